Context: an optimization exercise on an open-source flow, tuned for small area. The choices shown serve that exercise and are no tape-out recipe.
RTL that was checked went through simulation tests only; none was proved equivalent to the original.
Order is by start time. A run may have started before the one above it ended, and the first run may already hold edits.
The series may have gaps, and a smaller design here may also do less where the tests do not look.
No functional check of the RTL was part of run 4.

**flow/constraint.sdc**
```tcl
create_clock -name core_clock -period 20.0 [get_ports {clk}]
set_input_delay 4.0000 -clock core_clock [delete_from_list [all_inputs] [get_ports {clk}]]
set_output_delay 4.0000 -clock core_clock [all_outputs]
set_load 0.01 [all_outputs]
```
**flow/run.sh**
```bash
#!/bin/bash
# synth_recipe.tcl (not shown) runs the flow's synth.tcl, then flattens the netlist and writes it again
# the make line also repeats each setting of config.mk as NAME=value (left out here)
make -C /OpenROAD-flow-scripts/flow DESIGN_CONFIG=/design/flow/config.mk WORK_HOME=/design/flow/orfs CLKGATE_MAP_FILE= SYNTH_SCRIPT=/design/flow/synth_recipe.tcl finish
```
**flow/design.v**
```verilog
`timescale 1ns / 1ps
module bin_to_dec(
        input [11:0] bin,      
        output reg [15:0] bcd  
    );
    reg [3:0] i;
    always @(bin) begin
        bcd = 0;
        for (i = 0; i < 12; i = i+1)begin
            bcd = {bcd[14:0], bin[11-i]};
            if(i < 11 && bcd[3:0] > 4) bcd[3:0] = bcd[3:0] + 3;
            if(i < 11 && bcd[7:4] > 4) bcd[7:4] = bcd[7:4] + 3;
            if(i < 11 && bcd[11:8] > 4) bcd[11:8] = bcd[11:8] + 3;
            if(i < 11 && bcd[15:12] > 4) bcd[15:12] = bcd[15:12] + 3;
        end
    end
endmodule
`timescale 1ns / 1ps
module edge_detector_n (
    input clk, reset_p,
    input cp, 
    output p_edge, n_edge
    );
    reg ff_cur, ff_old;
    always @(negedge clk or posedge reset_p) begin
        if(reset_p) begin 
            ff_cur <= 0;
            ff_old <= 0;
        end
        else begin
            ff_old <= ff_cur;
            ff_cur <= cp;
        end
    end
    assign p_edge = ({ff_cur, ff_old} == 2'b10) ? 1 : 0;
    assign n_edge = ({ff_cur, ff_old} == 2'b01) ? 1 : 0;
endmodule
module edge_detector_p (
    input clk, reset_p,
    input cp, 
    output p_edge, n_edge
    );
    reg ff_cur, ff_old;
    always @(posedge clk or posedge reset_p) begin
        if(reset_p) begin 
            ff_cur <= 0;
            ff_old <= 0;
        end
        else begin
            ff_old <= ff_cur;
            ff_cur <= cp;
        end
    end
    assign p_edge = ({ff_cur, ff_old} == 2'b10) ? 1 : 0;
    assign n_edge = ({ff_cur, ff_old} == 2'b01) ? 1 : 0;
endmodule
module button_cntr(
    input clk, reset_p,
    input btn,
    output btn_p_edge, btn_n_edge
    );
    reg [16:0] clk_div;
    always @(posedge clk, posedge reset_p)begin
        if (reset_p) begin
            clk_div <= 0;
        end
        else begin
            clk_div <= clk_div + 1;
        end
    end 
    wire clk_div_16;
    edge_detector_n ed1(clk, reset_p, clk_div[16], clk_div_16);
    reg debounced_btn;
    always @(posedge clk, posedge reset_p) begin
        if (reset_p) debounced_btn <= 0;
        else if (clk_div_16) debounced_btn <= btn;
    end
    edge_detector_n ed2(clk, reset_p, debounced_btn, btn_p_edge, btn_n_edge);
endmodule
`timescale 1ns / 1ps
module clock_usec # (
	parameter freq = 2  
	)(
	input clk, reset_p,
	output clock_usec );
	localparam half_freq = freq/2;
	reg [6:0] cnt_sysclk;  
	wire cp_usec;
	always @(posedge clk, posedge reset_p) begin
		if (reset_p) cnt_sysclk =0;
		else if (cnt_sysclk >= freq-1) cnt_sysclk = 0;
		else cnt_sysclk = cnt_sysclk + 1;
	end
	assign cp_usec = (cnt_sysclk < half_freq) ? 0 : 1;
	edge_detector_n ed1 (
		.clk(clk),
		.reset_p(reset_p),
		.cp(cp_usec),
		.n_edge(clock_usec)
	);
endmodule
module clock_div_1000 (
	input clk, reset_p,
	input clk_source,
	output clock_div_1000 );
	reg [8:0] cnt;
	reg cp_div_1000;
	always @(posedge clk, posedge reset_p) begin
		if (reset_p) begin
			cnt = 0;
			cp_div_1000 = 0;
		end
		else if (clk_source) begin
			if (cnt >= 499) begin 
				cnt = 0;
				cp_div_1000 = ~cp_div_1000;
			end
			else cnt = cnt + 1;
		end
	end
	edge_detector_n ed1 (
		.clk(clk),
		.reset_p(reset_p),
		.cp(cp_div_1000),
		.n_edge(clock_div_1000) );
endmodule
module clock_div_N #(
	parameter N = 1000
)(
	input clk, reset_p,
	input clk_source,
	output clock_div_N );
	reg [8:0] cnt;
	reg cp_div_N;
	always @(posedge clk, posedge reset_p) begin
		if (reset_p) begin
			cnt = 0;
			cp_div_N = 0;
		end
		else if (clk_source) begin
			if (cnt >= (N/2) -1) begin 
				cnt = 0;
				cp_div_N = ~cp_div_N;
			end
			else cnt = cnt + 1;
		end
	end
	edge_detector_n ed1 (
		.clk(clk),
		.reset_p(reset_p),
		.cp(cp_div_N),
		.n_edge(clock_div_N) );
endmodule
module clock_usec_duty50 # (
	parameter freq = 2,  
	parameter half_freq = freq/2
	)(
	input clk, reset_p,
	output cp_usec,
	output clock_usec );
	reg [6:0] cnt_sysclk;  
	always @(posedge clk, posedge reset_p) begin
		if (reset_p) cnt_sysclk =0;
		else if (cnt_sysclk >= freq-1) cnt_sysclk = 0;
		else cnt_sysclk = cnt_sysclk + 1;
	end
	assign cp_usec = (cnt_sysclk < half_freq) ? 0 : 1;
	edge_detector_n ed1 (
		.clk(clk),
		.reset_p(reset_p),
		.cp(cp_usec),
		.n_edge(clock_usec)
	);
endmodule
module clock_div_10 (
	input clk, reset_p,
	input clk_source,
	output clock_div_10 );
	integer cnt;  
	reg cp_div_10;
	always @(posedge clk, posedge reset_p) begin
		if (reset_p) begin
			cnt = 0;
			cp_div_10 = 0;
		end
		else if (clk_source) begin
			if (cnt >= 4) begin 
				cnt = 0;
				cp_div_10 = ~cp_div_10;
			end
			else cnt = cnt + 1;
		end
	end
	edge_detector_n ed1 (
		.clk(clk),
		.reset_p(reset_p),
		.cp(cp_div_10),
		.n_edge(clock_div_10) );
endmodule
module clock_min (
	input clk, reset_p,
	input clk_sec,
	output clock_min);
	reg [5:0] cnt;
	wire cp_min;
	always @(posedge clk, posedge reset_p) begin
		if (reset_p) cnt = 0;
		else if (cnt > 59)  cnt = 0;		
		else if (clk_sec) cnt = cnt + 1;
	end
	assign cp_min = (cnt < 30) ? 0 : 1;
	edge_detector_n ed1 (
		.clk(clk),
		.reset_p(reset_p),
		.cp(cp_min),
		.n_edge(clock_min) );
endmodule
module load_count_ud_N #(
	parameter N = 10 )(
	input clk, reset_p,
	input clk_up,
	input clk_dn,
	input data_load,
	input [3:0] set_value,
	output reg [3:0] digit,
	output reg clk_over_flow,
	output reg clk_under_flow );
	always @(posedge clk, posedge reset_p) begin
		if (reset_p) begin
			digit = 0;
			clk_over_flow = 0;
			clk_under_flow = 0;
		end
		else begin
			if (data_load) begin
				digit = set_value;
			end
			else if (clk_up) begin
				if (digit >= (N-1)) begin 
					digit = 0; 
					clk_over_flow = 1;
				end
				else begin digit = digit + 1;
				end
			end
			else if (clk_dn) begin
				digit = digit - 1;
				if (digit > (N-1)) begin
					digit = (N-1);
					clk_under_flow = 1;
				end
			end
			else begin 
				clk_over_flow = 0;
				clk_under_flow = 0;
			end
		end
	end
endmodule
module clk_set(
    input clk, reset_p,
    output clk_msec, clk_csec, clk_sec, clk_min);
    clock_usec usec_clk(clk, reset_p, clk_usec);
    clock_div_1000 msec_clk(clk, reset_p, clk_usec, clk_msec);
    clock_div_10 csec_clk(clk, reset_p, clk_msec, clk_csec);
    clock_div_1000 sec_clk(clk, reset_p, clk_msec, clk_sec);
    clock_min min_clk(clk, reset_p, clk_sec, clk_min);
endmodule
`timescale 1ns / 1ps
module pwm_controller #(
    parameter SYS_FREQ = 2,  
    parameter N = 12
    )(
    input clk, reset_p,
    input [N-1:0] duty,
    input [13:0] pwm_freq,
    output reg pwm    );
    localparam REAL_SYS_FREQ = SYS_FREQ * 1000 * 1000;
    reg [26:0] cnt;
    reg pwm_clk_nbit; 
    wire [26:0] temp;
    assign temp = (REAL_SYS_FREQ /pwm_freq);
    always @(posedge reset_p, posedge clk) begin
        if (reset_p) begin
            pwm_clk_nbit <= 0;
            cnt <= 0;
        end
        else begin
            if (cnt >= temp[26:N] - 1) begin
                cnt <= 0;
                pwm_clk_nbit <= 1'b1;
            end
            else begin
                pwm_clk_nbit <= 1'b0;
                cnt <= cnt + 1;
            end
        end
    end
    reg [N-1:0] cnt_duty;
    always @(posedge reset_p, posedge clk) begin
        if (reset_p) begin
            pwm <= 1'b0;
            cnt_duty <= 0;
        end
        else begin
            if (pwm_clk_nbit) begin
                cnt_duty <= cnt_duty + 1;
                if(cnt_duty < duty) pwm <= 1'b1;
                else pwm <= 1'b0;
            end           
        end
    end
endmodule
`timescale 1ns / 1ps
module btn_double_long #(
    parameter HOLD_TIME   = 700_000,  
              DOUBLE_TIME = 100_000   
)(
    input clk, reset_p,
    input btn,
    output reg single,
    output reg double,
    output reg long );
    localparam WAIT_FOR_PEDGE         = 8'b0000_0001 ,
               TIMER_RUNNING          = 8'b0000_0010 ,
               WAIT_FOR_SECOND_PEDGE  = 8'b0000_0100 ,
               SHORT_PRESS_OUT        = 8'b0000_1000 ,
               LONG_PRESS_OUT         = 8'b0001_0000 ,
               DOUBLE_TAP_OUT         = 8'b0010_0000 ;
    wire btn_p, btn_n;
    button_cntr btn0(.clk(clk),
                     .reset_p(reset_p), 
                     .btn(btn),
                     .btn_p_edge(btn_p),
                     .btn_n_edge(btn_n));
    wire clk_usec;
	clock_usec #(2) clk_us(clk, reset_p, clk_usec);
	reg [20:0] cnt_us;
	reg cnt_us_e;
	always @(negedge clk, posedge reset_p) begin
		if (reset_p) begin
			cnt_us <= 20'b0;
		end
		else begin
			if (cnt_us_e) begin
				if (clk_usec) begin
					cnt_us <= cnt_us + 1;
				end
			end
			else begin
				cnt_us <= 20'b0;
			end
		end
	end
    reg [7:0] state, next_state;
    assign led_bar = state;
    always @(negedge clk, posedge reset_p) begin
        if (reset_p) begin
            state <= WAIT_FOR_PEDGE;
        end
        else begin
            state <= next_state;
        end
    end
    always @(posedge clk, posedge reset_p) begin
        if (reset_p) begin
            cnt_us_e <= 0;
            single <= 0;
            long <= 0;
            double <= 0;
            next_state <= WAIT_FOR_PEDGE;
        end
        else begin
            case (state)
                WAIT_FOR_PEDGE : begin 
                    single <= 0;
                    long <= 0;
                    double <= 0;
                    if(btn_p)begin
                        cnt_us_e <= 1;
                        next_state <= TIMER_RUNNING;
                    end
                end
                TIMER_RUNNING : begin
                    if (cnt_us < HOLD_TIME) begin                 
                        if (btn_n) begin
                            cnt_us_e <= 0;
                            next_state <= WAIT_FOR_SECOND_PEDGE;
                        end
                    end
                    else begin
                        cnt_us_e <= 0;
                        next_state <= LONG_PRESS_OUT;
                    end
                end
                WAIT_FOR_SECOND_PEDGE : begin 
                    if (cnt_us < DOUBLE_TIME) begin
                        cnt_us_e <= 1;
                        if(btn_p) begin
                            cnt_us_e <= 0;
                            next_state <= DOUBLE_TAP_OUT;
                        end
                    end
                    else begin
                        cnt_us_e <= 0;
                        next_state <= SHORT_PRESS_OUT;
                    end
                end
                SHORT_PRESS_OUT : begin
                    single <= 1;
                    next_state <= WAIT_FOR_PEDGE;
                end
                LONG_PRESS_OUT : begin
                    long <= 1;
                    next_state <= WAIT_FOR_PEDGE;
                end
                DOUBLE_TAP_OUT : begin
                    double <= 1;
                    next_state <= WAIT_FOR_PEDGE;
                end
            endcase
        end
    end
endmodule
`timescale 1ns / 1ps
module clap_controller #(
    parameter CLAP_TO_CLAP_TIME  = 500_000,  
              DEBOUNCE_TIME      = 80_000    
)(
    input clk, reset_p,
    input clap,
    output reg single,
    output reg double  );
    localparam WAIT_FOR_FIRST_CLAP         = 8'b0000_0001 ,
               DEBOUNCE_FIRST              = 8'b0000_0010 ,
               DEBOUNCE_SECOND             = 8'b0000_0100 ,
               WAIT_FOR_SECOND_CLAP        = 8'b0000_1000 ,
               SINGLE_CLAP_OUT             = 8'b0001_0000 ,
               DOUBLE_CLAP_OUT             = 8'b0010_0000 ;
    edge_detector_n ed_clap ( .clk(clk), .reset_p(reset_p), .cp(clap), .p_edge(clap_p) );
    wire clk_usec;
	clock_usec #(2) clk_us(clk, reset_p, clk_usec);
	reg [20:0] cnt_us;
	reg cnt_us_e;
	always @(negedge clk, posedge reset_p) begin
		if (reset_p) begin
			cnt_us <= 20'b0;
		end
		else begin
			if (cnt_us_e) begin
				if (clk_usec) begin
					cnt_us <= cnt_us + 1;
				end
			end
			else begin
				cnt_us <= 20'b0;
			end
		end
	end
    reg [7:0] state, next_state;
    assign led_bar = state;
    always @(negedge clk, posedge reset_p) begin
        if (reset_p) begin
            state <= WAIT_FOR_FIRST_CLAP;
        end
        else begin
            state <= next_state;
        end
    end
    always @(posedge clk, posedge reset_p) begin
        if (reset_p) begin
            cnt_us_e <= 0;
            single <= 0;
            double <= 0;
            next_state <= WAIT_FOR_FIRST_CLAP;
        end
        else begin
            case (state) 
                WAIT_FOR_FIRST_CLAP : begin
                    if (clap_p) begin
                        next_state <= DEBOUNCE_FIRST;
                    end
                    else begin
                        single <= 0;
                        double <= 0;
                    end
                end
                DEBOUNCE_FIRST : begin
                    if (cnt_us < DEBOUNCE_TIME) begin
                        cnt_us_e <= 1;
                    end
                    else begin
                        cnt_us_e <= 0;
                        next_state <= WAIT_FOR_SECOND_CLAP;
                    end
                end
                WAIT_FOR_SECOND_CLAP : begin
                    if (cnt_us < CLAP_TO_CLAP_TIME) begin
                        cnt_us_e <= 1;
                        if (clap_p) begin
                            cnt_us_e <= 0;
                            next_state <= DEBOUNCE_SECOND;
                        end
                    end
                    else begin
                        cnt_us_e <= 0;
                        next_state <= SINGLE_CLAP_OUT;
                    end
                end
                DEBOUNCE_SECOND : begin
                    if (cnt_us < DEBOUNCE_TIME) begin
                        cnt_us_e <= 1;
                    end
                    else begin
                        cnt_us_e <= 0;
                        next_state <= DOUBLE_CLAP_OUT;
                    end
                end
                SINGLE_CLAP_OUT : begin
                    single <= 1;
                    next_state <= WAIT_FOR_FIRST_CLAP;
                end
                DOUBLE_CLAP_OUT : begin
                    double <= 1;
                    next_state <= WAIT_FOR_FIRST_CLAP;
                end
            endcase
        end
    end
endmodule
`timescale 1ns / 1ps
module dht11(
    input clk, reset_p,
    input dht11_in,
    output dht11_drive_low,
    output reg [7:0] humidity, temperature,
    output [7:0] led_bar);
    parameter S_IDLE        = 6'b000001;
    parameter S_LOW_18MS    = 6'b000010;
    parameter S_HIGH_20US   = 6'b000100;
    parameter S_LOW_80US    = 6'b001000;
    parameter S_HIGH_80US   = 6'b010000;
    parameter S_READ_DATA   = 6'b100000;
    parameter S_WAIT_PEDGE = 2'b01;
    parameter S_WAIT_NEDGE = 2'b10;
    reg [21:0] count_usec;
    wire clk_usec;
    reg count_usec_e;
    clock_usec usec_clk(clk, reset_p, clk_usec);
    always @(negedge clk, posedge reset_p) begin
        if(reset_p) count_usec = 0;
        else begin
            if(clk_usec && count_usec_e) count_usec = count_usec + 1;
            else if(!count_usec_e) count_usec = 0;
        end
    end
    wire dht_pedge, dht_nedge;
    edge_detector_n ed(.clk(clk), .reset_p(reset_p), .cp(dht11_in),
        .p_edge(dht_pedge), .n_edge(dht_nedge));
    reg [5:0] state, next_state;
    reg [1:0] read_state;
    assign led_bar[5:0] = state;
    always @(negedge clk, posedge reset_p) begin
        if(reset_p) state = S_IDLE;
        else state = next_state;
    end
    reg [39:0] temp_data;  
    reg [5:0] data_count;
    reg dht11_buffer;
    assign dht11_drive_low = ~dht11_buffer;
    always @(posedge clk, posedge reset_p) begin
        if(reset_p) begin
            count_usec_e = 0;
            next_state = S_IDLE;
            dht11_buffer = 1'b1;
            read_state = S_WAIT_PEDGE;
            data_count = 0;
            temp_data = 40'b0;
            humidity <= 8'b0;
            temperature <= 8'b0;
        end
        else begin
            case(state)
                S_IDLE : begin
                    if(count_usec <= 22'd3_000_000) begin
                        count_usec_e = 1;
                        dht11_buffer = 1'b1;
                    end
                    else begin
                        next_state = S_LOW_18MS;
                        count_usec_e = 0;
                    end
                end
                S_LOW_18MS : begin
                    if(count_usec <= 22'd20_000) begin
                        count_usec_e = 1;
                        dht11_buffer = 0;    
                    end
                    else begin
                        count_usec_e = 0;
                        next_state = S_HIGH_20US;
                        dht11_buffer = 1'b1;
                    end
                end
                S_HIGH_20US : begin
                    if(dht_nedge) begin
                        next_state = S_LOW_80US;
                        count_usec_e = 0;
                    end
                    else begin
                        count_usec_e = 1;
                        if (count_usec > 20) begin
                            count_usec_e = 0;
                            next_state = S_IDLE; 
                        end
                    end
                end
                S_LOW_80US : begin
                    if(dht_pedge) begin
                        next_state = S_HIGH_80US;
                        count_usec_e = 0;
                    end
                    else begin 
                        count_usec_e = 1;
                        if (count_usec > 100) begin
                            count_usec_e = 0;
                            next_state = S_IDLE; 
                        end
                    end
                end
                S_HIGH_80US : begin
                    if(dht_nedge) begin
                        next_state = S_READ_DATA;
                        count_usec_e = 0;
                    end
                    else begin 
                        count_usec_e = 1;
                        if (count_usec > 100) begin
                            count_usec_e = 0;
                            next_state = S_IDLE; 
                        end
                    end
                end
                S_READ_DATA : begin
                    case (read_state)
                        S_WAIT_PEDGE : begin
                            if(dht_pedge) begin
                                count_usec_e = 0;
                                read_state = S_WAIT_NEDGE;
                            end
                            else begin
                                count_usec_e = 1;
                                if (count_usec > 60) begin
                                    count_usec_e = 0;
                                    next_state = S_IDLE;
                                end
                            end
                        end
                        S_WAIT_NEDGE : begin
                            if (dht_nedge) begin
                                if (count_usec < 50) begin
                                    temp_data = {temp_data[38:0], 1'b0};
                                end
                                else if (count_usec < 100)begin
                                    temp_data = {temp_data[38:0], 1'b1};
                                end
                                else begin
                                    temp_data = 40'b0;
                                    next_state = S_IDLE;
                                end
                                count_usec_e = 0;
                                data_count = data_count + 1;
                                read_state = S_WAIT_PEDGE;
                            end
                            else begin
                                count_usec_e = 1;
                            end
                        end
                    endcase
                    if (data_count >= 40) begin
                        data_count = 0;
                        next_state = S_IDLE;
                        humidity <= temp_data[39:32];
                        temperature <= temp_data[23:16];
                    end
                end
                default : next_state = S_IDLE;
            endcase
        end
    end
endmodule
module dht11_top_1 (
    input clk, reset_p,
    input dht11_in,
    output dht11_drive_low,
    output [3:0] bcd_humi_10,
    output [3:0] bcd_humi_1,
    output [3:0] bcd_temp_10,
    output [3:0] bcd_temp_1
    );
    wire [7:0] humidity, temperature;
    dht11 dht(  .clk        (clk),
                .reset_p    (reset_p),
                .dht11_in   (dht11_in),
                .dht11_drive_low(dht11_drive_low),
                .humidity   (humidity),
                .temperature(temperature),
                .led_bar    (led_bar) );
    wire [15:0] bcd_humi, bcd_tmpr;
    bin_to_dec humi(.bin({4'b0000,humidity}),
                    .bcd(bcd_humi)          );
    bin_to_dec tmpr(.bin({4'b0000,temperature}),
                    .bcd(bcd_tmpr)          );
    assign bcd_humi_10 = bcd_humi[7:4];
    assign bcd_humi_1  = bcd_humi[3:0];
    assign bcd_temp_10 = bcd_tmpr[7:4];
    assign bcd_temp_1  = bcd_tmpr[3:0];
endmodule
`timescale 1ns / 1ps
module i2c_master (
	input clk, reset_p,
	input rw,
	input [6:0] addr,
	input [7:0] data_in,
	input valid,
	output reg sda,
	output reg scl );
	localparam S_IDLE      		 = 7'b000_0001;
	localparam S_COMM_START		 = 7'b000_0010;
	localparam S_SEND_ADDR 		 = 7'b000_0100;
	localparam S_RD_ACK    		 = 7'b000_1000;
	localparam S_SEND_DATA 		 = 7'b001_0000;
	localparam S_SCL_STOP  		 = 7'b010_0000;
	localparam S_COMM_STOP 		 = 7'b100_0000;
	wire [7:0] addr_rw;
	assign addr_rw = {addr, rw};
	wire clock_usec;
	clock_usec #(2) clk_us(clk, reset_p, clock_usec);
	reg [2:0] cnt_usec_5;
	reg scl_toggle_e;
	always @(posedge clk, posedge reset_p) begin
		if (reset_p) begin
			cnt_usec_5 = 3'b000;
			scl = 1'b1;
		end
		else begin
			if (scl_toggle_e) begin
				if (clock_usec) begin
					if(cnt_usec_5 >= 4) begin
						cnt_usec_5 = 0;
						scl = ~scl;
					end
					else begin
						cnt_usec_5 = cnt_usec_5 + 1;
					end
				end
			end
			else begin
				cnt_usec_5 = 3'b000;
				scl = 1'b1;
			end
		end
	end
	wire valid_p;
	edge_detector_n edge_valid(clk, reset_p, valid, valid_p);
	wire scl_p, scl_n;
	edge_detector_n edge_scl(clk, reset_p, scl, scl_p, scl_n);
	reg [6:0] state, next_state;
	always @(negedge clk, posedge reset_p)begin
		if(reset_p) begin
			state <= S_IDLE;
		end else 
		begin
			state <= next_state;
		end
	end
	reg [7:0] data_out;
	reg [2:0] d_out_cnt;
	reg send_data_done_flag;
	reg [2:0] cnt_stop;
	always @(posedge clk or posedge reset_p)begin
		if(reset_p) begin
			sda <= 1'b1;
			next_state <= S_IDLE;
			scl_toggle_e <= 1'b0;
			d_out_cnt <= 7;
			send_data_done_flag <= 1'b0;
			cnt_stop <= 0;
		end else 
		begin
			if (1) begin
				case (state)
					S_IDLE : begin 
						if(valid_p) begin
							next_state <= S_COMM_START;
						end
						else begin
							next_state <= S_IDLE;
							d_out_cnt <= 7;
						end
					end
					S_COMM_START : begin
						sda <= 1'b0;
						scl_toggle_e <= 1'b1;
						next_state <= S_SEND_ADDR;
					end
					S_SEND_ADDR : begin
						if(scl_n) sda <= addr_rw[d_out_cnt];
						else if (scl_p) begin
							if (d_out_cnt == 0) begin
								d_out_cnt <= 7;
								next_state <= S_RD_ACK;
							end
							else d_out_cnt <= d_out_cnt - 1;
						end
					end
					S_RD_ACK : begin
						if(scl_n) begin 
							sda <= 1'b1;
						end
						else if(scl_p) begin
							if(send_data_done_flag) begin
								next_state <= S_SCL_STOP; 
							end
							else begin
								next_state <= S_SEND_DATA;
							end
							send_data_done_flag <= 0;
						end
					end
					S_SEND_DATA : begin
						if(scl_n) sda <= data_in[d_out_cnt];
						else if (scl_p) begin
							if (d_out_cnt == 0) begin
								d_out_cnt <= 7;
								next_state <= S_RD_ACK;
								send_data_done_flag <= 1;
							end
							else d_out_cnt <= d_out_cnt - 1;
						end
					end
					S_SCL_STOP : begin
						if (scl_n) begin
							sda <= 1'b0;
						end
						else if (scl_p) begin
							scl_toggle_e <= 1'b0;
							next_state <= S_COMM_STOP;
						end
					end
					S_COMM_STOP : begin
						if(clock_usec) begin
							cnt_stop <= cnt_stop + 1;
							if(cnt_stop >= 3) begin
								sda <= 1'b1;
								cnt_stop <= 0;
								next_state <= S_IDLE;
							end
						end
					end
				endcase
			end
		end
	end
endmodule
module i2c_txt_lcd_top (
    input clk, reset_p,
    input rs,  
    input line,
    input [6:0] pos,
    input [(16*8)-1:0] str_data,  
    input [4:0] char_num,
    input send,
	output reg init_flag,
    output scl, sda);
    localparam ADDR = 7'h27;
    localparam IDLE         = 6'b00_0001;
    localparam WAIT         = 6'b00_0010;
    localparam INIT         = 6'b00_0100;
    localparam SEND_DATA    = 6'b00_1000;
    localparam SEND_CMD_XY  = 6'b01_0000;
    localparam RS_DATA = 1'b1;
    localparam RS_CMD  = 1'b0;
    localparam EN_0    = 1'b0;
    localparam EN_1    = 1'b1;
    localparam SET_DDRAM_ADDR_LINE1     = 8'b10_00_0000;  
    localparam SET_DDRAM_ADDR_LINE2     = 8'b11_00_0000;  
    localparam SHIFT_DIPLAY_RIGHT = 8'b0001_1100;
    localparam SHIFT_DIPLAY_LEFT  = 8'b0001_1000;
    localparam SHIFT_CURSOR_RIGHT = 8'b0001_0100;
    localparam SHIFT_CURSOR_LEFT  = 8'b0001_0000;
    reg [7:0] send_buffer;
    edge_detector_n ed_send(.clk(clk), .reset_p(reset_p), .cp(send), .p_edge(send_p) );
    wire clk_usec;
	clock_usec #(2) clk_us(clk, reset_p, clk_usec);
	reg [20:0] cnt_us;
	reg cnt_us_e;
	always @(negedge clk, posedge reset_p) begin
		if (reset_p) begin
			cnt_us <= 20'b0;
		end
		else begin
			if (cnt_us_e) begin
				if (clk_usec) begin
					cnt_us <= cnt_us + 1;
				end
			end
			else begin
				cnt_us <= 20'b0;
			end
		end
	end
	reg [5:0]state, next_state;
	always @(negedge clk, posedge reset_p) begin
		if (reset_p) begin
			state <= IDLE;
		end
		else begin
			state <= next_state;
		end
	end
    reg send_e;
    reg [7:0] data_out;
    reg [7:0] cmd_out;
    reg [7:0] char_parse[15:0];
    reg [5:0] i;
    always @(posedge clk, posedge reset_p) begin
		if (reset_p) begin
            i <= 0;
            data_out <= 8'b0;
            cmd_out <= 8'b0;
			next_state <= IDLE;
            send_buffer <= 8'b0;
            send_e <= 1'b0;
            cnt_us_e <= 1'b0;
            init_flag <= 1'b0;
			char_parse[0]  <= 8'b0;           
			char_parse[1]  <= 8'b0;           
			char_parse[2]  <= 8'b0;           
			char_parse[3]  <= 8'b0;           
			char_parse[4]  <= 8'b0;           
			char_parse[5]  <= 8'b0;           
			char_parse[6]  <= 8'b0;           
			char_parse[7]  <= 8'b0;           
			char_parse[8]  <= 8'b0;           
			char_parse[9]  <= 8'b0;           
			char_parse[10] <= 8'b0;           
			char_parse[11] <= 8'b0;           
			char_parse[12] <= 8'b0;           
			char_parse[13] <= 8'b0;           
			char_parse[14] <= 8'b0;           
			char_parse[15] <= 8'b0;   
		end
		else begin
			case (state)
                IDLE : begin
                    if (init_flag == 1) begin
                        if(send_p) begin
                            if (rs) begin
                                next_state <= SEND_DATA;
                                char_parse[ 0]  <= str_data[  7:  0];
                                char_parse[ 1]  <= str_data[ 15:  8];
                                char_parse[ 2]  <= str_data[ 23: 16];
                                char_parse[ 3]  <= str_data[ 31: 24];
                                char_parse[ 4]  <= str_data[ 39: 32];
                                char_parse[ 5]  <= str_data[ 47: 40];
                                char_parse[ 6]  <= str_data[ 55: 48];
                                char_parse[ 7]  <= str_data[ 63: 56];
                                char_parse[ 8]  <= str_data[ 71: 64];
                                char_parse[ 9]  <= str_data[ 79: 72];
                                char_parse[10]  <= str_data[ 87: 80];
                                char_parse[11]  <= str_data[ 95: 88];
                                char_parse[12]  <= str_data[103: 96];
                                char_parse[13]  <= str_data[111:104];
                                char_parse[14]  <= str_data[119:112];
                                char_parse[15]  <= str_data[127:120];
                            end
                            else begin
                                next_state <= SEND_CMD_XY;
                            end
                        end
                        else next_state <= IDLE;
                    end
                    else next_state <= WAIT;
                end
                WAIT : begin
                    if (cnt_us <= 20'd40_000) begin
                            cnt_us_e <= 1'b1;
                        end
                    else begin
                        next_state = INIT;
                        cnt_us_e <= 1'b0;
                    end
                end
                INIT : begin 
                    cnt_us_e = 1'b1;
                    if      (cnt_us <= 20'd100) send_buffer <= {4'b0011, 4'b0000};
                    else if (cnt_us <= 20'd200) send_e      <= 1'b1;
                    else if (cnt_us <= 20'd300) send_e      <= 1'b0;
                    else if (cnt_us <= 20'd4500) send_buffer <= {4'b0011, 4'b0100};
                    else if (cnt_us <= 20'd4600) send_e      <= 1'b1;
                    else if (cnt_us <= 20'd4700) send_e      <= 1'b0;
                    else if (cnt_us <= 20'd4800) send_buffer <= {4'b0011, 4'b0000};
                    else if (cnt_us <= 20'd4900) send_e      <= 1'b1;
                    else if (cnt_us <= 20'd5000) send_e      <= 1'b0;
                    else if (cnt_us <= 20'd9000) send_buffer <= {4'b0011, 4'b0100};
                    else if (cnt_us <= 20'd9100) send_e      <= 1'b1;
                    else if (cnt_us <= 20'd9200) send_e      <= 1'b0;
                    else if (cnt_us <= 20'd9300) send_buffer <= {4'b0011, 4'b0000};
                    else if (cnt_us <= 20'd9400) send_e      <= 1'b1;
                    else if (cnt_us <= 20'd9500) send_e      <= 1'b0;
                    else if (cnt_us <= 20'd14000) send_buffer <= {4'b0011, 4'b0100};
                    else if (cnt_us <= 20'd14100) send_e      <= 1'b1;
                    else if (cnt_us <= 20'd14200) send_e      <= 1'b0;
                    else if (cnt_us <= 20'd14300) send_buffer <= {4'b0011, 4'b0000};
                    else if (cnt_us <= 20'd14400) send_e      <= 1'b1;
                    else if (cnt_us <= 20'd14500) send_e      <= 1'b0;
                    else if (cnt_us <= 20'd18000) send_buffer <= {4'b0010, 4'b0100};
                    else if (cnt_us <= 20'd18100) send_e      <= 1'b1;
                    else if (cnt_us <= 20'd18200) send_e      <= 1'b0;
                    else if (cnt_us <= 20'd18300) send_buffer <= {4'b0010, 4'b0000};
                    else if (cnt_us <= 20'd18400) send_e      <= 1'b1;
                    else if (cnt_us <= 20'd18500) send_e      <= 1'b0;
                    else if (cnt_us <= 20'd19000) send_buffer <= {4'b0010, 4'b0100};
                    else if (cnt_us <= 20'd19100) send_e      <= 1'b1;
                    else if (cnt_us <= 20'd19200) send_e      <= 1'b0;
                    else if (cnt_us <= 20'd19300) send_buffer <= {4'b0010, 4'b0000};
                    else if (cnt_us <= 20'd19400) send_e      <= 1'b1;
                    else if (cnt_us <= 20'd19500) send_e      <= 1'b0;
                    else if (cnt_us <= 20'd19600) send_buffer <= {4'b1000, 4'b0100};
                    else if (cnt_us <= 20'd19700) send_e      <= 1'b1;
                    else if (cnt_us <= 20'd19800) send_e      <= 1'b0;
                    else if (cnt_us <= 20'd19900) send_buffer <= {4'b1000, 4'b0000};
                    else if (cnt_us <= 20'd20000) send_e      <= 1'b1;
                    else if (cnt_us <= 20'd20100) send_e      <= 1'b0;
                    else if (cnt_us <= 20'd20200) send_buffer <= {4'b0000, 4'b0100};
                    else if (cnt_us <= 20'd20300) send_e      <= 1'b1;
                    else if (cnt_us <= 20'd20400) send_e      <= 1'b0;
                    else if (cnt_us <= 20'd20500) send_buffer <= {4'b0000, 4'b0000};
                    else if (cnt_us <= 20'd20600) send_e      <= 1'b1;
                    else if (cnt_us <= 20'd20700) send_e      <= 1'b0;
                    else if (cnt_us <= 20'd20800) send_buffer <= {4'b1100, 4'b0100};
                    else if (cnt_us <= 20'd20900) send_e      <= 1'b1;
                    else if (cnt_us <= 20'd21000) send_e      <= 1'b0;
                    else if (cnt_us <= 20'd21100) send_buffer <= {4'b1100, 4'b0000};
                    else if (cnt_us <= 20'd21200) send_e      <= 1'b1;
                    else if (cnt_us <= 20'd21300) send_e      <= 1'b0;
                    else if (cnt_us <= 20'd21400) send_buffer <= {4'b0000, 4'b0100};
                    else if (cnt_us <= 20'd21500) send_e      <= 1'b1;
                    else if (cnt_us <= 20'd21600) send_e      <= 1'b0;
                    else if (cnt_us <= 20'd21700) send_buffer <= {4'b0000, 4'b0000};
                    else if (cnt_us <= 20'd21800) send_e      <= 1'b1;
                    else if (cnt_us <= 20'd21900) send_e      <= 1'b0;
                    else if (cnt_us <= 20'd22000) send_buffer <= {4'b0001, 4'b0100};
                    else if (cnt_us <= 20'd22100) send_e      <= 1'b1;
                    else if (cnt_us <= 20'd22200) send_e      <= 1'b0;
                    else if (cnt_us <= 20'd22300) send_buffer <= {4'b0001, 4'b0000};
                    else if (cnt_us <= 20'd22400) send_e      <= 1'b1;
                    else if (cnt_us <= 20'd22500) send_e      <= 1'b0;
                    else if (cnt_us <= 20'd22600) send_buffer <= {4'b0000, 4'b0100};
                    else if (cnt_us <= 20'd22700) send_e      <= 1'b1;
                    else if (cnt_us <= 20'd22800) send_e      <= 1'b0;
                    else if (cnt_us <= 20'd22900) send_buffer <= {4'b0000, 4'b0000};
                    else if (cnt_us <= 20'd23000) send_e      <= 1'b1;
                    else if (cnt_us <= 20'd23100) send_e      <= 1'b0;
                    else if (cnt_us <= 20'd23200) send_buffer <= {4'b0110, 4'b0100};
                    else if (cnt_us <= 20'd23300) send_e      <= 1'b1;
                    else if (cnt_us <= 20'd23400) send_e      <= 1'b0;
                    else if (cnt_us <= 20'd23500) send_buffer <= {4'b0110, 4'b1000};
                    else if (cnt_us <= 20'd23600) send_e      <= 1'b1;
                    else if (cnt_us <= 20'd23700) send_e      <= 1'b0;
                    else if (cnt_us <= 20'd23800) begin
                        init_flag <= 1'b1;
                        next_state <= IDLE;
                        cnt_us_e = 1'b0;
                    end
                end
                SEND_CMD_XY : begin
                    cnt_us_e = 1'b1;
                    cmd_out = line ? (SET_DDRAM_ADDR_LINE2+pos) : (SET_DDRAM_ADDR_LINE1+pos) ;
                    if      (cnt_us <= 20'd100) send_buffer  <= {cmd_out[7:4], 1'b1, EN_1, 1'b0, RS_CMD};
                    else if (cnt_us <= 20'd200) send_e       <= 1'b1;
                    else if (cnt_us <= 20'd300) send_e       <= 1'b0;
                    else if (cnt_us <= 20'd400) send_buffer  <= {cmd_out[7:4], 1'b1, EN_0, 1'b0, RS_CMD};
                    else if (cnt_us <= 20'd500) send_e       <= 1'b1;
                    else if (cnt_us <= 20'd600) send_e       <= 1'b0;
                    else if (cnt_us <= 20'd700) send_buffer <= {cmd_out[3:0], 1'b1, EN_1, 1'b0, RS_CMD};
                    else if (cnt_us <= 20'd800) send_e      <= 1'b1;
                    else if (cnt_us <= 20'd900) send_e      <= 1'b0;
                    else if (cnt_us <= 20'd1000) send_buffer <= {cmd_out[3:0], 1'b1, EN_0, 1'b0, RS_CMD};
                    else if (cnt_us <= 20'd1100) send_e      <= 1'b1;
                    else if (cnt_us <= 20'd1200) send_e      <= 1'b0;
                    else if (cnt_us <= 20'd1300) begin
                        next_state <= IDLE;
                        cnt_us_e = 1'b0;
                    end
                end
                SEND_DATA : begin
                    cnt_us_e = 1'b1;                    
                    data_out = char_parse[char_num-1-i];
                    if      (cnt_us <= 20'd100) send_buffer  <= {data_out[7:4], 1'b1, EN_1, 1'b0, RS_DATA};
                    else if (cnt_us <= 20'd200) send_e       <= 1'b1;
                    else if (cnt_us <= 20'd300) send_e       <= 1'b0;
                    else if (cnt_us <= 20'd400) send_buffer  <= {data_out[7:4], 1'b1, EN_0, 1'b0, RS_DATA};
                    else if (cnt_us <= 20'd500) send_e       <= 1'b1;
                    else if (cnt_us <= 20'd600) send_e       <= 1'b0;
                    else if (cnt_us <= 20'd700) send_buffer <= {data_out[3:0], 1'b1, EN_1, 1'b0, RS_DATA};
                    else if (cnt_us <= 20'd800) send_e      <= 1'b1;
                    else if (cnt_us <= 20'd900) send_e      <= 1'b0;
                    else if (cnt_us <= 20'd1000) send_buffer <= {data_out[3:0], 1'b1, EN_0, 1'b0, RS_DATA};
                    else if (cnt_us <= 20'd1100) send_e      <= 1'b1;
                    else if (cnt_us <= 20'd1200) send_e      <= 1'b0;
                    else if (cnt_us <= 20'd1300) begin
                        i = i + 1;
                        cnt_us_e = 1'b0;
                        if (i == char_num) begin
                            next_state <= IDLE;
                            i = 0;
                        end
                        else begin
                            next_state <= SEND_DATA;
                        end
                    end
                end
            endcase
 		end
	end
    i2c_master i2c( .clk(clk),
                    .reset_p(reset_p),
                    .rw(1'b0),
                    .addr(ADDR),
                    .data_in(send_buffer),
                    .valid(send_e),
                    .sda(sda),
                    .scl(scl) );
endmodule 
module fan_info( 
    input clk, reset_p,
	input dht11_in,
	output dht11_drive_low,
	input [7:0] fan_speed,
	input [3:0] fan_timer_state,
    input [7:0] time_h_1, time_m_10, time_m_1, time_s_10, time_s_1,
    output scl, sda );
    localparam GOTO_LINE1    = 10'b00_0000_0001;
    localparam SEND_LINE1    = 10'b00_0000_0010;
    localparam GOTO_LINE2    = 10'b00_0000_0100;
    localparam SEND_LINE2    = 10'b00_0000_1000;
    wire init_flag;
    wire clk_usec, clk_msec, clk_sec;
	clock_usec #(2) usec (clk, reset_p, clk_usec);
    clock_div_1000     msec (clk, reset_p, clk_usec, clk_msec);
    clock_div_1000      sec (clk, reset_p, clk_msec, clk_sec);
	reg [20:0] cnt_ms;
	reg toggle_var;
	always @(negedge clk, posedge reset_p) begin
		if (reset_p) begin
			cnt_ms <= 20'b0;
			toggle_var <= 1'b0;
		end
		else begin
			if (clk_msec) begin
				cnt_ms <= cnt_ms + 1;
				if (cnt_ms > 500)begin
					toggle_var <= ~toggle_var;
					cnt_ms <= 20'b0;
				end
			end
		end
	end
    assign led_bar = {7'b0, toggle_var};
	reg [20:0] cnt_us;
	reg cnt_us_e;
	always @(negedge clk, posedge reset_p) begin
		if (reset_p) begin
			cnt_us <= 20'b0;
		end
		else begin
			if (cnt_us_e) begin
				if (clk_usec) begin
					cnt_us <= cnt_us + 1;
				end
			end
			else begin
				cnt_us <= 20'b0;
			end
		end
	end
	reg [9:0]state, next_state;
	always @(negedge clk, posedge reset_p) begin
		if (reset_p) begin
			state <= GOTO_LINE1;
		end
		else begin
			state <= next_state;
		end
	end
	wire [7:0] temp_10, temp_1;
	wire [7:0] humi_10, humi_1;
	reg [(7*8)-1:0] fan_speed_display;
    always @(posedge clk, posedge reset_p) begin
        if (reset_p) begin
			fan_speed_display <= 56'b0;
        end
        else begin		
			if (toggle_var) begin
				case (fan_speed)
					8'b0000_0001 : fan_speed_display       <= "       ";
					8'b0000_0010 : fan_speed_display       <= "+      ";
					8'b0000_0100 : fan_speed_display       <= "+*     ";
					8'b0000_1000 : fan_speed_display       <= "+*+    ";
					8'b0001_0000 : fan_speed_display       <= "+*+*   ";
					8'b0010_0000 : fan_speed_display       <= "+*+*+  ";
					8'b0100_0000 : fan_speed_display       <= "+*+*+* ";
					8'b1000_0000 : fan_speed_display       <= "+*+*+*+";
					default      : fan_speed_display       <= "       ";
				endcase 
			end
			else begin
				case (fan_speed)
					8'b0000_0001 : fan_speed_display       <= "       ";
					8'b0000_0010 : fan_speed_display       <= "*      ";
					8'b0000_0100 : fan_speed_display       <= "*+     ";
					8'b0000_1000 : fan_speed_display       <= "*+*    ";
					8'b0001_0000 : fan_speed_display       <= "*+*+   ";
					8'b0010_0000 : fan_speed_display       <= "*+*+*  ";
					8'b0100_0000 : fan_speed_display       <= "*+*+*+ ";
					8'b1000_0000 : fan_speed_display       <= "*+*+*+*";
					default      : fan_speed_display       <= "       ";
				endcase 
			end
        end
    end
    reg rs;
    reg line;
    reg [6:0] pos;
    reg [(16*8)-1:0] str_data;
    reg [4:0] char_num;
    reg send;
    always @(posedge clk, posedge reset_p) begin
        if (reset_p) begin
            rs <= 0;
            line <= 0;
            pos <= 0;
            str_data <= 128'b0;
            char_num <= 0;
            send <= 0;
            cnt_us_e <= 0;
            next_state <= GOTO_LINE1;
        end
        else if (init_flag) begin
            case (state)
                GOTO_LINE1 : begin
                    if (cnt_us < 50_000) begin
                        cnt_us_e <= 1;
                        line <= 0;
                        pos <= 0;
                        rs <= 0;
                        send <= 1;
                    end
                    else begin
                        send <= 0;
                        cnt_us_e <= 0;
                        next_state <= SEND_LINE1;
                    end
                end
                SEND_LINE1 : begin
                    if (cnt_us < 50_000) begin  
                        cnt_us_e <= 1;
                        str_data <= {fan_speed_display, " ", humi_10+8'h30, humi_1+8'h30, "% ", temp_10+8'h30, temp_1+8'h30, 8'b1101_1111,"C"};  
                        char_num <= 16;
                        rs <= 1;
                        send <= 1;
                    end
                    else begin
                        send <= 0;
                        cnt_us_e <= 0;
                        next_state <= GOTO_LINE2;                        
                    end
                end
                GOTO_LINE2: begin
                    if (cnt_us < 50_000) begin
                        cnt_us_e <= 1;
                        line <= 1;
                        pos <= 0;
                        rs <= 0;
                        send <= 1;
                    end
                    else begin
                        send <= 0;
                        cnt_us_e <= 0;
                        next_state <= SEND_LINE2;
                    end
                end
                SEND_LINE2 : begin
                    if (cnt_us < 50_000) begin  
                        cnt_us_e <= 1;
						if (fan_timer_state == 4'b0001) begin
							if (fan_speed == 8'b0000_0001) begin
								str_data <= "  WA!! SANS!!!  ";
							end
							else begin
								str_data <= "  FAN  RUNNING  ";
							end
						end
						else begin
							str_data <= {"RUNNING ", time_h_1+8'h30, "h", time_m_10+8'h30, time_m_1+8'h30, "m", time_s_10+8'h30, time_s_1+8'h30, "s"};
						end
                        char_num <= 16;
                        rs <= 1;
                        send <= 1;
                    end
                    else begin
                        send <= 0;
                        cnt_us_e <= 0;
                        next_state <= GOTO_LINE1;                        
                    end
                end
            endcase
        end
    end
	dht11_top_1 dht(.clk            (clk),
					.reset_p        (reset_p),
					.dht11_in       (dht11_in),
					.dht11_drive_low(dht11_drive_low),
                    .bcd_humi_10    (humi_10),
                    .bcd_humi_1     (humi_1),
                    .bcd_temp_10    (temp_10),
                    .bcd_temp_1     (temp_1)  );
    i2c_txt_lcd_top str(.clk        (clk),
                        .reset_p    (reset_p),
                        .rs         (rs),
                        .line       (line),
                        .pos        (pos),
                        .str_data     (str_data),
                        .char_num   (char_num),
                        .send       (send),
                        .init_flag  (init_flag),
                        .scl        (scl),
                        .sda        (sda) );
endmodule
module fan_controller #(parameter SYS_FREQ = 2, N = 12) (
    input clk, reset_p,
    input btn,
    input btn_back,
    input fan_en,
    input set_idle,
    output reg [7:0] state,
    output pwm, 
    output reg run_e);
    localparam S_IDLE = 8'b0000_0001;
    localparam S_1    = 8'b0000_0010;
    localparam S_2    = 8'b0000_0100;
    localparam S_3    = 8'b0000_1000;
    localparam S_4    = 8'b0001_0000;
    localparam S_5    = 8'b0010_0000;
    localparam S_6    = 8'b0100_0000;
    localparam S_7    = 8'b1000_0000;
    reg [7:0] next_state;
    always @(negedge clk, posedge reset_p) begin
        if(reset_p) begin
            state <= S_IDLE;
        end
        else begin
            state <= next_state;
        end
    end
    always @(posedge clk, posedge reset_p) begin
        if(reset_p) begin
            next_state <= S_IDLE;
        end
        else begin
            if ( (fan_en == 1) && (set_idle == 0) ) begin
                if (btn) begin
                    next_state <= {state[6:0], state[7]};
                end 
                if (btn_back) begin
                    next_state <= {state[0], state[7:1]};
                end
            end
            else begin
                next_state <= S_IDLE; 
            end
        end
    end
    reg [N-1:0] fan_duty;
    always @(posedge clk, posedge reset_p) begin
        if (reset_p) begin
            fan_duty <= 0;
        end
        else begin
            case (state)
                S_IDLE : begin
                    fan_duty <= 0;
                    run_e <= 0;
                end
                S_1 : begin
                    fan_duty <= 1023;
                    run_e <= 1;
                end
                S_2 : begin
                    fan_duty <= 1535;
                end
                S_3 : begin
                    fan_duty <= 2047;
                end
                S_4 : begin
                    fan_duty <= 2559;
                end
                S_5 : begin
                    fan_duty <= 3071;
                end
                S_6 : begin
                    fan_duty <= 3583;
                end
                S_7 : begin
                    fan_duty <= 4095;
                    run_e <= 1;
                end
            endcase
        end
    end
    pwm_controller #(SYS_FREQ, N) pwm_fan (.clk(clk),
                                   .reset_p(reset_p),
                                   .duty(fan_duty),  
                                   .pwm_freq(200),
                                   .pwm(pwm)
                                   );
endmodule
`timescale 1ns / 1ps
module led_controller(
    input clk, reset_p,
    input btn,
    input led_clr,
    output led);
    parameter IDLE      = 4'b0001;       
    parameter LED_1STEP = 4'b0010;
    parameter LED_2STEP = 4'b0100;
    parameter LED_3STEP = 4'b1000;
    reg [6:0] duty;    
    reg [3:0] state;       
    always @(posedge clk, posedge reset_p) begin
        if(reset_p)begin
            state <= IDLE;
            duty <= 0;
        end
        else begin 
            if(btn)begin
                if(state == IDLE)begin
                    state <= LED_1STEP;
                    duty <= 13;
                end
                else if(state == LED_1STEP)begin
                    state <= LED_2STEP;
                    duty <= 38;
                end
                else if(state == LED_2STEP)begin
                    state <= LED_3STEP;
                    duty <= 64;
                end
                else begin
                    state <= IDLE;
                    duty <= 0;
                end
            end
            else if (led_clr)begin
                state <= IDLE;
                duty <= 0;
            end
        end
    end
    pwm_controller #(2, 9) pwm_led (.clk(clk),
                              .reset_p(reset_p),
                              .duty(duty),
                              .pwm_freq(100),
                              .pwm(led)
                              );    
endmodule
`timescale 1ns / 1ps
module servo_rotation #(
    parameter SYS_FREQ = 2,
    parameter N = 12
) (
    input clk, reset_p,
    input start_stop,
    input rot_toggle,
    input btn_long,
    input rot_en,
    output [7:0]duty_out,
    output motor_pwm );
    localparam offset = 9;
    localparam deg_0_t   =  512;  
    localparam deg_90_t  =  308;  
    localparam deg_180_t =  104;  
    localparam deg_0_a   = deg_0_t   + offset;  
    localparam deg_90_a  = deg_90_t  + offset;  
    localparam deg_180_a = deg_180_t + offset;  
    wire clk_usec, clk_msec, clk_Nmsec;
    clock_usec #(SYS_FREQ) usec(clk, reset_p, clk_usec);
    clock_div_1000 msec(clk, reset_p, clk_usec, clk_msec);
    clock_div_N #(4) Nmsec(clk, reset_p, clk_msec, clk_Nmsec);
    reg [N-1:0] pwm_duty;
    reg dir_toggle;
    reg on_off;
    reg [N-1:0] pwm_duty_v;
    reg dir_toggle_v;
    always @(posedge clk, posedge reset_p) begin
        if(reset_p) begin 
            pwm_duty <= deg_90_a;
            dir_toggle <= 1'b1;
            on_off <= 1'b0;
        end
        else begin
            if (start_stop) begin
                on_off <= ~on_off;
            end
            else if (rot_toggle) begin
                dir_toggle <= ~dir_toggle;
            end
            else begin
                if (on_off && rot_en) begin
                    if (clk_Nmsec) begin
                        pwm_duty_v = ( dir_toggle ? pwm_duty + 1 : pwm_duty - 1 );
                        dir_toggle_v = dir_toggle;
                        if (pwm_duty_v <= deg_180_a) dir_toggle_v = ~dir_toggle;
                        else if (pwm_duty_v >= deg_0_a) dir_toggle_v = ~dir_toggle;
                        pwm_duty <= pwm_duty_v;
                        dir_toggle <= dir_toggle_v;
                    end
                end
            end
        end
    end
    assign duty_out = pwm_duty[7:0];
    pwm_controller #(SYS_FREQ, N) pwm_motor(.clk      (clk), 
                                            .reset_p  (reset_p), 
                                            .duty     (pwm_duty),
                                            .pwm_freq (50), 
                                            .pwm      (motor_pwm)          );
endmodule
module fan_timer(
    input clk, reset_p,
    input btn,
    input run_e,
    output reg alarm, 
    output reg [3:0] state,
    output timeout_pedge,
    output [19:0] cur_time,
    output [3:0] led_bar);
    parameter OFF          = 4'b0001;
    parameter ONE          = 4'b0010;
    parameter THREE        = 4'b0100;
    parameter FIVE         = 4'b1000;
    wire btn_pedge, btn_nedge;
    button_cntr ed0(.clk(clk), .reset_p(reset_p), .btn(btn), .btn_p_edge(btn_pedge), .btn_n_edge(btn_nedge));
    reg [3:0]next_state;
    always @(negedge clk or posedge reset_p)begin
        if(reset_p)state = OFF;
        else state = next_state;
    end
    assign led_bar = state;
    reg clk_en;
    reg [3:0] set_value;
    down_timer down(.clk(clk), .en(clk_en), .reset_p(reset_p), .load_enable(btn_nedge), .set_value(set_value), .cur_time(cur_time));
    always @(posedge clk, posedge reset_p) begin
        if(reset_p) begin
            next_state <= OFF;
        end
        else begin
            if (run_e) begin
                if (btn_pedge) begin
                    next_state <= {state[2:0], state[3]};
                end 
            end
            else begin
                next_state <= OFF;
            end
        end
    end
    always @(posedge clk or posedge reset_p)begin
        if(reset_p)begin
            clk_en <= 0;
            set_value <= 0;
        end
        else begin
            case(state)
            OFF:begin
                clk_en <= 0;
            end
            ONE:begin
                clk_en <= 1;
                set_value <= 1;
            end
            THREE:begin
                set_value <= 3;
            end
            FIVE:begin
                set_value <= 5;
            end
            endcase
        end
    end
    always @(posedge clk or posedge reset_p)begin
        if(reset_p) alarm = 0;
        else begin
            if(cur_time==0) alarm = 1;
            else alarm = 0;
        end
    end
    edge_detector_n ed_timeout(.clk(clk), .reset_p(reset_p), .cp(alarm), .p_edge(timeout_pedge));
endmodule
module down_timer(
    input clk, reset_p,
    input en,
    input load_enable,
    input [3:0] set_value,
    output [19:0] cur_time);
    wire clk_sec, clk_sec10, clk_min1, clk_min10, clk_hour;
    wire [3:0] cur_sec1, cur_sec10, cur_min1, cur_min10, cur_hour;
    clk_set_en tb_clk(clk, en, reset_p, clk_msec, clk_sec);
    load_count_dn_en #(10) sec1(.clk(clk), .en(en), .reset_p(reset_p), .clk_dn(clk_sec),
        .data_load(load_enable), .set_value(4'd0), .digit(cur_sec1), .clk_under_flow(clk_sec10));
    load_count_dn_en #(6) sec10(.clk(clk), .en(en), .reset_p(reset_p), .clk_dn(clk_sec10),
        .data_load(load_enable), .set_value(set_value), .digit(cur_sec10), .clk_under_flow(clk_min1));
    load_count_dn_en #(10) min1(.clk(clk), .en(en), .reset_p(reset_p), .clk_dn(clk_min1),
        .data_load(load_enable), .set_value(4'd0), .digit(cur_min1), .clk_under_flow(clk_min10));
    load_count_dn_en #(6) min10(.clk(clk), .en(en), .reset_p(reset_p), .clk_dn(clk_min10),
        .data_load(load_enable), .set_value(4'd0), .digit(cur_min10), .clk_under_flow(clk_hour));
    load_count_dn_en #(10) hour(.clk(clk), .en(en), .reset_p(reset_p), .clk_dn(clk_hour),
        .data_load(load_enable), .set_value(4'd0), .digit(cur_hour), .clk_under_flow());
    assign cur_time = {cur_hour, cur_min10, cur_min1, cur_sec10, cur_sec1};
endmodule
module clk_set_en(
    input clk, en, reset_p,
    output clk_msec, clk_sec);
    reg [6:0] cnt_sysclk;
    always @(posedge clk, posedge reset_p) begin
        if (reset_p) cnt_sysclk <= 0;
        else if (en) begin
            if (cnt_sysclk >= 2-1) cnt_sysclk <= 0;
            else cnt_sysclk <= cnt_sysclk + 1;
        end
    end
    wire cp_usec = (cnt_sysclk < 1) ? 0 : 1;
    wire clk_usec;
    edge_detector_n_en ed_us(clk, en, reset_p, cp_usec, clk_usec);
    reg [8:0] cnt_ms, cnt_s;
    reg cp_ms, cp_s;
    always @(posedge clk, posedge reset_p) begin
        if (reset_p) begin
            cnt_ms <= 0; cp_ms <= 0;
            cnt_s <= 0; cp_s <= 0;
        end
        else if (en) begin
            if (clk_usec) begin
                if (cnt_ms >= 499) begin cnt_ms <= 0; cp_ms <= ~cp_ms; end
                else cnt_ms <= cnt_ms + 1;
            end
            if (clk_msec) begin
                if (cnt_s >= 499) begin cnt_s <= 0; cp_s <= ~cp_s; end
                else cnt_s <= cnt_s + 1;
            end
        end
    end
    edge_detector_n_en ed_ms(clk, en, reset_p, cp_ms, clk_msec);
    edge_detector_n_en ed_s (clk, en, reset_p, cp_s,  clk_sec);
endmodule
module edge_detector_n_en (
    input clk, en, reset_p,
    input cp,
    output n_edge);
    reg ff_cur, ff_old;
    always @(negedge clk or posedge reset_p) begin
        if(reset_p) begin
            ff_cur <= 0;
            ff_old <= 0;
        end
        else if (en) begin
            ff_old <= ff_cur;
            ff_cur <= cp;
        end
    end
    assign n_edge = ({ff_cur, ff_old} == 2'b01) ? 1 : 0;
endmodule
module load_count_dn_en #(
    parameter N = 10 )(
    input clk, en, reset_p,
    input clk_dn,
    input data_load,
    input [3:0] set_value,
    output reg [3:0] digit,
    output reg clk_under_flow );
    always @(posedge clk, posedge reset_p) begin
        if (reset_p) begin
            digit <= 0;
            clk_under_flow <= 0;
        end
        else if (en) begin
            if (data_load) begin
                digit <= set_value;
            end
            else if (clk_dn) begin
                if (digit - 4'd1 > (N-1)) begin
                    digit <= (N-1);
                    clk_under_flow <= 1;
                end
                else digit <= digit - 4'd1;
            end
            else begin
                clk_under_flow <= 0;
            end
        end
    end
endmodule
`timescale 1ns / 1ps
module ultra_sonic_controller(
    input clk, 
    input reset_p, 
    input echo,
    output reg trig,
    output reg sencer);
    parameter S_IDLE = 3'b001;
    parameter S_Trig_10US = 3'b010;
    parameter S_Read_Data = 3'b100;
    reg [11:0] distance;
    reg [21:0] count_usec;
    wire clk_usec;
    reg count_usec_e;
    clock_usec #(2) usec_clk(clk, reset_p, clk_usec);
    always @(negedge clk or posedge reset_p)begin
        if(reset_p) count_usec = 0;
        else begin
            if(clk_usec && count_usec_e) count_usec = count_usec +1;
            else if(!count_usec_e) count_usec = 0;
        end
    end
    wire echo_pedge, echo_nedge;
    edge_detector_n ed(.clk(clk), .reset_p(reset_p), .cp(echo), .p_edge(echo_pedge), .n_edge(echo_nedge));
    reg [2:0] state, next_state;
    always @(posedge clk, posedge reset_p)begin
        if(reset_p)sencer <= 0;
        else if(distance < 12'h5)sencer <= 1;
        else sencer <= 0;
    end
    always @(negedge clk or posedge reset_p) begin
        if(reset_p) state = S_IDLE;
        else state = next_state;
    end
    reg cnt_e;
    wire [11:0] cm;
    sr04_div58 div58(clk, reset_p, clk_usec, cnt_e, cm);
    always @(posedge clk or posedge reset_p)begin
        if(reset_p)begin
            count_usec_e = 0;
            next_state = S_IDLE;
            trig = 0;
            cnt_e <= 0;
            distance <= 0;
        end
        else begin
            case(state)
                S_IDLE:begin
                    if(count_usec < 22'd1000_000)begin
                        count_usec_e = 1;
                    end
                    else begin
                        next_state = S_Trig_10US;
                        count_usec_e = 0;
                    end
                end
                S_Trig_10US:begin
                    if(count_usec <= 22'd10)begin
                        count_usec_e = 1;
                        trig = 1;
                    end
                    else begin
                        count_usec_e = 0;
                        next_state = S_Read_Data;
                        trig = 0;
                    end
                end
                S_Read_Data:begin
                    if(echo_pedge)begin
                        cnt_e <= 1;
                    end
                    else if(echo_nedge)begin
                        next_state = S_IDLE;
                        distance <= cm;
                        cnt_e <= 0;
                    end
                end
                default : next_state = S_IDLE;
            endcase
        end
    end
endmodule
module sr04_div58(
    input clk, reset_p,
    input clk_usec, cnt_e,
    output reg [11:0] cm);
    integer cnt;
    always @(posedge clk or posedge reset_p)begin
        if (reset_p)begin
            cm <= 0;
            cnt <= 0;
        end
        else begin
            if(cnt_e)begin
                if(clk_usec)begin
                    if(cnt + 1 >= 58)begin
                        cnt <= 0;
                        cm <= cm +1;
                    end
                    else cnt <= cnt + 1;
                end
            end
            else begin
                cnt <= 0;
                cm <= 0;
            end
        end
    end
endmodule
`timescale 1ns / 1ps
module buz (
	input clk, reset_p,
	input [6:0] melody_data,
	input buz_stop,
	output reg buz_clk
	);
	parameter sys_freq = 2;  
	parameter do_1_freq	   = 33;
	parameter do_s_1_freq  = 35;
	parameter re_1_freq	   = 37;
	parameter re_s_1_freq  = 39;
	parameter mi_1_freq	   = 41;
	parameter pa_1_freq	   = 44;
	parameter pa_s_1_freq  = 46;
	parameter so_1_freq	   = 49;
	parameter so_s_1_freq  = 52;
	parameter la_1_freq	   = 55;
	parameter la_s_1_freq  = 58;
	parameter ti_1_freq	   = 62;
	parameter do_2_freq	   = 65;
	parameter do_s_2_freq  = 69;
	parameter re_2_freq	   = 73;
	parameter re_s_2_freq  = 78;
	parameter mi_2_freq	   = 82;
	parameter pa_2_freq	   = 87;
	parameter pa_s_2_freq  = 92;
	parameter so_2_freq	   = 98;
	parameter so_s_2_freq  = 104;
	parameter la_2_freq	   = 110;
	parameter la_s_2_freq  = 117;
	parameter ti_2_freq	   = 123;
	parameter do_3_freq	   = 131;
	parameter do_s_3_freq  = 139;
	parameter re_3_freq	   = 147;
	parameter re_s_3_freq  = 156;
	parameter mi_3_freq	   = 165;
	parameter pa_3_freq	   = 175;
	parameter pa_s_3_freq  = 185;
	parameter so_3_freq	   = 196;
	parameter so_s_3_freq  = 208;
	parameter la_3_freq	   = 220;
	parameter la_s_3_freq  = 233;
	parameter ti_3_freq	   = 247;
	parameter do_4_freq	   = 262;
	parameter do_s_4_freq  = 277;
	parameter re_4_freq	   = 294;
	parameter re_s_4_freq  = 311;
	parameter mi_4_freq	   = 330;
	parameter pa_4_freq	   = 349;
	parameter pa_s_4_freq  = 370;
	parameter so_4_freq	   = 392;
	parameter so_s_4_freq  = 415;
	parameter la_4_freq	   = 440;
	parameter la_s_4_freq  = 466;
	parameter ti_4_freq	   = 494;
	parameter do_5_freq	   = 523;
	parameter do_s_5_freq  = 554;
	parameter re_5_freq	   = 587;
	parameter re_s_5_freq  = 622;
	parameter mi_5_freq	   = 659;
	parameter pa_5_freq	   = 698;
	parameter pa_s_5_freq  = 740;
	parameter so_5_freq	   = 784;
	parameter so_s_5_freq  = 831;
	parameter la_5_freq	   = 880;
	parameter la_s_5_freq  = 932;
	parameter ti_5_freq	   = 988;
	parameter do_6_freq	   = 1047;
	parameter do_s_6_freq  = 1109;
	parameter re_6_freq	   = 1175;
	parameter re_s_6_freq  = 1245;
	parameter mi_6_freq	   = 1319;
	parameter pa_6_freq	   = 1397;
	parameter pa_s_6_freq  = 1480;
	parameter so_6_freq	   = 1568;
	parameter so_s_6_freq  = 1661;
	parameter la_6_freq	   = 1760;
	parameter la_s_6_freq  = 1865;
	parameter ti_6_freq	   = 1976;
	parameter do_7_freq	   = 2093;
	parameter do_s_7_freq  = 2217;
	parameter re_7_freq	   = 2349;
	parameter re_s_7_freq  = 2489;
	parameter mi_7_freq	   = 2637;
	parameter pa_7_freq	   = 2794;
	parameter pa_s_7_freq  = 2960;
	parameter so_7_freq	   = 3136;
	parameter so_s_7_freq  = 3322;
	parameter la_7_freq	   = 3520;
	parameter la_s_7_freq  = 3729;
	parameter ti_7_freq	   = 3951;
	parameter do_8_freq	   = 4186;
	parameter do_s_8_freq  = 4435;
	parameter re_8_freq	   = 4699;
	parameter re_s_8_freq  = 4978;
	parameter mi_8_freq	   = 5274;
	parameter pa_8_freq	   = 5588;
	parameter pa_s_8_freq  = 5920;
	parameter so_8_freq	   = 6272;
	parameter so_s_8_freq  = 6645;
	parameter la_8_freq	   = 7040;
	parameter la_s_8_freq  = 7459;
	parameter ti_8_freq	   = 7902;
	parameter do_9_freq	   = 8372;
	parameter do_s_9_freq  = 8870;
	parameter re_9_freq	   = 9397;
	parameter re_s_9_freq  = 9956;
	parameter mi_9_freq	   = 10548;
	parameter pa_9_freq	   = 11175;
	parameter pa_s_9_freq  = 11840;
	parameter so_9_freq	   = 12544;
	parameter so_s_9_freq  = 13290;
	parameter la_9_freq	   = 14080;
	parameter la_s_9_freq  = 14917;
	parameter ti_9_freq	   = 15804;
	wire clk_usec_duty50;
	wire clk_msec_duty50;
	wire clk_usec_tick;
	clock_usec_duty50 #(sys_freq) clk_usec (
		.clk(clk),
		.reset_p(reset_p),
		.cp_usec(clk_usec_duty50),
		.clock_usec(clk_usec_tick) 
	);
	reg [13:0] freq;
	always @(posedge clk, posedge reset_p) begin
		if (reset_p) begin
			freq <= 0;
		end
		else begin
			case (melody_data)
				 0 : freq <= 1;
				 1 : freq <= do_1_freq;
				 2 : freq <= do_s_1_freq;
				 3 : freq <= re_1_freq;
				 4 : freq <= re_s_1_freq;
				 5 : freq <= mi_1_freq;
				 6 : freq <= pa_1_freq;
				 7 : freq <= pa_s_1_freq;
				 8 : freq <= so_1_freq;
				 9 : freq <= so_s_1_freq;
				10 : freq <= la_1_freq;
				11 : freq <= la_s_1_freq;
				12 : freq <= ti_1_freq;
				13 : freq <= do_2_freq;
				14 : freq <= do_s_2_freq;
				15 : freq <= re_2_freq;
				16 : freq <= re_s_2_freq;
				17 : freq <= mi_2_freq;
				18 : freq <= pa_2_freq;
				19 : freq <= pa_s_2_freq;
				20 : freq <= so_2_freq;
				21 : freq <= so_s_2_freq;
				22 : freq <= la_2_freq;
				23 : freq <= la_s_2_freq;
				24 : freq <= ti_2_freq;
				25 : freq <= do_3_freq;
				26 : freq <= do_s_3_freq;
				27 : freq <= re_3_freq;
				28 : freq <= re_s_3_freq;
				29 : freq <= mi_3_freq;
				30 : freq <= pa_3_freq;
				31 : freq <= pa_s_3_freq;
				32 : freq <= so_3_freq;
				33 : freq <= so_s_3_freq;
				34 : freq <= la_3_freq;
				35 : freq <= la_s_3_freq;
				36 : freq <= ti_3_freq;
				37 : freq <= do_4_freq;
				38 : freq <= do_s_4_freq;
				39 : freq <= re_4_freq;
				40 : freq <= re_s_4_freq;
				41 : freq <= mi_4_freq;
				42 : freq <= pa_4_freq;
				43 : freq <= pa_s_4_freq;
				44 : freq <= so_4_freq;
				45 : freq <= so_s_4_freq;
				46 : freq <= la_4_freq;
				47 : freq <= la_s_4_freq;
				48 : freq <= ti_4_freq;
				49 : freq <= do_5_freq;
				50 : freq <= do_s_5_freq;
				51 : freq <= re_5_freq;
				52 : freq <= re_s_5_freq;
				53 : freq <= mi_5_freq;
				54 : freq <= pa_5_freq;
				55 : freq <= pa_s_5_freq;
				56 : freq <= so_5_freq;
				57 : freq <= so_s_5_freq;
				58 : freq <= la_5_freq;
				59 : freq <= la_s_5_freq;
				60 : freq <= ti_5_freq;
				61 : freq <= do_6_freq;
				62 : freq <= do_s_6_freq;
				63 : freq <= re_6_freq;
				64 : freq <= re_s_6_freq;
				65 : freq <= mi_6_freq;
				66 : freq <= pa_6_freq;
				67 : freq <= pa_s_6_freq;
				68 : freq <= so_6_freq;
				69 : freq <= so_s_6_freq;
				70 : freq <= la_6_freq;
				71 : freq <= la_s_6_freq;
				72 : freq <= ti_6_freq;
				73 : freq <= do_7_freq;
				74 : freq <= do_s_7_freq;
				75 : freq <= re_7_freq;
				76 : freq <= re_s_7_freq;
				77 : freq <= mi_7_freq;
				78 : freq <= pa_7_freq;
				79 : freq <= pa_s_7_freq;
				80 : freq <= so_7_freq;
				81 : freq <= so_s_7_freq;
				82 : freq <= la_7_freq;
				83 : freq <= la_s_7_freq;
				84 : freq <= ti_7_freq;
				85 : freq <= do_8_freq;
				86 : freq <= do_s_8_freq;
				87 : freq <= re_8_freq;
				88 : freq <= re_s_8_freq;
				89 : freq <= mi_8_freq;
				90 : freq <= pa_8_freq;
				91 : freq <= pa_s_8_freq;
				92 : freq <= so_8_freq;
				93 : freq <= so_s_8_freq;
				94 : freq <= la_8_freq;
				95 : freq <= la_s_8_freq;
				96 : freq <= ti_8_freq;
				97 : freq <= do_9_freq;
				98 : freq <= do_s_9_freq;
				99 : freq <= re_9_freq;
				100: freq <= re_s_9_freq;
				101: freq <= mi_9_freq;
				102: freq <= pa_9_freq;
				103: freq <= pa_s_9_freq;
				104: freq <= so_9_freq;
				105: freq <= so_s_9_freq;
				106: freq <= la_9_freq;
				107: freq <= la_s_9_freq;
				108: freq <= ti_9_freq;				
				default: freq <= 1;
			endcase
		end
	end
	reg [18:0] freq_cnt;
	always @(posedge clk, posedge reset_p) begin
		if (reset_p) begin 
			buz_clk <= 0;
			freq_cnt <= 0;
		end
		else begin
			if (buz_stop==0) begin
				if (clk_usec_tick) begin
					freq_cnt <= freq_cnt + freq;
					if (freq_cnt > 500000) begin 
						freq_cnt <= 0;
						buz_clk <= ~buz_clk;
					end
				end	
			end
		end
	end
endmodule
module time_millis #(
	parameter sys_freq = 2  
	)(
	input clk, reset_p,
	input timer_en,
	output reg [31:0] millis
	);
	wire clk_usec_tick, clk_msec_tick;
	clock_usec #(sys_freq) clk_usec (.clk(clk),
									 .reset_p(reset_p),
									 .clock_usec(clk_usec_tick) );
	clock_div_1000 clk_msec (.clk(clk),
							 .reset_p(reset_p),
							 .clk_source(clk_usec_tick),
							 .clock_div_1000(clk_msec_tick) );
	always @(posedge clk, posedge reset_p) begin
		if (reset_p) begin
			millis <= 0;
		end
		else begin
			if (timer_en) begin
				if (clk_msec_tick) begin
					millis <= millis + 1;
				end
			end
			else begin
				millis <= 0;
			end
		end
	end
endmodule
module buz_top (
	input clk, reset_p,
	input buz_on,
	output buz_clk
	);
	parameter C1  =   1;
	parameter Db1 =   2;
	parameter D1  =   3;
	parameter Eb1 =   4;
	parameter E1  =   5;
	parameter F1  =   6;
	parameter Gb1 =   7;
	parameter G1  =   8;
	parameter Ab1 =   9;
	parameter A1  =  10;
	parameter Bb1 =  11;
	parameter B1  =  12;
	parameter C2  =  13;
	parameter Db2 =  14;
	parameter D2  =  15;
	parameter Eb2 =  16;
	parameter E2  =  17;
	parameter F2  =  18;
	parameter Gb2 =  19;
	parameter G2  =  20;
	parameter Ab2 =  21;
	parameter A2  =  22;
	parameter Bb2 =  23;
	parameter B2  =  24;
	parameter C3  =  25;
	parameter Db3 =  26;
	parameter D3  =  27;
	parameter Eb3 =  28;
	parameter E3  =  29;
	parameter F3  =  30;
	parameter Gb3 =  31;
	parameter G3  =  32;
	parameter Ab3 =  33;
	parameter A3  =  34;
	parameter Bb3 =  35;
	parameter B3  =  36;
	parameter C4  =  37;
	parameter Db4 =  38;
	parameter D4  =  39;
	parameter Eb4 =  40;
	parameter E4  =  41;
	parameter F4  =  42;
	parameter Gb4 =  43;
	parameter G4  =  44;
	parameter Ab4 =  45;
	parameter A4  =  46;
	parameter Bb4 =  47;
	parameter B4  =  48;
	parameter C5  =  49;
	parameter Db5 =  50;
	parameter D5  =  51;
	parameter Eb5 =  52;
	parameter E5  =  53;
	parameter F5  =  54;
	parameter Gb5 =  55;
	parameter G5  =  56;
	parameter Ab5 =  57;
	parameter A5  =  58;
	parameter Bb5 =  59;
	parameter B5  =  60;
	parameter C6  =  61;
	parameter Db6 =  62;
	parameter D6  =  63;
	parameter Eb6 =  64;
	parameter E6  =  65;
	parameter F6  =  66;
	parameter Gb6 =  67;
	parameter G6  =  68;
	parameter Ab6 =  69;
	parameter A6  =  70;
	parameter Bb6 =  71;
	parameter B6  =  72;
	parameter C7  =  73;
	parameter Db7 =  74;
	parameter D7  =  75;
	parameter Eb7 =  76;
	parameter E7  =  77;
	parameter F7  =  78;
	parameter Gb7 =  79;
	parameter G7  =  80;
	parameter Ab7 =  81;
	parameter A7  =  82;
	parameter Bb7 =  83;
	parameter B7  =  84;
	parameter C8  =  85;
	parameter Db8 =  86;
	parameter D8  =  87;
	parameter Eb8 =  88;
	parameter E8  =  89;
	parameter F8  =  90;
	parameter Gb8 =  91;
	parameter G8  =  92;
	parameter Ab8 =  93;
	parameter A8  =  94;
	parameter Bb8 =  95;
	parameter B8  =  96;
	parameter C9  =  97;
	parameter Db9 =  98;
	parameter D9  =  99;
	parameter Eb9 = 100;
	parameter E9  = 101;
	parameter F9  = 102;
	parameter Gb9 = 103;
	parameter G9  = 104;
	parameter Ab9 = 105;
	parameter A9  = 106;
	parameter Bb9 = 107; 
	parameter B9  = 108;		
	localparam integer DIV = 2;
	function [6:0] tone_rom(input [9:0] k);
		case (k)
			10'd0: tone_rom = 0;
			10'd1: tone_rom = 0;
			10'd2: tone_rom = D4;
			10'd3: tone_rom = 0;
			10'd4: tone_rom = D4;
			10'd5: tone_rom = 0;
			10'd6: tone_rom = D5;
			10'd7: tone_rom = 0;
			10'd8: tone_rom = A4;
			10'd9: tone_rom = 0;
			10'd10: tone_rom = Ab4;
			10'd11: tone_rom = 0;
			10'd12: tone_rom = G4;
			10'd13: tone_rom = 0;
			10'd14: tone_rom = F4;
			10'd15: tone_rom = 0;
			10'd16: tone_rom = D4;
			10'd17: tone_rom = 0;
			10'd18: tone_rom = F4;
			10'd19: tone_rom = 0;
			10'd20: tone_rom = G4;
			10'd21: tone_rom = 0;
			10'd22: tone_rom = C4;
			10'd23: tone_rom = 0;
			10'd24: tone_rom = C4;
			10'd25: tone_rom = 0;
			10'd26: tone_rom = 0;
			10'd27: tone_rom = 0;
			10'd28: tone_rom = 0;
			10'd29: tone_rom = 0;
			10'd30: tone_rom = D5;
			10'd31: tone_rom = 0;
			10'd32: tone_rom = A4;
			10'd33: tone_rom = 0;
			10'd34: tone_rom = Ab4;
			10'd35: tone_rom = 0;
			10'd36: tone_rom = G4;
			10'd37: tone_rom = 0;
			10'd38: tone_rom = F4;
			10'd39: tone_rom = 0;
			10'd40: tone_rom = D4;
			10'd41: tone_rom = 0;
			10'd42: tone_rom = F4;
			10'd43: tone_rom = 0;
			10'd44: tone_rom = G4;
			10'd45: tone_rom = 0;
			10'd46: tone_rom = B3;
			10'd47: tone_rom = 0;
			10'd48: tone_rom = B3;
			10'd49: tone_rom = 0;
			10'd50: tone_rom = D5;
			10'd51: tone_rom = 0;
			10'd52: tone_rom = A4;
			10'd53: tone_rom = 0;
			10'd54: tone_rom = Ab4;
			10'd55: tone_rom = 0;
			10'd56: tone_rom = G4;
			10'd57: tone_rom = 0;
			10'd58: tone_rom = F4;
			10'd59: tone_rom = 0;
			10'd60: tone_rom = D4;
			10'd61: tone_rom = 0;
			10'd62: tone_rom = F4;
			10'd63: tone_rom = 0;
			10'd64: tone_rom = G4;
			10'd65: tone_rom = 0;
			10'd66: tone_rom = 0;
			10'd67: tone_rom = 0;
			10'd68: tone_rom = 0;
			10'd69: tone_rom = 0;
			10'd70: tone_rom = Bb3;
			10'd71: tone_rom = 0;
			10'd72: tone_rom = Bb3;
			10'd73: tone_rom = 0;
			10'd74: tone_rom = D5;
			10'd75: tone_rom = 0;
			10'd76: tone_rom = A4;
			10'd77: tone_rom = 0;
			10'd78: tone_rom = Ab4;
			10'd79: tone_rom = 0;
			10'd80: tone_rom = G4;
			10'd81: tone_rom = 0;
			10'd82: tone_rom = F4;
			10'd83: tone_rom = 0;
			10'd84: tone_rom = D4;
			10'd85: tone_rom = 0;
			10'd86: tone_rom = F4;
			10'd87: tone_rom = 0;
			10'd88: tone_rom = G4;
			10'd89: tone_rom = 0;
			10'd90: tone_rom = D5;
			10'd91: tone_rom = 0;
			10'd92: tone_rom = D5;
			10'd93: tone_rom = 0;
			10'd94: tone_rom = D6;
			10'd95: tone_rom = 0;
			10'd96: tone_rom = A5;
			10'd97: tone_rom = 0;
			10'd98: tone_rom = Ab5;
			10'd99: tone_rom = 0;
			10'd100: tone_rom = G5;
			10'd101: tone_rom = 0;
			10'd102: tone_rom = F5;
			10'd103: tone_rom = 0;
			10'd104: tone_rom = D5;
			10'd105: tone_rom = 0;
			10'd106: tone_rom = F5;
			10'd107: tone_rom = 0;
			10'd108: tone_rom = G5;
			10'd109: tone_rom = 0;
			10'd110: tone_rom = C5;
			10'd111: tone_rom = 0;
			10'd112: tone_rom = C5;
			10'd113: tone_rom = 0;
			10'd114: tone_rom = D6;
			10'd115: tone_rom = 0;
			10'd116: tone_rom = A5;
			10'd117: tone_rom = 0;
			10'd118: tone_rom = Ab5;
			10'd119: tone_rom = 0;
			10'd120: tone_rom = G5;
			10'd121: tone_rom = 0;
			10'd122: tone_rom = F5;
			10'd123: tone_rom = 0;
			10'd124: tone_rom = D5;
			10'd125: tone_rom = 0;
			10'd126: tone_rom = F5;
			10'd127: tone_rom = 0;
			10'd128: tone_rom = G5;
			10'd129: tone_rom = 0;
			10'd130: tone_rom = B4;
			10'd131: tone_rom = 0;
			10'd132: tone_rom = B4;
			10'd133: tone_rom = 0;
			10'd134: tone_rom = D6;
			10'd135: tone_rom = 0;
			10'd136: tone_rom = A5;
			10'd137: tone_rom = 0;
			10'd138: tone_rom = Ab5;
			10'd139: tone_rom = 0;
			10'd140: tone_rom = G5;
			10'd141: tone_rom = 0;
			10'd142: tone_rom = F5;
			10'd143: tone_rom = 0;
			10'd144: tone_rom = D5;
			10'd145: tone_rom = 0;
			10'd146: tone_rom = F5;
			10'd147: tone_rom = 0;
			10'd148: tone_rom = G5;
			10'd149: tone_rom = 0;
			10'd150: tone_rom = Bb4;
			10'd151: tone_rom = 0;
			10'd152: tone_rom = Bb4;
			10'd153: tone_rom = 0;
			10'd154: tone_rom = D6;
			10'd155: tone_rom = 0;
			10'd156: tone_rom = A5;
			10'd157: tone_rom = 0;
			10'd158: tone_rom = Ab5;
			10'd159: tone_rom = 0;
			10'd160: tone_rom = G5;
			10'd161: tone_rom = 0;
			10'd162: tone_rom = F5;
			10'd163: tone_rom = 0;
			10'd164: tone_rom = D5;
			10'd165: tone_rom = 0;
			10'd166: tone_rom = F5;
			10'd167: tone_rom = 0;
			10'd168: tone_rom = G5;
			10'd169: tone_rom = 0;
			10'd170: tone_rom = D5;
			10'd171: tone_rom = 0;
			10'd172: tone_rom = D5;
			10'd173: tone_rom = 0;
			10'd174: tone_rom = D6;
			10'd175: tone_rom = 0;
			10'd176: tone_rom = A5;
			10'd177: tone_rom = 0;
			10'd178: tone_rom = Ab5;
			10'd179: tone_rom = 0;
			10'd180: tone_rom = G5;
			10'd181: tone_rom = 0;
			10'd182: tone_rom = F5;
			10'd183: tone_rom = 0;
			10'd184: tone_rom = D5;
			10'd185: tone_rom = 0;
			10'd186: tone_rom = F5;
			10'd187: tone_rom = 0;
			10'd188: tone_rom = G5;
			10'd189: tone_rom = 0;
			10'd190: tone_rom = C5;
			10'd191: tone_rom = 0;
			10'd192: tone_rom = C5;
			10'd193: tone_rom = 0;
			10'd194: tone_rom = D6;
			10'd195: tone_rom = 0;
			10'd196: tone_rom = A5;
			10'd197: tone_rom = 0;
			10'd198: tone_rom = Ab5;
			10'd199: tone_rom = 0;
			10'd200: tone_rom = G5;
			10'd201: tone_rom = 0;
			10'd202: tone_rom = F5;
			10'd203: tone_rom = 0;
			10'd204: tone_rom = D5;
			10'd205: tone_rom = 0;
			10'd206: tone_rom = F5;
			10'd207: tone_rom = 0;
			10'd208: tone_rom = G5;
			10'd209: tone_rom = 0;
			10'd210: tone_rom = B4;
			10'd211: tone_rom = 0;
			10'd212: tone_rom = B4;
			10'd213: tone_rom = 0;
			10'd214: tone_rom = D6;
			10'd215: tone_rom = 0;
			10'd216: tone_rom = A5;
			10'd217: tone_rom = 0;
			10'd218: tone_rom = Ab5;
			10'd219: tone_rom = 0;
			10'd220: tone_rom = G5;
			10'd221: tone_rom = 0;
			10'd222: tone_rom = F5;
			10'd223: tone_rom = 0;
			10'd224: tone_rom = D5;
			10'd225: tone_rom = 0;
			10'd226: tone_rom = F5;
			10'd227: tone_rom = 0;
			10'd228: tone_rom = G5;
			10'd229: tone_rom = 0;
			10'd230: tone_rom = Bb4;
			10'd231: tone_rom = 0;
			10'd232: tone_rom = Bb4;
			10'd233: tone_rom = 0;
			10'd234: tone_rom = D6;
			10'd235: tone_rom = 0;
			10'd236: tone_rom = A5;
			10'd237: tone_rom = 0;
			10'd238: tone_rom = Ab5;
			10'd239: tone_rom = 0;
			10'd240: tone_rom = G5;
			10'd241: tone_rom = 0;
			10'd242: tone_rom = F5;
			10'd243: tone_rom = 0;
			10'd244: tone_rom = D5;
			10'd245: tone_rom = 0;
			10'd246: tone_rom = F5;
			10'd247: tone_rom = 0;
			10'd248: tone_rom = G5;
			10'd249: tone_rom = 0;
			10'd250: tone_rom = F5;
			10'd251: tone_rom = 0;
			10'd252: tone_rom = F5;
			10'd253: tone_rom = 0;
			10'd254: tone_rom = F5;
			10'd255: tone_rom = 0;
			10'd256: tone_rom = F5;
			10'd257: tone_rom = 0;
			10'd258: tone_rom = F5;
			10'd259: tone_rom = 0;
			10'd260: tone_rom = D5;
			10'd261: tone_rom = 0;
			10'd262: tone_rom = D5;
			10'd263: tone_rom = 0;
			10'd264: tone_rom = F5;
			10'd265: tone_rom = 0;
			10'd266: tone_rom = F5;
			10'd267: tone_rom = 0;
			10'd268: tone_rom = F5;
			10'd269: tone_rom = 0;
			10'd270: tone_rom = G5;
			10'd271: tone_rom = 0;
			10'd272: tone_rom = Ab5;
			10'd273: tone_rom = 0;
			10'd274: tone_rom = G5;
			10'd275: tone_rom = 0;
			10'd276: tone_rom = Ab5;
			10'd277: tone_rom = 0;
			10'd278: tone_rom = G5;
			10'd279: tone_rom = 0;
			10'd280: tone_rom = F5;
			10'd281: tone_rom = 0;
			10'd282: tone_rom = D5;
			10'd283: tone_rom = 0;
			10'd284: tone_rom = F5;
			10'd285: tone_rom = 0;
			10'd286: tone_rom = G5;
			10'd287: tone_rom = 0;
			10'd288: tone_rom = F5;
			10'd289: tone_rom = 0;
			10'd290: tone_rom = F5;
			10'd291: tone_rom = 0;
			10'd292: tone_rom = F5;
			10'd293: tone_rom = 0;
			10'd294: tone_rom = G5;
			10'd295: tone_rom = 0;
			10'd296: tone_rom = Ab5;
			10'd297: tone_rom = 0;
			10'd298: tone_rom = A5;
			10'd299: tone_rom = 0;
			10'd300: tone_rom = C6;
			10'd301: tone_rom = 0;
			10'd302: tone_rom = A5;
			10'd303: tone_rom = 0;
			10'd304: tone_rom = D6;
			10'd305: tone_rom = 0;
			10'd306: tone_rom = D6;
			10'd307: tone_rom = 0;
			10'd308: tone_rom = D6;
			10'd309: tone_rom = 0;
			10'd310: tone_rom = A5;
			10'd311: tone_rom = 0;
			10'd312: tone_rom = D6;
			10'd313: tone_rom = 0;
			10'd314: tone_rom = C6;
			10'd315: tone_rom = 0;
			10'd316: tone_rom = G6;
			10'd317: tone_rom = 0;
			10'd318: tone_rom = A5;
			10'd319: tone_rom = 0;
			10'd320: tone_rom = A5;
			10'd321: tone_rom = 0;
			10'd322: tone_rom = A5;
			10'd323: tone_rom = 0;
			10'd324: tone_rom = A5;
			10'd325: tone_rom = 0;
			10'd326: tone_rom = A5;
			10'd327: tone_rom = 0;
			10'd328: tone_rom = G5;
			10'd329: tone_rom = 0;
			10'd330: tone_rom = G5;
			10'd331: tone_rom = 0;
			10'd332: tone_rom = A5;
			10'd333: tone_rom = 0;
			10'd334: tone_rom = A5;
			10'd335: tone_rom = 0;
			10'd336: tone_rom = A5;
			10'd337: tone_rom = 0;
			10'd338: tone_rom = A5;
			10'd339: tone_rom = 0;
			10'd340: tone_rom = G5;
			10'd341: tone_rom = 0;
			10'd342: tone_rom = A5;
			10'd343: tone_rom = 0;
			10'd344: tone_rom = D6;
			10'd345: tone_rom = 0;
			10'd346: tone_rom = A5;
			10'd347: tone_rom = 0;
			10'd348: tone_rom = G5;
			10'd349: tone_rom = 0;
			10'd350: tone_rom = D6;
			10'd351: tone_rom = 0;
			10'd352: tone_rom = A5;
			10'd353: tone_rom = 0;
			10'd354: tone_rom = G5;
			10'd355: tone_rom = 0;
			10'd356: tone_rom = F5;
			10'd357: tone_rom = 0;
			10'd358: tone_rom = C6;
			10'd359: tone_rom = 0;
			10'd360: tone_rom = G5;
			10'd361: tone_rom = 0;
			10'd362: tone_rom = F5;
			10'd363: tone_rom = 0;
			10'd364: tone_rom = E5;
			10'd365: tone_rom = 0;
			10'd366: tone_rom = Bb4;
			10'd367: tone_rom = 0;
			10'd368: tone_rom = C5;
			10'd369: tone_rom = 0;
			10'd370: tone_rom = D5;
			10'd371: tone_rom = 0;
			10'd372: tone_rom = F5;
			10'd373: tone_rom = 0;
			10'd374: tone_rom = C6;
			10'd375: tone_rom = 0;
			default: tone_rom = 0;
		endcase
	endfunction
	function [12:0] dur_rom(input [8:0] k);
		case (k)
			9'd0: dur_rom = 0;
			9'd1: dur_rom = 0;
			9'd2: dur_rom = 125/DIV;
			9'd3: dur_rom = 125/DIV;
			9'd4: dur_rom = 125/DIV;
			9'd5: dur_rom = 125/DIV;
			9'd6: dur_rom = 250/DIV;
			9'd7: dur_rom = 250/DIV;
			9'd8: dur_rom = 375/DIV;
			9'd9: dur_rom = 375/DIV;
			9'd10: dur_rom = 250/DIV;
			9'd11: dur_rom = 250/DIV;
			9'd12: dur_rom = 250/DIV;
			9'd13: dur_rom = 250/DIV;
			9'd14: dur_rom = 250/DIV;
			9'd15: dur_rom = 250/DIV;
			9'd16: dur_rom = 125/DIV;
			9'd17: dur_rom = 125/DIV;
			9'd18: dur_rom = 125/DIV;
			9'd19: dur_rom = 125/DIV;
			9'd20: dur_rom = 125/DIV;
			9'd21: dur_rom = 125/DIV;
			9'd22: dur_rom = 125/DIV;
			9'd23: dur_rom = 125/DIV;
			9'd24: dur_rom = 125/DIV;
			9'd25: dur_rom = 125/DIV;
			9'd26: dur_rom = 0/DIV;
			9'd27: dur_rom = 0/DIV;
			9'd28: dur_rom = 0/DIV;
			9'd29: dur_rom = 0/DIV;
			9'd30: dur_rom = 250/DIV;
			9'd31: dur_rom = 250/DIV;
			9'd32: dur_rom = 375/DIV;
			9'd33: dur_rom = 375/DIV;
			9'd34: dur_rom = 250/DIV;
			9'd35: dur_rom = 250/DIV;
			9'd36: dur_rom = 250/DIV;
			9'd37: dur_rom = 250/DIV;
			9'd38: dur_rom = 250/DIV;
			9'd39: dur_rom = 250/DIV;
			9'd40: dur_rom = 125/DIV;
			9'd41: dur_rom = 125/DIV;
			9'd42: dur_rom = 125/DIV;
			9'd43: dur_rom = 125/DIV;
			9'd44: dur_rom = 125/DIV;
			9'd45: dur_rom = 125/DIV;
			9'd46: dur_rom = 125/DIV;
			9'd47: dur_rom = 125/DIV;
			9'd48: dur_rom = 125/DIV;
			9'd49: dur_rom = 125/DIV;
			9'd50: dur_rom = 250/DIV;
			9'd51: dur_rom = 250/DIV;
			9'd52: dur_rom = 375/DIV;
			9'd53: dur_rom = 375/DIV;
			9'd54: dur_rom = 250/DIV;
			9'd55: dur_rom = 250/DIV;
			9'd56: dur_rom = 250/DIV;
			9'd57: dur_rom = 250/DIV;
			9'd58: dur_rom = 250/DIV;
			9'd59: dur_rom = 250/DIV;
			9'd60: dur_rom = 125/DIV;
			9'd61: dur_rom = 125/DIV;
			9'd62: dur_rom = 125/DIV;
			9'd63: dur_rom = 125/DIV;
			9'd64: dur_rom = 125/DIV;
			9'd65: dur_rom = 125/DIV;
			9'd66: dur_rom = 0/DIV;
			9'd67: dur_rom = 0/DIV;
			9'd68: dur_rom = 0/DIV;
			9'd69: dur_rom = 0/DIV;
			9'd70: dur_rom = 125/DIV;
			9'd71: dur_rom = 125/DIV;
			9'd72: dur_rom = 125/DIV;
			9'd73: dur_rom = 125/DIV;
			9'd74: dur_rom = 250/DIV;
			9'd75: dur_rom = 250/DIV;
			9'd76: dur_rom = 375/DIV;
			9'd77: dur_rom = 375/DIV;
			9'd78: dur_rom = 250/DIV;
			9'd79: dur_rom = 250/DIV;
			9'd80: dur_rom = 250/DIV;
			9'd81: dur_rom = 250/DIV;
			9'd82: dur_rom = 250/DIV;
			9'd83: dur_rom = 250/DIV;
			9'd84: dur_rom = 125/DIV;
			9'd85: dur_rom = 125/DIV;
			9'd86: dur_rom = 125/DIV;
			9'd87: dur_rom = 125/DIV;
			9'd88: dur_rom = 125/DIV;
			9'd89: dur_rom = 125/DIV;
			9'd90: dur_rom = 125/DIV;
			9'd91: dur_rom = 125/DIV;
			9'd92: dur_rom = 125/DIV;
			9'd93: dur_rom = 125/DIV;
			9'd94: dur_rom = 250/DIV;
			9'd95: dur_rom = 250/DIV;
			9'd96: dur_rom = 375/DIV;
			9'd97: dur_rom = 375/DIV;
			9'd98: dur_rom = 250/DIV;
			9'd99: dur_rom = 250/DIV;
			9'd100: dur_rom = 250/DIV;
			9'd101: dur_rom = 250/DIV;
			9'd102: dur_rom = 250/DIV;
			9'd103: dur_rom = 250/DIV;
			9'd104: dur_rom = 125/DIV;
			9'd105: dur_rom = 125/DIV;
			9'd106: dur_rom = 125/DIV;
			9'd107: dur_rom = 125/DIV;
			9'd108: dur_rom = 125/DIV;
			9'd109: dur_rom = 125/DIV;
			9'd110: dur_rom = 125/DIV;
			9'd111: dur_rom = 125/DIV;
			9'd112: dur_rom = 125/DIV;
			9'd113: dur_rom = 125/DIV;
			9'd114: dur_rom = 250/DIV;
			9'd115: dur_rom = 250/DIV;
			9'd116: dur_rom = 375/DIV;
			9'd117: dur_rom = 375/DIV;
			9'd118: dur_rom = 250/DIV;
			9'd119: dur_rom = 250/DIV;
			9'd120: dur_rom = 250/DIV;
			9'd121: dur_rom = 250/DIV;
			9'd122: dur_rom = 250/DIV;
			9'd123: dur_rom = 250/DIV;
			9'd124: dur_rom = 125/DIV;
			9'd125: dur_rom = 125/DIV;
			9'd126: dur_rom = 125/DIV;
			9'd127: dur_rom = 125/DIV;
			9'd128: dur_rom = 125/DIV;
			9'd129: dur_rom = 125/DIV;
			9'd130: dur_rom = 125/DIV;
			9'd131: dur_rom = 125/DIV;
			9'd132: dur_rom = 125/DIV;
			9'd133: dur_rom = 125/DIV;
			9'd134: dur_rom = 250/DIV;
			9'd135: dur_rom = 250/DIV;
			9'd136: dur_rom = 375/DIV;
			9'd137: dur_rom = 375/DIV;
			9'd138: dur_rom = 250/DIV;
			9'd139: dur_rom = 250/DIV;
			9'd140: dur_rom = 250/DIV;
			9'd141: dur_rom = 250/DIV;
			9'd142: dur_rom = 250/DIV;
			9'd143: dur_rom = 250/DIV;
			9'd144: dur_rom = 125/DIV;
			9'd145: dur_rom = 125/DIV;
			9'd146: dur_rom = 125/DIV;
			9'd147: dur_rom = 125/DIV;
			9'd148: dur_rom = 125/DIV;
			9'd149: dur_rom = 125/DIV;
			9'd150: dur_rom = 125/DIV;
			9'd151: dur_rom = 125/DIV;
			9'd152: dur_rom = 125/DIV;
			9'd153: dur_rom = 125/DIV;
			9'd154: dur_rom = 250/DIV;
			9'd155: dur_rom = 250/DIV;
			9'd156: dur_rom = 375/DIV;
			9'd157: dur_rom = 375/DIV;
			9'd158: dur_rom = 250/DIV;
			9'd159: dur_rom = 250/DIV;
			9'd160: dur_rom = 250/DIV;
			9'd161: dur_rom = 250/DIV;
			9'd162: dur_rom = 250/DIV;
			9'd163: dur_rom = 250/DIV;
			9'd164: dur_rom = 125/DIV;
			9'd165: dur_rom = 125/DIV;
			9'd166: dur_rom = 125/DIV;
			9'd167: dur_rom = 125/DIV;
			9'd168: dur_rom = 125/DIV;
			9'd169: dur_rom = 125/DIV;
			9'd170: dur_rom = 125/DIV;
			9'd171: dur_rom = 125/DIV;
			9'd172: dur_rom = 125/DIV;
			9'd173: dur_rom = 125/DIV;
			9'd174: dur_rom = 250/DIV;
			9'd175: dur_rom = 250/DIV;
			9'd176: dur_rom = 375/DIV;
			9'd177: dur_rom = 375/DIV;
			9'd178: dur_rom = 250/DIV;
			9'd179: dur_rom = 250/DIV;
			9'd180: dur_rom = 250/DIV;
			9'd181: dur_rom = 250/DIV;
			9'd182: dur_rom = 250/DIV;
			9'd183: dur_rom = 250/DIV;
			9'd184: dur_rom = 125/DIV;
			9'd185: dur_rom = 125/DIV;
			9'd186: dur_rom = 125/DIV;
			9'd187: dur_rom = 125/DIV;
			9'd188: dur_rom = 125/DIV;
			9'd189: dur_rom = 125/DIV;
			9'd190: dur_rom = 125/DIV;
			9'd191: dur_rom = 125/DIV;
			9'd192: dur_rom = 125/DIV;
			9'd193: dur_rom = 125/DIV;
			9'd194: dur_rom = 250/DIV;
			9'd195: dur_rom = 250/DIV;
			9'd196: dur_rom = 375/DIV;
			9'd197: dur_rom = 375/DIV;
			9'd198: dur_rom = 250/DIV;
			9'd199: dur_rom = 250/DIV;
			9'd200: dur_rom = 250/DIV;
			9'd201: dur_rom = 250/DIV;
			9'd202: dur_rom = 250/DIV;
			9'd203: dur_rom = 250/DIV;
			9'd204: dur_rom = 125/DIV;
			9'd205: dur_rom = 125/DIV;
			9'd206: dur_rom = 125/DIV;
			9'd207: dur_rom = 125/DIV;
			9'd208: dur_rom = 125/DIV;
			9'd209: dur_rom = 125/DIV;
			9'd210: dur_rom = 125/DIV;
			9'd211: dur_rom = 125/DIV;
			9'd212: dur_rom = 125/DIV;
			9'd213: dur_rom = 125/DIV;
			9'd214: dur_rom = 250/DIV;
			9'd215: dur_rom = 250/DIV;
			9'd216: dur_rom = 375/DIV;
			9'd217: dur_rom = 325/DIV;
			9'd218: dur_rom = 250/DIV;
			9'd219: dur_rom = 250/DIV;
			9'd220: dur_rom = 250/DIV;
			9'd221: dur_rom = 250/DIV;
			9'd222: dur_rom = 250/DIV;
			9'd223: dur_rom = 250/DIV;
			9'd224: dur_rom = 125/DIV;
			9'd225: dur_rom = 125/DIV;
			9'd226: dur_rom = 125/DIV;
			9'd227: dur_rom = 125/DIV;
			9'd228: dur_rom = 125/DIV;
			9'd229: dur_rom = 125/DIV;
			9'd230: dur_rom = 125/DIV;
			9'd231: dur_rom = 125/DIV;
			9'd232: dur_rom = 125/DIV;
			9'd233: dur_rom = 125/DIV;
			9'd234: dur_rom = 250/DIV;
			9'd235: dur_rom = 250/DIV;
			9'd236: dur_rom = 375/DIV;
			9'd237: dur_rom = 375/DIV;
			9'd238: dur_rom = 250/DIV;
			9'd239: dur_rom = 250/DIV;
			9'd240: dur_rom = 250/DIV;
			9'd241: dur_rom = 250/DIV;
			9'd242: dur_rom = 250/DIV;
			9'd243: dur_rom = 250/DIV;
			9'd244: dur_rom = 125/DIV;
			9'd245: dur_rom = 125/DIV;
			9'd246: dur_rom = 125/DIV;
			9'd247: dur_rom = 125/DIV;
			9'd248: dur_rom = 125/DIV;
			9'd249: dur_rom = 125/DIV;
			9'd250: dur_rom = 250/DIV;
			9'd251: dur_rom = 250/DIV;
			9'd252: dur_rom = 125/DIV;
			9'd253: dur_rom = 125/DIV;
			9'd254: dur_rom = 125/DIV;
			9'd255: dur_rom = 250/DIV;
			9'd256: dur_rom = 250/DIV;
			9'd257: dur_rom = 250/DIV;
			9'd258: dur_rom = 250/DIV;
			9'd259: dur_rom = 250/DIV;
			9'd260: dur_rom = 250/DIV;
			9'd261: dur_rom = 250/DIV;
			9'd262: dur_rom = 625/DIV;
			9'd263: dur_rom = 625/DIV;
			9'd264: dur_rom = 250/DIV;
			9'd265: dur_rom = 250/DIV;
			9'd266: dur_rom = 125/DIV;
			9'd267: dur_rom = 125/DIV;
			9'd268: dur_rom = 125/DIV;
			9'd269: dur_rom = 250/DIV;
			9'd270: dur_rom = 250/DIV;
			9'd271: dur_rom = 250/DIV;
			9'd272: dur_rom = 250/DIV;
			9'd273: dur_rom = 250/DIV;
			9'd274: dur_rom = 42/DIV;
			9'd275: dur_rom = 42/DIV;
			9'd276: dur_rom = 42/DIV;
			9'd277: dur_rom = 42/DIV;
			9'd278: dur_rom = 42/DIV;
			9'd279: dur_rom = 42/DIV;
			9'd280: dur_rom = 125/DIV;
			9'd281: dur_rom = 125/DIV;
			9'd282: dur_rom = 125/DIV;
			9'd283: dur_rom = 125/DIV;
			9'd284: dur_rom = 125/DIV;
			9'd285: dur_rom = 125/DIV;
			9'd286: dur_rom = 125/DIV;
			9'd287: dur_rom = 375/DIV;
			9'd288: dur_rom = 250/DIV;
			9'd289: dur_rom = 250/DIV;
			9'd290: dur_rom = 125/DIV;
			9'd291: dur_rom = 125/DIV;
			9'd292: dur_rom = 125/DIV;
			9'd293: dur_rom = 250/DIV;
			9'd294: dur_rom = 250/DIV;
			9'd295: dur_rom = 250/DIV;
			9'd296: dur_rom = 125/DIV;
			9'd297: dur_rom = 250/DIV;
			9'd298: dur_rom = 250/DIV;
			9'd299: dur_rom = 250/DIV;
			9'd300: dur_rom = 250/DIV;
			9'd301: dur_rom = 250/DIV;
			9'd302: dur_rom = 375/DIV;
			9'd303: dur_rom = 375/DIV;
			9'd304: dur_rom = 250/DIV;
			9'd305: dur_rom = 250/DIV;
			9'd306: dur_rom = 250/DIV;
			9'd307: dur_rom = 250/DIV;
			9'd308: dur_rom = 125/DIV;
			9'd309: dur_rom = 125/DIV;
			9'd310: dur_rom = 125/DIV;
			9'd311: dur_rom = 125/DIV;
			9'd312: dur_rom = 125/DIV;
			9'd313: dur_rom = 125/DIV;
			9'd314: dur_rom = 625/DIV;
			9'd315: dur_rom = 625/DIV;
			9'd316: dur_rom = 500/DIV;
			9'd317: dur_rom = 500/DIV;
			9'd318: dur_rom = 250/DIV;
			9'd319: dur_rom = 250/DIV;
			9'd320: dur_rom = 125/DIV;
			9'd321: dur_rom = 125/DIV;
			9'd322: dur_rom = 125/DIV;
			9'd323: dur_rom = 250/DIV;
			9'd324: dur_rom = 250/DIV;
			9'd325: dur_rom = 250/DIV;
			9'd326: dur_rom = 250/DIV;
			9'd327: dur_rom = 250/DIV;
			9'd328: dur_rom = 250/DIV;
			9'd329: dur_rom = 250/DIV;
			9'd330: dur_rom = 625/DIV;
			9'd331: dur_rom = 625/DIV;
			9'd332: dur_rom = 250/DIV;
			9'd333: dur_rom = 250/DIV;
			9'd334: dur_rom = 125/DIV;
			9'd335: dur_rom = 125/DIV;
			9'd336: dur_rom = 125/DIV;
			9'd337: dur_rom = 250/DIV;
			9'd338: dur_rom = 250/DIV;
			9'd339: dur_rom = 250/DIV;
			9'd340: dur_rom = 125/DIV;
			9'd341: dur_rom = 250/DIV;
			9'd342: dur_rom = 250/DIV;
			9'd343: dur_rom = 250/DIV;
			9'd344: dur_rom = 125/DIV;
			9'd345: dur_rom = 250/DIV;
			9'd346: dur_rom = 125/DIV;
			9'd347: dur_rom = 125/DIV;
			9'd348: dur_rom = 250/DIV;
			9'd349: dur_rom = 250/DIV;
			9'd350: dur_rom = 250/DIV;
			9'd351: dur_rom = 250/DIV;
			9'd352: dur_rom = 250/DIV;
			9'd353: dur_rom = 250/DIV;
			9'd354: dur_rom = 250/DIV;
			9'd355: dur_rom = 250/DIV;
			9'd356: dur_rom = 250/DIV;
			9'd357: dur_rom = 250/DIV;
			9'd358: dur_rom = 250/DIV;
			9'd359: dur_rom = 250/DIV;
			9'd360: dur_rom = 250/DIV;
			9'd361: dur_rom = 250/DIV;
			9'd362: dur_rom = 250/DIV;
			9'd363: dur_rom = 250/DIV;
			9'd364: dur_rom = 250/DIV;
			9'd365: dur_rom = 250/DIV;
			9'd366: dur_rom = 250/DIV;
			9'd367: dur_rom = 250/DIV;
			9'd368: dur_rom = 125/DIV;
			9'd369: dur_rom = 125/DIV;
			9'd370: dur_rom = 125/DIV;
			9'd371: dur_rom = 250/DIV;
			9'd372: dur_rom = 250/DIV;
			9'd373: dur_rom = 250/DIV;
			9'd374: dur_rom = 1125/DIV;
			9'd375: dur_rom = 2125/DIV;
			default: dur_rom = 0;
		endcase
	endfunction
	wire buz_on_p;
	button_cntr btn0 (clk, reset_p, buz_on, buz_on_p, buz_on_n);
	wire [31:0] current_time;
	reg [31:0] last_time;
	reg timer_en;
	time_millis time_millis_inst (.clk(clk),
								  .reset_p(reset_p),
								  .timer_en(timer_en),
								  .millis(current_time) );	
	reg [6:0] melody_data;
	reg [8:0] i;
	reg buz_stop;
	always @(posedge clk, posedge reset_p) begin
		if (reset_p) begin 
			last_time <= 32'b0;
			i <= 0;
			melody_data <= 0;
			timer_en <= 0;
			buz_stop <= 0;
		end
		else begin
			if (current_time - last_time >= dur_rom(i)) begin
				last_time <= current_time;
				melody_data <= tone_rom({1'b0, i} + 10'd1);
				i <= i + 1;
				if (i == 374) begin
					i <= 0;
					timer_en <= 0;
					buz_stop <= 1;
				end
			end
			if (buz_on_p) begin
				timer_en <= 1;
				buz_stop <= 0;
			end
			else if (buz_on_n) begin
				timer_en <= 0;
				i <= 0;
				melody_data <= 0;
				buz_stop <= 1;
			end
		end
	end
	buz buz_module_0(clk, reset_p, melody_data, buz_stop, buz_clk);	
endmodule
`timescale 1us / 1ns
module project_1(
    input        clk, 
    input        reset_p,
    input  [3:0] btn,
    input        clap,
    input        echo,
    input        dht11_in,   
    output       dht11_drive_low,  
    output [7:0] led_bar,    
    output       trig,
    output       servo_pwm,
    output       pwm, 
    output       led,
    output       buz_clk,
    output       sda,
    output       scl    );
    localparam SYS_FREQ              = 2;         
    localparam BTN_HOLD_TIME         = 700_000;   
    localparam BTN_DOUBLE_TAP_TIME   = 100_000;   
    wire        fan_en;
    wire        run_e;
    wire [7:0]  fan_led;
    wire [7:0]  timer_led;
    wire [19:0] cur_time;
    wire [7:0]  fan_speed;
    wire [3:0]  fan_timer_state;
    wire [3:0]  btn_single;
    wire [3:0]  btn_double; 
    wire [3:0]  btn_long;
    wire        timeout_pedge;
    wire        alarm;
    assign      fan_en = timeout_pedge ? 0 : 1;
    reg         buz_on;
    always @(posedge clk, posedge reset_p)begin
        if(reset_p)begin
            buz_on <= 0;
        end
        else begin
            if(timeout_pedge)begin
                buz_on <= 1;
            end
            if(btn || clap) begin
                buz_on <= 0;
            end
        end
    end
    fan_info lcd( .clk            (clk),
                  .reset_p        (reset_p),
                  .dht11_in       (dht11_in),
                  .dht11_drive_low(dht11_drive_low),
                  .fan_speed      (fan_speed),
                  .fan_timer_state(fan_timer_state),
                  .sda            (sda), 
                  .scl            (scl),
                  .time_h_1       (cur_time[19:16]),
                  .time_m_10      (cur_time[15:12]),
                  .time_m_1       (cur_time[11: 8]),
                  .time_s_10      (cur_time[ 7: 4]),
                  .time_s_1       (cur_time[ 3: 0])    );
    wire sencer;
    ultra_sonic_controller us_inst(.clk     (clk),
                                   .reset_p (reset_p),
                                   .echo    (echo),
                                   .trig    (trig),
                                   .sencer  (sencer)  );
    assign led_bar = {7'b0, sencer};
    wire clap_single, clap_double;
    clap_controller clap_inst (.clk     (clk),
                               .reset_p (reset_p),
                               .clap    (clap),
                               .single  (clap_single),
                               .double  (clap_double)  );
    btn_double_long #(BTN_HOLD_TIME, BTN_DOUBLE_TAP_TIME) btn_fan_cntr  (.clk     (clk), 
                                                                         .reset_p (reset_p), 
                                                                         .btn     (btn[0]),
                                                                         .single  (btn_single[0]), 
                                                                         .double  (btn_double[0]), 
                                                                         .long    (btn_long[0])    );
    btn_double_long #(BTN_HOLD_TIME, BTN_DOUBLE_TAP_TIME) btn_led_cntr  (.clk     (clk), 
                                                                         .reset_p (reset_p), 
                                                                         .btn     (btn[1]),
                                                                         .single  (btn_single[1]), 
                                                                         .double  (btn_double[1]), 
                                                                         .long    (btn_long[1])    );
    btn_double_long #(BTN_HOLD_TIME, BTN_DOUBLE_TAP_TIME) btn_servo_cntr(.clk     (clk), 
                                                                         .reset_p (reset_p), 
                                                                         .btn     (btn[3]),
                                                                         .single  (btn_single[3]), 
                                                                         .double  (btn_double[3]), 
                                                                         .long    (btn_long[3])    );
    wire set_fan_idle;
    wire wind_inc;
    assign set_fan_idle = btn_long[0] || clap_double || sencer;
    assign wind_inc = btn_single[0] || clap_single;
    fan_controller #(SYS_FREQ, 12) fan_cntr (.clk      (clk), 
                                    .reset_p  (reset_p), 
                                    .btn      (wind_inc), 
                                    .btn_back (btn_double[0]),
                                    .set_idle (set_fan_idle),
                                    .fan_en   (fan_en), 
                                    .state    (fan_speed), 
                                    .pwm      (pwm), 
                                    .run_e    (run_e));
    wire rot_en;
    assign rot_en = ~fan_speed[0];
    servo_rotation servo_inst(.clk        (clk), 
                              .reset_p    (reset_p), 
                              .start_stop (btn_single[3]), 
                              .rot_toggle (btn_double[3]), 
                              .btn_long   (btn_long[3]), 
                              .rot_en     (rot_en),
                              .motor_pwm  (servo_pwm) );
    buz_top buzz(.clk     (clk), 
                 .reset_p (reset_p), 
                 .buz_on  (buz_on), 
                 .buz_clk (buz_clk) );
    led_controller led_cntr(clk, reset_p, btn_single[1], btn_long[1], led);
    fan_timer fan_tmr(clk, reset_p, btn[2], run_e, alarm, fan_timer_state, timeout_pedge, cur_time, timer_led);
endmodule
```
**flow/config.mk**
```make
export PLATFORM = sky130hd
export DESIGN_NAME = project_1
export DESIGN_NICKNAME = project_1
export VERILOG_FILES = /design/flow/design.v
export SDC_FILE = /design/flow/constraint.sdc
export NUM_CORES = 4
export LEC_CHECK = 0
export CAP_MARGIN = 20
export CORE_MARGIN = 2
export CORE_UTILIZATION = 40
export SLEW_MARGIN = 20
export SYNTH_MEMORY_MAX_BITS = 16384
```
==> impl_metrics.sql, run 1 <==
INSERT INTO impl_metrics (metric_group, metric, value, unit) VALUES
('synth', 'synth_commonest_cells', 'dfrtp_1 (872), nand2_1 (797), nor2_1 (557), o21ai_0 (518), a21oi_1 (368)', ''),
('clock_tree', 'cts.root.buffer_cell', 'clkbuf_16', ''),
('worst_hold_path', 'worst_hold_path_endpoint', 'clap_inst.clk_us.ed1.ff_old$_DFF_NP0_', ''),
('global_routing', 'first_global_vias', '51611', ''),
('final_layout', 'fraction_of_layout_instances_using_a_drive_strength_above_1', '7.549', '%'),
('worst_hold_path', 'worst_hold_path_type', 'register to register', ''),
('floorplanning', 'fp.coreArea', '165400', 'um^2'),
('setup_path', 'worstPathRequired', '10.78', 'ns'),
('synth', 'post_synth_edffs', '1', ''),
('clock_tree', 'tritoncts_clock_tree', 'done', ''),
('detailed_routing', 'final_antenna_net_count', '0', ''),
('synth', 'synthDominantCellAreaShare', '32.66', '%'),
('clock_tree', 'cts.sink_count', '1224', ''),
('timing', 'rsz_0062_raised_after_global_routing', 'false', ''),
('floorplanning', 'start_util', '40.40', '%'),
('final_layout', 'layout_overhead_on_the_synthesized_area', '11.24', '%'),
('setup_path', 'path_delay_family', 'buffers and inverters', ''),
('setup_path', 'cp_slowest_cell', 'clkinvlp_4', ''),
('timing', 'timing.final.setup_violations', '0', ''),
('detailed_routing', 'viasPerCell', '5.551', ''),
('clock_tree', 'clock_latency', '0.77', 'ns'),
('synth', 'async_set_or_reset_flop_fraction_in_the_synthesized_netlist', '99.92', '%'),
('clock_tree', 'htree_levels', '4', ''),
('synth', 'post_synthesis_register_bit_count', '1224', ''),
('setup_path', 'crit-reg2reg-capture', 'lcd.str.send_buffer[6]$_DFFE_PP0P_', ''),
('final_layout', 'number_of_nets_in_the_finished_design', '7517', ''),
('synth', 'synth.area.top_cells', 'dfrtp_1 (33%), dfrtn_1 (12%), ha_1 (4.7%), nand2_1 (4.5%), xnor2_1 (3.9%)', ''),
('placement', 'placed_wire_length_estimate', '117900', 'um'),
('setup_path', 'critPathMaxFanout', '172', ''),
('clock_tree', 'hold_buffers', '0', ''),
('timing', 'finalHoldViolations', '0', ''),
('setup_path', 'worstSetupPathDepth', '4', ''),
('worst_hold_path', 'timing.hold.worst.start', 'clap_inst.clk_us.ed1.ff_cur$_DFF_NP0_', ''),
('detailed_routing', 'drtPass1Iterations', '6', ''),
('floorplanning', 'placementRows', '149', ''),
('synth', 'synthMostInstantiatedCell', 'dfrtp_1', ''),
('clock_tree', 'cts_buffers', '136', ''),
('detailed_routing', 'routed_wire_length_per_instance', '17.86', 'um'),
('placement', 'finalWeightedCongestion', '0.9733', ''),
('placement', 'port_buffers', '17', ''),
('timing', 'post-route-worst-setup-slack', '4.474', 'ns'),
('setup_path', 'worst-endpoint-arrival', '6.30', 'ns'),
('floorplanning', 'die_area', '170300', 'um^2'),
('detailed_routing', 'routed-via-count', '53042', ''),
('run_status', 'outcome', 'timing/DRC/antenna clean', ''),
('setup_path', 'r2r.worst_path.cells', '11', ''),
('global_routing', 'largest_net_degree_at_the_start_of_global_routing', '173', ''),
('clock_tree', 'ctsResizeCount', '0', ''),
('floorplanning', 'die_y', '412.7', 'um'),
('timing', 'timing.final.max_slew_violations', '0', ''),
('global_routing', 'gr-total-overflow', '0', ''),
('setup_path', 'reg2reg_from', 'lcd.str.cnt_us[2]$_DFFE_NP0P_', ''),
('detailed_routing', 'dr.first_iter.drc_count', '4342', ''),
('run', 'timing.max_cap.violations', '0', ''),
('setup_path', 'reg2reg_setup_slack', '5.53', 'ns'),
('floorplanning', 'io-pin-count', '25', ''),
('clock_tree', 'post-cts-setup-buffer-count', '0', ''),
('setup_path', 'startpoint_type', 'input port', ''),
('synth', 'synthDistinctLibCells', '99', ''),
('detailed_routing', 'detail_route.wirelength', '170700', 'um'),
('placement', 'detailedPlace.worstSlack', '3.658', 'ns'),
('synth', 'syn_inst', '7218', ''),
('detailed_routing', 'drc', '0', ''),
('clock_tree', 'cts_buffer_depth', '3', ''),
('worst_hold_path', 'min_path_cells', '0', ''),
('setup_path', 'cp_num_buf_inv', '4', ''),
('global_routing', 'grt_antenna_before_repair', '3', ''),
('synth', 'post_synthesis_sequential_area_ratio', '45.93', '%'),
('setup_path', 'cp_slowest_stage_delay', '0.66', 'ns'),
('synth', 'ys.flop_type', 'dfrtp_1', ''),
('timing', 'slew_headroom', '24.38', '%');
==> worst max-delay path by stage <==
stage	start	to	slack, ns
after floorplan	reset_p	btn_fan_cntr.btn0.ed1.ff_cur$_DFF_NP0_	-10.44
after global placement	reset_p	us_inst.count_usec[1]$_DFFE_NP0P_	3.66
after detailed placement	reset_p	us_inst.ed.ff_cur$_DFF_NP0_	3.66
after CTS	reset_p	us_inst.ed.ff_cur$_DFF_NP0_	4.42
after global routing	reset_p	us_inst.count_usec[1]$_DFFE_NP0P_	4.21
final	reset_p	btn_fan_cntr.cnt_us[14]$_DFFE_NP0P_	4.47
==> through the flow <==
| stage | hold WS [ns] | util [%] | cells | area [um^2] | setup TNS (ns) |
|---|---|---|---|---|---|
| global route | 0.3257 | 44.94 | 9555 | 74310 | 0 |
| detailed placement | 0.3249 | 42.13 | 9294 | 69660 | 0 |
| CTS | 0.3181 | 44.93 | 9554 | 74290 | 0 |
| floorplan | 0.3057 | - | 7340 | 67270 | -4093.56 |
| global placement | 0.3124 | 42.12 | 9294 | 69660 | 0 |
| finish | 0.3146 | 44.94 | 9556 | 74310 | 0 |
==> cells by family (layout without fill, tap and decap cells) <==
kind of cell / count (synthesis) / count (layout) / synth area share, %
AOI/OAI and AO/OA: 1695 / 1695 / 16.11
xor gates and xnor gates: 424 / 424 / 5.559
adders and majority gates: 255 / 255 / 4.832
buffers and inverters: 613 / 638 / 3.540
DFF: 1224 / 1224 / 45.93
muxes: 180 / 180 / 2.976
other: 2 / 126 / 0.01124
and+or+nand+nor: 2825 / 2825 / 21.04
==> layout make-up <==
| cell class | count | area, um^2 |
|---|---|---|
| Fill cell | 15807 | 91050 |
| Tap cell | 2189 | 2739 |
| Multi-Input combinational cell | 5503 | 34300 |
| Timing Repair Buffer | 108 | 940.9 |
| Sequential cell | 1224 | 30680 |
| Inverter | 269 | 1013 |
| Antenna cell | 2 | 5.005 |
| Clock inverter | 67 | 653.1 |
| Clock buffer | 194 | 3978 |
==> worst register-to-register path: stages, from the launching register on <==
cell and delay, ns:
dfrtn_1 1.16, o21ai_0 0.22, buf_4 0.21, nor4_1 0.61, a211oi_1 0.32, a211oi_1 0.29, o21ai_0 0.19, o2111ai_1 0.25
a211oi_1 0.13, a31o_2 0.30, o21ai_2 0.34, mux2_2 0.38
==> cell usage in the layout (no fill, tap or decap), drive strengths merged, types with 194 or more instances in the layout <==
cell	n
a21oi	368
o21ai	546
nor2	557
xnor2	298
ha	250
nand2	797
clkbuf	194
inv	283
dfrtp	872
and2	214
nand3	265
dfrtn	314
==> routing by layer <==
metal | vias to the layer above | track usage [%] | share of wire [%]
met4 | 2 | 6.790 | 3.2
met2 | 1305 | 31.73 | 45
met5 | - | 0 | 0.0064
li1 | 25585 | - | -
met1 | 25823 | 28.34 | 47
met3 | 327 | 2.763 | 4.8
Power of run 1 is not shown: the default activity estimate is doubtful for this run.
==> run 2, diff against run 1 <==
==> flow/design.v (replaced) <==
`timescale 1ns / 1ps
module dht11_rd(
    input  clk, reset_p,
    input  usec_n,
    input  dht11_in,
    output dht11_drive_low,
    output reg [7:0] humidity,
    output reg [7:0] temperature );
    localparam S_IDLE = 3'd0, S_LOW_18MS = 3'd1, S_HIGH_20US = 3'd2, S_LOW_80US = 3'd3,
               S_HIGH_80US = 3'd4, S_READ_DATA = 3'd5;
    reg [21:0] cnt;
    reg        cnt_e;
    always @(negedge clk, posedge reset_p) begin
        if (reset_p) cnt <= 0;
        else begin
            if (usec_n && cnt_e) cnt <= cnt + 1'b1;
            else if (!cnt_e) cnt <= 0;
        end
    end
    reg ff_cur, ff_old;
    always @(negedge clk, posedge reset_p) begin
        if (reset_p) begin
            ff_cur <= 0;
            ff_old <= 0;
        end
        else begin
            ff_old <= ff_cur;
            ff_cur <= dht11_in;
        end
    end
    wire d_pedge = ff_cur & ~ff_old;
    wire d_nedge = ~ff_cur & ff_old;
    reg [2:0] state;
    reg       rd_nedge;      
    reg [5:0] data_count;
    reg       buffer;
    reg [7:0] h_sh, t_sh;    
    assign dht11_drive_low = ~buffer;
    wire [5:0] o = data_count + 1'b1;
    wire bit_end = (state == S_READ_DATA) && rd_nedge && d_nedge;
    wire bit_bad = (cnt >= 22'd100);
    wire bit_val = (cnt >= 22'd50);
    wire load    = bit_end && (o == 6'd40);
    always @(posedge clk) begin
        if (bit_end) begin
            if (bit_bad) begin
                h_sh <= 0;
                t_sh <= 0;
            end
            else begin
                if (o >= 6'd1 && o <= 6'd8) h_sh <= {h_sh[6:0], bit_val};
                if (o >= 6'd17 && o <= 6'd24) t_sh <= {t_sh[6:0], bit_val};
            end
        end
    end
    always @(posedge clk, posedge reset_p) begin
        if (reset_p) begin
            cnt_e <= 0;
            state <= S_IDLE;
            buffer <= 1'b1;
            rd_nedge <= 0;
            data_count <= 0;
            humidity <= 0;
            temperature <= 0;
        end
        else begin
            case (state)
                S_IDLE: begin
                    if (cnt <= 22'd3000000) begin
                        cnt_e <= 1;
                        buffer <= 1;
                    end
                    else begin
                        state <= S_LOW_18MS;
                        cnt_e <= 0;
                    end
                end
                S_LOW_18MS: begin
                    if (cnt <= 22'd20000) begin
                        cnt_e <= 1;
                        buffer <= 0;
                    end
                    else begin
                        cnt_e <= 0;
                        state <= S_HIGH_20US;
                        buffer <= 1;
                    end
                end
                S_HIGH_20US: begin
                    if (d_nedge) begin
                        state <= S_LOW_80US;
                        cnt_e <= 0;
                    end
                    else if (cnt > 22'd20) begin
                        cnt_e <= 0;
                        state <= S_IDLE;
                    end
                    else cnt_e <= 1;
                end
                S_LOW_80US: begin
                    if (d_pedge) begin
                        state <= S_HIGH_80US;
                        cnt_e <= 0;
                    end
                    else if (cnt > 22'd100) begin
                        cnt_e <= 0;
                        state <= S_IDLE;
                    end
                    else cnt_e <= 1;
                end
                S_HIGH_80US: begin
                    if (d_nedge) begin
                        state <= S_READ_DATA;
                        cnt_e <= 0;
                    end
                    else if (cnt > 22'd100) begin
                        cnt_e <= 0;
                        state <= S_IDLE;
                    end
                    else cnt_e <= 1;
                end
                S_READ_DATA: begin
                    if (!rd_nedge) begin
                        if (d_pedge) begin
                            cnt_e <= 0;
                            rd_nedge <= 1;
                        end
                        else if (cnt > 22'd60) begin
                            cnt_e <= 0;
                            state <= S_IDLE;
                        end
                        else cnt_e <= 1;
                    end
                    else begin
                        if (d_nedge) begin
                            if (bit_bad) state <= S_IDLE;
                            cnt_e <= 0;
                            data_count <= o;
                            rd_nedge <= 0;
                        end
                        else cnt_e <= 1;
                    end
                    if (load) begin
                        data_count <= 0;
                        state <= S_IDLE;
                        humidity <= bit_bad ? 8'd0 : h_sh;
                        temperature <= bit_bad ? 8'd0 : t_sh;
                    end
                end
                default: state <= S_IDLE;
            endcase
        end
    end
endmodule
`timescale 1ns / 1ps
module lcd_ctrl (
    input  clk, reset_p,
    input  usec_p,
    input  usec_n,
    input  msec_n,
    input  [2:0]  fan_speed,         
    input         timer_off,
    input  [7:0]  humidity,
    input  [7:0]  temperature,
    input  [19:0] cur_time,
    output sda,
    output scl );
    reg [8:0] cnt_ms;
    reg       toggle_var;
    always @(negedge clk, posedge reset_p) begin
        if (reset_p) begin
            cnt_ms <= 0;
            toggle_var <= 0;
        end
        else if (msec_n) begin
            if (cnt_ms > 9'd500) begin
                toggle_var <= ~toggle_var;
                cnt_ms <= 0;
            end
            else cnt_ms <= cnt_ms + 1'b1;
        end
    end
    reg [15:0] f_cnt;
    reg        f_e;
    always @(negedge clk, posedge reset_p) begin
        if (reset_p) f_cnt <= 0;
        else if (f_e) begin
            if (usec_n) f_cnt <= f_cnt + 1'b1;
        end
        else f_cnt <= 0;
    end
    reg [1:0]  f_st;
    reg        send, send_d;
    reg [21:0] snap;         
    wire       init_flag;
    always @(posedge clk, posedge reset_p) begin
        if (reset_p) begin
            f_st <= 0;
            send <= 0;
            f_e <= 0;
        end
        else if (init_flag) begin
            if (f_cnt < 16'd50000) begin
                f_e <= 1;
                send <= 1;
            end
            else begin
                send <= 0;
                f_e <= 0;
                f_st <= f_st + 1'b1;
            end
        end
    end
    always @(posedge clk) begin
        if (init_flag) begin
            if (f_cnt < 16'd50000) begin
                if (!send && f_st == 2'd1) snap[19:4] <= {temperature, humidity};
                if (!send && f_st == 2'd3) snap <= {cur_time, timer_off ? ((fan_speed == 3'd0) ? 2'd0 : 2'd1) : 2'd2};
            end
            else if (f_st == 2'd0) snap[3:0] <= {fan_speed, toggle_var};
        end
    end
    always @(posedge clk, posedge reset_p) begin
        if (reset_p) send_d <= 0;
        else send_d <= send;
    end
    wire send_p = send & ~send_d;
    wire rs     = f_st[0];
    wire line   = f_st[1];
    reg [3:0] ci;                    
    reg [7:0] ch;
    reg [7:0] bcd_in;
    reg [7:0] bcd;
    reg [3:0] sp;
    integer k;
    always @* begin
        bcd_in = ci[2] ? snap[19:12] : snap[11:4];
        bcd = 0;
        for (k = 7; k >= 0; k = k - 1) begin
            if (bcd[3:0] > 4) bcd[3:0] = bcd[3:0] + 4'd3;
            if (bcd[7:4] > 4) bcd[7:4] = bcd[7:4] + 4'd3;
            bcd = {bcd[6:0], bcd_in[k]};
        end
        sp = {1'b0, snap[3:1]};
        ch = " ";
        if (!line) begin
            case (ci)
                4'd0, 4'd1, 4'd2, 4'd3, 4'd4, 4'd5, 4'd6:
                    ch = (ci < sp) ? ((ci[0] == snap[0]) ? "*" : "+") : " ";
                4'd7:  ch = " ";
                4'd8:  ch = {4'h3, bcd[7:4]};
                4'd9:  ch = {4'h3, bcd[3:0]};
                4'd10: ch = "%";
                4'd11: ch = " ";
                4'd12: ch = {4'h3, bcd[7:4]};
                4'd13: ch = {4'h3, bcd[3:0]};
                4'd14: ch = 8'b1101_1111;
                4'd15: ch = "C";
            endcase
        end
        else if (snap[1:0] == 2'd0) begin
            case (ci)
                4'd2:  ch = "W";
                4'd3:  ch = "A";
                4'd4:  ch = "!";
                4'd5:  ch = "!";
                4'd7:  ch = "S";
                4'd8:  ch = "A";
                4'd9:  ch = "N";
                4'd10: ch = "S";
                4'd11: ch = "!";
                4'd12: ch = "!";
                4'd13: ch = "!";
                default: ch = " ";
            endcase
        end
        else if (snap[1:0] == 2'd1) begin
            case (ci)
                4'd2:  ch = "F";
                4'd3:  ch = "A";
                4'd4:  ch = "N";
                4'd7:  ch = "R";
                4'd8:  ch = "U";
                4'd9:  ch = "N";
                4'd10: ch = "N";
                4'd11: ch = "I";
                4'd12: ch = "N";
                4'd13: ch = "G";
                default: ch = " ";
            endcase
        end
        else begin
            case (ci)
                4'd0:  ch = "R";
                4'd1:  ch = "U";
                4'd2:  ch = "N";
                4'd3:  ch = "N";
                4'd4:  ch = "I";
                4'd5:  ch = "N";
                4'd6:  ch = "G";
                4'd7:  ch = " ";
                4'd8:  ch = {4'h3, snap[21:18]};
                4'd9:  ch = "h";
                4'd10: ch = {4'h3, snap[17:14]};
                4'd11: ch = {4'h3, snap[13:10]};
                4'd12: ch = "m";
                4'd13: ch = {4'h3, snap[9:6]};
                4'd14: ch = {4'h3, snap[5:2]};
                4'd15: ch = "s";
            endcase
        end
    end
    reg [6:0] t_b;
    reg [8:0] t_a;
    reg       t_e;
    always @(negedge clk, posedge reset_p) begin
        if (reset_p) begin
            t_b <= 0;
            t_a <= 0;
        end
        else if (t_e) begin
            if (usec_n) begin
                if (t_b == 7'd100) begin
                    t_b <= 7'd1;
                    t_a <= t_a + 1'b1;
                end
                else t_b <= t_b + 1'b1;
            end
        end
        else begin
            t_b <= 0;
            t_a <= 0;
        end
    end
    localparam L_IDLE = 3'd0, L_WAIT = 3'd1, L_INIT = 3'd2, L_DATA = 3'd3, L_CMD = 3'd4;
    reg [2:0] l_st;
    reg [7:0] send_buffer;
    reg       send_e;
    reg       init_r;
    assign init_flag = init_r;
    reg       in_ld, in_se, in_sv, in_done;
    reg [7:0] in_buf;
    always @* begin
        in_ld = 0; in_se = 0; in_sv = 0; in_done = 0; in_buf = 8'h00;
        if (t_a < 9'd3) begin
            if (t_a == 9'd0) begin in_ld = 1; in_buf = 8'h30; end
            else begin in_se = 1; in_sv = (t_a == 9'd1); end
        end
        else if (t_a < 9'd45) begin in_ld = 1; in_buf = 8'h34; end
        else if (t_a < 9'd47) begin in_se = 1; in_sv = (t_a == 9'd45); end
        else if (t_a < 9'd48) begin in_ld = 1; in_buf = 8'h30; end
        else if (t_a < 9'd50) begin in_se = 1; in_sv = (t_a == 9'd48); end
        else if (t_a < 9'd90) begin in_ld = 1; in_buf = 8'h34; end
        else if (t_a < 9'd92) begin in_se = 1; in_sv = (t_a == 9'd90); end
        else if (t_a < 9'd93) begin in_ld = 1; in_buf = 8'h30; end
        else if (t_a < 9'd95) begin in_se = 1; in_sv = (t_a == 9'd93); end
        else if (t_a < 9'd140) begin in_ld = 1; in_buf = 8'h34; end
        else if (t_a < 9'd142) begin in_se = 1; in_sv = (t_a == 9'd140); end
        else if (t_a < 9'd143) begin in_ld = 1; in_buf = 8'h30; end
        else if (t_a < 9'd145) begin in_se = 1; in_sv = (t_a == 9'd143); end
        else if (t_a < 9'd180) begin in_ld = 1; in_buf = 8'h24; end
        else if (t_a < 9'd182) begin in_se = 1; in_sv = (t_a == 9'd180); end
        else if (t_a < 9'd185) begin
            if (t_a == 9'd182) begin in_ld = 1; in_buf = 8'h20; end
            else begin in_se = 1; in_sv = (t_a == 9'd183); end
        end
        else if (t_a < 9'd190) begin in_ld = 1; in_buf = 8'h24; end
        else if (t_a < 9'd192) begin in_se = 1; in_sv = (t_a == 9'd190); end
        else if (t_a < 9'd237) begin
            case (t_a)
                9'd192, 9'd195, 9'd198, 9'd201, 9'd204, 9'd207, 9'd210, 9'd213,
                9'd216, 9'd219, 9'd222, 9'd225, 9'd228, 9'd231, 9'd234: in_ld = 1;
                9'd193, 9'd196, 9'd199, 9'd202, 9'd205, 9'd208, 9'd211, 9'd214,
                9'd217, 9'd220, 9'd223, 9'd226, 9'd229, 9'd232, 9'd235: begin in_se = 1; in_sv = 1; end
                default: in_se = 1;
            endcase
            if      (t_a < 9'd195) in_buf = 8'h20;
            else if (t_a < 9'd198) in_buf = 8'h84;
            else if (t_a < 9'd201) in_buf = 8'h80;
            else if (t_a < 9'd204) in_buf = 8'h04;
            else if (t_a < 9'd207) in_buf = 8'h00;
            else if (t_a < 9'd210) in_buf = 8'hC4;
            else if (t_a < 9'd213) in_buf = 8'hC0;
            else if (t_a < 9'd216) in_buf = 8'h04;
            else if (t_a < 9'd219) in_buf = 8'h00;
            else if (t_a < 9'd222) in_buf = 8'h14;
            else if (t_a < 9'd225) in_buf = 8'h10;
            else if (t_a < 9'd228) in_buf = 8'h04;
            else if (t_a < 9'd231) in_buf = 8'h00;
            else if (t_a < 9'd234) in_buf = 8'h64;
            else                   in_buf = 8'h68;
        end
        else if (t_a < 9'd238) in_done = 1;
    end
    wire [3:0] nib = (l_st == L_DATA) ? (t_a < 9'd6 ? ch[7:4] : ch[3:0])
                                      : (t_a < 9'd6 ? (line ? 4'hC : 4'h8) : 4'h0);
    wire       en_bit = (t_a == 9'd0) || (t_a == 9'd6);
    always @(posedge clk, posedge reset_p) begin
        if (reset_p) begin
            ci <= 0;
            l_st <= L_IDLE;
            send_buffer <= 8'b0;
            send_e <= 1'b0;
            t_e <= 1'b0;
            init_r <= 1'b0;
        end
        else begin
            case (l_st)
                L_IDLE: begin
                    if (init_r) begin
                        if (send_p) l_st <= rs ? L_DATA : L_CMD;
                    end
                    else l_st <= L_WAIT;
                end
                L_WAIT: begin
                    if (t_a < 9'd400) t_e <= 1'b1;
                    else begin
                        l_st <= L_INIT;
                        t_e <= 1'b0;
                    end
                end
                L_INIT: begin
                    t_e <= 1'b1;
                    if (in_ld) send_buffer <= in_buf;
                    if (in_se) send_e <= in_sv;
                    if (in_done) begin
                        init_r <= 1'b1;
                        l_st <= L_IDLE;
                        t_e <= 1'b0;
                    end
                end
                default: begin       
                    t_e <= 1'b1;
                    if (t_a < 9'd12) begin
                        case (t_a)
                            9'd0, 9'd3, 9'd6, 9'd9:
                                send_buffer <= {nib, 1'b1, en_bit, 1'b0, (l_st == L_DATA)};
                            9'd1, 9'd4, 9'd7, 9'd10: send_e <= 1'b1;
                            default: send_e <= 1'b0;
                        endcase
                    end
                    else if (t_a < 9'd13) begin
                        t_e <= 1'b0;
                        if (l_st == L_DATA) begin
                            ci <= ci + 1'b1;
                            if (ci == 4'd15) l_st <= L_IDLE;
                        end
                        else l_st <= L_IDLE;
                    end
                end
            endcase
        end
    end
    i2c_tx i2c(.clk(clk), .reset_p(reset_p), .usec_p(usec_p), .data_in(send_buffer),
               .valid(send_e), .sda(sda), .scl(scl));
endmodule
module i2c_tx (
    input clk, reset_p,
    input usec_p,
    input [7:0] data_in,
    input valid,
    output reg sda,
    output reg scl );
    localparam [7:0] ADDR_RW = {7'h27, 1'b0};
    localparam S_IDLE = 3'd0, S_COMM_START = 3'd1, S_SEND_ADDR = 3'd2, S_RD_ACK = 3'd3,
               S_SEND_DATA = 3'd4, S_SCL_STOP = 3'd5, S_COMM_STOP = 3'd6;
    reg [2:0] cnt_usec_5;
    reg       scl_toggle_e;
    always @(posedge clk, posedge reset_p) begin
        if (reset_p) begin
            cnt_usec_5 <= 3'b000;
            scl <= 1'b1;
        end
        else if (scl_toggle_e) begin
            if (usec_p) begin
                if (cnt_usec_5 >= 3'd4) begin
                    cnt_usec_5 <= 0;
                    scl <= ~scl;
                end
                else cnt_usec_5 <= cnt_usec_5 + 1'b1;
            end
        end
        else begin
            cnt_usec_5 <= 3'b000;
            scl <= 1'b1;
        end
    end
    reg valid_d, scl_d;
    always @(posedge clk, posedge reset_p) begin
        if (reset_p) begin
            valid_d <= 0;
            scl_d <= 1'b0;
        end
        else begin
            valid_d <= valid;
            scl_d <= scl;
        end
    end
    wire valid_p = valid & ~valid_d;
    wire scl_p = scl & ~scl_d;
    wire scl_n = ~scl & scl_d;
    reg [2:0] state;
    reg [2:0] d_out_cnt;
    reg       done_flag;
    reg [1:0] cnt_stop;
    always @(posedge clk, posedge reset_p) begin
        if (reset_p) begin
            sda <= 1'b1;
            state <= S_IDLE;
            scl_toggle_e <= 1'b0;
            d_out_cnt <= 7;
            done_flag <= 1'b0;
            cnt_stop <= 0;
        end
        else begin
            case (state)
                S_IDLE: begin
                    if (valid_p) state <= S_COMM_START;
                    else d_out_cnt <= 7;
                end
                S_COMM_START: begin
                    sda <= 1'b0;
                    scl_toggle_e <= 1'b1;
                    state <= S_SEND_ADDR;
                end
                S_SEND_ADDR: begin
                    if (scl_n) sda <= ADDR_RW[d_out_cnt];
                    else if (scl_p) begin
                        if (d_out_cnt == 0) begin
                            d_out_cnt <= 7;
                            state <= S_RD_ACK;
                        end
                        else d_out_cnt <= d_out_cnt - 1'b1;
                    end
                end
                S_RD_ACK: begin
                    if (scl_n) sda <= 1'b1;
                    else if (scl_p) begin
                        state <= done_flag ? S_SCL_STOP : S_SEND_DATA;
                        done_flag <= 0;
                    end
                end
                S_SEND_DATA: begin
                    if (scl_n) sda <= data_in[d_out_cnt];
                    else if (scl_p) begin
                        if (d_out_cnt == 0) begin
                            d_out_cnt <= 7;
                            state <= S_RD_ACK;
                            done_flag <= 1;
                        end
                        else d_out_cnt <= d_out_cnt - 1'b1;
                    end
                end
                S_SCL_STOP: begin
                    if (scl_n) sda <= 1'b0;
                    else if (scl_p) begin
                        scl_toggle_e <= 1'b0;
                        state <= S_COMM_STOP;
                    end
                end
                S_COMM_STOP: begin
                    if (usec_p) begin
                        cnt_stop <= cnt_stop + 1'b1;
                        if (cnt_stop == 2'd3) begin
                            sda <= 1'b1;
                            cnt_stop <= 0;
                            state <= S_IDLE;
                        end
                    end
                end
                default: ;
            endcase
        end
    end
endmodule
module buz_rom(input [8:0] i, input [4:0] nc, output reg [4:0] tcode, output reg [10:0] dur, output reg [13:0] freq);
    always @* begin
        case (i)
            9'd2: tcode = 5'd4;
            9'd4: tcode = 5'd4;
            9'd6: tcode = 5'd12;
            9'd8: tcode = 5'd8;
            9'd10: tcode = 5'd7;
            9'd12: tcode = 5'd6;
            9'd14: tcode = 5'd5;
            9'd16: tcode = 5'd4;
            9'd18: tcode = 5'd5;
            9'd20: tcode = 5'd6;
            9'd22: tcode = 5'd3;
            9'd24: tcode = 5'd3;
            9'd30: tcode = 5'd12;
            9'd32: tcode = 5'd8;
            9'd34: tcode = 5'd7;
            9'd36: tcode = 5'd6;
            9'd38: tcode = 5'd5;
            9'd40: tcode = 5'd4;
            9'd42: tcode = 5'd5;
            9'd44: tcode = 5'd6;
            9'd46: tcode = 5'd2;
            9'd48: tcode = 5'd2;
            9'd50: tcode = 5'd12;
            9'd52: tcode = 5'd8;
            9'd54: tcode = 5'd7;
            9'd56: tcode = 5'd6;
            9'd58: tcode = 5'd5;
            9'd60: tcode = 5'd4;
            9'd62: tcode = 5'd5;
            9'd64: tcode = 5'd6;
            9'd70: tcode = 5'd1;
            9'd72: tcode = 5'd1;
            9'd74: tcode = 5'd12;
            9'd76: tcode = 5'd8;
            9'd78: tcode = 5'd7;
            9'd80: tcode = 5'd6;
            9'd82: tcode = 5'd5;
            9'd84: tcode = 5'd4;
            9'd86: tcode = 5'd5;
            9'd88: tcode = 5'd6;
            9'd90: tcode = 5'd12;
            9'd92: tcode = 5'd12;
            9'd94: tcode = 5'd19;
            9'd96: tcode = 5'd17;
            9'd98: tcode = 5'd16;
            9'd100: tcode = 5'd15;
            9'd102: tcode = 5'd14;
            9'd104: tcode = 5'd12;
            9'd106: tcode = 5'd14;
            9'd108: tcode = 5'd15;
            9'd110: tcode = 5'd11;
            9'd112: tcode = 5'd11;
            9'd114: tcode = 5'd19;
            9'd116: tcode = 5'd17;
            9'd118: tcode = 5'd16;
            9'd120: tcode = 5'd15;
            9'd122: tcode = 5'd14;
            9'd124: tcode = 5'd12;
            9'd126: tcode = 5'd14;
            9'd128: tcode = 5'd15;
            9'd130: tcode = 5'd10;
            9'd132: tcode = 5'd10;
            9'd134: tcode = 5'd19;
            9'd136: tcode = 5'd17;
            9'd138: tcode = 5'd16;
            9'd140: tcode = 5'd15;
            9'd142: tcode = 5'd14;
            9'd144: tcode = 5'd12;
            9'd146: tcode = 5'd14;
            9'd148: tcode = 5'd15;
            9'd150: tcode = 5'd9;
            9'd152: tcode = 5'd9;
            9'd154: tcode = 5'd19;
            9'd156: tcode = 5'd17;
            9'd158: tcode = 5'd16;
            9'd160: tcode = 5'd15;
            9'd162: tcode = 5'd14;
            9'd164: tcode = 5'd12;
            9'd166: tcode = 5'd14;
            9'd168: tcode = 5'd15;
            9'd170: tcode = 5'd12;
            9'd172: tcode = 5'd12;
            9'd174: tcode = 5'd19;
            9'd176: tcode = 5'd17;
            9'd178: tcode = 5'd16;
            9'd180: tcode = 5'd15;
            9'd182: tcode = 5'd14;
            9'd184: tcode = 5'd12;
            9'd186: tcode = 5'd14;
            9'd188: tcode = 5'd15;
            9'd190: tcode = 5'd11;
            9'd192: tcode = 5'd11;
            9'd194: tcode = 5'd19;
            9'd196: tcode = 5'd17;
            9'd198: tcode = 5'd16;
            9'd200: tcode = 5'd15;
            9'd202: tcode = 5'd14;
            9'd204: tcode = 5'd12;
            9'd206: tcode = 5'd14;
            9'd208: tcode = 5'd15;
            9'd210: tcode = 5'd10;
            9'd212: tcode = 5'd10;
            9'd214: tcode = 5'd19;
            9'd216: tcode = 5'd17;
            9'd218: tcode = 5'd16;
            9'd220: tcode = 5'd15;
            9'd222: tcode = 5'd14;
            9'd224: tcode = 5'd12;
            9'd226: tcode = 5'd14;
            9'd228: tcode = 5'd15;
            9'd230: tcode = 5'd9;
            9'd232: tcode = 5'd9;
            9'd234: tcode = 5'd19;
            9'd236: tcode = 5'd17;
            9'd238: tcode = 5'd16;
            9'd240: tcode = 5'd15;
            9'd242: tcode = 5'd14;
            9'd244: tcode = 5'd12;
            9'd246: tcode = 5'd14;
            9'd248: tcode = 5'd15;
            9'd250: tcode = 5'd14;
            9'd252: tcode = 5'd14;
            9'd254: tcode = 5'd14;
            9'd256: tcode = 5'd14;
            9'd258: tcode = 5'd14;
            9'd260: tcode = 5'd12;
            9'd262: tcode = 5'd12;
            9'd264: tcode = 5'd14;
            9'd266: tcode = 5'd14;
            9'd268: tcode = 5'd14;
            9'd270: tcode = 5'd15;
            9'd272: tcode = 5'd16;
            9'd274: tcode = 5'd15;
            9'd276: tcode = 5'd16;
            9'd278: tcode = 5'd15;
            9'd280: tcode = 5'd14;
            9'd282: tcode = 5'd12;
            9'd284: tcode = 5'd14;
            9'd286: tcode = 5'd15;
            9'd288: tcode = 5'd14;
            9'd290: tcode = 5'd14;
            9'd292: tcode = 5'd14;
            9'd294: tcode = 5'd15;
            9'd296: tcode = 5'd16;
            9'd298: tcode = 5'd17;
            9'd300: tcode = 5'd18;
            9'd302: tcode = 5'd17;
            9'd304: tcode = 5'd19;
            9'd306: tcode = 5'd19;
            9'd308: tcode = 5'd19;
            9'd310: tcode = 5'd17;
            9'd312: tcode = 5'd19;
            9'd314: tcode = 5'd18;
            9'd316: tcode = 5'd20;
            9'd318: tcode = 5'd17;
            9'd320: tcode = 5'd17;
            9'd322: tcode = 5'd17;
            9'd324: tcode = 5'd17;
            9'd326: tcode = 5'd17;
            9'd328: tcode = 5'd15;
            9'd330: tcode = 5'd15;
            9'd332: tcode = 5'd17;
            9'd334: tcode = 5'd17;
            9'd336: tcode = 5'd17;
            9'd338: tcode = 5'd17;
            9'd340: tcode = 5'd15;
            9'd342: tcode = 5'd17;
            9'd344: tcode = 5'd19;
            9'd346: tcode = 5'd17;
            9'd348: tcode = 5'd15;
            9'd350: tcode = 5'd19;
            9'd352: tcode = 5'd17;
            9'd354: tcode = 5'd15;
            9'd356: tcode = 5'd14;
            9'd358: tcode = 5'd18;
            9'd360: tcode = 5'd15;
            9'd362: tcode = 5'd14;
            9'd364: tcode = 5'd13;
            9'd366: tcode = 5'd9;
            9'd368: tcode = 5'd11;
            9'd370: tcode = 5'd12;
            9'd372: tcode = 5'd14;
            9'd374: tcode = 5'd18;
            default: tcode = 5'd0;
        endcase
        case (i)
            9'd0: dur = 11'd0;
            9'd1: dur = 11'd0;
            9'd2: dur = 11'd62;
            9'd3: dur = 11'd62;
            9'd4: dur = 11'd62;
            9'd5: dur = 11'd62;
            9'd6: dur = 11'd125;
            9'd7: dur = 11'd125;
            9'd8: dur = 11'd187;
            9'd9: dur = 11'd187;
            9'd10: dur = 11'd125;
            9'd11: dur = 11'd125;
            9'd12: dur = 11'd125;
            9'd13: dur = 11'd125;
            9'd14: dur = 11'd125;
            9'd15: dur = 11'd125;
            9'd16: dur = 11'd62;
            9'd17: dur = 11'd62;
            9'd18: dur = 11'd62;
            9'd19: dur = 11'd62;
            9'd20: dur = 11'd62;
            9'd21: dur = 11'd62;
            9'd22: dur = 11'd62;
            9'd23: dur = 11'd62;
            9'd24: dur = 11'd62;
            9'd25: dur = 11'd62;
            9'd26: dur = 11'd0;
            9'd27: dur = 11'd0;
            9'd28: dur = 11'd0;
            9'd29: dur = 11'd0;
            9'd30: dur = 11'd125;
            9'd31: dur = 11'd125;
            9'd32: dur = 11'd187;
            9'd33: dur = 11'd187;
            9'd34: dur = 11'd125;
            9'd35: dur = 11'd125;
            9'd36: dur = 11'd125;
            9'd37: dur = 11'd125;
            9'd38: dur = 11'd125;
            9'd39: dur = 11'd125;
            9'd40: dur = 11'd62;
            9'd41: dur = 11'd62;
            9'd42: dur = 11'd62;
            9'd43: dur = 11'd62;
            9'd44: dur = 11'd62;
            9'd45: dur = 11'd62;
            9'd46: dur = 11'd62;
            9'd47: dur = 11'd62;
            9'd48: dur = 11'd62;
            9'd49: dur = 11'd62;
            9'd50: dur = 11'd125;
            9'd51: dur = 11'd125;
            9'd52: dur = 11'd187;
            9'd53: dur = 11'd187;
            9'd54: dur = 11'd125;
            9'd55: dur = 11'd125;
            9'd56: dur = 11'd125;
            9'd57: dur = 11'd125;
            9'd58: dur = 11'd125;
            9'd59: dur = 11'd125;
            9'd60: dur = 11'd62;
            9'd61: dur = 11'd62;
            9'd62: dur = 11'd62;
            9'd63: dur = 11'd62;
            9'd64: dur = 11'd62;
            9'd65: dur = 11'd62;
            9'd66: dur = 11'd0;
            9'd67: dur = 11'd0;
            9'd68: dur = 11'd0;
            9'd69: dur = 11'd0;
            9'd70: dur = 11'd62;
            9'd71: dur = 11'd62;
            9'd72: dur = 11'd62;
            9'd73: dur = 11'd62;
            9'd74: dur = 11'd125;
            9'd75: dur = 11'd125;
            9'd76: dur = 11'd187;
            9'd77: dur = 11'd187;
            9'd78: dur = 11'd125;
            9'd79: dur = 11'd125;
            9'd80: dur = 11'd125;
            9'd81: dur = 11'd125;
            9'd82: dur = 11'd125;
            9'd83: dur = 11'd125;
            9'd84: dur = 11'd62;
            9'd85: dur = 11'd62;
            9'd86: dur = 11'd62;
            9'd87: dur = 11'd62;
            9'd88: dur = 11'd62;
            9'd89: dur = 11'd62;
            9'd90: dur = 11'd62;
            9'd91: dur = 11'd62;
            9'd92: dur = 11'd62;
            9'd93: dur = 11'd62;
            9'd94: dur = 11'd125;
            9'd95: dur = 11'd125;
            9'd96: dur = 11'd187;
            9'd97: dur = 11'd187;
            9'd98: dur = 11'd125;
            9'd99: dur = 11'd125;
            9'd100: dur = 11'd125;
            9'd101: dur = 11'd125;
            9'd102: dur = 11'd125;
            9'd103: dur = 11'd125;
            9'd104: dur = 11'd62;
            9'd105: dur = 11'd62;
            9'd106: dur = 11'd62;
            9'd107: dur = 11'd62;
            9'd108: dur = 11'd62;
            9'd109: dur = 11'd62;
            9'd110: dur = 11'd62;
            9'd111: dur = 11'd62;
            9'd112: dur = 11'd62;
            9'd113: dur = 11'd62;
            9'd114: dur = 11'd125;
            9'd115: dur = 11'd125;
            9'd116: dur = 11'd187;
            9'd117: dur = 11'd187;
            9'd118: dur = 11'd125;
            9'd119: dur = 11'd125;
            9'd120: dur = 11'd125;
            9'd121: dur = 11'd125;
            9'd122: dur = 11'd125;
            9'd123: dur = 11'd125;
            9'd124: dur = 11'd62;
            9'd125: dur = 11'd62;
            9'd126: dur = 11'd62;
            9'd127: dur = 11'd62;
            9'd128: dur = 11'd62;
            9'd129: dur = 11'd62;
            9'd130: dur = 11'd62;
            9'd131: dur = 11'd62;
            9'd132: dur = 11'd62;
            9'd133: dur = 11'd62;
            9'd134: dur = 11'd125;
            9'd135: dur = 11'd125;
            9'd136: dur = 11'd187;
            9'd137: dur = 11'd187;
            9'd138: dur = 11'd125;
            9'd139: dur = 11'd125;
            9'd140: dur = 11'd125;
            9'd141: dur = 11'd125;
            9'd142: dur = 11'd125;
            9'd143: dur = 11'd125;
            9'd144: dur = 11'd62;
            9'd145: dur = 11'd62;
            9'd146: dur = 11'd62;
            9'd147: dur = 11'd62;
            9'd148: dur = 11'd62;
            9'd149: dur = 11'd62;
            9'd150: dur = 11'd62;
            9'd151: dur = 11'd62;
            9'd152: dur = 11'd62;
            9'd153: dur = 11'd62;
            9'd154: dur = 11'd125;
            9'd155: dur = 11'd125;
            9'd156: dur = 11'd187;
            9'd157: dur = 11'd187;
            9'd158: dur = 11'd125;
            9'd159: dur = 11'd125;
            9'd160: dur = 11'd125;
            9'd161: dur = 11'd125;
            9'd162: dur = 11'd125;
            9'd163: dur = 11'd125;
            9'd164: dur = 11'd62;
            9'd165: dur = 11'd62;
            9'd166: dur = 11'd62;
            9'd167: dur = 11'd62;
            9'd168: dur = 11'd62;
            9'd169: dur = 11'd62;
            9'd170: dur = 11'd62;
            9'd171: dur = 11'd62;
            9'd172: dur = 11'd62;
            9'd173: dur = 11'd62;
            9'd174: dur = 11'd125;
            9'd175: dur = 11'd125;
            9'd176: dur = 11'd187;
            9'd177: dur = 11'd187;
            9'd178: dur = 11'd125;
            9'd179: dur = 11'd125;
            9'd180: dur = 11'd125;
            9'd181: dur = 11'd125;
            9'd182: dur = 11'd125;
            9'd183: dur = 11'd125;
            9'd184: dur = 11'd62;
            9'd185: dur = 11'd62;
            9'd186: dur = 11'd62;
            9'd187: dur = 11'd62;
            9'd188: dur = 11'd62;
            9'd189: dur = 11'd62;
            9'd190: dur = 11'd62;
            9'd191: dur = 11'd62;
            9'd192: dur = 11'd62;
            9'd193: dur = 11'd62;
            9'd194: dur = 11'd125;
            9'd195: dur = 11'd125;
            9'd196: dur = 11'd187;
            9'd197: dur = 11'd187;
            9'd198: dur = 11'd125;
            9'd199: dur = 11'd125;
            9'd200: dur = 11'd125;
            9'd201: dur = 11'd125;
            9'd202: dur = 11'd125;
            9'd203: dur = 11'd125;
            9'd204: dur = 11'd62;
            9'd205: dur = 11'd62;
            9'd206: dur = 11'd62;
            9'd207: dur = 11'd62;
            9'd208: dur = 11'd62;
            9'd209: dur = 11'd62;
            9'd210: dur = 11'd62;
            9'd211: dur = 11'd62;
            9'd212: dur = 11'd62;
            9'd213: dur = 11'd62;
            9'd214: dur = 11'd125;
            9'd215: dur = 11'd125;
            9'd216: dur = 11'd187;
            9'd217: dur = 11'd162;
            9'd218: dur = 11'd125;
            9'd219: dur = 11'd125;
            9'd220: dur = 11'd125;
            9'd221: dur = 11'd125;
            9'd222: dur = 11'd125;
            9'd223: dur = 11'd125;
            9'd224: dur = 11'd62;
            9'd225: dur = 11'd62;
            9'd226: dur = 11'd62;
            9'd227: dur = 11'd62;
            9'd228: dur = 11'd62;
            9'd229: dur = 11'd62;
            9'd230: dur = 11'd62;
            9'd231: dur = 11'd62;
            9'd232: dur = 11'd62;
            9'd233: dur = 11'd62;
            9'd234: dur = 11'd125;
            9'd235: dur = 11'd125;
            9'd236: dur = 11'd187;
            9'd237: dur = 11'd187;
            9'd238: dur = 11'd125;
            9'd239: dur = 11'd125;
            9'd240: dur = 11'd125;
            9'd241: dur = 11'd125;
            9'd242: dur = 11'd125;
            9'd243: dur = 11'd125;
            9'd244: dur = 11'd62;
            9'd245: dur = 11'd62;
            9'd246: dur = 11'd62;
            9'd247: dur = 11'd62;
            9'd248: dur = 11'd62;
            9'd249: dur = 11'd62;
            9'd250: dur = 11'd125;
            9'd251: dur = 11'd125;
            9'd252: dur = 11'd62;
            9'd253: dur = 11'd62;
            9'd254: dur = 11'd62;
            9'd255: dur = 11'd125;
            9'd256: dur = 11'd125;
            9'd257: dur = 11'd125;
            9'd258: dur = 11'd125;
            9'd259: dur = 11'd125;
            9'd260: dur = 11'd125;
            9'd261: dur = 11'd125;
            9'd262: dur = 11'd312;
            9'd263: dur = 11'd312;
            9'd264: dur = 11'd125;
            9'd265: dur = 11'd125;
            9'd266: dur = 11'd62;
            9'd267: dur = 11'd62;
            9'd268: dur = 11'd62;
            9'd269: dur = 11'd125;
            9'd270: dur = 11'd125;
            9'd271: dur = 11'd125;
            9'd272: dur = 11'd125;
            9'd273: dur = 11'd125;
            9'd274: dur = 11'd21;
            9'd275: dur = 11'd21;
            9'd276: dur = 11'd21;
            9'd277: dur = 11'd21;
            9'd278: dur = 11'd21;
            9'd279: dur = 11'd21;
            9'd280: dur = 11'd62;
            9'd281: dur = 11'd62;
            9'd282: dur = 11'd62;
            9'd283: dur = 11'd62;
            9'd284: dur = 11'd62;
            9'd285: dur = 11'd62;
            9'd286: dur = 11'd62;
            9'd287: dur = 11'd187;
            9'd288: dur = 11'd125;
            9'd289: dur = 11'd125;
            9'd290: dur = 11'd62;
            9'd291: dur = 11'd62;
            9'd292: dur = 11'd62;
            9'd293: dur = 11'd125;
            9'd294: dur = 11'd125;
            9'd295: dur = 11'd125;
            9'd296: dur = 11'd62;
            9'd297: dur = 11'd125;
            9'd298: dur = 11'd125;
            9'd299: dur = 11'd125;
            9'd300: dur = 11'd125;
            9'd301: dur = 11'd125;
            9'd302: dur = 11'd187;
            9'd303: dur = 11'd187;
            9'd304: dur = 11'd125;
            9'd305: dur = 11'd125;
            9'd306: dur = 11'd125;
            9'd307: dur = 11'd125;
            9'd308: dur = 11'd62;
            9'd309: dur = 11'd62;
            9'd310: dur = 11'd62;
            9'd311: dur = 11'd62;
            9'd312: dur = 11'd62;
            9'd313: dur = 11'd62;
            9'd314: dur = 11'd312;
            9'd315: dur = 11'd312;
            9'd316: dur = 11'd250;
            9'd317: dur = 11'd250;
            9'd318: dur = 11'd125;
            9'd319: dur = 11'd125;
            9'd320: dur = 11'd62;
            9'd321: dur = 11'd62;
            9'd322: dur = 11'd62;
            9'd323: dur = 11'd125;
            9'd324: dur = 11'd125;
            9'd325: dur = 11'd125;
            9'd326: dur = 11'd125;
            9'd327: dur = 11'd125;
            9'd328: dur = 11'd125;
            9'd329: dur = 11'd125;
            9'd330: dur = 11'd312;
            9'd331: dur = 11'd312;
            9'd332: dur = 11'd125;
            9'd333: dur = 11'd125;
            9'd334: dur = 11'd62;
            9'd335: dur = 11'd62;
            9'd336: dur = 11'd62;
            9'd337: dur = 11'd125;
            9'd338: dur = 11'd125;
            9'd339: dur = 11'd125;
            9'd340: dur = 11'd62;
            9'd341: dur = 11'd125;
            9'd342: dur = 11'd125;
            9'd343: dur = 11'd125;
            9'd344: dur = 11'd62;
            9'd345: dur = 11'd125;
            9'd346: dur = 11'd62;
            9'd347: dur = 11'd62;
            9'd348: dur = 11'd125;
            9'd349: dur = 11'd125;
            9'd350: dur = 11'd125;
            9'd351: dur = 11'd125;
            9'd352: dur = 11'd125;
            9'd353: dur = 11'd125;
            9'd354: dur = 11'd125;
            9'd355: dur = 11'd125;
            9'd356: dur = 11'd125;
            9'd357: dur = 11'd125;
            9'd358: dur = 11'd125;
            9'd359: dur = 11'd125;
            9'd360: dur = 11'd125;
            9'd361: dur = 11'd125;
            9'd362: dur = 11'd125;
            9'd363: dur = 11'd125;
            9'd364: dur = 11'd125;
            9'd365: dur = 11'd125;
            9'd366: dur = 11'd125;
            9'd367: dur = 11'd125;
            9'd368: dur = 11'd62;
            9'd369: dur = 11'd62;
            9'd370: dur = 11'd62;
            9'd371: dur = 11'd125;
            9'd372: dur = 11'd125;
            9'd373: dur = 11'd125;
            9'd374: dur = 11'd562;
            9'd375: dur = 11'd1062;
            default: dur = 11'd0;
        endcase
        case (nc)
            5'd0: freq = 14'd1;
            5'd1: freq = 14'd233;
            5'd2: freq = 14'd247;
            5'd3: freq = 14'd262;
            5'd4: freq = 14'd294;
            5'd5: freq = 14'd349;
            5'd6: freq = 14'd392;
            5'd7: freq = 14'd415;
            5'd8: freq = 14'd440;
            5'd9: freq = 14'd466;
            5'd10: freq = 14'd494;
            5'd11: freq = 14'd523;
            5'd12: freq = 14'd587;
            5'd13: freq = 14'd659;
            5'd14: freq = 14'd698;
            5'd15: freq = 14'd784;
            5'd16: freq = 14'd831;
            5'd17: freq = 14'd880;
            5'd18: freq = 14'd1047;
            5'd19: freq = 14'd1175;
            5'd20: freq = 14'd1568;
            default: freq = 14'd1;
        endcase
    end
endmodule
`timescale 1us / 1ns
module project_1(
    input        clk,
    input        reset_p,
    input  [3:0] btn,
    input        clap,
    input        echo,
    input        dht11_in,
    output       dht11_drive_low,
    output [7:0] led_bar,
    output       trig,
    output       servo_pwm,
    output       pwm,
    output       led,
    output       buz_clk,
    output       sda,
    output       scl    );
    reg [10:0] tb_m;
    reg [1:0]  tb_q;
    reg        tb_f;
    always @(posedge clk, posedge reset_p) begin
        if (reset_p) begin
            tb_m <= 0;
            tb_q <= 0;
            tb_f <= 0;
        end
        else begin
            if (tb_m == 11'd1999) begin
                tb_m <= 0;
                tb_q <= tb_q + 1'b1;
            end
            else tb_m <= tb_m + 1'b1;
            if (tb_m == 11'd3) tb_f <= 1'b1;
        end
    end
    wire usec_p  = ~tb_m[0] & (tb_f | tb_m[1]);
    wire usec_n  =  tb_m[0] & (tb_f | tb_m[1]);
    wire msec_p  = (tb_m == 11'd1) & tb_f;
    wire msec_n  = (tb_m == 11'd2) & tb_f;
    wire ms4_p   = (tb_m == 11'd2) & (tb_q == 2'd0) & tb_f;
    reg [16:0] tb_g;
    always @(posedge clk, posedge reset_p) begin
        if (reset_p) tb_g <= 0;
        else tb_g <= tb_g + 1'b1;
    end
    wire smp = (tb_g == 17'h10000);
    wire [3:0] b_single, b_double, b_long;
    btn_dl b0(.clk(clk), .reset_p(reset_p), .smp(smp), .usec_n(usec_n), .btn(btn[0]),
              .single(b_single[0]), .double(b_double[0]), .long(b_long[0]));
    btn_dl b1(.clk(clk), .reset_p(reset_p), .smp(smp), .usec_n(usec_n), .btn(btn[1]),
              .single(b_single[1]), .double(b_double[1]), .long(b_long[1]));
    btn_dl b3(.clk(clk), .reset_p(reset_p), .smp(smp), .usec_n(usec_n), .btn(btn[3]),
              .single(b_single[3]), .double(b_double[3]), .long(b_long[3]));
    reg clp_cur, clp_old;
    always @(negedge clk, posedge reset_p) begin
        if (reset_p) begin
            clp_cur <= 0;
            clp_old <= 0;
        end
        else begin
            clp_old <= clp_cur;
            clp_cur <= clap;
        end
    end
    wire clap_p = clp_cur & ~clp_old;
    reg [18:0] cc_cnt;
    reg        cc_e;
    always @(negedge clk, posedge reset_p) begin
        if (reset_p) cc_cnt <= 0;
        else if (cc_e) begin
            if (usec_n) cc_cnt <= cc_cnt + 1'b1;
        end
        else cc_cnt <= 0;
    end
    localparam C_WF = 3'd0, C_DF = 3'd1, C_WS = 3'd2, C_DS = 3'd3, C_SO = 3'd4, C_DO = 3'd5;
    reg [2:0] cc_st;
    reg       clap_single, clap_double;
    always @(posedge clk, posedge reset_p) begin
        if (reset_p) begin
            cc_st <= C_WF;
            cc_e <= 0;
            clap_single <= 0;
            clap_double <= 0;
        end
        else begin
            case (cc_st)
                C_WF: begin
                    if (clap_p) cc_st <= C_DF;
                    else begin
                        clap_single <= 0;
                        clap_double <= 0;
                    end
                end
                C_DF: begin
                    if (cc_cnt < 19'd80000) cc_e <= 1;
                    else begin
                        cc_e <= 0;
                        cc_st <= C_WS;
                    end
                end
                C_WS: begin
                    if (cc_cnt < 19'd500000) begin
                        cc_e <= 1;
                        if (clap_p) begin
                            cc_e <= 0;
                            cc_st <= C_DS;
                        end
                    end
                    else begin
                        cc_e <= 0;
                        cc_st <= C_SO;
                    end
                end
                C_DS: begin
                    if (cc_cnt < 19'd80000) cc_e <= 1;
                    else begin
                        cc_e <= 0;
                        cc_st <= C_DO;
                    end
                end
                C_SO: begin
                    clap_single <= 1;
                    cc_st <= C_WF;
                end
                C_DO: begin
                    clap_double <= 1;
                    cc_st <= C_WF;
                end
                default: ;
            endcase
        end
    end
    reg [19:0] us_cnt;
    reg        us_e;
    always @(negedge clk, posedge reset_p) begin
        if (reset_p) us_cnt <= 0;
        else begin
            if (usec_n && us_e) us_cnt <= us_cnt + 1'b1;
            else if (!us_e) us_cnt <= 0;
        end
    end
    reg ec_cur, ec_old;
    always @(negedge clk, posedge reset_p) begin
        if (reset_p) begin
            ec_cur <= 0;
            ec_old <= 0;
        end
        else begin
            ec_old <= ec_cur;
            ec_cur <= echo;
        end
    end
    wire echo_p = ec_cur & ~ec_old;
    wire echo_n = ~ec_cur & ec_old;
    reg [5:0]  us_c58;
    reg [11:0] us_cm;
    reg        us_cnte;
    always @(posedge clk, posedge reset_p) begin
        if (reset_p) begin
            us_c58 <= 0;
            us_cm <= 0;
        end
        else if (us_cnte) begin
            if (usec_p) begin
                if (us_c58 == 6'd57) begin
                    us_c58 <= 0;
                    us_cm <= us_cm + 1'b1;
                end
                else us_c58 <= us_c58 + 1'b1;
            end
        end
        else begin
            us_c58 <= 0;
            us_cm <= 0;
        end
    end
    reg [1:0] us_st;
    reg       us_trig, us_near, sencer;
    always @(posedge clk, posedge reset_p) begin
        if (reset_p) begin
            us_st <= 0;
            us_e <= 0;
            us_trig <= 0;
            us_cnte <= 0;
            us_near <= 1;
            sencer <= 0;
        end
        else begin
            sencer <= us_near;
            case (us_st)
                2'd0: begin
                    if (us_cnt < 20'd1000000) us_e <= 1;
                    else begin
                        us_st <= 2'd1;
                        us_e <= 0;
                    end
                end
                2'd1: begin
                    if (us_cnt <= 20'd10) begin
                        us_e <= 1;
                        us_trig <= 1;
                    end
                    else begin
                        us_e <= 0;
                        us_st <= 2'd2;
                        us_trig <= 0;
                    end
                end
                2'd2: begin
                    if (echo_p) us_cnte <= 1;
                    else if (echo_n) begin
                        us_st <= 2'd0;
                        us_near <= (us_cm < 12'd5);
                        us_cnte <= 0;
                    end
                end
                default: us_st <= 2'd0;
            endcase
        end
    end
    assign trig = us_trig;
    assign led_bar = {7'b0, sencer};
    reg t_deb, t_deb_d;
    always @(posedge clk, posedge reset_p) begin
        if (reset_p) begin
            t_deb <= 0;
            t_deb_d <= 0;
        end
        else begin
            if (smp) t_deb <= btn[2];
            t_deb_d <= t_deb;
        end
    end
    wire t_bp = t_deb & ~t_deb_d;
    wire t_bn = ~t_deb & t_deb_d;
    wire run_e;
    reg [1:0] t_st, t_st_d;      
    always @(posedge clk, posedge reset_p) begin
        if (reset_p) begin
            t_st <= 0;
            t_st_d <= 0;
        end
        else begin
            t_st_d <= t_st;
            if (run_e) begin
                if (t_bp) t_st <= t_st + 1'b1;
            end
            else t_st <= 0;
        end
    end
    wire       t_en  = (t_st_d != 2'd0);
    wire [2:0] t_set = (t_st_d == 2'd1) ? 3'd1 : (t_st_d == 2'd2) ? 3'd3 : 3'd5;
    reg [20:0] t_tb;
    always @(posedge clk, posedge reset_p) begin
        if (reset_p) t_tb <= 0;
        else if (t_en) begin
            if (t_tb == 21'd2000002) t_tb <= 21'd3;
            else t_tb <= t_tb + 1'b1;
        end
    end
    wire t_sec = (t_tb == 21'd2000002);
    wire [3:0] d_s1, d_m1, d_h;
    wire [2:0] d_s10, d_m10;
    wire uf_s1, uf_s10, uf_m1, uf_m10;
    dn_digit #(10, 4) g_s1 (.clk(clk), .reset_p(reset_p), .en(t_en), .dn(t_sec),  .load(t_bn), .setv(4'd0),
                            .digit(d_s1),  .uf(uf_s1));
    dn_digit #(6, 3)  g_s10(.clk(clk), .reset_p(reset_p), .en(t_en), .dn(uf_s1),  .load(t_bn), .setv(t_set),
                            .digit(d_s10), .uf(uf_s10));
    dn_digit #(10, 4) g_m1 (.clk(clk), .reset_p(reset_p), .en(t_en), .dn(uf_s10), .load(t_bn), .setv(4'd0),
                            .digit(d_m1),  .uf(uf_m1));
    dn_digit #(6, 3)  g_m10(.clk(clk), .reset_p(reset_p), .en(t_en), .dn(uf_m1),  .load(t_bn), .setv(3'd0),
                            .digit(d_m10), .uf(uf_m10));
    dn_digit #(10, 4) g_h  (.clk(clk), .reset_p(reset_p), .en(t_en), .dn(uf_m10), .load(t_bn), .setv(4'd0),
                            .digit(d_h),   .uf());
    reg alarm, alarm_d;
    always @(posedge clk, posedge reset_p) begin
        if (reset_p) begin
            alarm <= 0;
            alarm_d <= 0;
        end
        else begin
            alarm <= ({d_h, d_m10, d_m1, d_s10, d_s1} == 18'd0);
            alarm_d <= alarm;
        end
    end
    wire timeout_pedge = alarm & ~alarm_d;
    wire set_idle = b_long[0] | clap_double | sencer;
    wire wind_inc = b_single[0] | clap_single;
    reg [2:0] f_st, f_st_d;
    always @(posedge clk, posedge reset_p) begin
        if (reset_p) begin
            f_st <= 0;
            f_st_d <= 0;
        end
        else begin
            f_st_d <= f_st;
            if (!timeout_pedge && !set_idle) begin
                if (b_double[0]) f_st <= f_st - 1'b1;
                else if (wind_inc) f_st <= f_st + 1'b1;
            end
            else f_st <= 0;
        end
    end
    assign run_e = (f_st_d != 3'd0);
    reg f_pwm;
    wire [11:0] f_x = tb_g[12:1];
    always @(posedge clk, posedge reset_p) begin
        if (reset_p) f_pwm <= 0;
        else if (!tb_g[0]) f_pwm <= (f_st_d != 3'd0) && (f_x != 12'd0) && (f_x[11:9] <= f_st_d);
    end
    assign pwm = f_pwm;
    reg [1:0] l_st;
    always @(posedge clk, posedge reset_p) begin
        if (reset_p) l_st <= 0;
        else if (b_single[1]) l_st <= l_st + 1'b1;
        else if (b_long[1]) l_st <= 0;
    end
    wire [6:0] l_duty = (l_st == 2'd0) ? 7'd0 : (l_st == 2'd1) ? 7'd13 : (l_st == 2'd2) ? 7'd38 : 7'd64;
    reg [5:0] l_c;
    reg [8:0] l_d;       
    reg       l_pwm;
    always @(posedge clk, posedge reset_p) begin
        if (reset_p) begin
            l_c <= 0;
            l_d <= 0;
            l_pwm <= 0;
        end
        else begin
            if (l_c == 6'd38) l_c <= 0;
            else l_c <= l_c + 1'b1;
            if (l_c == 6'd0) begin
                l_d <= l_d + 1'b1;
                l_pwm <= (l_d != 9'd0) && (l_d <= {2'b0, l_duty});
            end
        end
    end
    assign led = l_pwm;
    reg [11:0] sv_duty;
    reg        sv_dir, sv_on;
    reg [11:0] sv_v;
    reg        sv_dv;
    always @(posedge clk, posedge reset_p) begin
        if (reset_p) begin
            sv_duty <= 12'd317;
            sv_dir <= 1'b1;
            sv_on <= 1'b0;
        end
        else begin
            if (b_single[3]) sv_on <= ~sv_on;
            else if (b_double[3]) sv_dir <= ~sv_dir;
            else if (sv_on && (f_st != 3'd0) && ms4_p) begin
                sv_v = sv_dir ? sv_duty + 1'b1 : sv_duty - 1'b1;
                sv_dv = sv_dir;
                if (sv_v <= 12'd113) sv_dv = ~sv_dir;
                else if (sv_v >= 12'd521) sv_dv = ~sv_dir;
                sv_duty <= sv_v;
                sv_dir <= sv_dv;
            end
        end
    end
    reg [3:0]  sv_c;
    reg [11:0] sv_d;     
    reg        sv_pwm;
    always @(posedge clk, posedge reset_p) begin
        if (reset_p) begin
            sv_c <= 0;
            sv_d <= 0;
            sv_pwm <= 0;
        end
        else begin
            if (sv_c == 4'd8) sv_c <= 0;
            else sv_c <= sv_c + 1'b1;
            if (sv_c == 4'd0) begin
                sv_d <= sv_d + 1'b1;
                sv_pwm <= (sv_d != 12'd0) && (sv_d <= sv_duty);
            end
        end
    end
    assign servo_pwm = sv_pwm;
    reg buz_on;
    always @(posedge clk, posedge reset_p) begin
        if (reset_p) buz_on <= 0;
        else begin
            if (timeout_pedge) buz_on <= 1;
            if (btn != 4'd0 || clap) buz_on <= 0;
        end
    end
    buzzer bz(.clk(clk), .reset_p(reset_p), .smp(smp), .usec_p(usec_p), .msec_p(msec_p),
              .buz_on(buz_on), .buz_clk(buz_clk));
    wire [7:0] humidity, temperature;
    dht11_rd dht(.clk(clk), .reset_p(reset_p), .usec_n(usec_n), .dht11_in(dht11_in),
                 .dht11_drive_low(dht11_drive_low), .humidity(humidity), .temperature(temperature));
    lcd_ctrl lcd(.clk(clk), .reset_p(reset_p), .usec_p(usec_p), .usec_n(usec_n), .msec_n(msec_n),
                 .fan_speed(f_st), .timer_off(t_st == 2'd0),
                 .humidity(humidity), .temperature(temperature),
                 .cur_time({d_h, 1'b0, d_m10, d_m1, 1'b0, d_s10, d_s1}),
                 .sda(sda), .scl(scl));
endmodule
module btn_dl (
    input  clk, reset_p,
    input  smp,
    input  usec_n,
    input  btn,
    output single,
    output double,
    output long );
    reg deb, deb_d;
    always @(posedge clk, posedge reset_p) begin
        if (reset_p) begin
            deb <= 0;
            deb_d <= 0;
        end
        else begin
            if (smp) deb <= btn;
            deb_d <= deb;
        end
    end
    wire btn_p = deb & ~deb_d;
    wire btn_n = ~deb & deb_d;
    reg [19:0] cnt;
    reg        cnt_e;
    always @(negedge clk, posedge reset_p) begin
        if (reset_p) cnt <= 0;
        else if (cnt_e) begin
            if (usec_n) cnt <= cnt + 1'b1;
        end
        else cnt <= 0;
    end
    localparam W0 = 4'd0, TR = 4'd1, W2 = 4'd2, SO = 4'd3, LO = 4'd4, DO = 4'd5,
               WS = 4'd6, WL = 4'd7, WD = 4'd8;
    reg [3:0] st;
    always @(posedge clk, posedge reset_p) begin
        if (reset_p) begin
            st <= W0;
            cnt_e <= 0;
        end
        else begin
            case (st)
                TR: begin
                    if (cnt < 20'd700000) begin
                        if (btn_n) begin
                            cnt_e <= 0;
                            st <= W2;
                        end
                    end
                    else begin
                        cnt_e <= 0;
                        st <= LO;
                    end
                end
                W2: begin
                    if (cnt < 20'd100000) begin
                        cnt_e <= 1;
                        if (btn_p) begin
                            cnt_e <= 0;
                            st <= DO;
                        end
                    end
                    else begin
                        cnt_e <= 0;
                        st <= SO;
                    end
                end
                SO: st <= WS;
                LO: st <= WL;
                DO: st <= WD;
                default: begin
                    if (btn_p) begin
                        cnt_e <= 1;
                        st <= TR;
                    end
                    else st <= W0;
                end
            endcase
        end
    end
    assign single = (st == WS);
    assign long   = (st == WL);
    assign double = (st == WD);
endmodule
module dn_digit #(
    parameter N = 10,
    parameter W = 4 )(
    input clk, reset_p,
    input en,
    input dn,
    input load,
    input [W-1:0] setv,
    output reg [W-1:0] digit,
    output reg uf );
    always @(posedge clk, posedge reset_p) begin
        if (reset_p) begin
            digit <= 0;
            uf <= 0;
        end
        else if (en) begin
            if (load) digit <= setv;
            else if (dn) begin
                if (digit == 0) begin
                    digit <= N - 1;
                    uf <= 1;
                end
                else digit <= digit - 1'b1;
            end
            else uf <= 0;
        end
    end
endmodule
module buzzer (
    input  clk, reset_p,
    input  smp,
    input  usec_p,
    input  msec_p,
    input  buz_on,
    output reg buz_clk );
    reg deb, deb_d;
    always @(posedge clk, posedge reset_p) begin
        if (reset_p) begin
            deb <= 0;
            deb_d <= 0;
        end
        else begin
            if (smp) deb <= buz_on;
            deb_d <= deb;
        end
    end
    wire on_p = deb & ~deb_d;
    wire on_n = ~deb & deb_d;
    reg  [8:0]  i;
    reg  [4:0]  nc;          
    wire [4:0]  tcode;
    wire [10:0] dur;
    wire [13:0] freq;
    buz_rom rom(.i(i), .nc(nc), .tcode(tcode), .dur(dur), .freq(freq));
    reg [10:0] el;
    reg        el_n, z_m, z_l;
    reg        timer_en, buz_stop;
    wire adv = el_n | (el >= dur);
    always @(posedge clk, posedge reset_p) begin
        if (reset_p) begin
            el <= 0;
            el_n <= 0;
            z_m <= 1;
            z_l <= 1;
            i <= 0;
            nc <= 0;
            timer_en <= 0;
            buz_stop <= 0;
        end
        else begin
            nc <= tcode;
            if (timer_en) begin
                z_m <= z_m & ~msec_p;
                if (adv) el <= {10'd0, msec_p};
                else el <= el + msec_p;
                el_n <= 0;
            end
            else begin
                z_m <= 1;
                el <= 0;
                el_n <= adv ? ~z_m : ~z_l;
            end
            if (adv) begin
                z_l <= z_m;
                i <= i + 1'b1;
                if (i == 9'd374) begin
                    i <= 0;
                    timer_en <= 0;
                    buz_stop <= 1;
                end
            end
            if (on_p) begin
                timer_en <= 1;
                buz_stop <= 0;
            end
            else if (on_n) begin
                timer_en <= 0;
                i <= 0;
                buz_stop <= 1;
            end
        end
    end
    reg [18:0] fcnt;
    always @(posedge clk, posedge reset_p) begin
        if (reset_p) begin
            buz_clk <= 0;
            fcnt <= 0;
        end
        else if (!buz_stop && usec_p) begin
            fcnt <= fcnt + freq;
            if (fcnt > 19'd500000) begin
                fcnt <= 0;
                buz_clk <= ~buz_clk;
            end
        end
    end
endmodule
==> run 2 against run 1 <==
Effect of this change: synthesized cell count down 47%; first-iteration DRC count decreased by 43%; sequential share of layout area decreased by 4.9 points; via count down 49%; critical endpoint is now lcd.f_cnt[10]$_DFFE_NP0P_.
==> impl_metrics.sql, run 2 <==
INSERT INTO impl_metrics (metric_group, metric, value, unit) VALUES
('run_status', 'outcome', 'timing/DRC/antenna clean', ''),
('synth', 'avgSynthCellArea', '8.613', 'um^2'),
('synth', 'async_set_or_reset_flop_fraction_in_the_synthesized_netlist', '92.64', '%'),
('final_layout', 'multiInputGateArea', '18710', 'um^2'),
('global_routing', 'grt_pass1_wl', '127100', 'um'),
('floorplanning', 'start_util', '40.44', '%'),
('clock_tree', 'cts_buffer_depth', '3', ''),
('floorplanning', 'die_area', '85330', 'um^2'),
('setup_path', 'path_delay_family', 'buffers and inverters', ''),
('global_routing', 'grt_antenna_before_repair', '0', ''),
('placement', 'finalWeightedCongestion', '0.9115', ''),
('setup_path', 'end_kind', 'async pin', ''),
('floorplanning', 'io-pin-count', '25', ''),
('setup_path', 'critPathMaxFanout', '157', ''),
('global_routing', 'gr-total-overflow', '0', ''),
('floorplanning', 'fp.coreArea', '82110', 'um^2'),
('synth', 'synthesis.area', '33200', 'um^2'),
('global_routing', 'top_usage_layer', 'met2', ''),
('detailed_routing', 'drc', '0', ''),
('synth', 'syn_inst', '3855', ''),
('run', 'timing.max_cap.violations', '0', ''),
('clock_tree', 'cts.sink_count', '516', ''),
('synth', 'synth_warn', '9', ''),
('global_routing', 'globalRouteTotalUtil', '17.33', '%'),
('setup_path', 'startpoint_type', 'input port', ''),
('timing', 'worst_clock_skew', '0.05124', 'ns'),
('clock_tree', 'htree_levels', '2', ''),
('global_routing', 'first_global_vias', '25115', ''),
('synth', 'synthDominantCellAreaShare', '22.08', '%'),
('synth', 'synth.area.top_cells', 'dfrtp_1 (22%), dfrtn_1 (13%), ha_1 (6.4%), nand2_1 (4.6%), xnor2_1 (4.6%)', ''),
('detailed_routing', 'final_antenna_net_count', '0', ''),
('final_layout', 'layout_common_cells', 'nand2_1 (406), nor2_1 (336), o21ai_0 (301)', ''),
('detailed_routing', 'routed_wire_length_per_instance', '15.42', 'um'),
('floorplanning', 'die_y', '292.1', 'um'),
('worst_hold_path', 'worst_hold_path_type', 'register to register', ''),
('synth', 'ys.flop_type', 'dfrtp_1', ''),
('global_routing', 'met2_usage', '26.60', '%'),
('setup_path', 'cp_slowest_cell', 'buf_12', ''),
('clock_tree', 'clk_pin_slew', '0.04', 'ns'),
('detailed_routing', 'drtPass1Iterations', '8', ''),
('synth', 'post_synthesis_register_bit_count', '516', ''),
('setup_path', 'cp_num_buf_inv', '4', ''),
('clock_tree', 'cts_buffers', '56', ''),
('synth', 'post_synthesis_sequential_area_ratio', '39.52', '%'),
('final_layout', 'insertedDiodeCount', '0', ''),
('global_routing', 'global_route.usage.met3', '2.489', '%'),
('placement', 'port_buffers', '17', ''),
('timing', 'worst_slew_pin_slew', '0.9969', 'ns'),
('synth', 'synth_area_leader', 'dfrtp_1', ''),
('synth', 'synth_commonest_cells', 'nand2_1 (406), nor2_1 (337), o21ai_0 (302), dfrtp_1 (293), a21oi_1 (252)', ''),
('clock_tree', 'clock_latency', '0.63', 'ns'),
('timing', 'finalHoldViolations', '0', ''),
('detailed_routing', 'detail_route.wirelength', '75130', 'um'),
('timing', 'timing.final.setup_violations', '0', ''),
('final_layout', 'seq_area', '13130', 'um^2'),
('floorplanning', 'placementRows', '105', ''),
('placement', 'detailedPlace.worstSlack', '3.949', 'ns'),
('setup_path', 'cp_cell_sequence', 'clkdlybuf4s50_1 -> clkinvlp_4 -> buf_12 -> buf_4', ''),
('clock_tree', 'ctsResizeCount', '0', ''),
('setup_path', 'timing.setup.critical_path_class', 'input port to async pin', ''),
('placement', 'placed_wire_length_estimate', '50400', 'um'),
('synth', 'synthMostInstantiatedCell', 'nand2_1', ''),
('clock_tree', 'hold_buffers', '0', ''),
('global_routing', 'global_route.usage.met1', '25.87', '%'),
('timing', 'timing.final.max_slew_violations', '0', ''),
('setup_path', 'cp_slowest_stage_delay', '0.58', 'ns'),
('clock_tree', 'cts.root.buffer_cell', 'clkbuf_16', ''),
('final_layout', 'fraction_of_layout_instances_using_a_drive_strength_above_1', '5.417', '%'),
('timing', 'slew_headroom', '33.54', '%'),
('clock_tree', 'tritoncts_clock_tree', 'done', ''),
('final_layout', 'nFillCells', '7950', ''),
('detailed_routing', 'routed-via-count', '26914', ''),
('final_layout', 'number_of_nets_in_the_finished_design', '3936', ''),
('floorplanning', 'die-width', '292.1', 'um'),
('timing', 'post-route-worst-setup-slack', '4.766', 'ns'),
('clock_tree', 'post-cts-setup-buffer-count', '0', ''),
('timing', 'rsz_0062_raised_after_global_routing', 'false', ''),
('final_layout', 'most_common_library_cell_in_the_layout_ignoring_fill_and_taps', 'nand2_1', ''),
('global_routing', 'largest_net_degree_at_the_start_of_global_routing', '170', ''),
('setup_path', 'worstPathRequired', '10.79', 'ns'),
('synth', 'synthDistinctLibCells', '88', ''),
('setup_path', 'worst-endpoint-arrival', '6.03', 'ns'),
('synth', 'post_synth_edffs', '38', ''),
('final_layout', 'layout_overhead_on_the_synthesized_area', '8.776', '%'),
('detailed_routing', 'viasPerCell', '5.523', ''),
('detailed_routing', 'dr.first_iter.drc_count', '2489', '');
run 2: changes by cell type after synthesis, moves of 123 or more:
cell / before / now
dfrtp_1: 872 / 293
nand2_1: 797 / 406
nor2_1: 557 / 337
o21ai_0: 518 / 302
dfrtn_1: 314 / 169
xnor2_1: 298 / 174
clkbuf_1: 288 / 165
run 2: path summary, 6_finish.rpt:
kind / start / end / slack [ns] / cells after the start
max: reset_p / lcd.f_cnt[10]$_DFFE_NP0P_ / 4.77 / 4
min: clp_cur$_DFF_NP0_ / clp_old$_DFF_NP0_ / 0.34 / 0
max reg2reg: lcd.t_a[1]$_DFFE_NP0P_ / lcd.send_buffer[7]$_DFFE_PP0P_ / 5.72 / 11
min reg2reg: clp_cur$_DFF_NP0_ / clp_old$_DFF_NP0_ / 0.34 / 0
max in group core_clock: lcd.t_a[1]$_DFFE_NP0P_ / lcd.send_buffer[7]$_DFFE_PP0P_ / 5.72 / 11
min in group asynchronous: reset_p / lcd.send_buffer[0]$_DFFE_PP0P_ / 3.78 / 2
run 2: through the flow:
| step | std cells | setup TNS [ns] | util (%) | cell area, um^2 | hold WS, ns |
|---|---|---|---|---|---|
| 2_1_floorplan | 3861 | -42.73 | - | 33230 | 0.3145 |
| 3_3_place_gp | 4767 | 0 | 41.64 | 34190 | 0.3534 |
| 3_5_place_dp | 4767 | 0 | 41.64 | 34190 | 0.3519 |
| 4_1_cts | 4873 | 0 | 43.98 | 36110 | 0.3496 |
| 5_1_grt | 4873 | 0 | 43.99 | 36120 | 0.3567 |
| 6_report | 4873 | 0 | 43.99 | 36120 | 0.3421 |
run 2: layer usage:
layer	up-vias	part of all wire [%]	wire length, um
met4	0	1.5	1149
met5	-	0	0
met1	12673	50	37510
met3	113	5.0	3752
met2	605	44	32720
li1	13523	-	-
run 2: kinds of logic after synthesis:
kind of cell / synth area share (%)
AND/OR/NAND/NOR: 21.42
AO/OA/AOI/OAI: 18.51
flip-flops: 39.52
buffers and inverters: 4.307
XOR/XNOR: 6.805
adder cells (fa/ha/maj): 6.609
multiplexers: 2.811
other: 0.01129
run 2: layout make-up:
type,count,area share (%)
clock buffer,75,4.472
clock inverter,31,0.8487
inverter,161,1.684
multi-input combinational,2976,51.81
sequential,516,36.34
tap,1070,3.707
timing repair buffer,44,1.136
Power of run 2 is not shown: the default activity estimate is doubtful for this run.
==> run 3, diff against run 2 <==
--- a/flow/design.v
+++ b/flow/design.v
@@ -1212,12 +1212,14 @@
         else tb_g <= tb_g + 1'b1;
     end
     wire smp = (tb_g == 17'h10000);
+    wire t_long = (tb_g == 17'd23745);
+    wire t_dbl  = (tb_g == 17'd3393);
     wire [3:0] b_single, b_double, b_long;
-    btn_dl b0(.clk(clk), .reset_p(reset_p), .smp(smp), .usec_n(usec_n), .btn(btn[0]),
+    btn_dl b0(.clk(clk), .reset_p(reset_p), .smp(smp), .t_long(t_long), .t_dbl(t_dbl), .btn(btn[0]),
               .single(b_single[0]), .double(b_double[0]), .long(b_long[0]));
-    btn_dl b1(.clk(clk), .reset_p(reset_p), .smp(smp), .usec_n(usec_n), .btn(btn[1]),
+    btn_dl b1(.clk(clk), .reset_p(reset_p), .smp(smp), .t_long(t_long), .t_dbl(t_dbl), .btn(btn[1]),
               .single(b_single[1]), .double(b_double[1]), .long(b_long[1]));
-    btn_dl b3(.clk(clk), .reset_p(reset_p), .smp(smp), .usec_n(usec_n), .btn(btn[3]),
+    btn_dl b3(.clk(clk), .reset_p(reset_p), .smp(smp), .t_long(t_long), .t_dbl(t_dbl), .btn(btn[3]),
               .single(b_single[3]), .double(b_double[3]), .long(b_long[3]));
     reg clp_cur, clp_old;
     always @(negedge clk, posedge reset_p) begin
@@ -1567,7 +1569,8 @@
 module btn_dl (
     input  clk, reset_p,
     input  smp,
-    input  usec_n,
+    input  t_long,       
+    input  t_dbl,        
     input  btn,
     output single,
     output double,
@@ -1585,56 +1588,39 @@
     end
     wire btn_p = deb & ~deb_d;
     wire btn_n = ~deb & deb_d;
-    reg [19:0] cnt;
-    reg        cnt_e;
-    always @(negedge clk, posedge reset_p) begin
-        if (reset_p) cnt <= 0;
-        else if (cnt_e) begin
-            if (usec_n) cnt <= cnt + 1'b1;
-        end
-        else cnt <= 0;
-    end
     localparam W0 = 4'd0, TR = 4'd1, W2 = 4'd2, SO = 4'd3, LO = 4'd4, DO = 4'd5,
                WS = 4'd6, WL = 4'd7, WD = 4'd8;
     reg [3:0] st;
+    reg [3:0] n;
     always @(posedge clk, posedge reset_p) begin
         if (reset_p) begin
             st <= W0;
-            cnt_e <= 0;
+            n <= 0;
         end
         else begin
+            if (smp) n <= n + 1'b1;
             case (st)
                 TR: begin
-                    if (cnt < 20'd700000) begin
+                    if (!(t_long && n == 4'd10)) begin
                         if (btn_n) begin
-                            cnt_e <= 0;
+                            n <= 0;
                             st <= W2;
                         end
                     end
-                    else begin
-                        cnt_e <= 0;
-                        st <= LO;
-                    end
+                    else st <= LO;
                 end
                 W2: begin
-                    if (cnt < 20'd100000) begin
-                        cnt_e <= 1;
-                        if (btn_p) begin
-                            cnt_e <= 0;
-                            st <= DO;
-                        end
-                    end
-                    else begin
-                        cnt_e <= 0;
-                        st <= SO;
+                    if (!(t_dbl && n == 4'd1)) begin
+                        if (btn_p) st <= DO;
                     end
+                    else st <= SO;
                 end
                 SO: st <= WS;
                 LO: st <= WL;
                 DO: st <= WD;
                 default: begin
                     if (btn_p) begin
-                        cnt_e <= 1;
+                        n <= 0;
                         st <= TR;
                     end
                     else st <= W0;
==> run 3 against run 2 <==
Effect of this change: still clean; register-to-register slack better by 0.81 ns; non-clock buffer count up 1; clock-buffer cell count unchanged; critical path type unchanged; critical endpoint is now lcd.t_a[4]$_DFFE_NP0P_; highest routed layer unchanged.
==> impl_metrics.sql, run 3 <==
INSERT INTO impl_metrics (metric_group, metric, value, unit) VALUES
('run_status', 'outcome', 'timing/DRC/antenna clean', ''),
('floorplanning', 'die-width', '280.9', 'um'),
('timing', 'slew_headroom', '30.21', '%'),
('clock_tree', 'tritoncts_clock_tree', 'done', ''),
('floorplanning', 'die_y', '280.9', 'um'),
('timing', 'worst_slew_pin_slew', '1.045', 'ns'),
('global_routing', 'gr-total-overflow', '0', ''),
('synth', 'syn_inst', '3539', ''),
('clock_tree', 'hold_buffers', '0', ''),
('final_layout', 'fraction_of_layout_instances_using_a_drive_strength_above_1', '6.188', '%'),
('synth', 'synth_fa_ha_area_share', '7.374', '%'),
('synth', 'synthDominantCellAreaShare', '24.63', '%'),
('floorplanning', 'io-pin-count', '25', ''),
('clock_tree', 'clock_latency', '0.60', 'ns'),
('synth', 'post_synthesis_register_bit_count', '465', ''),
('timing', 'timing.setup.tns', '0', 'ns'),
('timing', 'finalHoldViolations', '0', ''),
('synth', 'avgSynthCellArea', '8.669', 'um^2'),
('synth', 'post_synthesis_sequential_area_ratio', '38.61', '%'),
('synth', 'async_set_or_reset_flop_fraction_in_the_synthesized_netlist', '91.83', '%'),
('clock_tree', 'htree_levels', '2', ''),
('synth', 'synth_xor_area_share', '6.052', '%'),
('global_routing', 'grt_antenna_before_repair', '0', ''),
('final_layout', 'most_common_library_cell_in_the_layout_ignoring_fill_and_taps', 'nor2_1', ''),
('detailed_routing', 'detail_route.wirelength', '71830', 'um'),
('final_layout', 'layout_common_cells', 'nor2_1 (339), nand2_1 (338), dfrtp_1 (299)', ''),
('setup_path', 'cp_num_buf_inv', '3', ''),
('setup_path', 'timing.setup.critical_path_class', 'input port to async pin', ''),
('clock_tree', 'post-cts-setup-buffer-count', '0', ''),
('clock_tree', 'cts_buffers', '52', ''),
('placement', 'placed_wire_length_estimate', '48490', 'um'),
('timing', 'timing.final.setup_violations', '0', ''),
('setup_path', 'cp_slowest_stage_delay', '0.52', 'ns'),
('worst_hold_path', 'worst_hold_path_type', 'register to register', ''),
('synth', 'synthDistinctLibCells', '93', ''),
('placement', 'port_buffers', '17', ''),
('clock_tree', 'ctsResizeCount', '0', ''),
('floorplanning', 'fp.coreArea', '75950', 'um^2'),
('final_layout', 'number_of_nets_in_the_finished_design', '3651', ''),
('timing', 'worst_clock_skew', '0.02555', 'ns'),
('timing', 'rsz_0062_raised_after_global_routing', 'false', ''),
('detailed_routing', 'routed_wire_length_per_instance', '15.83', 'um'),
('synth', 'synth.area.top_cells', 'dfrtp_1 (25%), dfrtn_1 (8.9%), ha_1 (7.2%), nor2_1 (4.2%), nand2_1 (4.1%)', ''),
('synth', 'synthMostInstantiatedCell', 'nor2_1', ''),
('detailed_routing', 'routed-via-count', '25266', ''),
('setup_path', 'worst-endpoint-arrival', '5.59', 'ns'),
('synth', 'synth.area.mux_share', '3.271', '%'),
('final_layout', 'layout_overhead_on_the_synthesized_area', '9.209', '%'),
('clock_tree', 'cts.sink_count', '465', ''),
('global_routing', 'first_global_vias', '23597', ''),
('synth', 'synth_warn', '9', ''),
('setup_path', 'startpoint_type', 'input port', ''),
('setup_path', 'path_delay_family', 'buffers and inverters', ''),
('synth', 'largest_family_of_logic_cells_by_synthesized_area', 'simple AND/OR/NAND/NOR gates', ''),
('synth', 'synth_area_leader', 'dfrtp_1', ''),
('detailed_routing', 'drtPass1Iterations', '6', ''),
('clock_tree', 'cts.root.buffer_cell', 'clkbuf_16', ''),
('final_layout', 'insertedDiodeCount', '0', ''),
('global_routing', 'largest_net_degree_at_the_start_of_global_routing', '149', ''),
('floorplanning', 'start_util', '40.39', '%'),
('run', 'timing.max_cap.violations', '0', ''),
('setup_path', 'cp_cell_sequence', 'clkdlybuf4s50_1 -> clkinvlp_4 -> buf_12', ''),
('setup_path', 'end_kind', 'async pin', ''),
('timing', 'timing.final.max_slew_violations', '0', ''),
('final_layout', 'final_core_utilization', '44.11', '%'),
('synth', 'synth_commonest_cells', 'nor2_1 (340), nand2_1 (338), dfrtp_1 (302), o21ai_0 (234), a21oi_1 (219)', ''),
('synth', 'synth-compound-area-share', '18.45', '%'),
('clock_tree', 'clk_pin_slew', '0.04', 'ns'),
('synth', 'synth_simple_gate_area_share', '21.78', '%'),
('global_routing', 'globalRouteTotalUtil', '18.23', '%'),
('setup_path', 'critPathMaxFanout', '148', ''),
('detailed_routing', 'dr.first_iter.drc_count', '2038', ''),
('placement', 'finalWeightedCongestion', '0.9337', ''),
('setup_path', 'worstPathRequired', '10.67', 'ns'),
('synth', 'synthesis.area', '30680', 'um^2'),
('synth', 'post_synth_edffs', '38', ''),
('floorplanning', 'placementRows', '101', ''),
('global_routing', 'grt_pass1_wl', '121600', 'um'),
('detailed_routing', 'final_antenna_net_count', '0', ''),
('synth', 'ys.flop_type', 'dfrtp_1', ''),
('setup_path', 'cp_slowest_cell', 'buf_12', ''),
('detailed_routing', 'viasPerCell', '5.569', ''),
('clock_tree', 'cts_buffer_depth', '3', ''),
('detailed_routing', 'drc', '0', ''),
('floorplanning', 'die_area', '78930', 'um^2');
==> run 3: final timing paths <==
path | from | to | slack (ns) | cells after the start
max | reset_p | lcd.t_a[4]$_DFFE_NP0P_ | 5.08 | 3
min | clp_cur$_DFF_NP0_ | clp_old$_DFF_NP0_ | 0.33 | 0
max reg2reg | lcd.t_a[6]$_DFFE_NP0P_ | lcd.send_buffer[5]$_DFFE_PP0P_ | 6.53 | 9
min reg2reg | clp_cur$_DFF_NP0_ | clp_old$_DFF_NP0_ | 0.33 | 0
max in group core_clock | clap | clp_cur$_DFF_NP0_ | 5.99 | 1
min in group asynchronous | reset_p | l_c[5]$_DFF_PP0_ | 3.79 | 2
==> run 3: metal layers <==
| metal | part of all wire, % | vias up | GRT usage [%] | routed length (um) |
|---|---|---|---|---|
| li1 | - | 12499 | - | - |
| met1 | 49 | 11986 | 26.76 | 35160 |
| met2 | 44 | 639 | 27.84 | 31330 |
| met3 | 4.7 | 142 | 2.328 | 3409 |
| met4 | 2.7 | 0 | 5.512 | 1929 |
| met5 | 0 | - | 0 | 0 |
==> run 3: through the flow <==
stage / hold slack (ns) / setup slack (ns) / cells / instance area, um^2
floorplan: 0.3145 / 0.4444 / 3545 / 30700
global placement: 0.3297 / 4.434 / 4438 / 31660
detailed placement: 0.3320 / 4.438 / 4438 / 31660
CTS: 0.3332 / 5.066 / 4536 / 33480
global route: 0.3459 / 4.895 / 4537 / 33500
finish: 0.3332 / 5.078 / 4537 / 33500
==> run 3: kinds of logic (layout without fill, tap and decap cells) <==
family | Yosys count | count (layout)
and+or+nand+nor | 1359 | 1359
AOI/OAI and AO/OA | 884 | 884
DFF | 465 | 465
buffers and inverters | 349 | 311
xor gates and xnor gates | 212 | 212
adders and majority gates | 179 | 179
muxes | 90 | 90
other | 1 | 7
==> run 3: worst reg2reg max path, cell delays in order, from the launching register on <==
cell	delay, ns
dfrtn_1	0.87
nand4b_1	0.40
nor4_1	0.71
o32ai_1	0.24
a21oi_1	0.21
a21oi_1	0.13
or4_1	0.50
o41a_1	0.14
nand3_2	0.09
o211ai_2	0.08
==> run 3: final cells by class <==
type / instances / area, um^2
Clock buffer: 75 / 1489
Multi-Input combinational cell: 2731 / 17510
Timing Repair Buffer: 45 / 396.6
Inverter: 168 / 634.4
Fill cell: 7411 / 42450
Clock inverter: 23 / 334.1
Sequential cell: 465 / 11850
Tap cell: 1030 / 1289
Power of run 3 is not shown: the default activity estimate is doubtful for this run.
--- run 4: outline of the changes from run 3 ---
flow/design.v: 1751 -> 6516 lines; modules unchanged: 0
  project_1: edited, 399 -> 6516 lines, shown in part
  removed: dht11_rd, lcd_ctrl, i2c_tx, buz_rom, btn_dl, dn_digit, buzzer
  code outside the modules changed too, not shown
==> module project_1 as of run 4, first 107 of 6516 lines <==
module project_1(clk, reset_p, btn, clap, echo, dht11_in, dht11_drive_low, led_bar, trig, servo_pwm, pwm, led, buz_clk, sda, scl);
  input clk;
  wire clk;
  input reset_p;
  wire reset_p;
  input [3:0] btn;
  wire [3:0] btn;
  input clap;
  wire clap;
  input echo;
  wire echo;
  input dht11_in;
  wire dht11_in;
  output dht11_drive_low;
  wire dht11_drive_low;
  output [7:0] led_bar;
  wire [7:0] led_bar;
  output trig;
  reg trig;
  output servo_pwm;
  reg servo_pwm;
  output pwm;
  reg pwm;
  output led;
  reg led;
  output buz_clk;
  reg buz_clk;
  output sda;
  reg sda;
  output scl;
  reg scl;
  wire _0000_;
  wire _0001_;
  wire _0002_;
  wire _0003_;
  wire _0004_;
  wire [2:0] _0005_;
  wire [5:0] _0006_;
  wire [1:0] _0007_;
  wire [3:0] _0008_;
  wire [1:0] _0009_;
  wire [10:0] _0010_;
  wire [19:0] _0011_;
  wire _0012_;
  wire _0013_;
  wire _0014_;
  wire _0015_;
  wire _0016_;
  wire _0017_;
  wire _0018_;
  wire _0019_;
  wire _0020_;
  wire _0021_;
  wire _0022_;
  wire _0023_;
  wire _0024_;
  wire _0025_;
  wire _0026_;
  wire _0027_;
  wire _0028_;
  wire _0029_;
  wire _0030_;
  wire _0031_;
  wire _0032_;
  wire _0033_;
  wire _0034_;
  wire _0035_;
  wire _0036_;
  wire _0037_;
  wire _0038_;
  wire _0039_;
  wire _0040_;
  wire _0041_;
  wire _0042_;
  wire _0043_;
  wire _0044_;
  wire _0045_;
  wire _0046_;
  wire _0047_;
  wire _0048_;
  wire _0049_;
  wire _0050_;
  wire _0051_;
  wire _0052_;
  wire _0053_;
  wire _0054_;
  wire _0055_;
  wire _0056_;
  wire _0057_;
  wire _0058_;
  wire _0059_;
  wire _0060_;
  wire _0061_;
  wire _0062_;
  wire _0063_;
  wire _0064_;
  wire _0065_;
  wire _0066_;
  wire _0067_;
  wire _0068_;
  wire _0069_;
  wire _0070_;
  wire _0071_;
  wire _0072_;
  wire _0073_;
  wire _0074_;
  wire _0075_;
--- a/flow/config.mk
+++ b/flow/config.mk
@@ -5,8 +5,12 @@
 export SDC_FILE = /design/flow/constraint.sdc
 export NUM_CORES = 4
 export LEC_CHECK = 0
+export ABC_AREA = 1
 export CAP_MARGIN = 20
 export CORE_MARGIN = 2
-export CORE_UTILIZATION = 40
+export CORE_UTILIZATION = 60
+export CTS_CLUSTER_DIAMETER = 100
+export CTS_CLUSTER_SIZE = 30
+export HOLD_SLACK_MARGIN = 0
 export SLEW_MARGIN = 20
 export SYNTH_MEMORY_MAX_BITS = 16384
==> run 4 against run 3 <==
Effect of this change: clock-buffer cell count shrank 56; register-to-register slack improved by 0.27 ns; non-clock buffer count decreased by 16; synthesized cell count decreased by 14%; die area fell by 48%; clock skew rose by 0.071 ns; utilization grew 21 points; first-iteration DRC count down 35%; worst setup slack got worse by 0.15 ns; critical endpoint is now lcd.cnt_ms[0]$_DFFE_NP0P_.
==> impl_metrics.sql, run 4 <==
INSERT INTO impl_metrics (metric_group, metric, value, unit) VALUES
('detailed_routing', 'routed-via-count', '20271', ''),
('synth', 'ys.flop_type', 'dfrtp_1', ''),
('detailed_routing', 'drc', '0', ''),
('setup_path', 'cp_num_buf_inv', '4', ''),
('synth', 'synthMostInstantiatedCell', 'nand2_1', ''),
('floorplanning', 'die_y', '202.5', 'um'),
('synth', 'synth_warn', '1', ''),
('setup_path', 'path_delay_family', 'buffers and inverters', ''),
('synth', 'avgSynthCellArea', '7.794', 'um^2'),
('final_layout', 'layout_overhead_on_the_synthesized_area', '6.026', '%'),
('global_routing', 'grt_antenna_before_repair', '0', ''),
('global_routing', 'first_global_vias', '19818', ''),
('synth', 'synthDistinctLibCells', '81', ''),
('placement', 'finalWeightedCongestion', '0.9679', ''),
('timing', 'worst_clock_skew', '0.09644', 'ns'),
('clock_tree', 'htree_levels', '1', ''),
('timing', 'timing.setup.tns', '0', 'ns'),
('synth', 'synth_area_leader', 'dfrtp_1', ''),
('timing', 'finalHoldViolations', '0', ''),
('clock_tree', 'cts_buffer_depth', '3', ''),
('clock_tree', 'hold_buffers', '0', ''),
('floorplanning', 'die-width', '202.5', 'um'),
('setup_path', 'end_kind', 'async pin', ''),
('detailed_routing', 'drtPass1Iterations', '6', ''),
('setup_path', 'critPathMaxFanout', '146', ''),
('run_status', 'outcome', 'timing/DRC/antenna clean', ''),
('synth', 'post_synth_edffs', '37', ''),
('synth', 'synthesis.area', '23650', 'um^2'),
('setup_path', 'timing.setup.critical_path_class', 'input port to async pin', ''),
('timing', 'rsz_0062_raised_after_global_routing', 'false', ''),
('clock_tree', 'clk_pin_slew', '0.08', 'ns'),
('floorplanning', 'start_util', '61.05', '%'),
('synth', 'synthDominantCellAreaShare', '26.24', '%'),
('clock_tree', 'tritoncts_clock_tree', 'done', ''),
('final_layout', 'insertedDiodeCount', '0', ''),
('floorplanning', 'placementRows', '72', ''),
('clock_tree', 'post-cts-setup-buffer-count', '0', ''),
('floorplanning', 'fp.coreArea', '38740', 'um^2'),
('synth', 'post_synthesis_register_bit_count', '404', ''),
('clock_tree', 'cts.sink_count', '404', ''),
('synth', 'syn_inst', '3034', ''),
('final_layout', 'most_common_library_cell_in_the_layout_ignoring_fill_and_taps', 'nand2_1', ''),
('setup_path', 'critPathMostFrequentCell', 'buf_12', ''),
('detailed_routing', 'detail_route.wirelength', '54390', 'um'),
('final_layout', 'number_of_nets_in_the_finished_design', '3254', ''),
('floorplanning', 'die_area', '41020', 'um^2'),
('clock_tree', 'cts.root.buffer_cell', 'clkbuf_16', ''),
('global_routing', 'largest_net_degree_at_the_start_of_global_routing', '147', ''),
('synth', 'post_synthesis_sequential_area_ratio', '42.11', '%'),
('setup_path', 'cp_slowest_cell', 'buf_12', ''),
('setup_path', 'cp_slowest_stage_delay', '0.49', 'ns'),
('synth', 'synth_commonest_cells', 'nand2_1 (569), inv_1 (477), nor2_1 (347), dfrtp_1 (248), o21ai_0 (243)', ''),
('detailed_routing', 'final_antenna_net_count', '0', ''),
('placement', 'placed_wire_length_estimate', '40860', 'um'),
('clock_tree', 'cts_buffers', '18', ''),
('setup_path', 'startpoint_type', 'input port', ''),
('placement', 'port_buffers', '17', ''),
('final_layout', 'layout_common_cells', 'nand2_1 (569), inv_1 (510), nor2_1 (346)', ''),
('detailed_routing', 'routed_wire_length_per_instance', '15.15', 'um'),
('worst_hold_path', 'worst_hold_path_type', 'register to register', ''),
('synth', 'synth.area.top_cells', 'dfrtp_1 (26%), ha_1 (9.3%), nand2_1 (9.0%), inv_1 (7.6%), dfxtp_1 (5.9%)', ''),
('timing', 'hold_ws', '0.3583', 'ns'),
('timing', 'worst_slew_pin_slew', '1.107', 'ns'),
('timing', 'timing.final.setup_violations', '0', ''),
('detailed_routing', 'viasPerCell', '5.645', ''),
('final_layout', 'fraction_of_layout_instances_using_a_drive_strength_above_1', '4.198', '%'),
('setup_path', 'worstPathRequired', '10.66', 'ns'),
('timing', 'timing.final.max_slew_violations', '0', ''),
('setup_path', 'cp_cell_sequence', 'clkdlybuf4s50_1 -> clkinvlp_4 -> buf_12 -> buf_12', ''),
('run', 'timing.max_cap.violations', '0', ''),
('clock_tree', 'ctsResizeCount', '0', ''),
('global_routing', 'globalRouteTotalUtil', '26.95', '%'),
('global_routing', 'gr-total-overflow', '0', ''),
('global_routing', 'grt_pass1_wl', '93170', 'um'),
('setup_path', 'worst-endpoint-arrival', '5.74', 'ns'),
('clock_tree', 'clock_latency', '0.63', 'ns'),
('detailed_routing', 'dr.first_iter.drc_count', '1328', ''),
('synth', 'async_set_or_reset_flop_fraction_in_the_synthesized_netlist', '73.51', '%'),
('timing', 'slew_headroom', '25.43', '%'),
('floorplanning', 'io-pin-count', '25', '');
run 4: changes by cell type in the layout (fill, tap and decap cells not counted), sizes merged, moves of 42 or more:
cell    delta
dfrtp     -54
clkbuf    -56
a21oi     -70
dfrtn     -71
and2      -98
dfxtp     +70
inv      +365
nand2b    -51
xnor2    -138
mux2      -51
and3      -42
nand2    +242
nor2b     -52
run 4: area by class of cell:
cell class / instances / area [um^2]
clock inverter: 48 / 282.8
timing repair buffer: 29 / 285.3
multi-input combinational: 2076 / 11550
clock buffer: 19 / 475.5
inverter: 497 / 1873
tap: 518 / 648.1
fill: 3337 / 13660
sequential: 404 / 9958
run 4: stage by stage:
step / setup slack [ns] / instances / util (%) / area, um^2
final: 4.927 / 3591 / 64.73 / 25070
after global routing: 4.673 / 3591 / 64.73 / 25070
after CTS: 4.716 / 3590 / 64.67 / 25050
after detailed placement: 4.140 / 3524 / 62.73 / 24300
after global placement: 4.158 / 3524 / 62.72 / 24300
after floorplan: 2.219 / 3040 / - / 23670
run 4: routing by layer:
| metal | track usage, % | wire [um] |
|---|---|---|
| met1 | 34.83 | 23760 |
| met2 | 47.49 | 26630 |
| met3 | 2.761 | 2197 |
| met4 | 8.994 | 1805 |
| met5 | 0 | 0 |
run 4: cells by family (layout without fill, tap and decap cells):
logic type,count (synthesis),count (layout),synth area share [%]
buffers and inverters,560,593,9.153
xor gates and xnor gates,36,36,1.365
and+or+nand+nor,1279,1279,23.43
adders and majority gates,184,184,10.02
AOI/OAI and AO/OA,567,567,13.77
DFF,404,404,42.11
muxes,3,3,0.1376
other,1,7,0.01586
run 4: final timing paths:
kind / depth (start not counted) / startpoint / slack [ns] / end
max in group core_clock: 1 / clap / 5.99 / clp_cur$_DFF_NP0_
max: 4 / reset_p / 4.93 / lcd.cnt_ms[0]$_DFFE_NP0P_
max reg2reg: 21 / ec_cur$_DFF_NP0_ / 6.80 / us_cm[11]$_DFFE_PP0N_
min reg2reg: 0 / dht.ff_cur$_DFF_NP0_ / 0.36 / dht.ff_old$_DFF_NP0_
min: 0 / dht.ff_cur$_DFF_NP0_ / 0.36 / dht.ff_old$_DFF_NP0_
min in group asynchronous: 2 / reset_p / 3.78 / t_tb[8]$_DFFE_PP0N_
Power of run 4 is not shown: the default activity estimate is doubtful for this run.
==> run 5: too many edits to list; what changed since run 4 <==
flow/design.v: 6516 -> 6362 lines; modules unchanged: 0
  project_1: edited, 6516 -> 6362 lines, shown in part
==> module project_1 as of run 5, first 107 of 6362 lines <==
module project_1(clk, reset_p, btn, clap, echo, dht11_in, dht11_drive_low, led_bar, trig, servo_pwm, pwm, led, buz_clk, sda, scl);
  input clk;
  wire clk;
  input reset_p;
  wire reset_p;
  input [3:0] btn;
  wire [3:0] btn;
  input clap;
  wire clap;
  input echo;
  wire echo;
  input dht11_in;
  wire dht11_in;
  output dht11_drive_low;
  wire dht11_drive_low;
  output [7:0] led_bar;
  wire [7:0] led_bar;
  output trig;
  reg trig;
  output servo_pwm;
  reg servo_pwm;
  output pwm;
  reg pwm;
  output led;
  reg led;
  output buz_clk;
  reg buz_clk;
  output sda;
  reg sda;
  output scl;
  reg scl;
  wire ds0000;
  wire ds0001;
  wire ds0002;
  wire ds0003;
  wire ds0004;
  wire [2:0] ds0005;
  wire [5:0] ds0006;
  wire [1:0] ds0007;
  wire [3:0] ds0008;
  wire [1:0] ds0009;
  wire [10:0] ds0010;
  wire [19:0] ds0011;
  wire ds0012;
  wire ds0013;
  wire ds0014;
  wire ds0015;
  wire ds0016;
  wire ds0017;
  wire ds0018;
  wire ds0019;
  wire ds0020;
  wire ds0021;
  wire ds0022;
  wire ds0023;
  wire ds0024;
  wire ds0025;
  wire ds0026;
  wire ds0027;
  wire ds0028;
  wire ds0029;
  wire ds0030;
  wire ds0031;
  wire ds0032;
  wire ds0033;
  wire ds0034;
  wire ds0035;
  wire ds0036;
  wire ds0037;
  wire ds0038;
  wire ds0039;
  wire ds0040;
  wire ds0041;
  wire ds0042;
  wire ds0043;
  wire ds0044;
  wire ds0045;
  wire ds0046;
  wire ds0047;
  wire ds0048;
  wire ds0049;
  wire ds0050;
  wire ds0051;
  wire ds0052;
  wire ds0053;
  wire ds0054;
  wire ds0055;
  wire ds0056;
  wire ds0057;
  wire ds0058;
  wire ds0059;
  wire ds0060;
  wire ds0061;
  wire ds0062;
  wire ds0063;
  wire ds0064;
  wire ds0065;
  wire ds0066;
  wire ds0067;
  wire ds0068;
  wire ds0069;
  wire ds0070;
  wire ds0071;
  wire ds0072;
  wire ds0073;
  wire ds0074;
  wire ds0075;
--- a/flow/config.mk
+++ b/flow/config.mk
@@ -9,8 +9,8 @@
 export CAP_MARGIN = 20
 export CORE_MARGIN = 2
 export CORE_UTILIZATION = 60
-export CTS_CLUSTER_DIAMETER = 100
-export CTS_CLUSTER_SIZE = 30
+export CTS_CLUSTER_DIAMETER = 80
+export CTS_CLUSTER_SIZE = 20
 export HOLD_SLACK_MARGIN = 0
 export SLEW_MARGIN = 20
 export SYNTH_MEMORY_MAX_BITS = 16384
==> run 5 against run 4 <==
Effect of this change: global-route usage shrank 0.14 points; sequential share of layout area up 0.057 points; first-iteration DRC count rose by 4.1%; die area decreased by 1.8%; still clean; hold slack improved by 0.00068 ns; critical path depth decreased by 1; largest cell class unchanged; register-to-register slack worse by 0.70 ns; design area shrank 0.54%; non-clock buffer count down 1; utilization up 0.25 points; highest routed layer unchanged; flip-flop and latch count is 2 lower; critical path type unchanged.
==> impl_metrics.sql, run 5 <==
INSERT INTO impl_metrics (metric_group, metric, value, unit) VALUES
('run_status', 'outcome', 'timing/DRC/antenna clean', ''),
('final_layout', 'largest_register', 'dht.cnt', ''),
('global_routing', 'grt_antenna_before_repair', '0', ''),
('timing', 'timing.setup.tns', '0', 'ns'),
('synth', 'synthesis.area', '23210', 'um^2'),
('floorplanning', 'io-pin-count', '25', ''),
('detailed_routing', 'routed-via-count', '19600', ''),
('global_routing', 'grt_pass1_wl', '91270', 'um'),
('floorplanning', 'die_area', '40270', 'um^2'),
('synth', 'largest_family_of_logic_cells_by_synthesized_area', 'simple AND/OR/NAND/NOR gates', ''),
('global_routing', 'largest_net_degree_at_the_start_of_global_routing', '122', ''),
('final_layout', 'insertedDiodeCount', '0', ''),
('timing', 'timing.final.max_slew_violations', '0', ''),
('synth', 'synth_simple_gate_area_share', '21.50', '%'),
('setup_path', 'cp_slowest_cell', 'buf_4', ''),
('clock_tree', 'cts.sink_count', '402', ''),
('clock_tree', 'cts_buffers', '27', ''),
('global_routing', 'gr-total-overflow', '0', ''),
('synth', 'post_synthesis_sequential_area_ratio', '42.74', '%'),
('final_layout', 'post_layout_nonfiller_instances', '3460', ''),
('placement', 'finalWeightedCongestion', '0.9706', ''),
('synth', 'synthDistinctLibCells', '78', ''),
('synth', 'synthDominantCellAreaShare', '26.74', '%'),
('synth', 'synth_fa_ha_area_share', '10.51', '%'),
('detailed_routing', 'dr.first_iter.drc_count', '1382', ''),
('synth', 'synthMostInstantiatedCell', 'nand2_1', ''),
('detailed_routing', 'detail_route.wirelength', '53690', 'um'),
('synth', 'avgSynthCellArea', '8.033', 'um^2'),
('timing', 'worst_slew_pin_slew', '0.9158', 'ns'),
('final_layout', 'multiInputGateArea', '11360', 'um^2'),
('synth', 'synth.area.mux_share', '0.1402', '%'),
('clock_tree', 'hold_buffers', '0', ''),
('setup_path', 'cp_num_buf_inv', '3', ''),
('final_layout', 'seq_area', '9918', 'um^2'),
('floorplanning', 'start_util', '60.47', '%'),
('synth', 'syn_inst', '2889', ''),
('global_routing', 'first_global_vias', '19105', ''),
('worst_hold_path', 'worst_hold_path_type', 'register to register', ''),
('final_layout', 'fraction_of_layout_instances_using_a_drive_strength_above_1', '4.419', '%'),
('synth', 'ys.flop_type', 'dfrtp_1', ''),
('placement', 'placed_area', '23840', 'um^2'),
('clock_tree', 'tritoncts_clock_tree', 'done', ''),
('clock_tree', 'htree_levels', '1', ''),
('clock_tree', 'post-cts-setup-buffer-count', '0', ''),
('timing', 'rsz_0062_raised_after_global_routing', 'false', ''),
('setup_path', 'critPathMaxFanout', '59', ''),
('final_layout', 'layout_common_cells', 'nand2_1 (496), inv_1 (450), nor2_1 (281)', ''),
('synth', 'synth.area.top_cells', 'dfrtp_1 (27%), ha_1 (9.7%), nand2_1 (8.0%), inv_1 (6.7%), dfxtp_1 (5.9%)', ''),
('clock_tree', 'clock_latency', '0.66', 'ns'),
('placement', 'placedCellCount', '3376', ''),
('setup_path', 'end_kind', 'async pin', ''),
('floorplanning', 'die_y', '200.7', 'um'),
('setup_path', 'cp_cell_sequence', 'clkdlybuf4s50_1 -> clkinvlp_4 -> buf_4', ''),
('final_layout', 'number_of_nets_in_the_finished_design', '3119', ''),
('clock_tree', 'cts_buffer_depth', '3', ''),
('detailed_routing', 'final_antenna_net_count', '0', ''),
('setup_path', 'timing.setup.critical_path_class', 'input port to async pin', ''),
('synth', 'synth_xor_area_share', '1.774', '%'),
('detailed_routing', 'drc', '0', ''),
('final_layout', 'finish.instance_area', '24940', 'um^2'),
('detailed_routing', 'drtPass1Iterations', '6', ''),
('placement', 'port_buffers', '17', ''),
('detailed_routing', 'viasPerCell', '5.665', ''),
('synth', 'synth_area_leader', 'dfrtp_1', ''),
('clock_tree', 'ctsResizeCount', '0', ''),
('setup_path', 'path_delay_family', 'buffers and inverters', ''),
('final_layout', 'largest_reg_flops', '22', ''),
('synth', 'post_synth_edffs', '37', ''),
('synth', 'synth_warn', '1', ''),
('timing', 'worst_clock_skew', '0.08506', 'ns'),
('placement', 'placed_wire_length_estimate', '39320', 'um'),
('timing', 'slew_headroom', '38.72', '%'),
('global_routing', 'globalRouteTotalUtil', '26.81', '%'),
('timing', 'timing.final.setup_violations', '0', ''),
('setup_path', 'startpoint_type', 'input port', ''),
('floorplanning', 'placementRows', '72', ''),
('run', 'timing.max_cap.violations', '0', ''),
('clock_tree', 'clk_pin_slew', '0.06', 'ns'),
('final_layout', 'most_common_library_cell_in_the_layout_ignoring_fill_and_taps', 'nand2_1', ''),
('setup_path', 'worstPathRequired', '10.73', 'ns'),
('clock_tree', 'cts.root.buffer_cell', 'clkbuf_16', ''),
('detailed_routing', 'routed_wire_length_per_instance', '15.52', 'um'),
('synth', 'synth-compound-area-share', '14.85', '%'),
('synth', 'async_set_or_reset_flop_fraction_in_the_synthesized_netlist', '73.88', '%'),
('synth', 'synth_commonest_cells', 'nand2_1 (496), inv_1 (417), nor2_1 (281), o21ai_0 (268), dfrtp_1 (248)', ''),
('synth', 'post_synthesis_register_bit_count', '402', ''),
('floorplanning', 'fp.coreArea', '38380', 'um^2'),
('setup_path', 'worst-endpoint-arrival', '5.65', 'ns'),
('final_layout', 'layout_overhead_on_the_synthesized_area', '7.457', '%'),
('setup_path', 'cp_slowest_stage_delay', '0.68', 'ns'),
('timing', 'finalHoldViolations', '0', ''),
('final_layout', 'nFillCells', '3293', ''),
('floorplanning', 'die-width', '200.7', 'um'),
('final_layout', 'final_core_utilization', '64.98', '%');
[run 5: cell count changes after synthesis, moves of 13 or more]
cell / previous run / this run
o21ai_0: 243 / 268
o22ai_1: 40 / 27
inv_1: 477 / 417
nor2_1: 347 / 281
o31ai_1: 12 / 27
nand2_1: 569 / 496
nand3_1: 154 / 173
[run 5: worst paths after layout]
kind	slack (ns)	depth (start not counted)	end	startpoint
min reg2reg	0.36	0	dht.ff_old$_DFF_NP0_	dht.ff_cur$_DFF_NP0_
max in group core_clock	5.99	1	clp_cur$_DFF_NP0_	clap
min in group asynchronous	3.87	2	dht.data_count[4]$_DFFE_PP0P_	reset_p
min	0.36	0	dht.ff_old$_DFF_NP0_	dht.ff_cur$_DFF_NP0_
max reg2reg	6.10	26	us_cm[11]$_DFFE_PP0N_	ec_cur$_DFF_NP0_
max	5.08	3	dht.cnt[0]$_DFFE_NP0P_	reset_p
[run 5: kinds of logic after synthesis]
logic type	Yosys count
AND/OR/NAND/NOR	1145
XOR/XNOR	47
buffers and inverters	503
AO/OA/AOI/OAI	599
flip-flops	402
multiplexers	3
adder cells (fa/ha/maj)	189
other	1
[run 5: per-stage QoR]
| step | hold slack (ns) | worst slack (ns) |
|---|---|---|
| after CTS | 0.3638 | 4.985 |
| after floorplan | 0.3139 | 2.219 |
| after detailed placement | 0.3638 | 4.365 |
| final | 0.3590 | 5.077 |
| after global routing | 0.3806 | 4.798 |
| after global placement | 0.3470 | 4.377 |
[run 5: layout make-up]
type | count | share of cell area, %
clock inverters | 50 | 1.119
well taps | 518 | 2.599
clock buffers | 35 | 3.297
flip-flops and latches | 402 | 39.77
repair buffers | 28 | 1.064
inverters | 437 | 6.603
multi-input cells | 1990 | 45.54
[run 5: routing by layer]
layer,routed length (um),share of wire [%],track usage (%)
met2,25940,48,46.89
met4,1553,2.9,8.122
met5,0,0,0
met1,23650,44,35.22
met3,2547,4.7,2.938
Power of run 5 is not shown: the default activity estimate is doubtful for this run.
==> run 6, diff against run 5 <==
--- a/flow/config.mk
+++ b/flow/config.mk
@@ -8,7 +8,7 @@
 export ABC_AREA = 1
 export CAP_MARGIN = 20
 export CORE_MARGIN = 2
-export CORE_UTILIZATION = 60
+export CORE_UTILIZATION = 75
 export CTS_CLUSTER_DIAMETER = 80
 export CTS_CLUSTER_SIZE = 20
 export HOLD_SLACK_MARGIN = 0
==> run 6 against run 5 <==
Effect of this change: final cell count fell by 3.8%; register-to-register slack worse by 0.09 ns; routed wire length increased by 11%; clock-buffer cell count fell by 10; hold slack worse by 0.016 ns; design area fell by 1.1%; critical path type unchanged; critical endpoint is now lcd.toggle_var$_DFFE_NP0P_.
==> impl_metrics.sql, run 6 <==
INSERT INTO impl_metrics (metric_group, metric, value, unit) VALUES
('run_status', 'outcome', 'timing/DRC/antenna clean', ''),
('global_routing', 'gr-total-overflow', '0', ''),
('setup_path', 'r2r.worst_path.cells', '26', ''),
('global_routing', 'globalRouteTotalUtil', '36.86', '%'),
('floorplanning', 'io-pin-count', '25', ''),
('timing', 'finalHoldViolations', '0', ''),
('clock_tree', 'cts.sink_count', '402', ''),
('detailed_routing', 'routed_wire_length_per_instance', '17.89', 'um'),
('setup_path', 'crit_path_end', 'lcd.toggle_var$_DFFE_NP0P_', ''),
('synth', 'avgSynthCellArea', '8.033', 'um^2'),
('clock_tree', 'tritoncts_clock_tree', 'done', ''),
('synth', 'synthDistinctLibCells', '78', ''),
('global_routing', 'first_global_vias', '20952', ''),
('detailed_routing', 'viasPerCell', '6.353', ''),
('timing', 'worst_clock_skew', '0.08069', 'ns'),
('setup_path', 'end_kind', 'async pin', ''),
('placement', 'finalWeightedCongestion', '0.9882', ''),
('global_routing', 'grt_pass1_wl', '100400', 'um'),
('timing', 'timing.final.max_slew_violations', '0', ''),
('synth', 'syn_inst', '2889', ''),
('global_routing', 'grt_antenna_before_repair', '0', ''),
('synth', 'synth_warn', '1', ''),
('final_layout', 'largest_register', 'dht.cnt', ''),
('floorplanning', 'die_y', '179.9', 'um'),
('final_layout', 'most_common_library_cell_in_the_layout_ignoring_fill_and_taps', 'nand2_1', ''),
('synth', 'synthesis.area', '23210', 'um^2'),
('final_layout', 'insertedDiodeCount', '0', ''),
('clock_tree', 'clk_pin_slew', '0.06', 'ns'),
('final_layout', 'layout_common_cells', 'nand2_1 (496), inv_1 (450), nor2_1 (280)', ''),
('global_routing', 'largest_net_degree_at_the_start_of_global_routing', '124', ''),
('synth', 'synth_area_leader', 'dfrtp_1', ''),
('synth', 'synthMostInstantiatedCell', 'nand2_1', ''),
('setup_path', 'cp_slowest_stage_delay', '0.54', 'ns'),
('setup_path', 'startpoint_type', 'input port', ''),
('floorplanning', 'start_util', '76.06', '%'),
('detailed_routing', 'drtPass1Iterations', '6', ''),
('synth', 'post_synthesis_sequential_area_ratio', '42.74', '%'),
('clock_tree', 'cts.root.buffer_cell', 'clkbuf_16', ''),
('run', 'timing.max_cap.violations', '0', ''),
('final_layout', 'fraction_of_layout_instances_using_a_drive_strength_above_1', '4.226', '%'),
('synth', 'synthDominantCellAreaShare', '26.74', '%'),
('synth', 'async_set_or_reset_flop_fraction_in_the_synthesized_netlist', '73.88', '%'),
('clock_tree', 'cts_buffers', '25', ''),
('final_layout', 'layout_overhead_on_the_synthesized_area', '6.314', '%'),
('floorplanning', 'fp.coreArea', '30510', 'um^2'),
('placement', 'port_buffers', '17', ''),
('final_layout', 'number_of_nets_in_the_finished_design', '3113', ''),
('clock_tree', 'htree_levels', '1', ''),
('floorplanning', 'placementRows', '64', ''),
('synth', 'synth_commonest_cells', 'nand2_1 (496), inv_1 (417), nor2_1 (281), o21ai_0 (268), dfrtp_1 (248)', ''),
('detailed_routing', 'drc', '0', ''),
('timing', 'rsz_0062_raised_after_global_routing', 'false', ''),
('floorplanning', 'die_area', '32360', 'um^2'),
('clock_tree', 'clock_latency', '0.64', 'ns'),
('setup_path', 'reg2reg_from', 'ec_cur$_DFF_NP0_', ''),
('setup_path', 'cp_cell_sequence', 'clkdlybuf4s50_1 -> clkinvlp_4 -> buf_12', ''),
('final_layout', 'seq_area', '9918', 'um^2'),
('clock_tree', 'post-cts-setup-buffer-count', '0', ''),
('clock_tree', 'cts_buffer_depth', '3', ''),
('detailed_routing', 'detail_route.wirelength', '59570', 'um'),
('synth', 'synth.area.top_cells', 'dfrtp_1 (27%), ha_1 (9.7%), nand2_1 (8.0%), inv_1 (6.7%), dfxtp_1 (5.9%)', ''),
('setup_path', 'reg2reg_setup_slack', '6.01', 'ns'),
('setup_path', 'worstPathRequired', '10.68', 'ns'),
('clock_tree', 'ctsResizeCount', '0', ''),
('synth', 'ys.flop_type', 'dfrtp_1', ''),
('synth', 'post_synthesis_register_bit_count', '402', ''),
('synth', 'post_synth_edffs', '37', ''),
('final_layout', 'nFillCells', '1880', ''),
('setup_path', 'timing.setup.critical_path_class', 'input port to async pin', ''),
('floorplanning', 'die-width', '179.9', 'um'),
('setup_path', 'timing.critical_path.from', 'reset_p', ''),
('detailed_routing', 'dr.first_iter.drc_count', '2129', ''),
('timing', 'timing.final.setup_violations', '0', ''),
('setup_path', 'cp_slowest_cell', 'clkinvlp_4', ''),
('final_layout', 'multiInputGateArea', '11360', 'um^2'),
('setup_path', 'critPathMaxFanout', '123', ''),
('final_layout', 'largest_reg_flops', '22', ''),
('detailed_routing', 'routed-via-count', '21156', ''),
('clock_tree', 'hold_buffers', '0', ''),
('worst_hold_path', 'worst_hold_path_type', 'register to register', ''),
('timing', 'worst_slew_pin_slew', '0.9920', 'ns'),
('setup_path', 'worst-endpoint-arrival', '5.72', 'ns'),
('setup_path', 'crit-reg2reg-capture', 'us_cm[11]$_DFFE_PP0N_', ''),
('detailed_routing', 'final_antenna_net_count', '0', ''),
('timing', 'slew_headroom', '33.62', '%'),
('timing', 'timing.setup.tns', '0', 'ns'),
('placement', 'placed_wire_length_estimate', '40580', 'um');
[run 6: cell count changes in the layout (fill, tap and decap cells not counted), moves of 3 or more]
cell,delta
buf_4,-5
clkinv_4,-3
clkbuf_16,-7
clkinv_2,+7
inv_6,-3
bufinv_16,+4
inv_4,-3
clkinvlp_2,+3
[run 6: kinds of logic after synthesis]
logic type / count (synthesis) / share of synthesized area, %
muxes: 3 / 0.1402
and+or+nand+nor: 1145 / 21.50
DFF: 402 / 42.74
AOI/OAI and AO/OA: 599 / 14.85
xor gates and xnor gates: 47 / 1.774
other: 1 / 0.01616
buffers and inverters: 503 / 8.465
adders and majority gates: 189 / 10.51
[run 6: worst min-delay path by stage]
stage / start / end / slack, ns / cells past startpoint
3_5_place_dp: clp_cur$_DFF_NP0_ / clp_old$_DFF_NP0_ / 0.33 / 0
3_3_place_gp: clp_cur$_DFF_NP0_ / clp_old$_DFF_NP0_ / 0.34 / 0
4_1_cts: clp_cur$_DFF_NP0_ / clp_old$_DFF_NP0_ / 0.34 / 0
2_1_floorplan: clp_cur$_DFF_NP0_ / clp_old$_DFF_NP0_ / 0.31 / 0
5_1_grt: clp_cur$_DFF_NP0_ / clp_old$_DFF_NP0_ / 0.34 / 0
6_report: clp_cur$_DFF_NP0_ / clp_old$_DFF_NP0_ / 0.34 / 0
[run 6: metrics by stage]
step                      area [um^2]  std cells  worst slack (ns)  util (%)  hold WS (ns)
final                           24670       3330             4.957     80.86        0.3435
after global routing            24670       3330             4.709     80.86        0.3431
after CTS                       24660       3330             4.635     80.82        0.3383
after detailed placement        23650       3250             4.048     77.52        0.3277
after global placement          23650       3250             4.067     77.52        0.3435
after floorplan                 23230       2895             2.219         -        0.3139
[run 6: final cells by class]
cell class	instances	area share (%)
repair buffers	24	0.9687
multi-input cells	1990	46.04
well taps	396	2.008
inverters	437	6.674
flip-flops and latches	402	40.20
clock inverters	56	1.567
clock buffers	25	2.536
[run 6: layer usage]
| metal | global-route usage [%] | vias up | part of all wire, % |
|---|---|---|---|
| li1 | - | 9706 | - |
| met1 | 47.46 | 10011 | 39 |
| met2 | 63.91 | 1165 | 49 |
| met3 | 4.315 | 274 | 7.5 |
| met4 | 14.67 | 0 | 4.7 |
| met5 | 0 | - | 0 |
[run 6: worst max-delay path: cells and delay by family]
kind	cells	cell delay, ns
buf+inv	3	1.44
Power of run 6 is not shown: the default activity estimate is doubtful for this run.
